Background: an optimization exercise with open tools, aiming at small area. Do not read the settings as production practice. At most, simulation tests tie the RTL to the original design; equivalence was not proved. The runs stand in the order in which they began. Some may have run side by side, so a run need not build on the results above it, and the first need not be the original design. Not every run is shown, and edits may drop behaviour that the tests do not exercise. Function not checked in runs 1 to 4, 6 to 11, 23 and 24: the RTL went through the layout flow alone. Power is estimated from default activity; no workload was simulated.

**design.v**
```verilog
module dma_module #(
	parameter DATA_SIZE = 1280 * 720 * 3 / 8,
	parameter DATA_SIZE_LOG = 19,
	parameter BURST_SIZE = 16,
	parameter BURST_NUM = DATA_SIZE / BURST_SIZE
)
(
	input					read_active,
	input		[31:0]		read_address,
	output	reg				read_idle,
	input					write_active,
	input		[31:0]		write_address,
	output 	reg 			write_idle,
	output		[3:0]		rw_resp,
	input					m_axi_acp_aclk,
	input					axi_resetn,
	output	reg	[31:0]		m_axi_acp_araddr,
	output	reg				m_axi_acp_arvalid,
	input					m_axi_acp_arready,
	input		[2:0]		m_axi_acp_rid,
	input		[63:0]		m_axi_acp_rdata,
	input		[1:0]		m_axi_acp_rresp,
	input					m_axi_acp_rlast,
	input					m_axi_acp_rvalid,
	output					m_axi_acp_rready,
	output	reg	[31:0]		m_axi_acp_awaddr,
	output	reg				m_axi_acp_awvalid,
	input					m_axi_acp_awready,
	output		[63:0]		m_axi_acp_wdata,
	output					m_axi_acp_wlast,
	output					m_axi_acp_wvalid,
	input					m_axi_acp_wready,
	input		[2:0]		m_axi_acp_bid,
	input		[1:0]		m_axi_acp_bresp,
	input		[4:0]		m_axi_acp_buser,
	input					m_axi_acp_bvalid,
	output	reg				m_axi_acp_bready,
	output		[63:0]		mm2s_data,
	output					mm2s_valid,
	input					mm2s_ready,
	input		[63:0]		s2mm_data,
	input					s2mm_valid,
	output					s2mm_ready
);
	localparam [9:0] BN_HI = BURST_NUM / 32;
	reg	[DATA_SIZE_LOG-1:0]	rdata_count;
	reg						rdata_ch_active;
	reg	[4:0]				rdata_addr_count;
	reg	[DATA_SIZE_LOG-1:0]	wdata_count;
	reg						wdata_ch_active;
	reg	[1:0]				bresp;
	assign rw_resp = {m_axi_acp_rresp, bresp};
	wire ar_hs = m_axi_acp_arvalid & m_axi_acp_arready;
	wire r_beat = m_axi_acp_rready & m_axi_acp_rvalid;
	wire r_last = r_beat & m_axi_acp_rlast;
	wire aw_hs = m_axi_acp_awvalid & m_axi_acp_awready;
	wire w_beat = m_axi_acp_wvalid & m_axi_acp_wready;
	wire [9:0] r_ah = rdata_count[18:9];
	wire [4:0] r_al = rdata_count[8:4];
	wire r_ah_mid = (r_ah[9:1] == BN_HI[9:1]);
	wire r_done = r_ah_mid & r_ah[0] & (r_al == 5'd0);
	wire r_cnt_zero = (rdata_addr_count == 5'd0);
	wire r_sum_hit = r_ah_mid & (r_ah[0] == r_cnt_zero) & (((r_al + rdata_addr_count) & 5'h1f) == 5'd0);
	always @(posedge m_axi_acp_aclk) begin
		if (read_active)
			m_axi_acp_araddr <= read_address;
		else
			m_axi_acp_araddr[31:7] <= m_axi_acp_araddr[31:7] + ar_hs;
	end
	always @(posedge m_axi_acp_aclk) begin
		if (~axi_resetn)
			rdata_addr_count <= 0;
		else if (ar_hs & ~r_last)
			rdata_addr_count <= rdata_addr_count + 1;
		else if (~ar_hs & r_last)
			rdata_addr_count <= rdata_addr_count - 1;
	end
	always @(posedge m_axi_acp_aclk) begin
		if (~axi_resetn)
			m_axi_acp_arvalid <= 0;
		else
			m_axi_acp_arvalid <= ~read_idle & ~(&rdata_addr_count) & ~r_sum_hit;
	end
	always @(posedge m_axi_acp_aclk) begin
		if (~axi_resetn)
			rdata_ch_active <= 0;
		else
			rdata_ch_active <= ~r_cnt_zero;
	end
	always @(posedge m_axi_acp_aclk) begin
		if (~axi_resetn)
			read_idle <= 1;
		else if (r_done)
			read_idle <= 1;
		else if (read_active)
			read_idle <= 0;
	end
	always @(posedge m_axi_acp_aclk) begin
		if (~axi_resetn)
			rdata_count <= 0;
		else
			rdata_count <= rdata_count + r_beat;
	end
	assign mm2s_data = m_axi_acp_rdata;
	assign m_axi_acp_rready = mm2s_ready & rdata_ch_active;
	assign mm2s_valid = m_axi_acp_rvalid & rdata_ch_active;
	wire w_done = (wdata_count[18:4] == BURST_NUM);
	assign m_axi_acp_wlast = &wdata_count[3:0];
	always @(posedge m_axi_acp_aclk) begin
		if (write_active)
			m_axi_acp_awaddr <= write_address;
		else
			m_axi_acp_awaddr[31:10] <= m_axi_acp_awaddr[31:10] + aw_hs;
	end
	always @(posedge m_axi_acp_aclk) begin
		if (~axi_resetn)
			m_axi_acp_awvalid <= 0;
		else
			m_axi_acp_awvalid <= ~aw_hs & ~wdata_ch_active & ((wdata_count[3:0] == 0) | write_active) & ~write_idle;
	end
	always @(posedge m_axi_acp_aclk) begin
		if (~axi_resetn)
			wdata_ch_active <= 0;
		else if (aw_hs)
			wdata_ch_active <= 1;
		else if (w_beat)
			wdata_ch_active <= ~m_axi_acp_wlast;
	end
	always @(posedge m_axi_acp_aclk) begin
		if (~axi_resetn)
			write_idle <= 1;
		else if (w_done)
			write_idle <= 1;
		else if (write_active)
			write_idle <= 0;
	end
	always @(posedge m_axi_acp_aclk) begin
		if (~axi_resetn)
			wdata_count <= 0;
		else
			wdata_count <= wdata_count + w_beat;
	end
	assign m_axi_acp_wdata = s2mm_data;
	assign m_axi_acp_wvalid = s2mm_valid & wdata_ch_active;
	assign s2mm_ready = m_axi_acp_wready & wdata_ch_active;
	always @(posedge m_axi_acp_aclk) begin
		if (~axi_resetn)
			m_axi_acp_bready <= 0;
		else
			m_axi_acp_bready <= w_beat & m_axi_acp_wlast;
	end
	always @(posedge m_axi_acp_aclk) begin
		if (~axi_resetn)
			bresp <= 0;
		else if (w_beat)
			bresp <= m_axi_acp_bresp;
	end
endmodule
```
**run.sh**
```bash
#!/bin/bash
# synth_recipe.tcl (not shown) runs the flow's synth.tcl, then flattens the netlist and writes it again
# the make line also repeats each setting of config.mk as NAME=value (left out here)
make -C /OpenROAD-flow-scripts/flow DESIGN_CONFIG=/design/flow/config.mk WORK_HOME=/design/flow/orfs CLKGATE_MAP_FILE= SYNTH_SCRIPT=/design/flow/synth_recipe.tcl finish
```
**config.mk**
```make
export PLATFORM = sky130hd
export DESIGN_NAME = dma_module
export DESIGN_NICKNAME = dma_module
export VERILOG_FILES = /design/flow/design.v
export SDC_FILE = /design/flow/constraint.sdc
export NUM_CORES = 4
export LEC_CHECK = 0
export CAP_MARGIN = 20
export CORE_MARGIN = 2
export CORE_UTILIZATION = 40
export SLEW_MARGIN = 20
```
**constraint.sdc**
```tcl
create_clock -name core_clock -period 2.5 [get_ports {m_axi_acp_aclk}]
set_input_delay 0.5000 -clock core_clock [delete_from_list [all_inputs] [get_ports {m_axi_acp_aclk}]]
set_output_delay 0.5000 -clock core_clock [all_outputs]
set_load 0.01 [all_outputs]
```
==> results of run 1 <==
-- registers in the layout, indices dropped and copies added (netlist names) --
register and flops:
rdata_ch_active 1, rdata_count 19, write_idle 1, m_axi_acp_arvalid 1, wdata_ch_active 1, rdata_addr_count 5
m_axi_acp_araddr 32, bresp 2, m_axi_acp_awaddr 32, wdata_count 19, m_axi_acp_awvalid 1, m_axi_acp_bready 1
read_idle 1
-- power breakdown --
group	switching (mW)	total (mW)	leakage (nW)	internal, mW
Clock	0.846	2.40	0.281	1.56
Sequential	0.115	2.12	0.983	2.01
Combinational	0.244	0.639	1.88	0.395
Total	1.20	5.17	3.14	3.96
-- routing by layer --
metal	track usage [%]	vias to the layer above	wire, um
met4	12.02	0	718
met2	29.29	206	7240
met5	1.176	-	0
li1	-	2313	-
met3	4.560	98	1081
met1	19.11	2127	5843
-- area by class of cell --
type | instances | area [um2]
clock buffer | 18 | 429.2
clock inverter | 14 | 162.7
fill | 1510 | 7823
inverter | 15 | 56.30
multi-input combinational | 413 | 2798
sequential | 116 | 2492
tap | 216 | 270.3
timing repair buffer | 180 | 1739
-- per-stage QoR --
step	cells	hold WS, ns	setup slack, ns	TNS, ns	power [mW]
final	972	0.4904	0.2241	0	5.166
after global routing	972	0.5467	0.01314	0	5.379
after CTS	972	0.4906	0.2216	0	5.228
after detailed placement	940	0.4842	-0.2073	-1.332	2.808
after global placement	940	0.4643	-0.1153	-0.5156	2.793
after floorplan	694	0.4544	0.3658	0	2.605
-- cell families after synthesis --
kind of cell	Yosys count	synth area share, %
flip-flops	116	38.94
AND/OR/NAND/NOR	241	21.62
adder cells (fa/ha/maj)	18	3.754
XOR/XNOR	81	11.09
buffers and inverters	165	17.34
AO/OA/AOI/OAI	62	5.396
multiplexers	11	1.857
-- cells in the mapped netlist, types with 3 or more instances --
library cell,number
a21boi_0,5
a21o_1,4
a21oi_1,4
and2_1,42
and3_1,18
and4_1,9
buf_4,130
clkbuf_1,18
dfxtp_1,99
edfxtp_1,17
ha_1,16
inv_1,15
mux2_2,7
mux2i_1,4
nand2_1,63
nand3_1,36
nand4_1,22
nor2_1,15
nor2b_1,4
nor3_1,6
nor4_1,5
nor4_4,3
o21ai_0,42
o21ai_1,4
or3_1,3
xnor2_1,43
xor2_1,38
-- tightest hold or removal path, stage by stage, from the launching register on --
cell	delay, ns
dfxtp_1	0.32
nand2_1	0.05
a21boi_0	0.07
-- worst max path at each step --
stage / start / to / slack (ns) / depth (start not counted)
final: mm2s_ready / rdata_count[18]$_SDFF_PN0_ / 0.22 / 10
after global routing: mm2s_ready / rdata_count[18]$_SDFF_PN0_ / 0.01 / 10
after CTS: mm2s_ready / rdata_count[18]$_SDFF_PN0_ / 0.22 / 10
after detailed placement: mm2s_ready / rdata_count[18]$_SDFF_PN0_ / -0.21 / 10
after global placement: mm2s_ready / rdata_addr_count[3]$_SDFFE_PN0P_ / -0.12 / 11
after floorplan: m_axi_acp_arready / m_axi_acp_araddr[31]$_DFF_P_ / 0.37 / 8
==> impl_metrics.json, run 1 <==
{
  "final_common_cell": "clkdlybuf4s50_1",
  "max_slew.worst_pin.slew_ns": 0.5994,
  "power_density_nw_per_um2": 650.0,
  "finalHoldViolations": 0,
  "cap_viol_max_count": 0,
  "synth_async_sr_flop_share_pct": 0,
  "grt_remaining_overflow": 0,
  "cts_root_buffer": "clkbuf_16",
  "detail_route.first_pass.iterations": 4,
  "wl_per_cell_um": 15.31,
  "layout-area-overhead-vs-synth_pct": 24.18,
  "globalRouteTotalUtil_pct": 17.39,
  "r2r_setup_slack_ns": 0.45,
  "tritoncts": "built",
  "synth-edff-count": 17,
  "cts.repair_timing.setup_buffer_count": 0,
  "wire_length_of_the_first_global_routing_pass_um": 23620,
  "timing.critical_path.slowest_cell_delay_ns": 0.47,
  "cts_hold_buffers": 0,
  "final_net_count": 980,
  "clock_pin_slew_reported_for_the_worst_setup_and_hold_paths_after_clock_tree_synthesis_ns": 0.05,
  "yosysTopAreaCellShare_pct": 30.97,
  "globalplace.congestion": 0.7981,
  "vdd_ir_drop_max_v": 0.0004011,
  "worstPathRequired_ns": 2.80,
  "die_h_um": 130.5,
  "io_buffers": 152,
  "worst_hold_startpoint": "wdata_count[16]$_SDFF_PN0_",
  "drive_gt1_share_pct": 10.19,
  "synthesis.instances": 694,
  "timing.rr.end": "rdata_count[18]$_SDFF_PN0_",
  "crit_path_frequent_cell": "ha_1",
  "grt_setup_unrepaired": "no",
  "clock_sink_count": 116,
  "floorplan.initialDensity_pct": 40.58,
  "drc": 0,
  "dp_hpwl_um": 11260,
  "hold_end": "wdata_count[16]$_SDFF_PN0_",
  "grt_antenna_before_repair": 0,
  "clock_tree.buffer_depth": 2,
  "holdCritPathClass": "flop to flop",
  "io_pins": 425,
  "grt_max_degree": 54,
  "final_standard_cell_area_without_fillers_um2": 7948,
  "grt_pass1_vias": 4815,
  "initialDrtViolationCount": 205,
  "htree_levels": 4,
  "wl_um": 14880,
  "cts_inserted_buffers": 17,
  "worst_r2r_path_depth": 9,
  "period_minus_slack_ns": 2.276,
  "core.rowCount": 46,
  "synthFlopType": "dfxtp_1",
  "synth_warnings": 1,
  "vias": 4744,
  "synthTopCellsByArea": "dfxtp_1, buf_4, edfxtp_1",
  "antenna_cells_inserted": 0,
  "post_route_core_utilization_pct": 50.40,
  "path_cells": "clkdlybuf4s50_1 > and3_1 > ha_1 > ha_1 > nand3_1 > buf_4 > nor3_1 > nand4_1 > xnor2_1 > and2_1",
  "cp_max_fo": 3,
  "static-leakage-power_nw": 3.140,
  "cpLargestDelayFamily": "simple AND/OR/NAND/NOR gates",
  "worstSetupStartpointType": "primary input",
  "synth_cell_type_count": 45,
  "wp_buf_inv": 2,
  "maxClockFrequency_mhz": 439.4,
  "synth.largest_area_cell": "dfxtp_1",
  "final_min_period_over_clock_period_pct": 91.04,
  "timing.final.max_slew_violations": 0,
  "final_cell_mix": "clkdlybuf4s50_1, dfxtp_1, nand2_1",
  "launch_point_of_the_worst_reg_to_reg_path": "rdata_ch_active$_SDFF_PN0_",
  "detail-route-antenna-nets": 0,
  "slew_headroom_pct": 60.04,
  "setup-violations-final": 0,
  "timing_worst_setup_path_type": "primary input to flop",
  "syn-mean-instance-area_um2": 9.222,
  "synth_area_um2": 6400,
  "outcome": "timing/DRC/antenna clean",
  "avgViaCountPerCell": 4.881,
  "critical_path_arrival_ns": 2.57,
  "cts-resized-gates": 0,
  "core_region_area_um2": 15770,
  "skew_ns": 0.006310,
  "die_area_um2": 17030,
  "die_w_um": 130.5,
  "clock_insertion_delay_worst_skew_ns": 0.41,
  "placement.cell_area_um2": 7356,
  "worst_hold_path.num_cells": 2,
  "seq_area_frac_synth_pct": 38.94,
  "element_type_at_the_critical_path_end": "flop",
  "postSynthRegisterBits": 116,
  "cpMaxStageDelayCell": "clkdlybuf4s50_1",
  "syn-num-nets": 931
}
==> inputs of run 2 (changes only) <==
==> flow/run.sh (new file) <==
#!/bin/bash
# Standard ORFS layout, with small port buffers and a lighter clock tree.
set -euo pipefail
cd "$(dirname "$0")/.."
cat >> config.mk <<'MK'
export BUFFER_PORTS_ARGS = -buffer_cell sky130_fd_sc_hd__buf_1
export CTS_ARGS = -sink_clustering_enable -repair_clock_nets -dont_use_dummy_load
MK
bash standard.sh > standard.log 2>&1
==> standard.sh (new file) <==
#!/bin/bash
# synth_recipe.tcl (not shown) runs the flow's synth.tcl, then flattens the netlist and writes it again
# the make line also repeats each setting of config.mk as NAME=value (left out here)
make -C /OpenROAD-flow-scripts/flow DESIGN_CONFIG=/design/flow/config.mk WORK_HOME=/design/flow/orfs CLKGATE_MAP_FILE= SYNTH_SCRIPT=/design/flow/synth_recipe.tcl "${@:-finish}"
--- a/config.mk
+++ b/config.mk
@@ -9,3 +9,5 @@
 export CORE_MARGIN = 2
 export CORE_UTILIZATION = 40
 export SLEW_MARGIN = 20
+export BUFFER_PORTS_ARGS = -buffer_cell sky130_fd_sc_hd__buf_1
+export CTS_ARGS = -sink_clustering_enable -repair_clock_nets -dont_use_dummy_load
removed: run.sh
==> run 2 against run 1 <==
Synthesized cell count unchanged. Die area unchanged. Via count down 4.6%. Sequential power about the same. Global-route usage down 2.0 points. Utilization down 7.9 points. Wire length down 9.4%. First-iteration DRC count up 7.3%. Critical path depth down 1. Clock power down 22%. Cell count down 3.3%. Power down 14%.
==> impl_metrics.json, run 2 <==
{
  "holdCritPathClass": "primary input to flop",
  "timing.critical_path.slowest_cell_delay_ns": 0.33,
  "synth.largest_area_cell": "dfxtp_1",
  "htree_levels": 4,
  "grt_pass1_vias": 4153,
  "clock_sink_count": 116,
  "cts_inserted_buffers": 17,
  "timing_worst_setup_path_type": "flop to flop",
  "grt_busiest_layer": "met2",
  "non_filler_instances": 940,
  "yosysTopAreaCellShare_pct": 30.97,
  "worst_hold_path.num_cells": 1,
  "total_power_mw": 4.418,
  "globalplace.congestion": 0.7725,
  "worstSetupStartpointType": "flop",
  "timing.final.max_slew_violations": 0,
  "antenna_cells_inserted": 0,
  "max_slew.worst_pin.slew_ns": 0.8247,
  "die_w_um": 130.5,
  "maxClockFrequency_mhz": 487.4,
  "die_area_um2": 17030,
  "power_density_nw_per_um2": 659.6,
  "globalRouteTotalUtil_pct": 15.41,
  "detail_route.first_pass.iterations": 5,
  "io_buffers": 152,
  "worst_r2r_path_depth": 9,
  "wire_length_of_the_first_global_routing_pass_um": 20480,
  "reg.largest.list": "m_axi_acp_araddr: 32 flops, m_axi_acp_awaddr: 32 flops",
  "dp_hpwl_um": 10110,
  "grt_remaining_overflow": 0,
  "syn-mean-instance-area_um2": 9.222,
  "clock_tree.buffer_depth": 2,
  "setup-violations-final": 0,
  "layout-area-overhead-vs-synth_pct": 4.653,
  "timing.rr.end": "rdata_addr_count[4]$_SDFFE_PN0P_",
  "slew_headroom_pct": 45.02,
  "tritoncts": "built",
  "static-leakage-power_nw": 2.579,
  "synth-edff-count": 17,
  "grt_use_met3_pct": 6.393,
  "hold_end": "m_axi_acp_awaddr[2]$_DFFE_PP_",
  "finalHoldViolations": 0,
  "cts_root_buffer": "clkbuf_16",
  "nFillCells": 1593,
  "synthesis.instances": 694,
  "post_synth_most_frequent_cells": "buf_4, dfxtp_1, nand2_1",
  "synthFlopType": "dfxtp_1",
  "skew_ns": 0.01664,
  "outcome": "timing/DRC/antenna clean",
  "synth_area_um2": 6400,
  "core_region_area_um2": 15770,
  "cp_max_fo": 4,
  "die_h_um": 130.5,
  "io_pins": 425,
  "worstPathRequired_ns": 2.83,
  "clock_insertion_delay_worst_skew_ns": 0.41,
  "final_cell_mix": "buf_1, dfxtp_1, nand2_1",
  "postSynthRegisterBits": 116,
  "grt.met1_usage_pct": 17.41,
  "cts.repair_timing.setup_buffer_count": 0,
  "final_common_cell": "buf_1",
  "post_route_core_utilization_pct": 42.47,
  "drc": 0,
  "final_net_count": 963,
  "wl_per_cell_um": 14.34,
  "synth_async_sr_flop_share_pct": 0,
  "r2r_setup_slack_ns": 0.45,
  "syn-num-nets": 931,
  "core.rowCount": 46,
  "synth_warnings": 1,
  "avgViaCountPerCell": 4.815,
  "synthTopCellsByArea": "dfxtp_1, buf_4, edfxtp_1",
  "critical_path_arrival_ns": 2.38,
  "vias": 4526,
  "element_type_at_the_critical_path_end": "flop",
  "grt_setup_unrepaired": "no",
  "seq_area_frac_synth_pct": 38.94,
  "floorplan.initialDensity_pct": 40.58,
  "launch_point_of_the_worst_reg_to_reg_path": "rdata_ch_active$_SDFF_PN0_",
  "detail-route-antenna-nets": 0,
  "cts-resized-gates": 0,
  "wl_um": 13480,
  "cap_viol_max_count": 0,
  "grt_antenna_before_repair": 0,
  "cpMaxStageDelayCell": "dfxtp_1",
  "cts_hold_buffers": 0,
  "path_cells": "and3_1 > nand2_1 > ha_1 > inv_1 > ha_1 > a21o_1 > a21oi_1 > mux2i_1 > mux2i_1",
  "grt_max_degree": 54,
  "clock_pin_slew_reported_for_the_worst_setup_and_hold_paths_after_clock_tree_synthesis_ns": 0.05,
  "period_minus_slack_ns": 2.052,
  "post-place-cells": 923,
  "post-synth-top-count-cell": "buf_4",
  "synth_cell_type_count": 45,
  "worst_hold_startpoint": "write_address[2]",
  "tns_ns": 0,
  "drive_gt1_share_pct": 6.492,
  "initialDrtViolationCount": 220,
  "global_route.usage.met2_pct": 24.05,
  "final_min_period_over_clock_period_pct": 82.07,
  "vdd_ir_drop_max_v": 0.0004574
}
[run 2: cell counts after synthesis]
Identical to the previous run, type by type.
[run 2: worst max-delay path: cells and delay by family (launching register included)]
family	cells	cell delay, ns
adders and majority gates	2	0.50
buffers and inverters	1	0.13
AOI/OAI and AO/OA	2	0.34
muxes	2	0.44
DFF	1	0.33
and+or+nand+nor	2	0.26
[run 2: per-stage QoR]
stage	cell area [um2]	hold slack, ns	worst slack, ns
after floorplan	6400	0.4544	0.3658
after global placement	6272	0.4716	0.1793
after detailed placement	6272	0.4801	0.1809
after CTS	6698	0.2399	0.4197
after global routing	6698	0.2396	0.2704
final	6698	0.2620	0.4484
[run 2: power breakdown]
group	switching (mW)	leakage, nW	internal (mW)
clock	0.708	0.209	1.17
combinational	0.234	1.39	0.184
sequential	0.110	0.983	2.01
total	1.05	2.58	3.36
[run 2: kinds of logic (layout without fill, tap and decap cells)]
group | Yosys count | after routing | synth area share (%)
AOI/OAI and AO/OA | 62 | 62 | 5.396
xor gates and xnor gates | 81 | 81 | 11.09
adders and majority gates | 18 | 18 | 3.754
buffers and inverters | 165 | 195 | 17.34
DFF | 116 | 116 | 38.94
muxes | 11 | 11 | 1.857
and+or+nand+nor | 241 | 241 | 21.62
[run 2: worst max path at each step]
stage / start / end / depth (start not counted)
after global routing: rdata_ch_active$_SDFF_PN0_ / rdata_addr_count[4]$_SDFFE_PN0P_ / 9
after floorplan: m_axi_acp_arready / m_axi_acp_araddr[31]$_DFF_P_ / 8
after CTS: m_axi_acp_arvalid$_SDFF_PN0_ / m_axi_acp_araddr[31]$_DFF_P_ / 8
after global placement: mm2s_ready / rdata_addr_count[4]$_SDFFE_PN0P_ / 10
after detailed placement: mm2s_ready / rdata_addr_count[4]$_SDFFE_PN0P_ / 10
final: rdata_ch_active$_SDFF_PN0_ / rdata_addr_count[4]$_SDFFE_PN0P_ / 9
[run 2: final cells by class]
cell class                      count  area [um2]  share of cell area (%)
Multi-Input combinational cell    413        2798                   41.77
Sequential cell                   116        2492                   37.21
Timing Repair Buffer              163       655.6                   9.789
Clock buffer                       17       425.4                   6.352
Tap cell                          216       270.3                   4.035
Inverter                           15       56.30                  0.8407
[run 2: routing by layer]
layer,wire length [um],vias to the layer above
met1,5643,2002
met3,1017,83
met2,6238,173
li1,-,2268
met5,0,-
met4,585,0
==> inputs of run 3 (changes only) <==
==> flow/run.sh (replaced) <==
#!/bin/bash
set -euo pipefail
cd "$(dirname "$0")/.."
cat >> config.mk <<'MK'
export BUFFER_PORTS_ARGS = -buffer_cell sky130_fd_sc_hd__buf_1
export CTS_ARGS = -sink_clustering_enable -repair_clock_nets -dont_use_dummy_load -buf_list {sky130_fd_sc_hd__clkbuf_2 sky130_fd_sc_hd__clkbuf_4 sky130_fd_sc_hd__clkbuf_8}
MK
bash standard.sh > standard.log 2>&1
--- a/config.mk
+++ b/config.mk
@@ -10,4 +10,4 @@
 export CORE_UTILIZATION = 40
 export SLEW_MARGIN = 20
 export BUFFER_PORTS_ARGS = -buffer_cell sky130_fd_sc_hd__buf_1
-export CTS_ARGS = -sink_clustering_enable -repair_clock_nets -dont_use_dummy_load
+export CTS_ARGS = -sink_clustering_enable -repair_clock_nets -dont_use_dummy_load -buf_list {sky130_fd_sc_hd__clkbuf_2 sky130_fd_sc_hd__clkbuf_4 sky130_fd_sc_hd__clkbuf_8}
==> run 3 against run 2 <==
Die area is the same. Still clean. Critical path type unchanged. Flip-flop and latch count unchanged. Cell area decreased by 2.9%.
==> impl_metrics.json, run 3 <==
{
  "outcome": "timing/DRC/antenna clean",
  "final_net_count": 963,
  "drive_gt1_share_pct": 6.492,
  "htree_levels": 4,
  "globalRouteTotalUtil_pct": 15.38,
  "non_filler_instances": 940,
  "max_slew.worst_pin.slew_ns": 0.8179,
  "tritoncts": "built",
  "cts.repair_timing.setup_buffer_count": 0,
  "finalHoldViolations": 0,
  "tns_ns": 0,
  "core.rowCount": 46,
  "power_density_nw_per_um2": 577.1,
  "launch_point_of_the_worst_reg_to_reg_path": "m_axi_acp_arvalid$_SDFF_PN0_",
  "worst_hold_startpoint": "read_address[1]",
  "postSynthRegisterBits": 116,
  "dp_hpwl_um": 10110,
  "cts_inserted_buffers": 17,
  "synthesis.instances": 694,
  "vias": 4545,
  "yosysTopAreaCellShare_pct": 30.97,
  "post_synth_most_frequent_cells": "buf_4, dfxtp_1, nand2_1",
  "io_pins": 425,
  "skew_ns": 0.02664,
  "synth_cell_type_count": 45,
  "die_area_um2": 17030,
  "reg.largest.list": "m_axi_acp_araddr: 32 flops, m_axi_acp_awaddr: 32 flops",
  "post-synth-top-count-cell": "buf_4",
  "static-leakage-power_nw": 2.491,
  "placement.cell_area_um2": 6272,
  "worstPathRequired_ns": 2.80,
  "layout-area-overhead-vs-synth_pct": 1.662,
  "grt_pass1_vias": 4154,
  "clock_power_share_pct": 32.4,
  "wire_length_of_the_first_global_routing_pass_um": 20490,
  "grt_remaining_overflow": 0,
  "clock_sink_count": 116,
  "synth-edff-count": 17,
  "cts_root_buffer": "clkbuf_8",
  "setup-violations-final": 0,
  "antenna_cells_inserted": 0,
  "element_type_at_the_critical_path_end": "flop",
  "wl_per_cell_um": 14.35,
  "drc": 0,
  "syn-num-nets": 931,
  "avgViaCountPerCell": 4.835,
  "syn-mean-instance-area_um2": 9.222,
  "slew_headroom_pct": 45.47,
  "grt_antenna_before_repair": 0,
  "synthFlopType": "dfxtp_1",
  "pwr-share-comb_pct": 11.2,
  "timing_worst_setup_path_type": "flop to flop",
  "vdd_ir_drop_max_v": 0.0002963,
  "worstSetupStartpointType": "flop",
  "critical_path_arrival_ns": 2.38,
  "post-place-cells": 923,
  "die_w_um": 130.5,
  "initialDrtViolationCount": 177,
  "worst_hold_slack_ns": 0.2379,
  "globalplace.congestion": 0.7725,
  "p_seq_share_pct": 56.5,
  "clock_insertion_delay_worst_skew_ns": 0.44,
  "grt_max_degree": 54,
  "synth.largest_area_cell": "dfxtp_1",
  "final_common_cell": "buf_1",
  "period_minus_slack_ns": 2.078,
  "io_buffers": 152,
  "core_region_area_um2": 15770,
  "final_standard_cell_area_without_fillers_um2": 6506,
  "holdCritPathClass": "primary input to flop",
  "maxClockFrequency_mhz": 481.1,
  "power.internal_mw": 2.788,
  "synth_area_um2": 6400,
  "crit_startpoint": "m_axi_acp_arvalid$_SDFF_PN0_",
  "cap_viol_max_count": 0,
  "die_h_um": 130.5,
  "final_min_period_over_clock_period_pct": 83.14,
  "seq_area_frac_synth_pct": 38.94,
  "floorplan.initialDensity_pct": 40.58,
  "clock_pin_slew_reported_for_the_worst_setup_and_hold_paths_after_clock_tree_synthesis_ns": 0.06,
  "detail-route-antenna-nets": 0,
  "sw_frac_of_total_pct": 25.74,
  "synth_async_sr_flop_share_pct": 0,
  "clock_tree.buffer_depth": 2,
  "cts-resized-gates": 0,
  "wl_um": 13490,
  "final_cell_mix": "buf_1, dfxtp_1, nand2_1",
  "total_power_mw": 3.755,
  "cts_hold_buffers": 0,
  "cp_max_fo": 3,
  "synthTopCellsByArea": "dfxtp_1, buf_4, edfxtp_1",
  "detail_route.first_pass.iterations": 4,
  "grt_setup_unrepaired": "no",
  "synth_warnings": 1,
  "timing.final.max_slew_violations": 0,
  "p_sw_uw": 966.5
}
-- run 3: changes by cell type in the layout (fill, tap and decap cells not counted) --
cell / previous run / this run
clkbuf_16: 17 / 0
clkbuf_8: 0 / 17
-- run 3: power by group through the flow --
stage | Combinational, mW | Sequential (mW) | Clock (mW)
6_report | 0.419 | 2.12 | 1.22
5_1_grt | 0.477 | 2.14 | 1.37
4_1_cts | 0.427 | 2.12 | 1.28
3_5_place_dp | 0.424 | 2.16 | 0
3_3_place_gp | 0.421 | 2.16 | 0
2_1_floorplan | 0.418 | 2.19 | 0
-- run 3: final timing paths --
kind | end | slack, ns | depth (start not counted)
worst min-delay path | m_axi_acp_araddr[1]$_DFFE_PP_ | 0.24 | 1
worst max register to register | m_axi_acp_araddr[31]$_DFF_P_ | 0.42 | 8
worst max-delay path | m_axi_acp_araddr[31]$_DFF_P_ | 0.42 | 8
worst min register to register | wdata_count[16]$_SDFF_PN0_ | 0.49 | 2
-- run 3: layer usage --
layer  vias up  global-route usage (%)  wire length [um]
li1       2263                       -                 -
met1      2012                   17.31              5511
met2       186                   24.20              6299
met3        84                   5.863              1080
met4         0                   10.20               600
met5         -                   1.176                 0
-- run 3: final cells by class --
type	count	area, um2
sequential	116	2492
clock buffer	17	234.0
tap	216	270.3
multi-input combinational	413	2798
fill	1615	9264
inverter	15	56.30
timing repair buffer	163	655.6
-- run 3: cells by family (layout without fill, tap and decap cells) --
| group | Yosys count | in the layout | synth area share [%] |
|---|---|---|---|
| AOI/OAI and AO/OA | 62 | 62 | 5.396 |
| xor gates and xnor gates | 81 | 81 | 11.09 |
| buffers and inverters | 165 | 195 | 17.34 |
| adders and majority gates | 18 | 18 | 3.754 |
| DFF | 116 | 116 | 38.94 |
| muxes | 11 | 11 | 1.857 |
| and+or+nand+nor | 241 | 241 | 21.62 |
-- run 3: stage by stage --
| stage | setup WS [ns] | utilization (%) |
|---|---|---|
| after floorplan | 0.3658 | - |
| after detailed placement | 0.1809 | 39.77 |
| final | 0.4215 | 41.26 |
| after global routing | 0.2679 | 41.26 |
| after CTS | 0.4154 | 41.26 |
| after global placement | 0.1793 | 39.77 |
-- run 3: critical path, stage by stage, from the launching register on --
cell     delay (ns)
dfxtp_1        0.31
and2_1         0.15
ha_1           0.23
ha_1           0.24
nand4_1        0.17
nor4_4         0.29
nand3_1        0.16
xnor2_1        0.15
mux2_2         0.25
==> inputs of run 4 (changes only) <==
==> flow/run.sh (replaced) <==
#!/bin/bash
set -euo pipefail
cd "$(dirname "$0")/.."
cat >> config.mk <<'MK'
export BUFFER_PORTS_ARGS = -buffer_cell sky130_fd_sc_hd__buf_1
export CTS_ARGS = -sink_clustering_enable -repair_clock_nets -dont_use_dummy_load -buf_list {sky130_fd_sc_hd__clkbuf_4} -sink_clustering_size 30 -sink_clustering_max_diameter 100
MK
bash standard.sh > standard.log 2>&1
--- a/config.mk
+++ b/config.mk
@@ -10,4 +10,4 @@
 export CORE_UTILIZATION = 40
 export SLEW_MARGIN = 20
 export BUFFER_PORTS_ARGS = -buffer_cell sky130_fd_sc_hd__buf_1
-export CTS_ARGS = -sink_clustering_enable -repair_clock_nets -dont_use_dummy_load -buf_list {sky130_fd_sc_hd__clkbuf_2 sky130_fd_sc_hd__clkbuf_4 sky130_fd_sc_hd__clkbuf_8}
+export CTS_ARGS = -sink_clustering_enable -repair_clock_nets -dont_use_dummy_load -buf_list {sky130_fd_sc_hd__clkbuf_4} -sink_clustering_size 30 -sink_clustering_max_diameter 100
==> run 4 against run 3 <==
Die area unchanged. Non-clock buffer count unchanged. Flip-flop and latch count unchanged. Utilization down 0.66 points. Sequential share of layout area up 0.62 points. Register-to-register slack better by 0.03 ns. Critical endpoint unchanged. Still clean on timing, DRC and antenna. Fmax up 1.3%.
==> impl_metrics.json, run 4 <==
{
  "cts_inserted_buffers": 17,
  "static-leakage-power_nw": 2.447,
  "tns_ns": 0,
  "reg.largest.list": "m_axi_acp_araddr: 32 flops, m_axi_acp_awaddr: 32 flops",
  "htree_levels": 4,
  "grt_antenna_before_repair": 1,
  "io_pins": 425,
  "max_slew.worst_pin.slew_ns": 0.8197,
  "outcome": "timing/DRC/antenna clean",
  "globalRouteTotalUtil_pct": 15.27,
  "synthesis.instances": 694,
  "die_h_um": 130.5,
  "post_route_core_utilization_pct": 40.60,
  "synth_async_sr_flop_share_pct": 0,
  "detail-route-antenna-nets": 0,
  "worstPathRequired_ns": 2.88,
  "power_density_nw_per_um2": 535.3,
  "layout_setup_ws_ns": 0.4480,
  "grt_max_degree": 54,
  "cts.repair_timing.setup_buffer_count": 0,
  "die_area_um2": 17030,
  "cp_max_fo": 3,
  "route.met2.wl_um": 6226,
  "slew_headroom_pct": 45.36,
  "synthFlopType": "dfxtp_1",
  "final_common_cell": "buf_1",
  "route.met3.wl_um": 1073,
  "post_synth_most_frequent_cells": "buf_4, dfxtp_1, nand2_1",
  "globalplace.congestion": 0.7725,
  "synth.largest_area_cell": "dfxtp_1",
  "synth_warnings": 1,
  "post-synth-top-count-cell": "buf_4",
  "detail_route.first_pass.iterations": 4,
  "dp_hpwl_um": 10110,
  "core_region_area_um2": 15770,
  "holdCritPathClass": "primary input to flop",
  "timing.final.max_slew_violations": 0,
  "final_net_count": 963,
  "seq_area_frac_synth_pct": 38.94,
  "synthTopCellsByArea": "dfxtp_1, buf_4, edfxtp_1",
  "m1WireLength_um": 5515,
  "clock_sink_count": 116,
  "cts_root_buffer": "clkbuf_4",
  "final_min_period_over_clock_period_pct": 82.08,
  "sw_frac_of_total_pct": 27.08,
  "drive_gt1_share_pct": 6.492,
  "syn-num-nets": 931,
  "maxClockFrequency_mhz": 487.3,
  "synth_area_um2": 6400,
  "postSynthRegisterBits": 116,
  "final_cell_mix": "buf_1, dfxtp_1, nand2_1",
  "pwr-share-comb_pct": 12.2,
  "die_w_um": 130.5,
  "wl_per_cell_um": 14.25,
  "wl_um": 13410,
  "vias": 4515,
  "drc": 0,
  "yosysTopAreaCellShare_pct": 30.97,
  "initialDrtViolationCount": 185,
  "clock_pin_slew_reported_for_the_worst_setup_and_hold_paths_after_clock_tree_synthesis_ns": 0.10,
  "p_sw_uw": 928.2,
  "grt_remaining_overflow": 0,
  "skew_ns": 0.03882,
  "layout-area-overhead-vs-synth_pct": 0.03909,
  "timing_worst_setup_path_type": "flop to flop",
  "finalHoldViolations": 0,
  "cts-resized-gates": 0,
  "placement.setup.worst_slack_ns": 0.1809,
  "p_seq_share_pct": 61.7,
  "power.internal_mw": 2.499,
  "io_buffers": 152,
  "worstSetupStartpointType": "flop",
  "core.rowCount": 46,
  "wire_length_of_the_first_global_routing_pass_um": 20380,
  "tritoncts": "built",
  "vdd_ir_drop_max_v": 0.0002090,
  "element_type_at_the_critical_path_end": "flop",
  "top_layer_used": "met4",
  "grt_pass1_vias": 4142,
  "syn-mean-instance-area_um2": 9.222,
  "floorplan.initialDensity_pct": 40.58,
  "synth_cell_type_count": 45,
  "cap_viol_max_count": 0,
  "period_minus_slack_ns": 2.052,
  "critical_path_arrival_ns": 2.44,
  "setup-violations-final": 0,
  "synth-edff-count": 17,
  "cts_hold_buffers": 0,
  "clock_power_share_pct": 26.1,
  "clock_tree.buffer_depth": 2,
  "clock_insertion_delay_worst_skew_ns": 0.53,
  "grt_setup_unrepaired": "no",
  "avgViaCountPerCell": 4.798
}
==> run 4: cell counts after synthesis <==
No cell type changed its count.
==> run 4: power by group through the flow <==
stage               logic [mW]  registers (mW)  clock network, mW
floorplan                0.418            2.19                  0
global placement         0.421            2.16                  0
detailed placement       0.424            2.16                  0
CTS                      0.427            2.11              0.949
global route             0.477            2.13               1.03
finish                   0.419            2.12              0.893
==> run 4: final timing paths <==
kind	start	endpoint	cells after the start	slack (ns)
worst max-delay path	m_axi_acp_arvalid$_SDFF_PN0_	m_axi_acp_araddr[31]$_DFF_P_	8	0.45
worst min-delay path	write_address[2]	m_axi_acp_awaddr[2]$_DFFE_PP_	1	0.14
worst max register to register	m_axi_acp_arvalid$_SDFF_PN0_	m_axi_acp_araddr[31]$_DFF_P_	8	0.45
worst min register to register	wdata_count[16]$_SDFF_PN0_	wdata_count[16]$_SDFF_PN0_	2	0.49
==> run 4: logic make-up after synthesis <==
family | synth area share [%]
AOI/OAI and AO/OA | 5.396
and+or+nand+nor | 21.62
muxes | 1.857
DFF | 38.94
xor gates and xnor gates | 11.09
adders and majority gates | 3.754
buffers and inverters | 17.34
==> run 4: per-layer routing <==
layer	vias up	track usage [%]
met5	-	1.176
met1	1987	17.18
met2	173	24.05
li1	2268	-
met3	87	6.107
met4	0	9.700
==> run 4: through the flow <==
stage               hold WS (ns)  std cells  total power, mW  area, um2
floorplan                 0.4544        694            2.605       6400
global placement          0.4716        923            2.578       6272
detailed placement        0.4801        923            2.583       6272
CTS                      0.09054        940            3.491       6400
global route             0.09782        941            3.643       6402
finish                    0.1445        941            3.427       6402
==> run 4: final cells by class <==
type                       count  area (um2)
fill                        1622        9368
antenna                        1       2.502
multi-input combinational    413        2798
clock buffer                  17       127.6
inverter                      15       56.30
tap                          216       270.3
sequential                   116        2492
timing repair buffer         163       655.6
==> run 4: worst max-delay path, stage by stage, from the launching register on <==
cell	delay (ns)
dfxtp_1	0.32
and2_1	0.15
ha_1	0.23
ha_1	0.23
nand4_1	0.17
nor4_4	0.28
nand3_1	0.16
xnor2_1	0.15
mux2_2	0.25
==> inputs of run 5 (changes only) <==
--- a/design.v
+++ b/design.v
@@ -61,11 +61,29 @@
 	wire r_done = r_ah_mid & r_ah[0] & (r_al == 5'd0);
 	wire r_cnt_zero = (rdata_addr_count == 5'd0);
 	wire r_sum_hit = r_ah_mid & (r_ah[0] == r_cnt_zero) & (((r_al + rdata_addr_count) & 5'h1f) == 5'd0);
+	wire [24:0] ra_q = m_axi_acp_araddr[31:7];
+	wire [24:0] ra_s;
+	wire [25:0] ra_c;
+	wire [6:0]  ra_g;
+	wire [6:0]  ra_p;
+	assign ra_p[0] = 1'b1;
+	genvar gi;
+	generate for (gi = 0; gi < 25; gi = gi + 1) begin : g_ra
+		if (gi % 4 == 0) begin : g_head
+			assign ra_g[gi/4] = &ra_q[(gi+3 > 24 ? 24 : gi+3):gi];
+			if (gi > 0) begin : g_pre
+				assign ra_p[gi/4] = ra_p[gi/4-1] & ra_g[gi/4-1];
+			end
+		end
+		wire cin = (gi % 4 == 0) ? (ar_hs & ra_p[gi/4]) : ra_c[gi];
+		assign ra_s[gi] = ra_q[gi] ^ cin;
+		assign ra_c[gi+1] = ra_q[gi] & cin;
+	end endgenerate
 	always @(posedge m_axi_acp_aclk) begin
 		if (read_active)
 			m_axi_acp_araddr <= read_address;
 		else
-			m_axi_acp_araddr[31:7] <= m_axi_acp_araddr[31:7] + ar_hs;
+			m_axi_acp_araddr[31:7] <= ra_s;
 	end
 	always @(posedge m_axi_acp_aclk) begin
 		if (~axi_resetn)
@@ -95,22 +113,55 @@
 		else if (read_active)
 			read_idle <= 0;
 	end
+	wire [18:0] rc_s;
+	wire [19:0] rc_c;
+	wire [4:0]  rc_g;
+	wire [4:0]  rc_p;
+	assign rc_p[0] = 1'b1;
+	generate for (gi = 0; gi < 19; gi = gi + 1) begin : g_rc
+		if (gi % 4 == 0) begin : g_head
+			assign rc_g[gi/4] = &rdata_count[(gi+3 > 18 ? 18 : gi+3):gi];
+			if (gi > 0) begin : g_pre
+				assign rc_p[gi/4] = rc_p[gi/4-1] & rc_g[gi/4-1];
+			end
+		end
+		wire cin = (gi % 4 == 0) ? (r_beat & rc_p[gi/4]) : rc_c[gi];
+		assign rc_s[gi] = rdata_count[gi] ^ cin;
+		assign rc_c[gi+1] = rdata_count[gi] & cin;
+	end endgenerate
 	always @(posedge m_axi_acp_aclk) begin
 		if (~axi_resetn)
 			rdata_count <= 0;
 		else
-			rdata_count <= rdata_count + r_beat;
+			rdata_count <= rc_s;
 	end
 	assign mm2s_data = m_axi_acp_rdata;
 	assign m_axi_acp_rready = mm2s_ready & rdata_ch_active;
 	assign mm2s_valid = m_axi_acp_rvalid & rdata_ch_active;
 	wire w_done = (wdata_count[18:4] == BURST_NUM);
 	assign m_axi_acp_wlast = &wdata_count[3:0];
+	wire [21:0] wa_q = m_axi_acp_awaddr[31:10];
+	wire [21:0] wa_s;
+	wire [22:0] wa_c;
+	wire [5:0]  wa_g;
+	wire [5:0]  wa_p;
+	assign wa_p[0] = 1'b1;
+	generate for (gi = 0; gi < 22; gi = gi + 1) begin : g_wa
+		if (gi % 4 == 0) begin : g_head
+			assign wa_g[gi/4] = &wa_q[(gi+3 > 21 ? 21 : gi+3):gi];
+			if (gi > 0) begin : g_pre
+				assign wa_p[gi/4] = wa_p[gi/4-1] & wa_g[gi/4-1];
+			end
+		end
+		wire cin = (gi % 4 == 0) ? (aw_hs & wa_p[gi/4]) : wa_c[gi];
+		assign wa_s[gi] = wa_q[gi] ^ cin;
+		assign wa_c[gi+1] = wa_q[gi] & cin;
+	end endgenerate
 	always @(posedge m_axi_acp_aclk) begin
 		if (write_active)
 			m_axi_acp_awaddr <= write_address;
 		else
-			m_axi_acp_awaddr[31:10] <= m_axi_acp_awaddr[31:10] + aw_hs;
+			m_axi_acp_awaddr[31:10] <= wa_s;
 	end
 	always @(posedge m_axi_acp_aclk) begin
 		if (~axi_resetn)
@@ -134,11 +185,27 @@
 		else if (write_active)
 			write_idle <= 0;
 	end
+	wire [18:0] wc_s;
+	wire [19:0] wc_c;
+	wire [4:0]  wc_g;
+	wire [4:0]  wc_p;
+	assign wc_p[0] = 1'b1;
+	generate for (gi = 0; gi < 19; gi = gi + 1) begin : g_wc
+		if (gi % 4 == 0) begin : g_head
+			assign wc_g[gi/4] = &wdata_count[(gi+3 > 18 ? 18 : gi+3):gi];
+			if (gi > 0) begin : g_pre
+				assign wc_p[gi/4] = wc_p[gi/4-1] & wc_g[gi/4-1];
+			end
+		end
+		wire cin = (gi % 4 == 0) ? (w_beat & wc_p[gi/4]) : wc_c[gi];
+		assign wc_s[gi] = wdata_count[gi] ^ cin;
+		assign wc_c[gi+1] = wdata_count[gi] & cin;
+	end endgenerate
 	always @(posedge m_axi_acp_aclk) begin
 		if (~axi_resetn)
 			wdata_count <= 0;
 		else
-			wdata_count <= wdata_count + w_beat;
+			wdata_count <= wc_s;
 	end
 	assign m_axi_acp_wdata = s2mm_data;
 	assign m_axi_acp_wvalid = s2mm_valid & wdata_ch_active;
==> run 5 against run 4 <==
Register-to-register slack worse by 0.22 ns. Area after synthesis fell by 4.1%. Die area decreased by 4.0%. Still clean.
==> impl_metrics.json, run 5 <==
{
  "tns_ns": 0,
  "timing.critical_path.slowest_cell_delay_ns": 0.33,
  "die_h_um": 127.9,
  "synth_area_um2": 6138,
  "wl_um": 17230,
  "clock_sink_count": 116,
  "core.rowCount": 45,
  "critical_path_arrival_ns": 2.68,
  "grt_busiest_layer": "met2",
  "cap_viol_max_count": 0,
  "floorplan.initialDensity_pct": 40.68,
  "synthFlopType": "dfxtp_1",
  "detail_route.first_pass.iterations": 4,
  "post_synth_most_frequent_cells": "buf_4, dfxtp_1, ha_1",
  "vdd_ir_drop_max_v": 0.0002151,
  "post-place-cells": 778,
  "postSynthRegisterBits": 116,
  "element_type_at_the_critical_path_end": "flop",
  "post_route_core_utilization_pct": 40.34,
  "reg.largest.list": "m_axi_acp_araddr: 32 flops, m_axi_acp_awaddr: 32 flops",
  "non_filler_instances": 797,
  "globalplace.congestion": 0.8606,
  "cpMaxStageDelayCell": "dfxtp_1",
  "final_common_cell": "buf_1",
  "worstPathRequired_ns": 2.91,
  "setup-violations-final": 0,
  "timing.final.max_slew_violations": 0,
  "synth.largest_area_cell": "dfxtp_1",
  "maxClockFrequency_mhz": 440.4,
  "cts_root_buffer": "clkbuf_4",
  "holdCritPathClass": "primary input to flop",
  "total_power_mw": 3.443,
  "die_area_um2": 16350,
  "tritoncts": "built",
  "io_buffers": 152,
  "wl_per_cell_um": 21.62,
  "grt_pass1_vias": 4185,
  "layout-area-overhead-vs-synth_pct": -0.8357,
  "synth_warnings": 1,
  "yosysTopAreaCellShare_pct": 32.29,
  "drc": 0,
  "avgViaCountPerCell": 5.085,
  "synthesis.instances": 577,
  "timing_worst_setup_path_type": "flop to flop",
  "grt_setup_unrepaired": "no",
  "synth_cell_type_count": 37,
  "die_w_um": 127.9,
  "final_cell_mix": "buf_1, dfxtp_1, ha_1",
  "grt_max_degree": 54,
  "synth-edff-count": 17,
  "detail-route-antenna-nets": 0,
  "clock_insertion_delay_worst_skew_ns": 0.52,
  "globalRouteTotalUtil_pct": 21.32,
  "cts_inserted_buffers": 17,
  "initialDrtViolationCount": 150,
  "grt_remaining_overflow": 0,
  "vias": 4053,
  "syn-num-nets": 868,
  "slew_headroom_pct": 40.95,
  "grt_use_met3_pct": 21.62,
  "cp_max_fo": 4,
  "global_route.usage.met2_pct": 28.91,
  "path_cells": "and2_1 > nand2_1 > inv_1 > nand2_1 > ha_2 > inv_2 > ha_1 > a21o_1 > a21oi_1 > mux2i_1 > mux2i_1",
  "seq_area_frac_synth_pct": 40.60,
  "synthTopCellsByArea": "dfxtp_1, buf_4, ha_1",
  "dp_hpwl_um": 14640,
  "synth_async_sr_flop_share_pct": 0,
  "core_region_area_um2": 15090,
  "wire_length_of_the_first_global_routing_pass_um": 24900,
  "skew_ns": 0.04172,
  "period_minus_slack_ns": 2.271,
  "final_min_period_over_clock_period_pct": 90.83,
  "worstSetupStartpointType": "flop",
  "finalHoldViolations": 0,
  "drive_gt1_share_pct": 10.38,
  "io_pins": 425,
  "power_density_nw_per_um2": 565.7,
  "outcome": "timing/DRC/antenna clean",
  "clock_tree.buffer_depth": 2,
  "post-synth-top-count-cell": "buf_4",
  "htree_levels": 4,
  "final_net_count": 900,
  "grt.met1_usage_pct": 19.99,
  "clock_pin_slew_reported_for_the_worst_setup_and_hold_paths_after_clock_tree_synthesis_ns": 0.11,
  "static-leakage-power_nw": 2.742,
  "grt_antenna_before_repair": 2,
  "syn-mean-instance-area_um2": 10.64,
  "max_slew.worst_pin.slew_ns": 0.8858
}
-- run 5: cell count changes after synthesis, moves of 5 or more --
cell / change
ha_1: +54
nand2_1: -39
nand3_1: -33
mux2_2: +27
o21ai_0: -27
xnor2_1: -26
xor2_1: -24
and3_1: -17
and2_1: +8
nand4_1: -7
a21boi_0: -5
clkbuf_1: -5
-- run 5: final cells by class --
class,instances,area [um2]
multi-input cells,303,2567
clock buffers,17,127.6
flip-flops and latches,116,2492
diodes,2,5.005
repair buffers,156,603.1
fillers,1519,9002
inverters,15,56.30
well taps,188,235.2
-- run 5: worst max-delay path: cells and delay by family, from the launching register on --
family          cells  cell delay (ns)
mux                 2             0.42
buf+inv             2             0.14
flops               1             0.33
fa+ha+maj           2             0.53
simple gates        3             0.41
compound gates      2             0.35
-- run 5: timing repair --
item / in CTS / in global routing
gates resized for setup: 0 / 2
endpoints found under the setup margin: 0 / 2
hold buffers: 0 / 0
buffers inserted: 0 / 0
-- run 5: kinds of logic (layout without fill, tap and decap cells) --
family	after synthesis	count (layout)	synth area share (%)
compound gates	28	28	2.670
xor+xnor	31	31	4.423
fa+ha+maj	72	72	14.92
buf+inv	158	188	17.61
flops	116	116	40.60
mux	38	38	6.890
other cells	0	2	0
simple gates	134	134	12.88
-- run 5: worst paths after layout --
| path | from | to | slack, ns | cells after the start |
|---|---|---|---|---|
| max reg2reg | rdata_ch_active$_SDFF_PN0_ | rdata_addr_count[4]$_SDFFE_PN0P_ | 0.23 | 11 |
| min reg2reg | bresp[1]$_SDFFE_PN0P_ | bresp[1]$_SDFFE_PN0P_ | 0.53 | 2 |
| min | write_address[1] | m_axi_acp_awaddr[1]$_DFFE_PP_ | 0.14 | 1 |
| max | rdata_ch_active$_SDFF_PN0_ | rdata_addr_count[4]$_SDFFE_PN0P_ | 0.23 | 11 |
-- run 5: metal layers --
metal,routed length [um],vias up
li1,-,1892
met1,5625,1844
met2,7082,248
met3,3635,63
met4,563,6
met5,322,-
-- run 5: stage by stage --
step                cell area [um2]  worst slack (ns)  hold WS (ns)
finish                         6087            0.2293        0.1361
global route                   6087           0.01517       0.07171
CTS                            6080            0.1594       0.07466
detailed placement             5952          -0.02370        0.5151
global placement               5952           0.06732        0.5067
floorplan                      6138            0.2215        0.4791
-- run 5: power breakdown --
group | leakage [nW] | internal (mW) | switching [mW]
sequential | 0.983 | 2.01 | 0.101
clock | 0.0782 | 0.309 | 0.575
combinational | 1.68 | 0.202 | 0.244
total | 2.74 | 2.52 | 0.920
==> inputs of run 6 (changes only) <==
--- a/design.v
+++ b/design.v
@@ -45,7 +45,7 @@
 	localparam [9:0] BN_HI = BURST_NUM / 32;
 	reg	[DATA_SIZE_LOG-1:0]	rdata_count;
 	reg						rdata_ch_active;
-	reg	[4:0]				rdata_addr_count;
+	reg	[4:0]				rd_neg;
 	reg	[DATA_SIZE_LOG-1:0]	wdata_count;
 	reg						wdata_ch_active;
 	reg	[1:0]				bresp;
@@ -59,8 +59,8 @@
 	wire [4:0] r_al = rdata_count[8:4];
 	wire r_ah_mid = (r_ah[9:1] == BN_HI[9:1]);
 	wire r_done = r_ah_mid & r_ah[0] & (r_al == 5'd0);
-	wire r_cnt_zero = (rdata_addr_count == 5'd0);
-	wire r_sum_hit = r_ah_mid & (r_ah[0] == r_cnt_zero) & (((r_al + rdata_addr_count) & 5'h1f) == 5'd0);
+	wire r_cnt_zero = (rd_neg == 5'd0);
+	wire r_sum_hit = r_ah_mid & (r_ah[0] == r_cnt_zero) & (r_al == rd_neg);
 	wire [24:0] ra_q = m_axi_acp_araddr[31:7];
 	wire [24:0] ra_s;
 	wire [25:0] ra_c;
@@ -87,17 +87,17 @@
 	end
 	always @(posedge m_axi_acp_aclk) begin
 		if (~axi_resetn)
-			rdata_addr_count <= 0;
+			rd_neg <= 0;
 		else if (ar_hs & ~r_last)
-			rdata_addr_count <= rdata_addr_count + 1;
+			rd_neg <= rd_neg - 1;
 		else if (~ar_hs & r_last)
-			rdata_addr_count <= rdata_addr_count - 1;
+			rd_neg <= rd_neg + 1;
 	end
 	always @(posedge m_axi_acp_aclk) begin
 		if (~axi_resetn)
 			m_axi_acp_arvalid <= 0;
 		else
-			m_axi_acp_arvalid <= ~read_idle & ~(&rdata_addr_count) & ~r_sum_hit;
+			m_axi_acp_arvalid <= ~read_idle & ~(rd_neg == 5'd1) & ~r_sum_hit;
 	end
 	always @(posedge m_axi_acp_aclk) begin
 		if (~axi_resetn)
==> run 6 against run 5 <==
Hold slack got worse by 0.0042 ns. Critical path type unchanged. Fmax rose by 2.0%. Non-clock buffer count rose by 1. Largest power group unchanged. Setup slack improved by 0.044 ns. First-iteration DRC count rose by 17%. Clock power rose by 2%. Via count fell by 3.3%. Die area fell by 1.8%. Synthesized cell count fell by 2.4%.
==> impl_metrics.json, run 6 <==
{
  "outcome": "timing/DRC/antenna clean",
  "clock_pin_slew_reported_for_the_worst_setup_and_hold_paths_after_clock_tree_synthesis_ns": 0.11,
  "static-leakage-power_nw": 2.618,
  "final_cell_mix": "buf_1, dfxtp_1, ha_1",
  "cts_hold_buffers": 0,
  "synthesis.instances": 563,
  "crit_startpoint": "m_axi_acp_araddr[7]$_DFF_P_",
  "synth-edff-count": 17,
  "die_h_um": 126.7,
  "core.rowCount": 44,
  "finalHoldViolations": 0,
  "wire_length_of_the_first_global_routing_pass_um": 23440,
  "worst_r2r_path_depth": 7,
  "element_type_at_the_critical_path_end": "flop",
  "die_w_um": 126.7,
  "grt_antenna_before_repair": 2,
  "initialDrtViolationCount": 176,
  "synth_cell_type_count": 36,
  "cts_root_buffer": "clkbuf_4",
  "postSynthRegisterBits": 116,
  "seq_area_frac_synth_pct": 41.38,
  "layout-area-overhead-vs-synth_pct": -0.8309,
  "holdCritPathClass": "primary input to flop",
  "synth.largest_area_cell": "dfxtp_1",
  "timing.final.max_slew_violations": 0,
  "tritoncts": "built",
  "dp_hpwl_um": 13430,
  "detail-route-antenna-nets": 0,
  "worst_hold_path.num_cells": 1,
  "wl_um": 16250,
  "final_min_period_over_clock_period_pct": 89.08,
  "post-synth-top-count-cell": "buf_4",
  "vias": 3921,
  "synth_async_sr_flop_share_pct": 0,
  "synth_area_um2": 6023,
  "power_density_nw_per_um2": 568.5,
  "cts.repair_timing.setup_buffer_count": 0,
  "reg.largest.list": "m_axi_acp_araddr: 32 flops, m_axi_acp_awaddr: 32 flops",
  "clock_tree.buffer_depth": 2,
  "cp_max_fo": 4,
  "slew_headroom_pct": 40.68,
  "globalRouteTotalUtil_pct": 20.08,
  "drive_gt1_share_pct": 10.25,
  "detail_route.first_pass.iterations": 4,
  "clock_sink_count": 116,
  "avgViaCountPerCell": 5.027,
  "core_region_area_um2": 14640,
  "timing.rr.end": "m_axi_acp_araddr[29]$_DFF_P_",
  "yosysTopAreaCellShare_pct": 32.90,
  "cts_inserted_buffers": 17,
  "synthTopCellsByArea": "dfxtp_1, buf_4, ha_1",
  "maxClockFrequency_mhz": 449.0,
  "die_area_um2": 16060,
  "grt_remaining_overflow": 0,
  "final_net_count": 883,
  "clock_insertion_delay_worst_skew_ns": 0.52,
  "htree_levels": 4,
  "worst_hold_slack_ns": 0.1319,
  "period_minus_slack_ns": 2.227,
  "floorplan.initialDensity_pct": 41.13,
  "post_synth_most_frequent_cells": "buf_4, dfxtp_1, ha_1",
  "worstPathRequired_ns": 2.91,
  "synth_warnings": 1,
  "cap_viol_max_count": 0,
  "syn-mean-instance-area_um2": 10.70,
  "wl_per_cell_um": 20.83,
  "vdd_ir_drop_max_v": 0.0002310,
  "worst_hold_startpoint": "write_address[0]",
  "launch_point_of_the_worst_reg_to_reg_path": "m_axi_acp_araddr[7]$_DFF_P_",
  "syn-num-nets": 849,
  "setup-violations-final": 0,
  "cts-resized-gates": 0,
  "r2r_setup_slack_ns": 0.27,
  "worstSetupStartpointType": "flop",
  "skew_ns": 0.03462,
  "grt_pass1_vias": 3945,
  "drc": 0,
  "critical_path_arrival_ns": 2.63,
  "nFillCells": 1470,
  "synthFlopType": "dfxtp_1",
  "final_common_cell": "buf_1",
  "grt_max_degree": 53,
  "globalplace.congestion": 0.8589,
  "io_buffers": 152,
  "max_slew.worst_pin.slew_ns": 0.8897,
  "grt_setup_unrepaired": "no",
  "tns_ns": 0,
  "io_pins": 425,
  "setup.worst_path.end": "m_axi_acp_araddr[29]$_DFF_P_",
  "timing_worst_setup_path_type": "flop to flop"
}
-- run 6: cell count changes after synthesis, sizes merged, moves of 3 or more --
cell,previous run,this run
nand2,24,18
ha,70,67
nor3,5,9
and4,5,2
a21o,4,0
-- run 6: layer usage --
metal	track usage [%]	share of wire (%)	routed length, um
met1	21.35	37	6070
met2	26.74	40	6469
met3	19.36	19	3165
met4	7.628	2.6	420
met5	5.263	0.78	126
-- run 6: power by group --
group | total, mW | leakage, nW | internal, mW | switching, mW
clock network | 0.900 | 0.0782 | 0.310 | 0.590
registers | 2.09 | 0.983 | 2.00 | 0.0856
logic | 0.406 | 1.56 | 0.176 | 0.230
total | 3.40 | 2.62 | 2.49 | 0.905
-- run 6: worst min path at each step --
stage | endpoint | slack (ns)
after global placement | m_axi_acp_araddr[31]$_DFF_P_ | 0.48
after floorplan | wdata_ch_active$_SDFFE_PN0P_ | 0.49
after CTS | m_axi_acp_awaddr[0]$_DFFE_PP_ | 0.08
final | m_axi_acp_awaddr[0]$_DFFE_PP_ | 0.13
after detailed placement | m_axi_acp_araddr[31]$_DFF_P_ | 0.49
after global routing | m_axi_acp_awaddr[3]$_DFFE_PP_ | 0.07
-- run 6: kinds of logic (layout without fill, tap and decap cells) --
group,after synthesis,in the layout,synth area share (%)
buf+inv,155,187,17.76
simple gates,131,131,12.84
mux,37,37,6.855
compound gates,25,25,2.597
xor+xnor,32,32,4.653
fa+ha+maj,67,67,13.92
flops,116,116,41.38
other cells,0,1,0
-- run 6: layout make-up --
| type | instances | area (um2) | area share (%) |
|---|---|---|---|
| timing repair buffer | 157 | 610.6 | 10.22 |
| clock buffer | 17 | 127.6 | 2.137 |
| multi-input combinational | 292 | 2461 | 41.20 |
| inverter | 13 | 48.80 | 0.8169 |
| sequential | 116 | 2492 | 41.73 |
| antenna | 1 | 2.502 | 0.04189 |
| tap | 184 | 230.2 | 3.854 |
-- run 6: through the flow --
stage | instance area (um2) | instances | power [mW] | worst slack, ns | utilization, %
2_1_floorplan | 6023 | 563 | 2.547 | 0.3237 | -
3_3_place_gp | 5843 | 762 | 2.526 | 0.1099 | 39.90
3_5_place_dp | 5843 | 762 | 2.544 | 0.06435 | 39.90
4_1_cts | 5971 | 779 | 3.456 | 0.2909 | 40.77
5_1_grt | 5973 | 780 | 3.587 | 0.08590 | 40.79
6_report | 5973 | 780 | 3.396 | 0.2730 | 40.79
-- run 6: critical path: stages (launching register included) --
cell and delay (ns):
dfxtp_1 0.39, nand4_2 0.15, or4_4 0.58, nor3_1 0.22, ha_1 0.18, ha_1 0.14, ha_1 0.22, mux2_2 0.26
==> inputs of run 7 (changes only) <==
--- a/config.mk
+++ b/config.mk
@@ -7,7 +7,7 @@
 export LEC_CHECK = 0
 export CAP_MARGIN = 20
 export CORE_MARGIN = 2
-export CORE_UTILIZATION = 40
+export CORE_UTILIZATION = 75
 export SLEW_MARGIN = 20
 export BUFFER_PORTS_ARGS = -buffer_cell sky130_fd_sc_hd__buf_1
 export CTS_ARGS = -sink_clustering_enable -repair_clock_nets -dont_use_dummy_load -buf_list {sky130_fd_sc_hd__clkbuf_4} -sink_clustering_size 30 -sink_clustering_max_diameter 100
==> run 7 against run 6 <==
Synthesized cell count stayed put. The run now fails in 3_2_place_iop. Area after synthesis unchanged.
==> impl_metrics.json, run 7 <==
{
  "postSynthRegisterBits": 116,
  "first-error": "[ERROR PPL-0024] Number of IO pins (425) exceeds maximum number of available positions (330). Increase the die perimeter from 374.46um to 578.00um.",
  "floorplan.initialDensity_pct": 77.55,
  "core.rowCount": 32,
  "seq_area_frac_synth_pct": 41.38,
  "synth-edff-count": 17,
  "yosysTopAreaCellShare_pct": 32.90,
  "synthFlopType": "dfxtp_1",
  "synth_area_um2": 6023,
  "syn-num-nets": 849,
  "synth_warnings": 1,
  "halt_stage": "3_2_place_iop",
  "post-synth-top-count-cell": "buf_4",
  "synth.largest_area_cell": "dfxtp_1",
  "synth_async_sr_flop_share_pct": 0,
  "synthTopCellsByArea": "dfxtp_1, buf_4, ha_1",
  "die_h_um": 93.62,
  "outcome": "stopped before the end",
  "synthesis.instances": 563,
  "post_synth_most_frequent_cells": "buf_4, dfxtp_1, ha_1",
  "syn-mean-instance-area_um2": 10.70,
  "synth_cell_type_count": 36,
  "die_w_um": 93.62
}
## run 7: cell counts after synthesis
Identical to the previous run, type by type.
## run 7: cell families after synthesis
group                      Yosys count  synth area share [%]
DFF                                116                 41.38
adders and majority gates           67                 13.92
buffers and inverters              155                 17.76
and+or+nand+nor                    131                 12.84
AOI/OAI and AO/OA                   25                 2.597
muxes                               37                 6.855
xor gates and xnor gates            32                 4.653
==> inputs of run 8 (changes only) <==
--- a/config.mk
+++ b/config.mk
@@ -7,7 +7,7 @@
 export LEC_CHECK = 0
 export CAP_MARGIN = 20
 export CORE_MARGIN = 2
-export CORE_UTILIZATION = 75
+export CORE_UTILIZATION = 60
 export SLEW_MARGIN = 20
 export BUFFER_PORTS_ARGS = -buffer_cell sky130_fd_sc_hd__buf_1
 export CTS_ARGS = -sink_clustering_enable -repair_clock_nets -dont_use_dummy_load -buf_list {sky130_fd_sc_hd__clkbuf_4} -sink_clustering_size 30 -sink_clustering_max_diameter 100
==> run 8 against run 7 <==
The flow again stops in 3_2_place_iop. Area after synthesis is the same. Synthesized cell count stayed put.
==> impl_metrics.json, run 8 <==
{
  "outcome": "stopped before the end",
  "halt_stage": "3_2_place_iop",
  "first-error": "[ERROR PPL-0024] Number of IO pins (425) exceeds maximum number of available positions (368). Increase the die perimeter from 416.78um to 578.00um.",
  "syn-mean-instance-area_um2": 10.70,
  "synth.largest_area_cell": "dfxtp_1",
  "synth_area_um2": 6023,
  "post-synth-top-count-cell": "buf_4",
  "synthTopCellsByArea": "dfxtp_1, buf_4, ha_1",
  "synth_async_sr_flop_share_pct": 0,
  "synth_cell_type_count": 36,
  "die_h_um": 104.2,
  "floorplan.initialDensity_pct": 61.62,
  "syn-num-nets": 849,
  "postSynthRegisterBits": 116,
  "synth-edff-count": 17,
  "seq_area_frac_synth_pct": 41.38,
  "synthFlopType": "dfxtp_1",
  "synth_warnings": 1,
  "yosysTopAreaCellShare_pct": 32.90,
  "synthesis.instances": 563,
  "core.rowCount": 36,
  "post_synth_most_frequent_cells": "buf_4, dfxtp_1, ha_1",
  "die_w_um": 104.2
}
[run 8: cell counts after synthesis]
No cell type changed its count.
[run 8: kinds of logic after synthesis]
logic type                 Yosys count  share of synthesized area, %
AOI/OAI and AO/OA                   25                         2.597
adders and majority gates           67                         13.92
muxes                               37                         6.855
DFF                                116                         41.38
and+or+nand+nor                    131                         12.84
buffers and inverters              155                         17.76
xor gates and xnor gates            32                         4.653
==> inputs of run 9 (changes only) <==
--- a/config.mk
+++ b/config.mk
@@ -5,9 +5,11 @@
 export SDC_FILE = /design/flow/constraint.sdc
 export NUM_CORES = 4
 export LEC_CHECK = 0
-export CAP_MARGIN = 20
+export CAP_MARGIN = 0
 export CORE_MARGIN = 2
-export CORE_UTILIZATION = 60
-export SLEW_MARGIN = 20
+export CORE_UTILIZATION = 40
+export GPL_ROUTABILITY_DRIVEN = 0
+export GPL_TIMING_DRIVEN = 0
+export SLEW_MARGIN = 0
 export BUFFER_PORTS_ARGS = -buffer_cell sky130_fd_sc_hd__buf_1
 export CTS_ARGS = -sink_clustering_enable -repair_clock_nets -dont_use_dummy_load -buf_list {sky130_fd_sc_hd__clkbuf_4} -sink_clustering_size 30 -sink_clustering_max_diameter 100
==> run 9 against run 8 <==
The run now finishes clean. Synthesized cell count did not move. Area after synthesis unchanged.
==> impl_metrics.json, run 9 <==
{
  "outcome": "timing/DRC/antenna clean",
  "maxClockFrequency_mhz": 442.8,
  "dp_hpwl_um": 15250,
  "power_density_nw_per_um2": 495.3,
  "postSynthRegisterBits": 116,
  "tns_ns": 0,
  "cap_viol_max_count": 0,
  "timing.final.max_slew_violations": 0,
  "clock_insertion_delay_worst_skew_ns": 0.51,
  "nFillCells": 1380,
  "wl_per_cell_um": 16.85,
  "htree_levels": 4,
  "critical_path_arrival_ns": 2.65,
  "vdd_ir_drop_max_v": 0.0003109,
  "grt_max_degree": 17,
  "syn-mean-instance-area_um2": 10.70,
  "layout-area-overhead-vs-synth_pct": 23.60,
  "io_pins": 425,
  "grt_remaining_overflow": 0,
  "post_synth_most_frequent_cells": "buf_4, dfxtp_1, ha_1",
  "final_cell_mix": "buf_1, buf_4, dfxtp_1",
  "die_w_um": 126.7,
  "share_of_the_synthesized_area_in_compound_gates_ao_oa_aoi_oai_pct": 2.597,
  "clock_pin_slew_reported_for_the_worst_setup_and_hold_paths_after_clock_tree_synthesis_ns": 0.10,
  "floorplan.initialDensity_pct": 41.13,
  "post_route_core_utilization_pct": 50.84,
  "tritoncts": "built",
  "vias": 4910,
  "globalRouteTotalUtil_pct": 21.15,
  "synth_top_family_by_area": "buffers and inverters",
  "synth_cell_type_count": 36,
  "die_area_um2": 16060,
  "muxShareOfSynthArea_pct": 6.855,
  "initialDrtViolationCount": 208,
  "cts.repair_timing.setup_buffer_count": 0,
  "worst_hold_startpoint": "read_address[5]",
  "worstPathRequired_ns": 2.89,
  "detail-route-antenna-nets": 0,
  "cts-resized-gates": 0,
  "multi_input_area_um2": 2461,
  "syn-num-nets": 849,
  "cp_max_fo": 3,
  "slew_headroom_pct": 48.65,
  "clock_sink_count": 116,
  "cts_hold_buffers": 0,
  "synth.largest_area_cell": "dfxtp_1",
  "synthesis.instances": 563,
  "grt_pass1_vias": 4703,
  "detail_route.first_pass.iterations": 4,
  "r2r_setup_slack_ns": 0.24,
  "synthTopCellsByArea": "dfxtp_1, buf_4, ha_1",
  "die_h_um": 126.7,
  "drive_gt1_share_pct": 21.35,
  "finalHoldViolations": 0,
  "final_net_count": 1150,
  "static-leakage-power_nw": 3.382,
  "post-synth-top-count-cell": "buf_4",
  "post_synth_xor_area_fraction_pct": 4.653,
  "hold_end": "m_axi_acp_araddr[5]$_DFFE_PP_",
  "area.sequential_um2": 2492,
  "timing.rr.end": "m_axi_acp_awaddr[28]$_DFF_P_",
  "core.rowCount": 44,
  "reg.largest.list": "m_axi_acp_araddr: 32 flops, m_axi_acp_awaddr: 32 flops",
  "synth_fa_ha_area_share_pct": 13.92,
  "cts_root_buffer": "clkbuf_4",
  "skew_ns": 0.04307,
  "avgViaCountPerCell": 4.685,
  "basic_gate_share_of_the_synthesized_area_counting_and_or_nand_and_nor_cells_pct": 12.84,
  "seq_area_frac_synth_pct": 41.38,
  "timing_worst_setup_path_type": "flop to flop",
  "synth-edff-count": 17,
  "io_buffers": 282,
  "holdCritPathClass": "primary input to flop",
  "max_slew.worst_pin.slew_ns": 0.7703,
  "core_region_area_um2": 14640,
  "synth_warnings": 1,
  "wire_length_of_the_first_global_routing_pass_um": 25930,
  "synth_area_um2": 6023,
  "worstSetupStartpointType": "flop",
  "synthFlopType": "dfxtp_1",
  "grt_setup_unrepaired": "no",
  "launch_point_of_the_worst_reg_to_reg_path": "m_axi_acp_awaddr[10]$_DFF_P_",
  "setup-violations-final": 0,
  "drc": 0,
  "synth_async_sr_flop_share_pct": 0,
  "cts_inserted_buffers": 17,
  "element_type_at_the_critical_path_end": "flop",
  "grt_antenna_before_repair": 3,
  "wl_um": 17650,
  "worst_r2r_path_depth": 8,
  "period_minus_slack_ns": 2.258,
  "final_common_cell": "buf_1",
  "yosysTopAreaCellShare_pct": 32.90,
  "worst_hold_path.num_cells": 1,
  "clock_tree.buffer_depth": 2,
  "final_min_period_over_clock_period_pct": 90.33
}
-- run 9: cell counts after synthesis --
No cell type changed its count.
-- run 9: metal layers --
layer | global-route usage [%] | vias to the layer above | wire length, um
met1 | 29.90 | 2312 | 8239
li1 | - | 2388 | -
met2 | 31.41 | 192 | 7736
met5 | 0 | - | 13
met4 | 3.555 | 2 | 114
met3 | 7.887 | 16 | 1550
-- run 9: worst max path at each step --
| stage | startpoint | end | slack [ns] |
|---|---|---|---|
| finish | m_axi_acp_awaddr[10]$_DFF_P_ | m_axi_acp_awaddr[28]$_DFF_P_ | 0.24 |
| detailed placement | m_axi_acp_arready | m_axi_acp_araddr[29]$_DFF_P_ | 0.06 |
| floorplan | m_axi_acp_arready | m_axi_acp_araddr[29]$_DFF_P_ | 0.32 |
| CTS | m_axi_acp_araddr[7]$_DFF_P_ | m_axi_acp_araddr[29]$_DFF_P_ | 0.24 |
| global route | m_axi_acp_awaddr[10]$_DFF_P_ | m_axi_acp_awaddr[28]$_DFF_P_ | 0.12 |
| global placement | m_axi_acp_arready | m_axi_acp_araddr[29]$_DFF_P_ | 0.09 |
-- run 9: final cells by class --
class,instances,share of cell area (%)
inverters,13,0.6555
flip-flops and latches,116,33.48
clock buffers,17,1.714
repair buffers,282,14.22
diodes,2,0.06723
plain buffers,142,13.71
well taps,184,3.092
multi-input cells,292,33.06
-- run 9: logic make-up (layout without fill, tap and decap cells) --
group,Yosys count,count (layout)
AOI/OAI and AO/OA,25,25
xor gates and xnor gates,32,32
adders and majority gates,67,67
buffers and inverters,155,454
DFF,116,116
muxes,37,37
other,0,2
and+or+nand+nor,131,131
-- run 9: critical path, stage by stage, from the launching register on --
cell and delay (ns):
dfxtp_1 0.43, nand4_1 0.18, nor4_1 0.48, inv_1 0.12, nor2_1 0.14, ha_1 0.16
ha_1 0.15, ha_1 0.22, mux2_2 0.26
-- run 9: stage by stage --
step	power [mW]	hold WS [ns]	cell area, um2	instances	setup WS [ns]
global route	3.882	0.1103	7440	1046	0.1238
CTS	3.737	0.1259	7440	1046	0.2448
finish	3.687	0.1759	7445	1048	0.2417
global placement	2.839	0.4764	7312	1029	0.08683
detailed placement	2.850	0.4908	7312	1029	0.05782
floorplan	2.547	0.4876	6023	563	0.3237
-- run 9: where the power goes --
group | total (mW) | internal (mW) | leakage, nW | switching, mW
sequential | 2.09 | 2.00 | 0.983 | 0.0888
clock | 0.886 | 0.310 | 0.0782 | 0.576
combinational | 0.707 | 0.343 | 2.32 | 0.364
==> inputs of run 10 (changes only) <==
--- a/config.mk
+++ b/config.mk
@@ -8,8 +8,6 @@
 export CAP_MARGIN = 0
 export CORE_MARGIN = 2
 export CORE_UTILIZATION = 40
-export GPL_ROUTABILITY_DRIVEN = 0
-export GPL_TIMING_DRIVEN = 0
 export SLEW_MARGIN = 0
 export BUFFER_PORTS_ARGS = -buffer_cell sky130_fd_sc_hd__buf_1
 export CTS_ARGS = -sink_clustering_enable -repair_clock_nets -dont_use_dummy_load -buf_list {sky130_fd_sc_hd__clkbuf_4} -sink_clustering_size 30 -sink_clustering_max_diameter 100
==> run 10 against run 9 <==
Hold slack got worse by 0.044 ns. Area after synthesis did not move. Largest power group unchanged. Still clean. Cell area decreased by 20%. Highest routed layer unchanged.
==> impl_metrics.json, run 10 <==
{
  "synthTopCellsByArea": "dfxtp_1, buf_4, ha_1",
  "wire_length_of_the_first_global_routing_pass_um": 23440,
  "cts-resized-gates": 0,
  "cts_inserted_buffers": 17,
  "placement.setup.worst_slack_ns": 0.06435,
  "worst_hold_path.num_cells": 1,
  "skew_ns": 0.03462,
  "layout_setup_ws_ns": 0.2730,
  "worst_r2r_path_depth": 7,
  "io_pins": 425,
  "die_area_um2": 16060,
  "drive_gt1_share_pct": 10.25,
  "timing.critical_path.slowest_cell_delay_ns": 0.58,
  "detail-route-antenna-nets": 0,
  "cts_root_buffer": "clkbuf_4",
  "element_type_at_the_critical_path_end": "flop",
  "die_w_um": 126.7,
  "clock_tree.buffer_depth": 2,
  "clock_sink_count": 116,
  "period_minus_slack_ns": 2.227,
  "final_min_period_over_clock_period_pct": 89.08,
  "tritoncts": "built",
  "holdCritPathClass": "primary input to flop",
  "syn-num-nets": 849,
  "critical_path_arrival_ns": 2.63,
  "crit_path_frequent_cell": "ha_1",
  "cts_hold_buffers": 0,
  "die_h_um": 126.7,
  "grt_pass1_vias": 3945,
  "timing_worst_setup_path_type": "flop to flop",
  "wl_per_cell_um": 20.83,
  "vdd_ir_drop_max_v": 0.0002310,
  "reg.largest.list": "m_axi_acp_araddr: 32 flops, m_axi_acp_awaddr: 32 flops",
  "max_slew.worst_pin.slew_ns": 0.8897,
  "synth_cell_type_count": 36,
  "cp_max_fo": 4,
  "globalplace.congestion": 0.8589,
  "r2r_setup_slack_ns": 0.27,
  "vias": 3921,
  "seq_area_frac_synth_pct": 41.38,
  "synthesis.instances": 563,
  "synth_async_sr_flop_share_pct": 0,
  "worstSetupStartpointType": "flop",
  "maxClockFrequency_mhz": 449.0,
  "yosysTopAreaCellShare_pct": 32.90,
  "static-leakage-power_nw": 2.618,
  "post_synth_most_frequent_cells": "buf_4, dfxtp_1, ha_1",
  "cap_viol_max_count": 0,
  "syn-mean-instance-area_um2": 10.70,
  "timing.final.max_slew_violations": 0,
  "hold_end": "m_axi_acp_awaddr[0]$_DFFE_PP_",
  "drc": 0,
  "wp_buf_inv": 0,
  "final_cell_mix": "buf_1, dfxtp_1, ha_1",
  "setup-violations-final": 0,
  "worstPathRequired_ns": 2.91,
  "synth.largest_area_cell": "dfxtp_1",
  "synth-edff-count": 17,
  "post-synth-top-count-cell": "buf_4",
  "core.rowCount": 44,
  "power_density_nw_per_um2": 568.5,
  "synthFlopType": "dfxtp_1",
  "globalRouteTotalUtil_pct": 20.08,
  "grt_setup_unrepaired": "no",
  "cts.repair_timing.setup_buffer_count": 0,
  "initialDrtViolationCount": 176,
  "grt_remaining_overflow": 0,
  "synth_warnings": 1,
  "cpLargestDelayFamily": "simple AND/OR/NAND/NOR gates",
  "final_common_cell": "buf_1",
  "layout-area-overhead-vs-synth_pct": -0.8309,
  "synth_area_um2": 6023,
  "clock_pin_slew_reported_for_the_worst_setup_and_hold_paths_after_clock_tree_synthesis_ns": 0.11,
  "final_net_count": 883,
  "path_cells": "nand4_2 > or4_4 > nor3_1 > ha_1 > ha_1 > ha_1 > mux2_2",
  "timing.rr.end": "m_axi_acp_araddr[29]$_DFF_P_",
  "htree_levels": 4,
  "detail_route.first_pass.iterations": 4,
  "tns_ns": 0,
  "wl_um": 16250,
  "postSynthRegisterBits": 116,
  "slew_headroom_pct": 40.68,
  "outcome": "timing/DRC/antenna clean",
  "clock_insertion_delay_worst_skew_ns": 0.52,
  "floorplan.initialDensity_pct": 41.13,
  "worst_hold_startpoint": "write_address[0]",
  "cpMaxStageDelayCell": "or4_4",
  "dp_hpwl_um": 13430,
  "io_buffers": 152,
  "finalHoldViolations": 0,
  "launch_point_of_the_worst_reg_to_reg_path": "m_axi_acp_araddr[7]$_DFF_P_",
  "avgViaCountPerCell": 5.027,
  "core_region_area_um2": 14640,
  "grt_max_degree": 53,
  "grt_antenna_before_repair": 2
}
==> run 10: metrics by stage <==
stage,std cells,utilization [%],instance area (um2),hold slack (ns),power [mW]
floorplan,563,-,6023,0.4876,2.547
detailed placement,762,39.90,5843,0.4880,2.544
CTS,779,40.77,5971,0.08220,3.456
finish,780,40.79,5973,0.1319,3.396
global route,780,40.79,5973,0.07371,3.587
global placement,762,39.90,5843,0.4796,2.526
==> run 10: cell type report <==
class                      count  area (um2)
antenna                        1       2.502
fill                        1470        8671
clock buffer                  17       127.6
multi-input combinational    292        2461
timing repair buffer         157       610.6
sequential                   116        2492
tap                          184       230.2
inverter                      13       48.80
==> run 10: power breakdown <==
part / internal [mW] / switching (mW)
Sequential: 2.00 / 0.0856
Clock: 0.310 / 0.590
Combinational: 0.176 / 0.230
==> run 10: layer usage <==
metal | wire length (um) | global-route usage [%]
met4 | 420 | 7.628
met2 | 6469 | 26.74
met5 | 126 | 5.263
met3 | 3165 | 19.36
met1 | 6070 | 21.35
==> run 10: worst max-delay path by stage <==
stage | slack [ns] | cells past startpoint | to | startpoint
2_1_floorplan | 0.32 | 7 | m_axi_acp_araddr[29]$_DFF_P_ | m_axi_acp_arready
4_1_cts | 0.29 | 7 | m_axi_acp_araddr[29]$_DFF_P_ | m_axi_acp_araddr[8]$_DFF_P_
3_3_place_gp | 0.11 | 8 | m_axi_acp_araddr[29]$_DFF_P_ | m_axi_acp_arready
3_5_place_dp | 0.06 | 8 | m_axi_acp_araddr[29]$_DFF_P_ | m_axi_acp_arready
6_report | 0.27 | 7 | m_axi_acp_araddr[29]$_DFF_P_ | m_axi_acp_araddr[7]$_DFF_P_
5_1_grt | 0.09 | 8 | m_axi_acp_awaddr[28]$_DFF_P_ | m_axi_acp_awaddr[10]$_DFF_P_
==> run 10: logic make-up after synthesis <==
kind of cell | Yosys count | synth area share (%)
and+or+nand+nor | 131 | 12.84
muxes | 37 | 6.855
xor gates and xnor gates | 32 | 4.653
AOI/OAI and AO/OA | 25 | 2.597
DFF | 116 | 41.38
buffers and inverters | 155 | 17.76
adders and majority gates | 67 | 13.92
==> run 10: worst register-to-register path: cells and delay by family (launching register included) <==
| kind | cells | cell delay, ns |
|---|---|---|
| mux | 1 | 0.26 |
| flops | 1 | 0.39 |
| fa+ha+maj | 3 | 0.54 |
| simple gates | 3 | 0.95 |
==> inputs of run 11 (changes only) <==
==> design.v (replaced) <==
module dma_module #(
	parameter DATA_SIZE = 1280 * 720 * 3 / 8,
	parameter DATA_SIZE_LOG = 19,
	parameter BURST_SIZE = 16,
	parameter BURST_NUM = DATA_SIZE / BURST_SIZE
)
(
	input					read_active,
	input		[31:0]		read_address,
	output	reg				read_idle,
	input					write_active,
	input		[31:0]		write_address,
	output	reg				write_idle,
	output		[3:0]		rw_resp,
	input					m_axi_acp_aclk,
	input					axi_resetn,
	output	reg	[31:0]		m_axi_acp_araddr,
	output	reg				m_axi_acp_arvalid,
	input					m_axi_acp_arready,
	input		[2:0]		m_axi_acp_rid,
	input		[63:0]		m_axi_acp_rdata,
	input		[1:0]		m_axi_acp_rresp,
	input					m_axi_acp_rlast,
	input					m_axi_acp_rvalid,
	output					m_axi_acp_rready,
	output	reg	[31:0]		m_axi_acp_awaddr,
	output	reg				m_axi_acp_awvalid,
	input					m_axi_acp_awready,
	output		[63:0]		m_axi_acp_wdata,
	output					m_axi_acp_wlast,
	output					m_axi_acp_wvalid,
	input					m_axi_acp_wready,
	input		[2:0]		m_axi_acp_bid,
	input		[1:0]		m_axi_acp_bresp,
	input		[4:0]		m_axi_acp_buser,
	input					m_axi_acp_bvalid,
	output	reg				m_axi_acp_bready,
	output		[63:0]		mm2s_data,
	output					mm2s_valid,
	input					mm2s_ready,
	input		[63:0]		s2mm_data,
	input					s2mm_valid,
	output					s2mm_ready
);
	localparam GS = 6;
	localparam [9:0] BN_HI = BURST_NUM / 32;
	reg	[DATA_SIZE_LOG-1:0]	rdata_count;
	reg						rdata_ch_active;
	reg	[4:0]				rd_neg;
	reg	[DATA_SIZE_LOG-1:0]	wdata_count;
	reg						wdata_ch_active;
	reg	[1:0]				bresp;
	assign rw_resp = {m_axi_acp_rresp, bresp};
	wire ar_hs  = m_axi_acp_arvalid & m_axi_acp_arready;
	wire r_beat = m_axi_acp_rready & m_axi_acp_rvalid;
	wire r_last = r_beat & m_axi_acp_rlast;
	wire aw_hs  = m_axi_acp_awvalid & m_axi_acp_awready;
	wire w_beat = m_axi_acp_wvalid & m_axi_acp_wready;
	genvar i;
	wire [24:0] ra_q = m_axi_acp_araddr[31:7];
	wire [24:0] ra_s;
	wire [25:0] ra_c;
	wire [4:0]  ra_g, ra_p;
	generate for (i = 0; i < 25; i = i + 1) begin : g_ra
		if (i % GS == 0) begin : g_grp
			assign ra_g[i/GS] = &ra_q[(i+GS-1 > 24 ? 24 : i+GS-1):i];
			if (i == 0) begin : g_first
				assign ra_p[0] = 1'b1;
			end else begin : g_next
				assign ra_p[i/GS] = ra_p[i/GS-1] & ra_g[i/GS-1];
			end
			assign ra_c[i] = ar_hs & ra_p[i/GS];
		end
		assign ra_s[i] = ra_q[i] ^ ra_c[i];
		assign ra_c[i+1] = ra_q[i] & ra_c[i];
	end endgenerate
	always @(posedge m_axi_acp_aclk) begin
		if (read_active)
			m_axi_acp_araddr <= read_address;
		else
			m_axi_acp_araddr[31:7] <= ra_s;
	end
	wire [18:0] rc_s;
	wire [19:0] rc_c;
	wire [3:0]  rc_g, rc_p;
	generate for (i = 0; i < 19; i = i + 1) begin : g_rc
		if (i % GS == 0) begin : g_grp
			assign rc_g[i/GS] = &rdata_count[(i+GS-1 > 18 ? 18 : i+GS-1):i];
			if (i == 0) begin : g_first
				assign rc_p[0] = 1'b1;
			end else begin : g_next
				assign rc_p[i/GS] = rc_p[i/GS-1] & rc_g[i/GS-1];
			end
			assign rc_c[i] = r_beat & rc_p[i/GS];
		end
		assign rc_s[i] = rdata_count[i] ^ rc_c[i];
		assign rc_c[i+1] = rdata_count[i] & rc_c[i];
	end endgenerate
	always @(posedge m_axi_acp_aclk) begin
		if (~axi_resetn)
			rdata_count <= 0;
		else
			rdata_count <= rc_s;
	end
	wire [9:0] r_ah = rdata_count[18:9];
	wire [4:0] r_al = rdata_count[8:4];
	wire r_ah_mid = (r_ah[9:1] == BN_HI[9:1]);
	wire r_done = r_ah_mid & r_ah[0] & (r_al == 5'd0);
	wire r_cnt_zero = (rd_neg == 5'd0);
	wire r_sum_hit = r_ah_mid & (r_ah[0] == r_cnt_zero) & (r_al == rd_neg);
	always @(posedge m_axi_acp_aclk) begin
		if (~axi_resetn)
			rd_neg <= 0;
		else if (ar_hs & ~r_last)
			rd_neg <= rd_neg - 1;
		else if (~ar_hs & r_last)
			rd_neg <= rd_neg + 1;
	end
	always @(posedge m_axi_acp_aclk) begin
		if (~axi_resetn)
			m_axi_acp_arvalid <= 0;
		else
			m_axi_acp_arvalid <= ~read_idle & (rd_neg != 5'd1) & ~r_sum_hit;
	end
	always @(posedge m_axi_acp_aclk) begin
		if (~axi_resetn)
			rdata_ch_active <= 0;
		else
			rdata_ch_active <= ~r_cnt_zero;
	end
	always @(posedge m_axi_acp_aclk) begin
		if (~axi_resetn)
			read_idle <= 1;
		else if (r_done)
			read_idle <= 1;
		else if (read_active)
			read_idle <= 0;
	end
	assign mm2s_data = m_axi_acp_rdata;
	assign m_axi_acp_rready = mm2s_ready & rdata_ch_active;
	assign mm2s_valid = m_axi_acp_rvalid & rdata_ch_active;
	wire [21:0] wa_q = m_axi_acp_awaddr[31:10];
	wire [21:0] wa_s;
	wire [22:0] wa_c;
	wire [3:0]  wa_g, wa_p;
	generate for (i = 0; i < 22; i = i + 1) begin : g_wa
		if (i % GS == 0) begin : g_grp
			assign wa_g[i/GS] = &wa_q[(i+GS-1 > 21 ? 21 : i+GS-1):i];
			if (i == 0) begin : g_first
				assign wa_p[0] = 1'b1;
			end else begin : g_next
				assign wa_p[i/GS] = wa_p[i/GS-1] & wa_g[i/GS-1];
			end
			assign wa_c[i] = aw_hs & wa_p[i/GS];
		end
		assign wa_s[i] = wa_q[i] ^ wa_c[i];
		assign wa_c[i+1] = wa_q[i] & wa_c[i];
	end endgenerate
	always @(posedge m_axi_acp_aclk) begin
		if (write_active)
			m_axi_acp_awaddr <= write_address;
		else
			m_axi_acp_awaddr[31:10] <= wa_s;
	end
	wire [18:0] wc_s;
	wire [19:0] wc_c;
	wire [3:0]  wc_g, wc_p;
	generate for (i = 0; i < 19; i = i + 1) begin : g_wc
		if (i % GS == 0) begin : g_grp
			assign wc_g[i/GS] = &wdata_count[(i+GS-1 > 18 ? 18 : i+GS-1):i];
			if (i == 0) begin : g_first
				assign wc_p[0] = 1'b1;
			end else begin : g_next
				assign wc_p[i/GS] = wc_p[i/GS-1] & wc_g[i/GS-1];
			end
			assign wc_c[i] = w_beat & wc_p[i/GS];
		end
		assign wc_s[i] = wdata_count[i] ^ wc_c[i];
		assign wc_c[i+1] = wdata_count[i] & wc_c[i];
	end endgenerate
	always @(posedge m_axi_acp_aclk) begin
		if (~axi_resetn)
			wdata_count <= 0;
		else
			wdata_count <= wc_s;
	end
	wire w_done = (wdata_count[18:4] == BURST_NUM);
	assign m_axi_acp_wlast = &wdata_count[3:0];
	always @(posedge m_axi_acp_aclk) begin
		if (~axi_resetn)
			m_axi_acp_awvalid <= 0;
		else
			m_axi_acp_awvalid <= ~aw_hs & ~wdata_ch_active & ((wdata_count[3:0] == 4'd0) | write_active) & ~write_idle;
	end
	always @(posedge m_axi_acp_aclk) begin
		if (~axi_resetn)
			wdata_ch_active <= 0;
		else if (aw_hs)
			wdata_ch_active <= 1;
		else if (w_beat)
			wdata_ch_active <= ~m_axi_acp_wlast;
	end
	always @(posedge m_axi_acp_aclk) begin
		if (~axi_resetn)
			write_idle <= 1;
		else if (w_done)
			write_idle <= 1;
		else if (write_active)
			write_idle <= 0;
	end
	assign m_axi_acp_wdata = s2mm_data;
	assign m_axi_acp_wvalid = s2mm_valid & wdata_ch_active;
	assign s2mm_ready = m_axi_acp_wready & wdata_ch_active;
	always @(posedge m_axi_acp_aclk) begin
		if (~axi_resetn)
			m_axi_acp_bready <= 0;
		else
			m_axi_acp_bready <= w_beat & m_axi_acp_wlast;
	end
	always @(posedge m_axi_acp_aclk) begin
		if (~axi_resetn)
			bresp <= 0;
		else if (w_beat)
			bresp <= m_axi_acp_bresp;
	end
endmodule
--- a/config.mk
+++ b/config.mk
@@ -5,9 +5,9 @@
 export SDC_FILE = /design/flow/constraint.sdc
 export NUM_CORES = 4
 export LEC_CHECK = 0
-export CAP_MARGIN = 0
+export CAP_MARGIN = 20
 export CORE_MARGIN = 2
 export CORE_UTILIZATION = 40
-export SLEW_MARGIN = 0
+export SLEW_MARGIN = 20
 export BUFFER_PORTS_ARGS = -buffer_cell sky130_fd_sc_hd__buf_1
 export CTS_ARGS = -sink_clustering_enable -repair_clock_nets -dont_use_dummy_load -buf_list {sky130_fd_sc_hd__clkbuf_4} -sink_clustering_size 30 -sink_clustering_max_diameter 100
==> run 11 against run 10 <==
The layout now fails its checks (negative setup slack). Area after synthesis shrank 2.4%. Wire length shrank 20%. Non-clock buffer count grew 27. Largest power group unchanged.
==> impl_metrics.json, run 11 <==
{
  "grt_antenna_before_repair": 4,
  "synth_cell_type_count": 36,
  "clock_pin_slew_reported_for_the_worst_setup_and_hold_paths_after_clock_tree_synthesis_ns": 0.10,
  "placement.setup.worst_slack_ns": -2.346,
  "timing_worst_setup_path_type": "flop to flop",
  "htree_levels": 4,
  "clock_tree.buffer_depth": 2,
  "skew_ns": 0.03042,
  "check-failures": "negative setup slack",
  "grt_pass1_vias": 3834,
  "initialDrtViolationCount": 135,
  "synthTopCellsByArea": "dfxtp_1, ha_1, buf_4",
  "max_slew.worst_pin.slew_ns": 0.9269,
  "wl_per_cell_um": 17.20,
  "final_standard_cell_area_without_fillers_um2": 7188,
  "cts_root_buffer": "clkbuf_4",
  "worstSetupStartpointType": "flop",
  "final_cell_mix": "buf_1, dfxtp_1, ha_4",
  "core.rowCount": 44,
  "static-leakage-power_nw": 2.703,
  "dp_hpwl_um": 10500,
  "final_min_period_over_clock_period_pct": 181.9,
  "cp_max_fo": 2,
  "io_buffers": 152,
  "timing.critical_path.slowest_cell_delay_ns": 0.32,
  "outcome": "failed layout checks",
  "clock_sink_count": 116,
  "post-synth-top-count-cell": "buf_4",
  "reg.largest.list": "m_axi_acp_araddr: 32 flops, m_axi_acp_awaddr: 32 flops",
  "finalHoldViolations": 0,
  "synth-edff-count": 17,
  "floorplan.initialDensity_pct": 40.77,
  "cts_inserted_buffers": 17,
  "synth_async_sr_flop_share_pct": 0,
  "cts_hold_buffers": 0,
  "die_h_um": 125.3,
  "wl_um": 12940,
  "detail_route.first_pass.iterations": 5,
  "critical_path_arrival_ns": 4.97,
  "syn-mean-instance-area_um2": 11.60,
  "wp_buf_inv": 0,
  "slew_headroom_pct": 38.21,
  "placement.cell_area_um2": 6974,
  "power_density_nw_per_um2": 484.8,
  "vdd_ir_drop_max_v": 0.0002441,
  "layout-area-overhead-vs-synth_pct": 22.23,
  "grt_remaining_overflow": 0,
  "drc": 0,
  "total_power_mw": 3.484,
  "globalRouteTotalUtil_pct": 16.42,
  "tritoncts": "built",
  "seq_area_frac_synth_pct": 42.38,
  "synthFlopType": "dfxtp_1",
  "crit_path_frequent_cell": "ha_4",
  "timing.final.max_slew_violations": 0,
  "worst_hold_slack_ns": 0.1449,
  "cap_viol_max_count": 0,
  "avgViaCountPerCell": 4.918,
  "cpLargestDelayFamily": "adder cells",
  "globalplace.congestion": 0.8116,
  "grt_setup_unrepaired": "yes",
  "core_region_area_um2": 14420,
  "holdCritPathClass": "primary input to flop",
  "detail-route-antenna-nets": 0,
  "drive_gt1_share_pct": 36.04,
  "die_w_um": 125.3,
  "syn-num-nets": 812,
  "wire_length_of_the_first_global_routing_pass_um": 19860,
  "worstPathRequired_ns": 2.92,
  "element_type_at_the_critical_path_end": "flop",
  "synthesis.instances": 507,
  "layout_setup_ws_ns": -2.049,
  "vias": 3698,
  "synth.largest_area_cell": "dfxtp_1",
  "cpMaxStageDelayCell": "dfxtp_2",
  "synth_area_um2": 5881,
  "yosysTopAreaCellShare_pct": 33.70,
  "io_pins": 425,
  "final_common_cell": "buf_1",
  "synth_warnings": 14,
  "postSynthRegisterBits": 116,
  "setup-violations-final": 43,
  "grt_max_degree": 36,
  "die_area_um2": 15690,
  "clock_insertion_delay_worst_skew_ns": 0.52,
  "period_minus_slack_ns": 4.549,
  "maxClockFrequency_mhz": 219.9,
  "final_net_count": 873,
  "post_synth_most_frequent_cells": "buf_4, dfxtp_1, ha_1"
}
-- run 11: cell count changes in the layout (fill, tap and decap cells not counted), sizes merged, moves of 8 or more --
cell   previous run  this run
buf             155       182
ha               67        86
nand4            18         1
mux2             34        45
nand2            18         7
o21ai            15         5
xnor2            17         7
inv              13         5
xor2             15         7
-- run 11: routing by layer --
| layer | up-vias | wire, um | global-route usage (%) |
|---|---|---|---|
| li1 | 1721 | - | - |
| met3 | 49 | 1505 | 10.61 |
| met1 | 1706 | 5649 | 20.26 |
| met2 | 218 | 5474 | 23.15 |
| met4 | 4 | 280 | 5.621 |
| met5 | - | 26 | 0 |
-- run 11: kinds of logic after synthesis --
logic type | Yosys count | share of synthesized area, %
AO/OA/AOI/OAI | 14 | 1.638
buffers and inverters | 147 | 17.77
flip-flops | 116 | 42.38
AND/OR/NAND/NOR | 82 | 8.702
multiplexers | 48 | 9.128
adder cells (fa/ha/maj) | 86 | 18.30
XOR/XNOR | 14 | 2.085
-- run 11: where the power goes --
group / internal [mW] / switching (mW) / total [mW]
registers: 2.01 / 0.111 / 2.12
clock network: 0.309 / 0.580 / 0.890
logic: 0.249 / 0.227 / 0.476
-- run 11: final timing paths --
check	startpoint	cells after the start	slack [ns]	end
max	m_axi_acp_arvalid$_SDFF_PN0_	26	-2.05	m_axi_acp_araddr[30]$_DFF_P_
min	read_address[3]	1	0.14	m_axi_acp_araddr[3]$_DFFE_PP_
max reg2reg	m_axi_acp_arvalid$_SDFF_PN0_	26	-2.05	m_axi_acp_araddr[30]$_DFF_P_
min reg2reg	bresp[1]$_SDFFE_PN0P_	2	0.53	bresp[1]$_SDFFE_PN0P_
-- run 11: timing repair --
action | 4_1_cts | 5_1_grt
buffers inserted | 0 | 1
endpoints found under the setup margin | 43 | 46
resized for setup | 11 | 14
pin swaps | 24 | 3
-- run 11: worst reg2reg max path, stage by stage (launching register included) --
cell	delay, ns
dfxtp_2	0.32
and2_4	0.14
ha_4	0.15
ha_4	0.15
ha_4	0.15
ha_4	0.15
ha_4	0.15
ha_4	0.15
ha_4	0.16
ha_4	0.15
ha_4	0.15
ha_4	0.15
ha_4	0.16
ha_4	0.16
ha_4	0.15
ha_4	0.15
ha_4	0.15
ha_4	0.16
ha_4	0.15
ha_4	0.15
ha_4	0.16
ha_4	0.16
ha_4	0.15
ha_4	0.15
ha_4	0.15
ha_4	0.20
mux2_4	0.26
-- run 11: cell type report --
class	instances	area, um2
Fill cell	1304	7236
Clock buffer	17	127.6
Multi-Input combinational cell	244	3478
Timing Repair Buffer	184	825.8
Antenna cell	2	5.005
Inverter	5	21.27
Sequential cell	116	2500
Tap cell	184	230.2
-- run 11: through the flow --
stage	TNS, ns	utilization [%]	cells
6_report	-38.19	49.84	752
5_1_grt	-41.06	49.82	751
4_1_cts	-38.88	49.46	749
3_5_place_dp	-52.91	48.35	732
3_3_place_gp	-50.78	48.35	732
2_1_floorplan	-44.16	-	507
==> inputs of run 12 (changes only) <==
--- a/design.v
+++ b/design.v
@@ -69,10 +69,10 @@
 			end else begin : g_next
 				assign ra_p[i/GS] = ra_p[i/GS-1] & ra_g[i/GS-1];
 			end
-			assign ra_c[i] = ar_hs & ra_p[i/GS];
-		end
-		assign ra_s[i] = ra_q[i] ^ ra_c[i];
-		assign ra_c[i+1] = ra_q[i] & ra_c[i];
+		end
+		wire cin = (i % GS == 0) ? (ar_hs & ra_p[i/GS]) : ra_c[i];
+		assign ra_s[i] = ra_q[i] ^ cin;
+		assign ra_c[i+1] = ra_q[i] & cin;
 	end endgenerate
 	always @(posedge m_axi_acp_aclk) begin
 		if (read_active)
@@ -91,10 +91,10 @@
 			end else begin : g_next
 				assign rc_p[i/GS] = rc_p[i/GS-1] & rc_g[i/GS-1];
 			end
-			assign rc_c[i] = r_beat & rc_p[i/GS];
-		end
-		assign rc_s[i] = rdata_count[i] ^ rc_c[i];
-		assign rc_c[i+1] = rdata_count[i] & rc_c[i];
+		end
+		wire cin = (i % GS == 0) ? (r_beat & rc_p[i/GS]) : rc_c[i];
+		assign rc_s[i] = rdata_count[i] ^ cin;
+		assign rc_c[i+1] = rdata_count[i] & cin;
 	end endgenerate
 	always @(posedge m_axi_acp_aclk) begin
 		if (~axi_resetn)
@@ -151,10 +151,10 @@
 			end else begin : g_next
 				assign wa_p[i/GS] = wa_p[i/GS-1] & wa_g[i/GS-1];
 			end
-			assign wa_c[i] = aw_hs & wa_p[i/GS];
-		end
-		assign wa_s[i] = wa_q[i] ^ wa_c[i];
-		assign wa_c[i+1] = wa_q[i] & wa_c[i];
+		end
+		wire cin = (i % GS == 0) ? (aw_hs & wa_p[i/GS]) : wa_c[i];
+		assign wa_s[i] = wa_q[i] ^ cin;
+		assign wa_c[i+1] = wa_q[i] & cin;
 	end endgenerate
 	always @(posedge m_axi_acp_aclk) begin
 		if (write_active)
@@ -173,10 +173,10 @@
 			end else begin : g_next
 				assign wc_p[i/GS] = wc_p[i/GS-1] & wc_g[i/GS-1];
 			end
-			assign wc_c[i] = w_beat & wc_p[i/GS];
-		end
-		assign wc_s[i] = wdata_count[i] ^ wc_c[i];
-		assign wc_c[i+1] = wdata_count[i] & wc_c[i];
+		end
+		wire cin = (i % GS == 0) ? (w_beat & wc_p[i/GS]) : wc_c[i];
+		assign wc_s[i] = wdata_count[i] ^ cin;
+		assign wc_c[i+1] = wdata_count[i] & cin;
 	end endgenerate
 	always @(posedge m_axi_acp_aclk) begin
 		if (~axi_resetn)
==> run 12 against run 11 <==
Now clean on timing, DRC and antenna. Register-to-register slack better by 2.3 ns. Sequential power hardly changed. Cell count up 2.8%. Critical path type unchanged. Largest power group unchanged.
==> impl_metrics.json, run 12 <==
{
  "total_power_mw": 3.387,
  "clock_pin_slew_reported_for_the_worst_setup_and_hold_paths_after_clock_tree_synthesis_ns": 0.12,
  "worstPathRequired_ns": 2.88,
  "vdd_ir_drop_max_v": 0.0003346,
  "detail-route-antenna-nets": 0,
  "core.rowCount": 44,
  "io_buffers": 152,
  "finalHoldViolations": 0,
  "power_density_nw_per_um2": 568.9,
  "wl_per_cell_um": 19.04,
  "cts_inserted_buffers": 17,
  "skew_ns": 0.04017,
  "globalplace.congestion": 0.8700,
  "post_synth_xor_area_fraction_pct": 3.496,
  "synth_async_sr_flop_share_pct": 0,
  "grt_pass1_vias": 3898,
  "htree_levels": 4,
  "synth_warnings": 1,
  "synth.largest_area_cell": "dfxtp_1",
  "avgViaCountPerCell": 5.017,
  "timing.rr.end": "m_axi_acp_araddr[29]$_DFF_P_",
  "worst_hold_startpoint": "write_address[9]",
  "static-leakage-power_nw": 2.560,
  "critical_path_arrival_ns": 2.66,
  "synth_area_um2": 6012,
  "cap_viol_max_count": 0,
  "launch_point_of_the_worst_reg_to_reg_path": "m_axi_acp_araddr[12]$_DFF_P_",
  "worstSetupStartpointType": "flop",
  "worst_hold_path.num_cells": 1,
  "hold_end": "m_axi_acp_awaddr[9]$_DFFE_PP_",
  "grt_setup_unrepaired": "no",
  "synth-edff-count": 17,
  "cts-resized-gates": 0,
  "drc": 0,
  "path_cells": "nand4_1 > nor4_1 > and2_1 > ha_1 > ha_1 > ha_1 > ha_1 > ha_1 > mux2_2",
  "crit_path_frequent_cell": "ha_1",
  "final_min_period_over_clock_period_pct": 91.38,
  "cts.repair_timing.setup_buffer_count": 0,
  "grt_antenna_before_repair": 0,
  "clock_tree.buffer_depth": 2,
  "syn-num-nets": 849,
  "wp_buf_inv": 0,
  "slew_headroom_pct": 40.37,
  "placement.setup.worst_slack_ns": -0.03774,
  "yosysTopAreaCellShare_pct": 32.97,
  "io_pins": 425,
  "outcome": "timing/DRC/antenna clean",
  "holdCritPathClass": "primary input to flop",
  "timing_worst_setup_path_type": "flop to flop",
  "synthFlopType": "dfxtp_1",
  "die_w_um": 126.6,
  "basic_gate_share_of_the_synthesized_area_counting_and_or_nand_and_nor_cells_pct": 12.09,
  "clock_sink_count": 116,
  "drive_gt1_share_pct": 11.22,
  "cts_hold_buffers": 0,
  "die_area_um2": 16030,
  "worst_r2r_path_depth": 9,
  "cpMaxStageDelayCell": "dfxtp_1",
  "floorplan.initialDensity_pct": 41.21,
  "synthesis.instances": 557,
  "cp_max_fo": 3,
  "path_depth": 9,
  "post-synth-top-count-cell": "buf_4",
  "share_of_the_synthesized_area_in_compound_gates_ao_oa_aoi_oai_pct": 2.373,
  "maxClockFrequency_mhz": 437.7,
  "r2r_setup_slack_ns": 0.22,
  "vias": 3878,
  "postSynthRegisterBits": 116,
  "layout-area-overhead-vs-synth_pct": -0.9573,
  "element_type_at_the_critical_path_end": "flop",
  "cts_root_buffer": "clkbuf_4",
  "final_cell_mix": "buf_1, dfxtp_1, ha_1",
  "seq_area_frac_synth_pct": 41.46,
  "timing.critical_path.slowest_cell_delay_ns": 0.40,
  "post_synth_most_frequent_cells": "buf_4, dfxtp_1, ha_1",
  "synth_cell_type_count": 42,
  "grt_remaining_overflow": 0,
  "wl_um": 14720,
  "initialDrtViolationCount": 132,
  "setup-violations-final": 0,
  "tritoncts": "built",
  "synthTopCellsByArea": "dfxtp_1, buf_4, ha_1",
  "nFillCells": 1430,
  "globalRouteTotalUtil_pct": 18.13,
  "final_net_count": 882,
  "muxShareOfSynthArea_pct": 7.784,
  "period_minus_slack_ns": 2.285,
  "layout_setup_ws_ns": 0.2154,
  "synth_fa_ha_area_share_pct": 15.19,
  "detail_route.first_pass.iterations": 4,
  "crit_startpoint": "m_axi_acp_araddr[12]$_DFF_P_",
  "syn-mean-instance-area_um2": 10.79,
  "max_slew.worst_pin.slew_ns": 0.8945,
  "reg.largest.list": "m_axi_acp_araddr: 32 flops, m_axi_acp_awaddr: 32 flops",
  "timing.final.max_slew_violations": 0,
  "core_region_area_um2": 14590,
  "dp_hpwl_um": 12150,
  "grt_max_degree": 40,
  "cpLargestDelayFamily": "adder cells",
  "die_h_um": 126.6,
  "synth_top_family_by_area": "buffers and inverters",
  "final_common_cell": "buf_1",
  "clock_insertion_delay_worst_skew_ns": 0.53,
  "wire_length_of_the_first_global_routing_pass_um": 22000
}
## run 12: cell families (layout without fill, tap and decap cells)
kind of cell / after synthesis / after routing
flops: 116 / 116
buf+inv: 152 / 183
xor+xnor: 24 / 24
simple gates: 127 / 127
mux: 42 / 42
compound gates: 23 / 23
other cells: 0 / 1
fa+ha+maj: 73 / 73
## run 12: where the power goes
group / switching (mW) / leakage (nW) / total, mW / internal [mW]
clock network: 0.584 / 0.0782 / 0.894 / 0.310
registers: 0.0900 / 0.983 / 2.10 / 2.01
logic: 0.216 / 1.50 / 0.396 / 0.180
## run 12: metal layers
metal	vias to the layer above	share of wire, %	global-route usage (%)
met5	-	0	0
met4	0	2.4	6.981
met3	50	18	15.52
met2	224	44	27.49
met1	1755	35	18.02
li1	1849	-	-
## run 12: worst max path at each step
stage                                         endpoint
after floorplan           m_axi_acp_araddr[29]$_DFF_P_
after global placement    m_axi_acp_araddr[29]$_DFF_P_
after detailed placement  m_axi_acp_araddr[29]$_DFF_P_
after CTS                 m_axi_acp_araddr[29]$_DFF_P_
after global routing      m_axi_acp_araddr[29]$_DFF_P_
final                     m_axi_acp_araddr[29]$_DFF_P_
## run 12: cell type report
class / count / area, um2 / area share [%]
Sequential cell: 116 / 2492 / 41.86
Multi-Input combinational cell: 289 / 2461 / 41.33
Timing Repair Buffer: 156 / 603.1 / 10.13
Tap cell: 184 / 230.2 / 3.866
Clock buffer: 17 / 127.6 / 2.143
Inverter: 10 / 37.54 / 0.6304
Antenna cell: 1 / 2.502 / 0.04203
## run 12: per-stage QoR
step                      setup TNS, ns  utilization, %  instance area, um2  std cells  hold slack (ns)
final                                 0           40.81                5954        773           0.1356
after global routing                  0           40.80                5952        772          0.06774
after CTS                             0           40.80                5952        772          0.07213
after detailed placement       -0.07147           39.92                5824        755           0.4535
after global placement         -0.02058           39.92                5824        755           0.4494
after floorplan                       0               -                6012        557           0.4379
## run 12: worst register-to-register path: cells and delay by family (launching register included)
kind / cells / cell delay, ns
muxes: 1 / 0.25
and+or+nand+nor: 3 / 0.72
adders and majority gates: 5 / 0.78
DFF: 1 / 0.40
==> inputs of run 13 (changes only) <==
==> flow/run.sh (replaced) <==
#!/bin/bash
# The standard ORFS layout, with three changes:
#  - ABC maps the logic with an area-oriented script (flow/abc_map.script)
#    instead of ORFS's speed script; the rest of the synthesis is unchanged
#  - the port buffers are the smallest buffer, sky130_fd_sc_hd__buf_1
#  - CTS uses clkbuf_4 only and no dummy loads
set -euo pipefail
cd "$(dirname "$0")/.."
W=$PWD
cat >> config.mk <<'MK'
export BUFFER_PORTS_ARGS = -buffer_cell sky130_fd_sc_hd__buf_1
export CTS_ARGS = -sink_clustering_enable -repair_clock_nets -dont_use_dummy_load -buf_list {sky130_fd_sc_hd__clkbuf_4} -sink_clustering_size 30 -sink_clustering_max_diameter 100
MK
# synthesis with a copy of ORFS's scripts whose ABC script is replaced
rm -rf "$W/scripts_abc"
cp -r "$FLOW_HOME/scripts" "$W/scripts_abc"
cp "$W/flow/abc_map.script" "$W/scripts_abc/abc_speed.script"
sed "s#^make #make SCRIPTS_DIR=$W/scripts_abc #" standard.sh > synth.sh
bash synth.sh synth > synth.log 2>&1
# the rest of the layout, as the standard flow
bash standard.sh > standard.log 2>&1
==> flow/abc_map.script (new file) <==
strash
dc2
dch -f
amap
topo
stime -c
==> run 13 against run 12 <==
Still clean. Setup slack worse by 0.023 ns. Clock skew down 0.019 ns. Sequential power about the same. Non-clock buffer count up 11. Power down 1.7%.
==> impl_metrics.json, run 13 <==
{
  "wl_per_cell_um": 18.68,
  "dp_hpwl_um": 12050,
  "area.sequential_um2": 2500,
  "vdd_ir_drop_max_v": 0.0001894,
  "drive_gt1_share_pct": 8.239,
  "worstSetupStartpointType": "flop",
  "period_minus_slack_ns": 2.307,
  "non_filler_instances": 805,
  "floorplan.initialDensity_pct": 40.49,
  "grt_setup_unrepaired": "no",
  "tns_ns": 0,
  "post-place-cells": 783,
  "syn-mean-instance-area_um2": 10.30,
  "tritoncts": "built",
  "syn-num-nets": 857,
  "clock_tree.buffer_depth": 2,
  "grt_max_degree": 39,
  "globalRouteTotalUtil_pct": 19.21,
  "layout-area-overhead-vs-synth_pct": 2.366,
  "maxClockFrequency_mhz": 433.4,
  "yosysTopAreaCellShare_pct": 34.06,
  "clock_insertion_delay_worst_skew_ns": 0.52,
  "setup-violations-final": 0,
  "initialDrtViolationCount": 188,
  "globalplace.congestion": 0.8680,
  "synthesis.instances": 565,
  "synth_warnings": 1,
  "clock_pin_slew_reported_for_the_worst_setup_and_hold_paths_after_clock_tree_synthesis_ns": 0.09,
  "io_buffers": 152,
  "max_slew.worst_pin.slew_ns": 0.6895,
  "post-synth-top-count-cell": "buf_4",
  "drc": 0,
  "slew_headroom_pct": 53.75,
  "io_pins": 425,
  "timing.final.max_slew_violations": 0,
  "synth.largest_area_cell": "dfxtp_1",
  "detail_route.first_pass.iterations": 4,
  "finalHoldViolations": 0,
  "placement.setup.worst_slack_ns": -0.08201,
  "synth_cell_type_count": 30,
  "cts_root_buffer": "clkbuf_4",
  "vias": 4186,
  "holdCritPathClass": "primary input to flop",
  "power_density_nw_per_um2": 559.0,
  "core_region_area_um2": 14370,
  "placement.cell_area_um2": 5733,
  "skew_ns": 0.02131,
  "cts_inserted_buffers": 17,
  "reg.largest.list": "m_axi_acp_araddr: 32 flops, m_axi_acp_awaddr: 32 flops",
  "final_common_cell": "buf_1",
  "seq_area_frac_synth_pct": 42.84,
  "launch_point_of_the_worst_reg_to_reg_path": "wdata_count[2]$_SDFF_PN0_",
  "postSynthRegisterBits": 116,
  "final_cell_mix": "buf_1, dfxtp_1, ha_1",
  "outcome": "timing/DRC/antenna clean",
  "die_w_um": 124.6,
  "cap_viol_max_count": 0,
  "critical_path_arrival_ns": 2.69,
  "die_h_um": 124.6,
  "detail-route-antenna-nets": 0,
  "die_area_um2": 15530,
  "layout_setup_ws_ns": 0.1926,
  "worstPathRequired_ns": 2.89,
  "crit_startpoint": "wdata_count[2]$_SDFF_PN0_",
  "grt_antenna_before_repair": 2,
  "final_min_period_over_clock_period_pct": 92.29,
  "synth_area_um2": 5818,
  "element_type_at_the_critical_path_end": "flop",
  "grt_pass1_vias": 4129,
  "wire_length_of_the_first_global_routing_pass_um": 22800,
  "wl_um": 15040,
  "final_standard_cell_area_without_fillers_um2": 5956,
  "synth-edff-count": 17,
  "worst_hold_startpoint": "read_address[4]",
  "timing_worst_setup_path_type": "flop to flop",
  "cts_hold_buffers": 0,
  "static-leakage-power_nw": 2.503,
  "core.rowCount": 44,
  "multi_input_area_um2": 2301,
  "clock_sink_count": 116,
  "synthFlopType": "dfxtp_1",
  "grt_remaining_overflow": 0,
  "synth_async_sr_flop_share_pct": 0,
  "post_synth_most_frequent_cells": "buf_4, dfxtp_1, ha_1",
  "avgViaCountPerCell": 5.200,
  "nFillCells": 1421,
  "final_net_count": 913,
  "cp_max_fo": 3,
  "synthTopCellsByArea": "dfxtp_1, buf_4, ha_1",
  "htree_levels": 4
}
## run 13: what timing repair did
item,4_1_cts,5_1_grt
endpoints found under the hold margin,0,0
endpoints found under the setup margin,0,6
buffers inserted,0,3
gates resized for setup,0,21
## run 13: through the flow
step	hold slack [ns]	utilization, %	total power, mW
2_1_floorplan	0.4055	-	2.496
3_5_place_dp	0.4204	39.90	2.490
4_1_cts	0.08184	40.79	3.385
6_report	0.1435	41.45	3.329
5_1_grt	0.08211	41.45	3.504
3_3_place_gp	0.4195	39.90	2.477
## run 13: area by class of cell
type	count	area share, %
Sequential cell	116	41.97
Multi-Input combinational cell	290	38.63
Timing Repair Buffer	167	11.47
Tap cell	184	3.866
Clock buffer	17	2.143
Inverter	29	1.828
Antenna cell	2	0.08403
## run 13: final timing paths
path	endpoint	slack, ns	cells past startpoint
worst max-delay path	wdata_count[16]$_SDFF_PN0_	0.19	11
worst min-delay path	m_axi_acp_araddr[4]$_DFFE_PP_	0.14	1
worst max register to register	wdata_count[16]$_SDFF_PN0_	0.19	11
worst min register to register	m_axi_acp_awvalid$_SDFF_PN0_	0.44	1
## run 13: kinds of logic after synthesis
family,Yosys count,share of synthesized area [%]
XOR/XNOR,1,0.1506
AND/OR/NAND/NOR,122,11.27
buffers and inverters,159,18.65
AO/OA/AOI/OAI,94,11.40
adder cells (fa/ha/maj),73,15.70
flip-flops,116,42.84
## run 13: per-layer routing
metal	global-route usage [%]	vias to the layer above	routed length (um)
met4	11.30	0	657
met1	22.37	1907	6218
li1	-	1976	-
met5	1.634	-	0
met2	26.20	237	6147
met3	12.33	66	2017
## run 13: where the power goes
group | internal (mW) | leakage (nW) | switching, mW
clock network | 0.310 | 0.0782 | 0.573
logic | 0.154 | 1.44 | 0.217
registers | 2.00 | 0.985 | 0.0802
## run 13: critical path, stage by stage (launching register included)
cell     delay, ns
dfxtp_2       0.34
nand4_1       0.21
nor2_4        0.18
nand3_2       0.10
nor4_2        0.26
buf_4         0.15
ha_2          0.18
ha_4          0.12
ha_2          0.16
ha_2          0.16
ha_1          0.21
nor2b_1       0.12
==> inputs of run 14 (changes only) <==
--- a/design.v
+++ b/design.v
@@ -42,7 +42,6 @@
 	input					s2mm_valid,
 	output					s2mm_ready
 );
-	localparam GS = 6;
 	localparam [9:0] BN_HI = BURST_NUM / 32;
 	reg	[DATA_SIZE_LOG-1:0]	rdata_count;
 	reg						rdata_ch_active;
@@ -58,21 +57,23 @@
 	wire w_beat = m_axi_acp_wvalid & m_axi_acp_wready;
 	genvar i;
 	wire [24:0] ra_q = m_axi_acp_araddr[31:7];
-	wire [24:0] ra_s;
-	wire [25:0] ra_c;
-	wire [4:0]  ra_g, ra_p;
+	localparam [24:0] RA_HEAD = 25'b0010001000010000010000001;
+	wire [24:0] ra_s, ra_c, ra_a, ra_p;
 	generate for (i = 0; i < 25; i = i + 1) begin : g_ra
-		if (i % GS == 0) begin : g_grp
-			assign ra_g[i/GS] = &ra_q[(i+GS-1 > 24 ? 24 : i+GS-1):i];
-			if (i == 0) begin : g_first
-				assign ra_p[0] = 1'b1;
-			end else begin : g_next
-				assign ra_p[i/GS] = ra_p[i/GS-1] & ra_g[i/GS-1];
-			end
-		end
-		wire cin = (i % GS == 0) ? (ar_hs & ra_p[i/GS]) : ra_c[i];
-		assign ra_s[i] = ra_q[i] ^ cin;
-		assign ra_c[i+1] = ra_q[i] & cin;
+		if (i == 0) begin : g_first
+			assign ra_a[i] = ra_q[i];
+			assign ra_p[i] = 1'b1;
+			assign ra_c[i] = ar_hs;
+		end else if (RA_HEAD[i]) begin : g_head
+			assign ra_a[i] = ra_q[i];
+			assign ra_p[i] = ra_p[i-1] & ra_a[i-1];
+			assign ra_c[i] = ar_hs & ra_p[i];
+		end else begin : g_body
+			assign ra_a[i] = ra_a[i-1] & ra_q[i];
+			assign ra_p[i] = ra_p[i-1];
+			assign ra_c[i] = ra_q[i-1] & ra_c[i-1];
+		end
+		assign ra_s[i] = ra_q[i] ^ ra_c[i];
 	end endgenerate
 	always @(posedge m_axi_acp_aclk) begin
 		if (read_active)
@@ -80,21 +81,23 @@
 		else
 			m_axi_acp_araddr[31:7] <= ra_s;
 	end
-	wire [18:0] rc_s;
-	wire [19:0] rc_c;
-	wire [3:0]  rc_g, rc_p;
+	localparam [18:0] RC_HEAD = 19'b0001000100001000001;
+	wire [18:0] rc_s, rc_c, rc_a, rc_p;
 	generate for (i = 0; i < 19; i = i + 1) begin : g_rc
-		if (i % GS == 0) begin : g_grp
-			assign rc_g[i/GS] = &rdata_count[(i+GS-1 > 18 ? 18 : i+GS-1):i];
-			if (i == 0) begin : g_first
-				assign rc_p[0] = 1'b1;
-			end else begin : g_next
-				assign rc_p[i/GS] = rc_p[i/GS-1] & rc_g[i/GS-1];
-			end
-		end
-		wire cin = (i % GS == 0) ? (r_beat & rc_p[i/GS]) : rc_c[i];
-		assign rc_s[i] = rdata_count[i] ^ cin;
-		assign rc_c[i+1] = rdata_count[i] & cin;
+		if (i == 0) begin : g_first
+			assign rc_a[i] = rdata_count[i];
+			assign rc_p[i] = 1'b1;
+			assign rc_c[i] = r_beat;
+		end else if (RC_HEAD[i]) begin : g_head
+			assign rc_a[i] = rdata_count[i];
+			assign rc_p[i] = rc_p[i-1] & rc_a[i-1];
+			assign rc_c[i] = r_beat & rc_p[i];
+		end else begin : g_body
+			assign rc_a[i] = rc_a[i-1] & rdata_count[i];
+			assign rc_p[i] = rc_p[i-1];
+			assign rc_c[i] = rdata_count[i-1] & rc_c[i-1];
+		end
+		assign rc_s[i] = rdata_count[i] ^ rc_c[i];
 	end endgenerate
 	always @(posedge m_axi_acp_aclk) begin
 		if (~axi_resetn)
@@ -140,21 +143,23 @@
 	assign m_axi_acp_rready = mm2s_ready & rdata_ch_active;
 	assign mm2s_valid = m_axi_acp_rvalid & rdata_ch_active;
 	wire [21:0] wa_q = m_axi_acp_awaddr[31:10];
-	wire [21:0] wa_s;
-	wire [22:0] wa_c;
-	wire [3:0]  wa_g, wa_p;
+	localparam [21:0] WA_HEAD = 22'b0001000010000010000001;
+	wire [21:0] wa_s, wa_c, wa_a, wa_p;
 	generate for (i = 0; i < 22; i = i + 1) begin : g_wa
-		if (i % GS == 0) begin : g_grp
-			assign wa_g[i/GS] = &wa_q[(i+GS-1 > 21 ? 21 : i+GS-1):i];
-			if (i == 0) begin : g_first
-				assign wa_p[0] = 1'b1;
-			end else begin : g_next
-				assign wa_p[i/GS] = wa_p[i/GS-1] & wa_g[i/GS-1];
-			end
-		end
-		wire cin = (i % GS == 0) ? (aw_hs & wa_p[i/GS]) : wa_c[i];
-		assign wa_s[i] = wa_q[i] ^ cin;
-		assign wa_c[i+1] = wa_q[i] & cin;
+		if (i == 0) begin : g_first
+			assign wa_a[i] = wa_q[i];
+			assign wa_p[i] = 1'b1;
+			assign wa_c[i] = aw_hs;
+		end else if (WA_HEAD[i]) begin : g_head
+			assign wa_a[i] = wa_q[i];
+			assign wa_p[i] = wa_p[i-1] & wa_a[i-1];
+			assign wa_c[i] = aw_hs & wa_p[i];
+		end else begin : g_body
+			assign wa_a[i] = wa_a[i-1] & wa_q[i];
+			assign wa_p[i] = wa_p[i-1];
+			assign wa_c[i] = wa_q[i-1] & wa_c[i-1];
+		end
+		assign wa_s[i] = wa_q[i] ^ wa_c[i];
 	end endgenerate
 	always @(posedge m_axi_acp_aclk) begin
 		if (write_active)
@@ -162,21 +167,23 @@
 		else
 			m_axi_acp_awaddr[31:10] <= wa_s;
 	end
-	wire [18:0] wc_s;
-	wire [19:0] wc_c;
-	wire [3:0]  wc_g, wc_p;
+	localparam [18:0] WC_HEAD = 19'b0001000100001000001;
+	wire [18:0] wc_s, wc_c, wc_a, wc_p;
 	generate for (i = 0; i < 19; i = i + 1) begin : g_wc
-		if (i % GS == 0) begin : g_grp
-			assign wc_g[i/GS] = &wdata_count[(i+GS-1 > 18 ? 18 : i+GS-1):i];
-			if (i == 0) begin : g_first
-				assign wc_p[0] = 1'b1;
-			end else begin : g_next
-				assign wc_p[i/GS] = wc_p[i/GS-1] & wc_g[i/GS-1];
-			end
-		end
-		wire cin = (i % GS == 0) ? (w_beat & wc_p[i/GS]) : wc_c[i];
-		assign wc_s[i] = wdata_count[i] ^ cin;
-		assign wc_c[i+1] = wdata_count[i] & cin;
+		if (i == 0) begin : g_first
+			assign wc_a[i] = wdata_count[i];
+			assign wc_p[i] = 1'b1;
+			assign wc_c[i] = w_beat;
+		end else if (WC_HEAD[i]) begin : g_head
+			assign wc_a[i] = wdata_count[i];
+			assign wc_p[i] = wc_p[i-1] & wc_a[i-1];
+			assign wc_c[i] = w_beat & wc_p[i];
+		end else begin : g_body
+			assign wc_a[i] = wc_a[i-1] & wdata_count[i];
+			assign wc_p[i] = wc_p[i-1];
+			assign wc_c[i] = wdata_count[i-1] & wc_c[i-1];
+		end
+		assign wc_s[i] = wdata_count[i] ^ wc_c[i];
 	end endgenerate
 	always @(posedge m_axi_acp_aclk) begin
 		if (~axi_resetn)
==> run 14 against run 13 <==
Highest routed layer is now met5. Flip-flop and latch count unchanged. Combinational power hardly changed. First-iteration DRC count up 1.6%. Clock skew up 0.0016 ns. Critical endpoint is now m_axi_acp_araddr[30]$_DFF_P_.
==> impl_metrics.json, run 14 <==
{
  "outcome": "timing/DRC/antenna clean",
  "cts_root_buffer": "clkbuf_4",
  "clock_pin_slew_reported_for_the_worst_setup_and_hold_paths_after_clock_tree_synthesis_ns": 0.09,
  "synthTopCellsByArea": "dfxtp_1, buf_4, ha_1",
  "crit_path_frequent_cell": "ha_1",
  "nFillCells": 1462,
  "grt_setup_unrepaired": "no",
  "synth-edff-count": 17,
  "final_cell_mix": "buf_1, dfxtp_1, ha_1",
  "wp_buf_inv": 1,
  "grt_antenna_before_repair": 3,
  "initialDrtViolationCount": 191,
  "synth.largest_area_cell": "dfxtp_1",
  "grt_pass1_vias": 4047,
  "route.met2.wl_um": 5765,
  "die_area_um2": 15530,
  "grt_remaining_overflow": 0,
  "finalHoldViolations": 0,
  "post-place-cells": 781,
  "io_pins": 425,
  "skew_ns": 0.02288,
  "vdd_ir_drop_max_v": 0.0002047,
  "synth_cell_type_count": 30,
  "synthFlopType": "dfxtp_1",
  "io_buffers": 152,
  "wl_um": 13790,
  "floorplan.initialDensity_pct": 40.49,
  "drive_gt1_share_pct": 5.041,
  "timing.critical_path.slowest_cell_delay_ns": 0.38,
  "timing.final.max_slew_violations": 0,
  "setup-violations-final": 0,
  "seq_area_frac_synth_pct": 42.84,
  "m1WireLength_um": 5749,
  "drc": 0,
  "clock_sink_count": 116,
  "tns_ns": 0,
  "core_region_area_um2": 14370,
  "maxClockFrequency_mhz": 440.5,
  "synthesis.instances": 568,
  "wl_per_cell_um": 17.21,
  "detail_route.first_pass.iterations": 5,
  "synth_warnings": 1,
  "placement.setup.worst_slack_ns": 0.04466,
  "tritoncts": "built",
  "final_common_cell": "buf_1",
  "die_w_um": 124.6,
  "period_minus_slack_ns": 2.270,
  "worstSetupStartpointType": "flop",
  "layout_setup_ws_ns": 0.2297,
  "synth_area_um2": 5818,
  "grt_max_degree": 38,
  "max_slew.worst_pin.slew_ns": 0.6381,
  "final_min_period_over_clock_period_pct": 90.81,
  "final_net_count": 909,
  "critical_path_arrival_ns": 2.66,
  "yosysTopAreaCellShare_pct": 34.06,
  "holdCritPathClass": "primary input to flop",
  "layout-area-overhead-vs-synth_pct": 0.5806,
  "cp_max_fo": 3,
  "detail-route-antenna-nets": 0,
  "avgViaCountPerCell": 5.112,
  "syn-num-nets": 860,
  "core.rowCount": 44,
  "worstPathRequired_ns": 2.89,
  "top_layer_used": "met5",
  "non_filler_instances": 801,
  "cts_inserted_buffers": 17,
  "syn-mean-instance-area_um2": 10.24,
  "postSynthRegisterBits": 116,
  "post-synth-top-count-cell": "buf_4",
  "die_h_um": 124.6,
  "clock_tree.buffer_depth": 2,
  "path_cells": "nand4_1 > nor4_1 > buf_4 > and4b_1 > nand4b_1 > nor3_1 > ha_1 > ha_1 > a22o_1",
  "timing_worst_setup_path_type": "flop to flop",
  "vias": 4095,
  "cpLargestDelayFamily": "simple AND/OR/NAND/NOR gates",
  "globalRouteTotalUtil_pct": 17.68,
  "dp_hpwl_um": 11010,
  "cap_viol_max_count": 0,
  "element_type_at_the_critical_path_end": "flop",
  "reg.largest.list": "m_axi_acp_araddr: 32 flops, m_axi_acp_awaddr: 32 flops",
  "clock_insertion_delay_worst_skew_ns": 0.51,
  "post_synth_most_frequent_cells": "buf_4, dfxtp_1, ha_1",
  "synth_async_sr_flop_share_pct": 0,
  "slew_headroom_pct": 57.20,
  "wire_length_of_the_first_global_routing_pass_um": 21360,
  "power_density_nw_per_um2": 570.2,
  "globalplace.congestion": 0.8934,
  "static-leakage-power_nw": 2.472,
  "cpMaxStageDelayCell": "dfxtp_2",
  "total_power_mw": 3.337,
  "htree_levels": 4,
  "route.met3.wl_um": 1863
}
==> run 14: cell count changes after synthesis, moves of 2 or more <==
| cell | delta |
|---|---|
| nand2_1 | -6 |
| o221ai_1 | -2 |
| o22ai_1 | +2 |
| a21oi_1 | +4 |
| clkinv_1 | +2 |
| nor3_1 | -2 |
| a22oi_1 | -2 |
| nand3_1 | +9 |
| nor3b_1 | +2 |
| nand4_1 | -3 |
| nor4_1 | -3 |
==> run 14: path summary, 6_finish.rpt <==
kind | slack (ns) | cells past startpoint | startpoint | end
setup / recovery | 0.23 | 9 | m_axi_acp_araddr[8]$_DFF_P_ | m_axi_acp_araddr[30]$_DFF_P_
hold / removal | 0.16 | 1 | read_address[4] | m_axi_acp_araddr[4]$_DFFE_PP_
setup reg to reg | 0.23 | 9 | m_axi_acp_araddr[8]$_DFF_P_ | m_axi_acp_araddr[30]$_DFF_P_
hold reg to reg | 0.47 | 1 | wdata_count[5]$_SDFF_PN0_ | wdata_count[5]$_SDFF_PN0_
==> run 14: logic make-up after synthesis <==
family	count (synthesis)	synth area share (%)
buf+inv	161	18.77
flops	116	42.84
simple gates	121	11.16
fa+ha+maj	73	15.70
compound gates	97	11.53
==> run 14: routing by layer <==
metal | vias to the layer above | global-route usage [%]
li1 | 1972 | -
met1 | 1857 | 20.65
met2 | 207 | 24.49
met3 | 57 | 11.90
met4 | 2 | 7.997
met5 | - | 4.248
==> run 14: worst reg2reg max path: stages (launching register included) <==
cell and delay (ns):
dfxtp_2 0.38, nand4_1 0.13, nor4_1 0.26, buf_4 0.17
and4b_1 0.24, nand4b_1 0.16, nor3_1 0.19, ha_1 0.19
ha_1 0.23, a22o_1 0.20
==> run 14: stage by stage <==
stage	area (um2)	util [%]	hold WS (ns)
floorplan	5818	-	0.4219
global placement	5697	39.65	0.4328
detailed placement	5697	39.65	0.4510
global route	5849	40.71	0.08534
CTS	5824	40.53	0.09319
finish	5852	40.73	0.1574
==> run 14: area by class of cell <==
type | count | area, um2 | area share [%]
inverters | 31 | 116.4 | 1.988
well taps | 184 | 230.2 | 3.934
multi-input cells | 291 | 2246 | 38.38
flip-flops and latches | 116 | 2495 | 42.63
repair buffers | 160 | 631.9 | 10.80
clock buffers | 17 | 127.6 | 2.181
diodes | 2 | 5.005 | 0.08552
==> run 14: where the power goes <==
group	total, mW	leakage (nW)	internal (mW)	switching [mW]
combinational	0.368	1.41	0.151	0.217
sequential	2.07	0.983	2.00	0.0775
clock	0.895	0.0782	0.310	0.585
total	3.34	2.47	2.46	0.880
==> run 14: repair_timing <==
item | 4_1_cts | 5_1_grt
resized for setup | 0 | 5
setup buffers | 0 | 1
endpoints found under the setup margin | 0 | 4
hold buffers | 0 | 0
==> inputs of run 15 (changes only) <==
--- a/config.mk
+++ b/config.mk
@@ -8,6 +8,7 @@
 export CAP_MARGIN = 20
 export CORE_MARGIN = 2
 export CORE_UTILIZATION = 40
+export PLACE_DENSITY = 0.6
 export SLEW_MARGIN = 20
 export BUFFER_PORTS_ARGS = -buffer_cell sky130_fd_sc_hd__buf_1
 export CTS_ARGS = -sink_clustering_enable -repair_clock_nets -dont_use_dummy_load -buf_list {sky130_fd_sc_hd__clkbuf_4} -sink_clustering_size 30 -sink_clustering_max_diameter 100
==> run 15 against run 14 <==
Fmax did not move. Critical path depth did not move. Non-clock buffer count did not move. Clock power barely moved. Cell count did not move. Clock skew did not move. Cell area did not move. First-iteration DRC count did not move. Die area did not move. Flip-flop and latch count did not move. Critical endpoint unchanged.
==> impl_metrics.json, run 15 <==
{
  "outcome": "timing/DRC/antenna clean",
  "drive_gt1_share_pct": 5.041,
  "post_synth_most_frequent_cells": "buf_4, dfxtp_1, ha_1",
  "element_type_at_the_critical_path_end": "flop",
  "post-synth-top-count-cell": "buf_4",
  "globalRouteTotalUtil_pct": 17.68,
  "finalHoldViolations": 0,
  "grt_antenna_before_repair": 3,
  "p_seq_share_pct": 62.1,
  "postSynthRegisterBits": 116,
  "synth_area_um2": 5818,
  "synth_cell_type_count": 30,
  "power_density_nw_per_um2": 570.2,
  "placement.setup.worst_slack_ns": 0.04466,
  "post_route_core_utilization_pct": 40.73,
  "vias": 4095,
  "vdd_ir_drop_max_v": 0.0002047,
  "synth_async_sr_flop_share_pct": 0,
  "timing_worst_setup_path_type": "flop to flop",
  "core_region_area_um2": 14370,
  "muxShareOfSynthArea_pct": 0,
  "synthTopCellsByArea": "dfxtp_1, buf_4, ha_1",
  "multi_input_area_um2": 2246,
  "clock_sink_count": 116,
  "static-leakage-power_nw": 2.472,
  "final_cell_mix": "buf_1, dfxtp_1, ha_1",
  "timing.critical_path.slowest_cell_delay_ns": 0.38,
  "floorplan.initialDensity_pct": 40.49,
  "clock_insertion_delay_worst_skew_ns": 0.51,
  "worstSetupStartpointType": "flop",
  "worstPathRequired_ns": 2.89,
  "synthFlopType": "dfxtp_1",
  "post_synth_xor_area_fraction_pct": 0,
  "clock_pin_slew_reported_for_the_worst_setup_and_hold_paths_after_clock_tree_synthesis_ns": 0.09,
  "detail_route.first_pass.iterations": 5,
  "die_area_um2": 15530,
  "die_h_um": 124.6,
  "skew_ns": 0.02288,
  "io_pins": 425,
  "drc": 0,
  "core.rowCount": 44,
  "holdCritPathClass": "primary input to flop",
  "grt_setup_unrepaired": "no",
  "wire_length_of_the_first_global_routing_pass_um": 21360,
  "cts_inserted_buffers": 17,
  "power.internal_mw": 2.457,
  "die_w_um": 124.6,
  "slew_headroom_pct": 57.20,
  "path_cells": "nand4_1 > nor4_1 > buf_4 > and4b_1 > nand4b_1 > nor3_1 > ha_1 > ha_1 > a22o_1",
  "critical_path_arrival_ns": 2.66,
  "io_buffers": 152,
  "synth-edff-count": 17,
  "final_common_cell": "buf_1",
  "crit_path_frequent_cell": "ha_1",
  "nFillCells": 1462,
  "wl_per_cell_um": 17.21,
  "pwr-share-comb_pct": 11.0,
  "syn-num-nets": 860,
  "cts_root_buffer": "clkbuf_4",
  "clock_power_share_pct": 26.8,
  "period_minus_slack_ns": 2.270,
  "tritoncts": "built",
  "clock_tree.buffer_depth": 2,
  "avgViaCountPerCell": 5.112,
  "globalplace.congestion": 0.8934,
  "synthesis.instances": 568,
  "reg.largest.list": "m_axi_acp_araddr: 32 flops, m_axi_acp_awaddr: 32 flops",
  "cpMaxStageDelayCell": "dfxtp_2",
  "grt_remaining_overflow": 0,
  "cap_viol_max_count": 0,
  "maxClockFrequency_mhz": 440.5,
  "final_net_count": 909,
  "grt_pass1_vias": 4047,
  "final_min_period_over_clock_period_pct": 90.81,
  "seq_area_frac_synth_pct": 42.84,
  "cts_hold_buffers": 0,
  "initialDrtViolationCount": 191,
  "yosysTopAreaCellShare_pct": 34.06,
  "synth_warnings": 1,
  "syn-mean-instance-area_um2": 10.24,
  "grt_max_degree": 38,
  "synth_top_family_by_area": "buffers and inverters",
  "dp_hpwl_um": 11010,
  "area.sequential_um2": 2495,
  "synth_fa_ha_area_share_pct": 15.70,
  "layout_setup_ws_ns": 0.2297,
  "synth.largest_area_cell": "dfxtp_1",
  "p_sw_uw": 879.5,
  "wl_um": 13790,
  "layout-area-overhead-vs-synth_pct": 0.5806,
  "timing.final.max_slew_violations": 0,
  "cp_max_fo": 3,
  "share_of_the_synthesized_area_in_compound_gates_ao_oa_aoi_oai_pct": 11.53,
  "setup-violations-final": 0,
  "sw_frac_of_total_pct": 26.36,
  "htree_levels": 4,
  "max_slew.worst_pin.slew_ns": 0.6381,
  "basic_gate_share_of_the_synthesized_area_counting_and_or_nand_and_nor_cells_pct": 11.16,
  "detail-route-antenna-nets": 0,
  "tns_ns": 0
}
==> run 15: worst paths after layout <==
kind	slack (ns)	cells past startpoint	end	from
min	0.16	1	m_axi_acp_araddr[4]$_DFFE_PP_	read_address[4]
max	0.23	9	m_axi_acp_araddr[30]$_DFF_P_	m_axi_acp_araddr[8]$_DFF_P_
min reg2reg	0.47	1	wdata_count[5]$_SDFF_PN0_	wdata_count[5]$_SDFF_PN0_
max reg2reg	0.23	9	m_axi_acp_araddr[30]$_DFF_P_	m_axi_acp_araddr[8]$_DFF_P_
==> run 15: cell families (layout without fill, tap and decap cells) <==
| group | after synthesis | in the layout |
|---|---|---|
| and+or+nand+nor | 121 | 121 |
| DFF | 116 | 116 |
| AOI/OAI and AO/OA | 97 | 97 |
| adders and majority gates | 73 | 73 |
| buffers and inverters | 161 | 208 |
| other | 0 | 2 |
==> run 15: final cells by class <==
type,count,area share [%]
Tap cell,184,3.934
Sequential cell,116,42.63
Clock buffer,17,2.181
Timing Repair Buffer,160,10.80
Multi-Input combinational cell,291,38.38
Antenna cell,2,0.08552
Inverter,31,1.988
==> run 15: per-stage QoR <==
| step | cells | power (mW) | hold WS, ns | area [um2] |
|---|---|---|---|---|
| after CTS | 798 | 3.400 | 0.09319 | 5824 |
| final | 801 | 3.337 | 0.1574 | 5852 |
| after floorplan | 568 | 2.493 | 0.4219 | 5818 |
| after detailed placement | 781 | 2.488 | 0.4510 | 5697 |
| after global routing | 800 | 3.529 | 0.08534 | 5849 |
| after global placement | 781 | 2.476 | 0.4328 | 5697 |
==> run 15: power groups by stage <==
stage	Clock [mW]	Sequential (mW)	Combinational (mW)
2_1_floorplan	0	2.15	0.345
3_3_place_gp	0	2.11	0.363
3_5_place_dp	0	2.12	0.370
4_1_cts	0.953	2.07	0.373
5_1_grt	1.03	2.09	0.408
6_report	0.895	2.07	0.368
==> run 15: worst max-delay path: cells and delay by family, from the launching register on <==
| kind | cells | cell delay, ns |
|---|---|---|
| compound gates | 1 | 0.20 |
| simple gates | 5 | 0.98 |
| flops | 1 | 0.38 |
| fa+ha+maj | 2 | 0.42 |
| buf+inv | 1 | 0.17 |
==> run 15: timing repair <==
item	4_1_cts	5_1_grt
resized for setup	0	5
setup endpoints to repair	0	4
buffers inserted	0	1
==> run 15: routing by layer <==
layer / wire length [um] / vias up / part of all wire (%) / track usage, %
met5: 93 / - / 0.67 / 4.248
met4: 312 / 2 / 2.3 / 7.997
met3: 1863 / 57 / 14 / 11.90
met2: 5765 / 207 / 42 / 24.49
met1: 5749 / 1857 / 42 / 20.65
li1: - / 1972 / - / -
==> inputs of run 16 (changes only) <==
--- a/config.mk
+++ b/config.mk
@@ -8,7 +8,7 @@
 export CAP_MARGIN = 20
 export CORE_MARGIN = 2
 export CORE_UTILIZATION = 40
-export PLACE_DENSITY = 0.6
+export PLACE_DENSITY = 0.25
 export SLEW_MARGIN = 20
 export BUFFER_PORTS_ARGS = -buffer_cell sky130_fd_sc_hd__buf_1
 export CTS_ARGS = -sink_clustering_enable -repair_clock_nets -dont_use_dummy_load -buf_list {sky130_fd_sc_hd__clkbuf_4} -sink_clustering_size 30 -sink_clustering_max_diameter 100
==> run 16 against run 15 <==
Sequential power is essentially flat. Hold slack lost 0.0012 ns. Cell count shrank 0.37%. Register-to-register slack gained 0.04 ns. Critical path type unchanged. Critical endpoint is now wdata_count[17]$_SDFF_PN0_.
==> impl_metrics.json, run 16 <==
{
  "reg.largest.list": "m_axi_acp_araddr: 32 flops, m_axi_acp_awaddr: 32 flops",
  "globalplace.congestion": 0.8380,
  "cpMaxStageDelayCell": "dfxtp_1",
  "syn-mean-instance-area_um2": 10.24,
  "vdd_ir_drop_max_v": 0.0002457,
  "io_buffers": 152,
  "grt_max_degree": 38,
  "cts_inserted_buffers": 17,
  "cpLargestDelayFamily": "simple AND/OR/NAND/NOR gates",
  "path_cells": "clkinv_1 > nor2b_1 > nand2_1 > nor2_2 > nand3_1 > nor3_2 > nor3b_1 > ha_1 > ha_1 > ha_1 > nor2b_1",
  "outcome": "timing/DRC/antenna clean",
  "worst_r2r_path_depth": 11,
  "pwr-share-comb_pct": 10.9,
  "core_region_area_um2": 14370,
  "final_net_count": 907,
  "wp_buf_inv": 1,
  "power_density_nw_per_um2": 572.5,
  "grt_antenna_before_repair": 1,
  "io_pins": 425,
  "wire_length_of_the_first_global_routing_pass_um": 24660,
  "grt_setup_unrepaired": "no",
  "holdCritPathClass": "primary input to flop",
  "die_w_um": 124.6,
  "sw_frac_of_total_pct": 26.37,
  "post-synth-top-count-cell": "buf_4",
  "synth_warnings": 1,
  "seq_area_frac_synth_pct": 42.84,
  "post_synth_most_frequent_cells": "buf_4, dfxtp_1, ha_1",
  "cp_max_fo": 4,
  "clock_tree.buffer_depth": 2,
  "yosysTopAreaCellShare_pct": 34.06,
  "dp_hpwl_um": 13550,
  "worstPathRequired_ns": 2.90,
  "skew_ns": 0.02954,
  "die_h_um": 124.6,
  "synth_cell_type_count": 30,
  "final_common_cell": "buf_1",
  "launch_point_of_the_worst_reg_to_reg_path": "wdata_ch_active$_SDFFE_PN0P_",
  "timing.final.max_slew_violations": 0,
  "drc": 0,
  "maxClockFrequency_mhz": 449.0,
  "floorplan.initialDensity_pct": 40.49,
  "p_sw_uw": 879.5,
  "drive_gt1_share_pct": 4.241,
  "clock_pin_slew_reported_for_the_worst_setup_and_hold_paths_after_clock_tree_synthesis_ns": 0.10,
  "timing_worst_setup_path_type": "flop to flop",
  "die_area_um2": 15530,
  "synthTopCellsByArea": "dfxtp_1, buf_4, ha_1",
  "clock_power_share_pct": 27.0,
  "cts_root_buffer": "clkbuf_4",
  "power.internal_mw": 2.456,
  "synth.largest_area_cell": "dfxtp_1",
  "synthFlopType": "dfxtp_1",
  "nFillCells": 1494,
  "static-leakage-power_nw": 2.462,
  "worst_hold_path.num_cells": 1,
  "worst_hold_slack_ns": 0.1562,
  "grt_remaining_overflow": 0,
  "worst_hold_startpoint": "read_address[2]",
  "final_cell_mix": "buf_1, dfxtp_1, ha_1",
  "detail_route.first_pass.iterations": 4,
  "wl_per_cell_um": 20.72,
  "synth-edff-count": 17,
  "core.rowCount": 44,
  "vias": 4066,
  "htree_levels": 4,
  "tritoncts": "built",
  "critical_path_arrival_ns": 2.63,
  "synthesis.instances": 568,
  "avgViaCountPerCell": 5.095,
  "grt_pass1_vias": 4110,
  "cap_viol_max_count": 0,
  "synth_area_um2": 5818,
  "final_min_period_over_clock_period_pct": 89.09,
  "crit_startpoint": "wdata_ch_active$_SDFFE_PN0P_",
  "postSynthRegisterBits": 116,
  "synth_async_sr_flop_share_pct": 0,
  "clock_insertion_delay_worst_skew_ns": 0.52,
  "crit_path_frequent_cell": "ha_1",
  "r2r_setup_slack_ns": 0.27,
  "initialDrtViolationCount": 147,
  "wl_um": 16540,
  "layout-area-overhead-vs-synth_pct": 0.1506,
  "max_slew.worst_pin.slew_ns": 0.6506,
  "tns_ns": 0,
  "hold_end": "m_axi_acp_araddr[2]$_DFFE_PP_",
  "element_type_at_the_critical_path_end": "flop",
  "timing.rr.end": "wdata_count[17]$_SDFF_PN0_",
  "detail-route-antenna-nets": 0,
  "worstSetupStartpointType": "flop",
  "timing.critical_path.slowest_cell_delay_ns": 0.37,
  "globalRouteTotalUtil_pct": 21.26,
  "finalHoldViolations": 0,
  "clock_sink_count": 116,
  "setup-violations-final": 0,
  "cts.repair_timing.setup_buffer_count": 0,
  "p_seq_share_pct": 62.2,
  "post_route_core_utilization_pct": 40.55,
  "slew_headroom_pct": 56.36,
  "syn-num-nets": 860,
  "period_minus_slack_ns": 2.227
}
-- run 16: cell counts after synthesis --
Identical to the previous run, type by type.
-- run 16: final cells by class --
cell class | count | area, um2 | share of cell area, %
Clock buffer | 17 | 127.6 | 2.190
Sequential cell | 116 | 2492 | 42.77
Multi-Input combinational cell | 291 | 2241 | 38.46
Antenna cell | 1 | 2.502 | 0.04295
Timing Repair Buffer | 158 | 616.8 | 10.59
Tap cell | 184 | 230.2 | 3.951
Inverter | 31 | 116.4 | 1.997
-- run 16: cell families after synthesis --
logic type	after synthesis	synth area share, %
flops	116	42.84
simple gates	121	11.16
compound gates	97	11.53
fa+ha+maj	73	15.70
buf+inv	161	18.77
-- run 16: worst max path at each step --
stage          slack [ns]  cells after the start                    endpoint
2_1_floorplan        0.24                     10  wdata_count[17]$_SDFF_PN0_
3_3_place_gp         0.07                     11  wdata_count[17]$_SDFF_PN0_
3_5_place_dp         0.07                     11  wdata_count[17]$_SDFF_PN0_
4_1_cts              0.14                     11  wdata_count[17]$_SDFF_PN0_
5_1_grt             0.006                     11  wdata_count[17]$_SDFF_PN0_
6_report             0.27                     11  wdata_count[17]$_SDFF_PN0_
-- run 16: repair_timing --
action,in CTS,in global routing
hold buffers,0,0
gates resized for setup,0,2
endpoints found under the setup margin,0,2
-- run 16: power by group through the flow --
| stage | Clock (mW) | Sequential [mW] | Combinational (mW) |
|---|---|---|---|
| 6_report | 0.899 | 2.07 | 0.363 |
| 5_1_grt | 1.04 | 2.09 | 0.409 |
| 4_1_cts | 0.955 | 2.07 | 0.371 |
| 3_5_place_dp | 0 | 2.12 | 0.369 |
| 3_3_place_gp | 0 | 2.12 | 0.367 |
| 2_1_floorplan | 0 | 2.15 | 0.345 |
-- run 16: routing by layer --
metal / share of wire [%] / track usage (%) / vias up
met5: 0.82 / 5.556 / -
met4: 2.0 / 5.948 / 4
met3: 20 / 21.52 / 42
met2: 41 / 29.86 / 275
met1: 36 / 21.42 / 1775
li1: - / - / 1970
-- run 16: worst reg2reg max path: cells and delay by family, from the launching register on --
family | cells | cell delay, ns
simple gates | 7 | 1.10
fa+ha+maj | 3 | 0.53
buf+inv | 1 | 0.10
flops | 1 | 0.37
-- run 16: metrics by stage --
stage	power [mW]	worst slack (ns)	instances	area, um2
floorplan	2.493	0.2362	568	5818
detailed placement	2.487	0.06535	780	5689
finish	3.336	0.2727	798	5827
global placement	2.482	0.07111	780	5689
CTS	3.401	0.1366	797	5817
global route	3.540	0.005770	797	5824
==> inputs of run 17 (changes only) <==
--- a/config.mk
+++ b/config.mk
@@ -8,7 +8,7 @@
 export CAP_MARGIN = 20
 export CORE_MARGIN = 2
 export CORE_UTILIZATION = 40
-export PLACE_DENSITY = 0.25
+export PLACE_DENSITY = 0.4
 export SLEW_MARGIN = 20
 export BUFFER_PORTS_ARGS = -buffer_cell sky130_fd_sc_hd__buf_1
 export CTS_ARGS = -sink_clustering_enable -repair_clock_nets -dont_use_dummy_load -buf_list {sky130_fd_sc_hd__clkbuf_4} -sink_clustering_size 30 -sink_clustering_max_diameter 100
==> run 17 against run 16 <==
Clock-buffer cell count did not move. Flip-flop and latch count stayed put. Critical endpoint unchanged. Power unchanged. Still clean on timing, DRC and antenna. Highest routed layer unchanged.
==> impl_metrics.json, run 17 <==
{
  "outcome": "timing/DRC/antenna clean",
  "crit_path_frequent_cell": "ha_1",
  "yosysTopAreaCellShare_pct": 34.06,
  "slew_headroom_pct": 56.36,
  "cpLargestDelayFamily": "simple AND/OR/NAND/NOR gates",
  "cts.repair_timing.setup_buffer_count": 0,
  "path_cells": "clkinv_1 > nor2b_1 > nand2_1 > nor2_2 > nand3_1 > nor3_2 > nor3b_1 > ha_1 > ha_1 > ha_1 > nor2b_1",
  "synth_warnings": 1,
  "final_common_cell": "buf_1",
  "nFillCells": 1494,
  "drc": 0,
  "post_synth_most_frequent_cells": "buf_4, dfxtp_1, ha_1",
  "worst_hold_slack_ns": 0.1562,
  "final_net_count": 907,
  "route.met2.wl_um": 6767,
  "tritoncts": "built",
  "top_layer_used": "met5",
  "cap_viol_max_count": 0,
  "cts_hold_buffers": 0,
  "cts-resized-gates": 0,
  "postSynthRegisterBits": 116,
  "final_cell_mix": "buf_1, dfxtp_1, ha_1",
  "post_route_core_utilization_pct": 40.55,
  "maxClockFrequency_mhz": 449.0,
  "wl_per_cell_um": 20.72,
  "wire_length_of_the_first_global_routing_pass_um": 24660,
  "die_w_um": 124.6,
  "globalplace.congestion": 0.8380,
  "io_buffers": 152,
  "cp_max_fo": 4,
  "setup-violations-final": 0,
  "grt_pass1_vias": 4110,
  "placement.setup.worst_slack_ns": 0.06535,
  "synth_area_um2": 5818,
  "dp_hpwl_um": 13550,
  "hold_end": "m_axi_acp_araddr[2]$_DFFE_PP_",
  "cts_root_buffer": "clkbuf_4",
  "die_area_um2": 15530,
  "reg.largest.list": "m_axi_acp_araddr: 32 flops, m_axi_acp_awaddr: 32 flops",
  "post-place-cells": 780,
  "m1WireLength_um": 5966,
  "synth-edff-count": 17,
  "clock_pin_slew_reported_for_the_worst_setup_and_hold_paths_after_clock_tree_synthesis_ns": 0.10,
  "synthFlopType": "dfxtp_1",
  "grt_remaining_overflow": 0,
  "synthTopCellsByArea": "dfxtp_1, buf_4, ha_1",
  "final_min_period_over_clock_period_pct": 89.09,
  "r2r_setup_slack_ns": 0.27,
  "placement.cell_area_um2": 5689,
  "finalHoldViolations": 0,
  "worst_hold_path.num_cells": 1,
  "timing.final.max_slew_violations": 0,
  "synth_cell_type_count": 30,
  "timing.critical_path.slowest_cell_delay_ns": 0.37,
  "cts_inserted_buffers": 17,
  "initialDrtViolationCount": 147,
  "layout_setup_ws_ns": 0.2727,
  "clock_sink_count": 116,
  "critical_path_arrival_ns": 2.63,
  "worst_hold_startpoint": "read_address[2]",
  "period_minus_slack_ns": 2.227,
  "layout-area-overhead-vs-synth_pct": 0.1506,
  "synth_async_sr_flop_share_pct": 0,
  "die_h_um": 124.6,
  "detail-route-antenna-nets": 0,
  "core.rowCount": 44,
  "htree_levels": 4,
  "launch_point_of_the_worst_reg_to_reg_path": "wdata_ch_active$_SDFFE_PN0P_",
  "seq_area_frac_synth_pct": 42.84,
  "clock_tree.buffer_depth": 2,
  "grt_antenna_before_repair": 1,
  "floorplan.initialDensity_pct": 40.49,
  "grt_setup_unrepaired": "no",
  "grt_max_degree": 38,
  "final_standard_cell_area_without_fillers_um2": 5827,
  "element_type_at_the_critical_path_end": "flop",
  "worstSetupStartpointType": "flop",
  "wp_buf_inv": 1,
  "timing.rr.end": "wdata_count[17]$_SDFF_PN0_",
  "core_region_area_um2": 14370,
  "skew_ns": 0.02954,
  "syn-mean-instance-area_um2": 10.24,
  "wl_um": 16540,
  "avgViaCountPerCell": 5.095,
  "vdd_ir_drop_max_v": 0.0002457,
  "non_filler_instances": 798,
  "static-leakage-power_nw": 2.462,
  "total_power_mw": 3.336,
  "drive_gt1_share_pct": 4.241,
  "vias": 4066,
  "clock_insertion_delay_worst_skew_ns": 0.52,
  "io_pins": 425,
  "cpMaxStageDelayCell": "dfxtp_1",
  "detail_route.first_pass.iterations": 4,
  "power_density_nw_per_um2": 572.5,
  "worstPathRequired_ns": 2.90,
  "synth.largest_area_cell": "dfxtp_1",
  "tns_ns": 0,
  "max_slew.worst_pin.slew_ns": 0.6506,
  "worst_r2r_path_depth": 11,
  "globalRouteTotalUtil_pct": 21.26,
  "synthesis.instances": 568,
  "route.met3.wl_um": 3340,
  "holdCritPathClass": "primary input to flop",
  "post-synth-top-count-cell": "buf_4",
  "syn-num-nets": 860,
  "timing_worst_setup_path_type": "flop to flop"
}
[run 17: cell counts in the layout (fill, tap and decap cells not counted)]
Identical to the previous run, type by type.
[run 17: cells by family (layout without fill, tap and decap cells)]
| kind of cell | count (synthesis) | count (layout) | share of synthesized area (%) |
|---|---|---|---|
| buffers and inverters | 161 | 206 | 18.77 |
| and+or+nand+nor | 121 | 121 | 11.16 |
| DFF | 116 | 116 | 42.84 |
| AOI/OAI and AO/OA | 97 | 97 | 11.53 |
| adders and majority gates | 73 | 73 | 15.70 |
| other | 0 | 1 | 0 |
[run 17: cell type report]
| cell class | count | area, um2 | share of cell area (%) |
|---|---|---|---|
| clock buffers | 17 | 127.6 | 2.190 |
| well taps | 184 | 230.2 | 3.951 |
| repair buffers | 158 | 616.8 | 10.59 |
| flip-flops and latches | 116 | 2492 | 42.77 |
| diodes | 1 | 2.502 | 0.04295 |
| inverters | 31 | 116.4 | 1.997 |
| multi-input cells | 291 | 2241 | 38.46 |
[run 17: per-layer routing]
metal  global-route usage, %  vias up
met1                   21.42     1775
met2                   29.86      275
met4                   5.948        4
met5                   5.556        -
met3                   21.52       42
li1                        -     1970
[run 17: power breakdown]
part           switching [mW]  internal, mW  total (mW)
sequential             0.0779          2.00        2.07
combinational           0.212         0.150       0.363
clock                   0.589         0.310       0.899
total                   0.879          2.46        3.34
[run 17: how the worst max path moves through the flow]
| stage | start | endpoint | slack (ns) | cells after the start |
|---|---|---|---|---|
| 6_report | wdata_ch_active$_SDFFE_PN0P_ | wdata_count[17]$_SDFF_PN0_ | 0.27 | 11 |
| 5_1_grt | wdata_ch_active$_SDFFE_PN0P_ | wdata_count[17]$_SDFF_PN0_ | 0.006 | 11 |
| 4_1_cts | wdata_ch_active$_SDFFE_PN0P_ | wdata_count[17]$_SDFF_PN0_ | 0.14 | 11 |
| 3_5_place_dp | m_axi_acp_wready | wdata_count[17]$_SDFF_PN0_ | 0.07 | 11 |
| 3_3_place_gp | m_axi_acp_wready | wdata_count[17]$_SDFF_PN0_ | 0.07 | 11 |
| 2_1_floorplan | m_axi_acp_wready | wdata_count[17]$_SDFF_PN0_ | 0.24 | 10 |
==> inputs of run 18 (changes only) <==
--- a/config.mk
+++ b/config.mk
@@ -8,7 +8,8 @@
 export CAP_MARGIN = 20
 export CORE_MARGIN = 2
 export CORE_UTILIZATION = 40
-export PLACE_DENSITY = 0.4
+export GPL_ROUTABILITY_DRIVEN = 0
+export PLACE_DENSITY = 0.3
 export SLEW_MARGIN = 20
 export BUFFER_PORTS_ARGS = -buffer_cell sky130_fd_sc_hd__buf_1
 export CTS_ARGS = -sink_clustering_enable -repair_clock_nets -dont_use_dummy_load -buf_list {sky130_fd_sc_hd__clkbuf_4} -sink_clustering_size 30 -sink_clustering_max_diameter 100
==> run 18 against run 17 <==
Sequential share of layout area unchanged. Register-to-register slack is essentially flat. Via count unchanged. Non-clock buffer count is the same. Synthesized cell count unchanged. Clock-buffer cell count did not move. Critical path type unchanged.
==> impl_metrics.json, run 18 <==
{
  "synthesis.instances": 568,
  "cts_root_buffer": "clkbuf_4",
  "io_pins": 425,
  "worstSetupStartpointType": "flop",
  "cts_inserted_buffers": 17,
  "crit_path_frequent_cell": "ha_1",
  "critical_path_arrival_ns": 2.63,
  "drive_gt1_share_pct": 4.241,
  "clock_sink_count": 116,
  "die_h_um": 124.6,
  "p_sw_uw": 879.5,
  "synth_warnings": 1,
  "static-leakage-power_nw": 2.462,
  "grt_setup_unrepaired": "no",
  "synth.largest_area_cell": "dfxtp_1",
  "core.rowCount": 44,
  "postSynthRegisterBits": 116,
  "final_standard_cell_area_without_fillers_um2": 5827,
  "io_buffers": 152,
  "max_slew.worst_pin.slew_ns": 0.6506,
  "r2r_setup_slack_ns": 0.27,
  "grt_remaining_overflow": 0,
  "synth_area_um2": 5818,
  "pwr-share-comb_pct": 10.9,
  "cap_viol_max_count": 0,
  "clock_insertion_delay_worst_skew_ns": 0.52,
  "floorplan.initialDensity_pct": 40.49,
  "grt.met1_usage_pct": 21.42,
  "die_w_um": 124.6,
  "dp_hpwl_um": 13550,
  "setup-violations-final": 0,
  "maxClockFrequency_mhz": 449.0,
  "synthTopCellsByArea": "dfxtp_1, buf_4, ha_1",
  "worst_r2r_path_depth": 11,
  "synth_async_sr_flop_share_pct": 0,
  "outcome": "timing/DRC/antenna clean",
  "wl_um": 16540,
  "reg.largest.list": "m_axi_acp_araddr: 32 flops, m_axi_acp_awaddr: 32 flops",
  "sw_frac_of_total_pct": 26.37,
  "syn-mean-instance-area_um2": 10.24,
  "grt_antenna_before_repair": 1,
  "grt_pass1_vias": 4110,
  "grt_busiest_layer": "met2",
  "clock_power_share_pct": 27.0,
  "launch_point_of_the_worst_reg_to_reg_path": "wdata_ch_active$_SDFFE_PN0P_",
  "synth_cell_type_count": 30,
  "worst_hold_path.num_cells": 1,
  "tritoncts": "built",
  "final_net_count": 907,
  "grt_use_met3_pct": 21.52,
  "htree_levels": 4,
  "setup.worst_path.end": "wdata_count[17]$_SDFF_PN0_",
  "finalHoldViolations": 0,
  "globalRouteTotalUtil_pct": 21.26,
  "worstPathRequired_ns": 2.90,
  "placement.cell_area_um2": 5689,
  "avgViaCountPerCell": 5.095,
  "power_density_nw_per_um2": 572.5,
  "slew_headroom_pct": 56.36,
  "path_cells": "clkinv_1 > nor2b_1 > nand2_1 > nor2_2 > nand3_1 > nor3_2 > nor3b_1 > ha_1 > ha_1 > ha_1 > nor2b_1",
  "cpMaxStageDelayCell": "dfxtp_1",
  "p_seq_share_pct": 62.2,
  "vdd_ir_drop_max_v": 0.0002457,
  "clock_tree.buffer_depth": 2,
  "post-synth-top-count-cell": "buf_4",
  "vias": 4066,
  "cts.repair_timing.setup_buffer_count": 0,
  "final_common_cell": "buf_1",
  "tns_ns": 0,
  "final_cell_mix": "buf_1, dfxtp_1, ha_1",
  "detail-route-antenna-nets": 0,
  "global_route.usage.met2_pct": 29.86,
  "final_min_period_over_clock_period_pct": 89.09,
  "yosysTopAreaCellShare_pct": 34.06,
  "synth-edff-count": 17,
  "clock_pin_slew_reported_for_the_worst_setup_and_hold_paths_after_clock_tree_synthesis_ns": 0.10,
  "holdCritPathClass": "primary input to flop",
  "period_minus_slack_ns": 2.227,
  "die_area_um2": 15530,
  "nFillCells": 1494,
  "grt_max_degree": 38,
  "element_type_at_the_critical_path_end": "flop",
  "timing.critical_path.slowest_cell_delay_ns": 0.37,
  "power.internal_mw": 2.456,
  "skew_ns": 0.02954,
  "timing_worst_setup_path_type": "flop to flop",
  "wire_length_of_the_first_global_routing_pass_um": 24660,
  "drc": 0,
  "initialDrtViolationCount": 147,
  "cp_max_fo": 4,
  "core_region_area_um2": 14370,
  "placement.setup.worst_slack_ns": 0.06535,
  "syn-num-nets": 860,
  "seq_area_frac_synth_pct": 42.84,
  "post_synth_most_frequent_cells": "buf_4, dfxtp_1, ha_1",
  "layout-area-overhead-vs-synth_pct": 0.1506,
  "wl_per_cell_um": 20.72,
  "synthFlopType": "dfxtp_1",
  "timing.final.max_slew_violations": 0,
  "timing.rr.end": "wdata_count[17]$_SDFF_PN0_",
  "layout_setup_ws_ns": 0.2727,
  "crit_startpoint": "wdata_ch_active$_SDFFE_PN0P_",
  "detail_route.first_pass.iterations": 4
}
==> run 18: critical path, delay by kind of cell (launching register included) <==
kind / cells / cell delay [ns]
DFF: 1 / 0.37
buffers and inverters: 1 / 0.10
adders and majority gates: 3 / 0.53
and+or+nand+nor: 7 / 1.10
==> run 18: cell families after synthesis <==
logic type,synth area share [%]
AOI/OAI and AO/OA,11.53
adders and majority gates,15.70
buffers and inverters,18.77
DFF,42.84
and+or+nand+nor,11.16
==> run 18: final cells by class <==
cell class	instances	area, um2	share of cell area [%]
antenna	1	2.502	0.04295
clock buffer	17	127.6	2.190
inverter	31	116.4	1.997
multi-input combinational	291	2241	38.46
sequential	116	2492	42.77
tap	184	230.2	3.951
timing repair buffer	158	616.8	10.59
==> run 18: how the worst min path moves through the flow <==
stage	startpoint	end
after detailed placement	rdata_count[18]$_SDFF_PN0_	rdata_count[18]$_SDFF_PN0_
after global placement	rdata_count[18]$_SDFF_PN0_	rdata_count[18]$_SDFF_PN0_
after CTS	write_address[1]	m_axi_acp_awaddr[1]$_DFFE_PP_
after global routing	read_address[0]	m_axi_acp_araddr[0]$_DFFE_PP_
after floorplan	rdata_count[18]$_SDFF_PN0_	rdata_count[18]$_SDFF_PN0_
final	read_address[2]	m_axi_acp_araddr[2]$_DFFE_PP_
==> run 18: repair_timing <==
action | CTS | global route
endpoints found under the setup margin | 0 | 2
hold buffers | 0 | 0
resized for setup | 0 | 2
==> run 18: routing by layer <==
metal,vias up,wire length (um)
li1,1970,-
met1,1775,5966
met2,275,6767
met3,42,3340
met4,4,327
met5,-,135
==> run 18: metrics by stage <==
stage | cells | power (mW) | util (%) | hold WS (ns)
2_1_floorplan | 568 | 2.493 | - | 0.4219
3_3_place_gp | 780 | 2.482 | 39.59 | 0.4366
3_5_place_dp | 780 | 2.487 | 39.59 | 0.4457
4_1_cts | 797 | 3.401 | 40.48 | 0.09868
5_1_grt | 797 | 3.540 | 40.53 | 0.08358
6_report | 798 | 3.336 | 40.55 | 0.1562
==> run 18: power groups by stage <==
stage / clock network (mW) / logic, mW / registers [mW]
finish: 0.899 / 0.363 / 2.07
floorplan: 0 / 0.345 / 2.15
global placement: 0 / 0.367 / 2.12
detailed placement: 0 / 0.369 / 2.12
global route: 1.04 / 0.409 / 2.09
CTS: 0.955 / 0.371 / 2.07
==> inputs of run 19 (changes only) <==
--- a/config.mk
+++ b/config.mk
@@ -8,7 +8,6 @@
 export CAP_MARGIN = 20
 export CORE_MARGIN = 2
 export CORE_UTILIZATION = 40
-export GPL_ROUTABILITY_DRIVEN = 0
 export PLACE_DENSITY = 0.3
 export SLEW_MARGIN = 20
 export BUFFER_PORTS_ARGS = -buffer_cell sky130_fd_sc_hd__buf_1
==> run 19 against run 18 <==
Still clean. Setup slack stayed put. Via count stayed put. Clock-buffer cell count stayed put. Cell area stayed put. Flip-flop and latch count stayed put. Wire length stayed put. Fmax stayed put. Synthesized cell count stayed put. Non-clock buffer count stayed put. Die area stayed put. Combinational power hardly changed. Critical path type unchanged. Highest routed layer unchanged.
==> impl_metrics.json, run 19 <==
{
  "outcome": "timing/DRC/antenna clean",
  "synth-edff-count": 17,
  "core.rowCount": 44,
  "critical_path_arrival_ns": 2.63,
  "grt_max_degree": 38,
  "worstPathRequired_ns": 2.90,
  "tns_ns": 0,
  "wl_um": 16540,
  "seq_area_frac_synth_pct": 42.84,
  "synthFlopType": "dfxtp_1",
  "htree_levels": 4,
  "clock_sink_count": 116,
  "globalplace.congestion": 0.8380,
  "worst_hold_path.num_cells": 1,
  "cap_viol_max_count": 0,
  "clock_tree.buffer_depth": 2,
  "globalRouteTotalUtil_pct": 21.26,
  "final_common_cell": "buf_1",
  "period_minus_slack_ns": 2.227,
  "cts.repair_timing.setup_buffer_count": 0,
  "layout_setup_ws_ns": 0.2727,
  "skew_ns": 0.02954,
  "syn-mean-instance-area_um2": 10.24,
  "synthTopCellsByArea": "dfxtp_1, buf_4, ha_1",
  "timing.final.max_slew_violations": 0,
  "cp_max_fo": 4,
  "wl_per_cell_um": 20.72,
  "cts_inserted_buffers": 17,
  "grt_antenna_before_repair": 1,
  "drive_gt1_share_pct": 4.241,
  "total_power_mw": 3.336,
  "holdCritPathClass": "primary input to flop",
  "drc": 0,
  "placement.setup.worst_slack_ns": 0.06535,
  "grt_pass1_vias": 4110,
  "clock_insertion_delay_worst_skew_ns": 0.52,
  "die_area_um2": 15530,
  "grt_remaining_overflow": 0,
  "dp_hpwl_um": 13550,
  "timing_worst_setup_path_type": "flop to flop",
  "reg.largest.list": "m_axi_acp_araddr: 32 flops, m_axi_acp_awaddr: 32 flops",
  "die_w_um": 124.6,
  "setup-violations-final": 0,
  "floorplan.initialDensity_pct": 40.49,
  "vdd_ir_drop_max_v": 0.0002457,
  "avgViaCountPerCell": 5.095,
  "tritoncts": "built",
  "io_buffers": 152,
  "synth_cell_type_count": 30,
  "static-leakage-power_nw": 2.462,
  "clock_pin_slew_reported_for_the_worst_setup_and_hold_paths_after_clock_tree_synthesis_ns": 0.10,
  "die_h_um": 124.6,
  "worst_r2r_path_depth": 11,
  "power_density_nw_per_um2": 572.5,
  "max_slew.worst_pin.slew_ns": 0.6506,
  "final_min_period_over_clock_period_pct": 89.09,
  "synth_warnings": 1,
  "detail_route.first_pass.iterations": 4,
  "postSynthRegisterBits": 116,
  "wire_length_of_the_first_global_routing_pass_um": 24660,
  "finalHoldViolations": 0,
  "final_cell_mix": "buf_1, dfxtp_1, ha_1",
  "nFillCells": 1494,
  "area.sequential_um2": 2492,
  "core_region_area_um2": 14370,
  "worstSetupStartpointType": "flop",
  "yosysTopAreaCellShare_pct": 34.06,
  "synth_async_sr_flop_share_pct": 0,
  "initialDrtViolationCount": 147,
  "synthesis.instances": 568,
  "final_net_count": 907,
  "multi_input_area_um2": 2241,
  "synth.largest_area_cell": "dfxtp_1",
  "maxClockFrequency_mhz": 449.0,
  "synth_area_um2": 5818,
  "layout-area-overhead-vs-synth_pct": 0.1506,
  "post-synth-top-count-cell": "buf_4",
  "vias": 4066,
  "element_type_at_the_critical_path_end": "flop",
  "io_pins": 425,
  "detail-route-antenna-nets": 0,
  "post_synth_most_frequent_cells": "buf_4, dfxtp_1, ha_1",
  "cts_root_buffer": "clkbuf_4",
  "slew_headroom_pct": 56.36,
  "grt_setup_unrepaired": "no",
  "syn-num-nets": 860,
  "worst_hold_slack_ns": 0.1562
}
## run 19: cell counts after synthesis
Identical to the previous run, type by type.
## run 19: final cells by class
type                    count  area share [%]
well taps                 184           3.951
repair buffers            158           10.59
flip-flops and latches    116           42.77
inverters                  31           1.997
multi-input cells         291           38.46
clock buffers              17           2.190
diodes                      1         0.04295
## run 19: cell families (layout without fill, tap and decap cells)
group	Yosys count	after routing	share of synthesized area [%]
buf+inv	161	206	18.77
fa+ha+maj	73	73	15.70
other cells	0	1	0
simple gates	121	121	11.16
flops	116	116	42.84
compound gates	97	97	11.53
## run 19: worst max-delay path, cell delays in order, from the launching register on
cell and delay [ns]:
dfxtp_1 0.37, clkinv_1 0.10, nor2b_1 0.14, nand2_1 0.14
nor2_2 0.18, nand3_1 0.14, nor3_2 0.17, nor3b_1 0.21
ha_1 0.18, ha_1 0.14, ha_1 0.21, nor2b_1 0.12
## run 19: worst paths after layout
path	start	end	slack, ns
max	wdata_ch_active$_SDFFE_PN0P_	wdata_count[17]$_SDFF_PN0_	0.27
min	read_address[2]	m_axi_acp_araddr[2]$_DFFE_PP_	0.16
max reg2reg	wdata_ch_active$_SDFFE_PN0P_	wdata_count[17]$_SDFF_PN0_	0.27
min reg2reg	rdata_count[18]$_SDFF_PN0_	rdata_count[18]$_SDFF_PN0_	0.46
## run 19: metrics by stage
step / instances / util (%) / area [um2]
after CTS: 797 / 40.48 / 5817
after floorplan: 568 / - / 5818
after detailed placement: 780 / 39.59 / 5689
after global routing: 797 / 40.53 / 5824
final: 798 / 40.55 / 5827
after global placement: 780 / 39.59 / 5689
## run 19: what timing repair did
action	in CTS	in global routing
hold buffers	0	0
resized for setup	0	2
endpoints found under the setup margin	0	2
## run 19: layer usage
metal	share of wire (%)	wire length (um)	global-route usage, %	up-vias
li1	-	-	-	1970
met1	36	5966	21.42	1775
met2	41	6767	29.86	275
met3	20	3340	21.52	42
met4	2.0	327	5.948	4
met5	0.82	135	5.556	-
## run 19: power breakdown
part	internal [mW]	switching, mW	total, mW	leakage (nW)
logic	0.150	0.212	0.363	1.40
clock network	0.310	0.589	0.899	0.0782
registers	2.00	0.0779	2.07	0.982
total	2.46	0.879	3.34	2.46
==> inputs of run 20 (changes only) <==
--- a/design.v
+++ b/design.v
@@ -111,13 +111,19 @@
 	wire r_done = r_ah_mid & r_ah[0] & (r_al == 5'd0);
 	wire r_cnt_zero = (rd_neg == 5'd0);
 	wire r_sum_hit = r_ah_mid & (r_ah[0] == r_cnt_zero) & (r_al == rd_neg);
+	wire rd_inc = ~ar_hs & r_last;
+	wire rd_dec = ar_hs & ~r_last;
+	wire [4:0] rd_t;
+	assign rd_t[0] = rd_inc | rd_dec;
+	assign rd_t[1] = (rd_inc & rd_neg[0]) | (rd_dec & ~rd_neg[0]);
+	assign rd_t[2] = (rd_inc & (&rd_neg[1:0])) | (rd_dec & ~(|rd_neg[1:0]));
+	assign rd_t[3] = (rd_inc & (&rd_neg[2:0])) | (rd_dec & ~(|rd_neg[2:0]));
+	assign rd_t[4] = (rd_inc & (&rd_neg[3:0])) | (rd_dec & ~(|rd_neg[3:0]));
 	always @(posedge m_axi_acp_aclk) begin
 		if (~axi_resetn)
 			rd_neg <= 0;
-		else if (ar_hs & ~r_last)
-			rd_neg <= rd_neg - 1;
-		else if (~ar_hs & r_last)
-			rd_neg <= rd_neg + 1;
+		else
+			rd_neg <= rd_neg ^ rd_t;
 	end
 	always @(posedge m_axi_acp_aclk) begin
 		if (~axi_resetn)
==> run 20 against run 19 <==
Still clean. Via count down 0.22%. Register-to-register slack better by 0.03 ns. Clock-buffer cell count unchanged. Area after synthesis is 1.1% lower. Utilization grew 0.67 points. Critical path depth is the same. Setup slack improved by 0.032 ns. Critical path type unchanged. Largest power group unchanged.
==> impl_metrics.json, run 20 <==
{
  "clock_sink_count": 116,
  "synthesis.instances": 562,
  "synthTopCellsByArea": "dfxtp_1, buf_4, ha_1",
  "static-leakage-power_nw": 2.445,
  "cts_root_buffer": "clkbuf_4",
  "avgViaCountPerCell": 5.142,
  "timing.critical_path.slowest_cell_delay_ns": 0.38,
  "grt_max_degree": 38,
  "grt_remaining_overflow": 0,
  "htree_levels": 4,
  "core.rowCount": 43,
  "power.internal_mw": 2.469,
  "syn-mean-instance-area_um2": 10.24,
  "worstPathRequired_ns": 2.90,
  "wl_per_cell_um": 22.23,
  "maxClockFrequency_mhz": 455.6,
  "pwr-share-comb_pct": 11.7,
  "detail-route-antenna-nets": 0,
  "io_pins": 425,
  "final_common_cell": "buf_1",
  "path_cells": "clkinv_1 > nor2b_1 > nand2_1 > nor2_1 > nand3_1 > nor3_2 > nor3b_1 > ha_1 > ha_1 > ha_1 > nor2b_1",
  "seq_area_frac_synth_pct": 43.32,
  "cts_inserted_buffers": 17,
  "p_sw_uw": 912.0,
  "power_density_nw_per_um2": 586.4,
  "die_h_um": 123.9,
  "detail_route.first_pass.iterations": 4,
  "drive_gt1_share_pct": 4.433,
  "io_buffers": 152,
  "worstSetupStartpointType": "flop",
  "grt.met1_usage_pct": 26.66,
  "wire_length_of_the_first_global_routing_pass_um": 23830,
  "vdd_ir_drop_max_v": 0.0002837,
  "crit_path_frequent_cell": "ha_1",
  "die_w_um": 123.9,
  "synth_area_um2": 5753,
  "final_min_period_over_clock_period_pct": 87.80,
  "floorplan.initialDensity_pct": 41.13,
  "timing_worst_setup_path_type": "flop to flop",
  "wl_um": 17540,
  "cpMaxStageDelayCell": "dfxtp_1",
  "finalHoldViolations": 0,
  "synth_cell_type_count": 27,
  "core_region_area_um2": 13990,
  "synthFlopType": "dfxtp_1",
  "global_route.usage.met2_pct": 35.13,
  "slew_headroom_pct": 56.52,
  "clock_power_share_pct": 26.5,
  "holdCritPathClass": "primary input to flop",
  "skew_ns": 0.02103,
  "final_net_count": 900,
  "yosysTopAreaCellShare_pct": 34.45,
  "synth-edff-count": 17,
  "cap_viol_max_count": 0,
  "cts-resized-gates": 0,
  "synth_warnings": 1,
  "synth.largest_area_cell": "dfxtp_1",
  "die_area_um2": 15360,
  "timing.final.max_slew_violations": 0,
  "outcome": "timing/DRC/antenna clean",
  "drc": 0,
  "grt_busiest_layer": "met2",
  "period_minus_slack_ns": 2.195,
  "syn-num-nets": 851,
  "setup-violations-final": 0,
  "layout-area-overhead-vs-synth_pct": 0.2392,
  "post-synth-top-count-cell": "buf_4",
  "grt_setup_unrepaired": "no",
  "cp_max_fo": 3,
  "antenna_cells_inserted": 0,
  "sw_frac_of_total_pct": 26.97,
  "p_seq_share_pct": 61.8,
  "dp_hpwl_um": 14560,
  "grt_antenna_before_repair": 1,
  "reg.largest.list": "m_axi_acp_araddr: 32 flops, m_axi_acp_awaddr: 32 flops",
  "element_type_at_the_critical_path_end": "flop",
  "cts.repair_timing.setup_buffer_count": 0,
  "final_cell_mix": "buf_1, dfxtp_1, ha_1",
  "cts_hold_buffers": 0,
  "grt_use_met3_pct": 11.08,
  "synth_async_sr_flop_share_pct": 0,
  "worst_hold_slack_ns": 0.1561,
  "clock_pin_slew_reported_for_the_worst_setup_and_hold_paths_after_clock_tree_synthesis_ns": 0.09,
  "clock_tree.buffer_depth": 2,
  "tns_ns": 0,
  "critical_path_arrival_ns": 2.60,
  "vias": 4057,
  "globalplace.congestion": 0.8809,
  "clock_insertion_delay_worst_skew_ns": 0.52,
  "grt_pass1_vias": 3845,
  "total_power_mw": 3.381,
  "max_slew.worst_pin.slew_ns": 0.6482,
  "postSynthRegisterBits": 116,
  "initialDrtViolationCount": 135,
  "post_synth_most_frequent_cells": "buf_4, dfxtp_1, ha_1",
  "globalRouteTotalUtil_pct": 22.44,
  "tritoncts": "built"
}
run 20: kinds of logic after synthesis:
logic type | Yosys count | synth area share [%]
fa+ha+maj | 70 | 15.22
buf+inv | 161 | 18.99
simple gates | 120 | 10.98
compound gates | 95 | 11.48
flops | 116 | 43.32
run 20: path summary, 6_finish.rpt:
check,start,endpoint,slack [ns],depth (start not counted)
setup / recovery,wdata_ch_active$_SDFFE_PN0P_,wdata_count[17]$_SDFF_PN0_,0.31,11
hold / removal,read_address[5],m_axi_acp_araddr[5]$_DFFE_PP_,0.16,1
setup reg to reg,wdata_ch_active$_SDFFE_PN0P_,wdata_count[17]$_SDFF_PN0_,0.31,11
hold reg to reg,rdata_count[18]$_SDFF_PN0_,rdata_count[18]$_SDFF_PN0_,0.45,1
run 20: layout make-up:
| class | count | area (um2) |
|---|---|---|
| clock buffer | 17 | 127.6 |
| fill | 1446 | 8222 |
| inverter | 31 | 116.4 |
| multi-input combinational | 285 | 2173 |
| sequential | 116 | 2492 |
| tap | 180 | 225.2 |
| timing repair buffer | 160 | 631.9 |
run 20: power by group through the flow:
stage                     registers (mW)  clock network [mW]  logic [mW]
after detailed placement            2.13                   0       0.397
after floorplan                     2.16                   0       0.360
final                               2.09               0.897       0.394
after global routing                2.10                1.02       0.447
after CTS                           2.09               0.947       0.400
after global placement              2.13                   0       0.395
run 20: routing by layer:
layer  part of all wire [%]  routed length (um)
met2                     47                8163
met4                    2.7                 465
met3                     11                1991
met5                      0                   0
met1                     39                6917
run 20: critical path: cells and delay by family (launching register included):
kind | cells | cell delay (ns)
adders and majority gates | 3 | 0.53
buffers and inverters | 1 | 0.11
DFF | 1 | 0.38
and+or+nand+nor | 7 | 1.05
run 20: through the flow:
| stage | instance area, um2 | util (%) | worst slack [ns] | cells |
|---|---|---|---|---|
| 2_1_floorplan | 5753 | - | 0.2366 | 562 |
| 3_3_place_gp | 5634 | 40.28 | 0.09107 | 772 |
| 3_5_place_dp | 5634 | 40.28 | 0.1246 | 772 |
| 4_1_cts | 5762 | 41.19 | 0.2132 | 789 |
| 5_1_grt | 5767 | 41.23 | 0.003534 | 789 |
| 6_report | 5767 | 41.23 | 0.3051 | 789 |
==> inputs of run 21 (changes only) <==
--- a/config.mk
+++ b/config.mk
@@ -7,7 +7,7 @@
 export LEC_CHECK = 0
 export CAP_MARGIN = 20
 export CORE_MARGIN = 2
-export CORE_UTILIZATION = 40
+export CORE_UTILIZATION = 50
 export PLACE_DENSITY = 0.3
 export SLEW_MARGIN = 20
 export BUFFER_PORTS_ARGS = -buffer_cell sky130_fd_sc_hd__buf_1
==> run 21 against run 20 <==
The run now fails in 3_2_place_iop. Area after synthesis unchanged. Synthesized cell count did not move.
==> impl_metrics.json, run 21 <==
{
  "post_synth_xor_area_fraction_pct": 0,
  "outcome": "stopped before the end",
  "synthesis.instances": 562,
  "first-error": "[ERROR PPL-0024] Number of IO pins (425) exceeds maximum number of available positions (394). Increase the die perimeter from 445.06um to 578.00um.",
  "seq_area_frac_synth_pct": 43.32,
  "die_w_um": 111.3,
  "synth_async_sr_flop_share_pct": 0,
  "post_synth_most_frequent_cells": "buf_4, dfxtp_1, ha_1",
  "share_of_the_synthesized_area_in_compound_gates_ao_oa_aoi_oai_pct": 11.48,
  "synthTopCellsByArea": "dfxtp_1, buf_4, ha_1",
  "synth_cell_type_count": 27,
  "syn-mean-instance-area_um2": 10.24,
  "synth_area_um2": 5753,
  "synthFlopType": "dfxtp_1",
  "halt_stage": "3_2_place_iop",
  "muxShareOfSynthArea_pct": 0,
  "die_h_um": 111.3,
  "postSynthRegisterBits": 116,
  "floorplan.initialDensity_pct": 50.82,
  "synth_fa_ha_area_share_pct": 15.22,
  "basic_gate_share_of_the_synthesized_area_counting_and_or_nand_and_nor_cells_pct": 10.98,
  "yosysTopAreaCellShare_pct": 34.45,
  "synth_top_family_by_area": "buffers and inverters",
  "synth-edff-count": 17,
  "post-synth-top-count-cell": "buf_4",
  "synth_warnings": 1,
  "synth.largest_area_cell": "dfxtp_1",
  "syn-num-nets": 851,
  "core.rowCount": 39
}
[run 21: cell counts after synthesis]
No cell type changed its count.
[run 21: cell families after synthesis]
logic type	count (synthesis)
compound gates	95
buf+inv	161
fa+ha+maj	70
simple gates	120
flops	116
==> inputs of run 22 (changes only) <==
--- a/config.mk
+++ b/config.mk
@@ -7,7 +7,7 @@
 export LEC_CHECK = 0
 export CAP_MARGIN = 20
 export CORE_MARGIN = 2
-export CORE_UTILIZATION = 50
+export CORE_UTILIZATION = 45
 export PLACE_DENSITY = 0.3
 export SLEW_MARGIN = 20
 export BUFFER_PORTS_ARGS = -buffer_cell sky130_fd_sc_hd__buf_1
==> run 22 against run 21 <==
The run again fails in 3_2_place_iop. Synthesized cell count unchanged. Area after synthesis unchanged.
==> impl_metrics.json, run 22 <==
{
  "synth.largest_area_cell": "dfxtp_1",
  "seq_area_frac_synth_pct": 43.32,
  "syn-num-nets": 851,
  "die_w_um": 117.1,
  "synth_warnings": 1,
  "yosysTopAreaCellShare_pct": 34.45,
  "post_synth_most_frequent_cells": "buf_4, dfxtp_1, ha_1",
  "synth_async_sr_flop_share_pct": 0,
  "synthFlopType": "dfxtp_1",
  "floorplan.initialDensity_pct": 45.77,
  "outcome": "stopped before the end",
  "synthTopCellsByArea": "dfxtp_1, buf_4, ha_1",
  "die_h_um": 117.1,
  "core.rowCount": 41,
  "synth_cell_type_count": 27,
  "synthesis.instances": 562,
  "synth_area_um2": 5753,
  "first-error": "[ERROR PPL-0024] Number of IO pins (425) exceeds maximum number of available positions (414). Increase the die perimeter from 468.28um to 578.00um.",
  "syn-mean-instance-area_um2": 10.24,
  "post-synth-top-count-cell": "buf_4",
  "halt_stage": "3_2_place_iop",
  "synth-edff-count": 17,
  "postSynthRegisterBits": 116
}
run 22: cells by family after synthesis:
group / Yosys count / synth area share, %
compound gates: 95 / 11.48
fa+ha+maj: 70 / 15.22
buf+inv: 161 / 18.99
flops: 116 / 43.32
simple gates: 120 / 10.98
==> inputs of run 23 (changes only) <==
--- a/design.v
+++ b/design.v
@@ -57,7 +57,7 @@
 	wire w_beat = m_axi_acp_wvalid & m_axi_acp_wready;
 	genvar i;
 	wire [24:0] ra_q = m_axi_acp_araddr[31:7];
-	localparam [24:0] RA_HEAD = 25'b0010001000010000010000001;
+	localparam [24:0] RA_HEAD = 25'b0001000001000000100000001;
 	wire [24:0] ra_s, ra_c, ra_a, ra_p;
 	generate for (i = 0; i < 25; i = i + 1) begin : g_ra
 		if (i == 0) begin : g_first
@@ -81,7 +81,7 @@
 		else
 			m_axi_acp_araddr[31:7] <= ra_s;
 	end
-	localparam [18:0] RC_HEAD = 19'b0001000100001000001;
+	localparam [18:0] RC_HEAD = 19'b0000010000010000001;
 	wire [18:0] rc_s, rc_c, rc_a, rc_p;
 	generate for (i = 0; i < 19; i = i + 1) begin : g_rc
 		if (i == 0) begin : g_first
@@ -149,7 +149,7 @@
 	assign m_axi_acp_rready = mm2s_ready & rdata_ch_active;
 	assign mm2s_valid = m_axi_acp_rvalid & rdata_ch_active;
 	wire [21:0] wa_q = m_axi_acp_awaddr[31:10];
-	localparam [21:0] WA_HEAD = 22'b0001000010000010000001;
+	localparam [21:0] WA_HEAD = 22'b0000001000000100000001;
 	wire [21:0] wa_s, wa_c, wa_a, wa_p;
 	generate for (i = 0; i < 22; i = i + 1) begin : g_wa
 		if (i == 0) begin : g_first
@@ -173,7 +173,7 @@
 		else
 			m_axi_acp_awaddr[31:10] <= wa_s;
 	end
-	localparam [18:0] WC_HEAD = 19'b0001000100001000001;
+	localparam [18:0] WC_HEAD = 19'b0000010000010000001;
 	wire [18:0] wc_s, wc_c, wc_a, wc_p;
 	generate for (i = 0; i < 19; i = i + 1) begin : g_wc
 		if (i == 0) begin : g_first
--- a/config.mk
+++ b/config.mk
@@ -7,7 +7,7 @@
 export LEC_CHECK = 0
 export CAP_MARGIN = 20
 export CORE_MARGIN = 2
-export CORE_UTILIZATION = 45
+export CORE_UTILIZATION = 40
 export PLACE_DENSITY = 0.3
 export SLEW_MARGIN = 20
 export BUFFER_PORTS_ARGS = -buffer_cell sky130_fd_sc_hd__buf_1
==> run 23 against run 22 <==
Now clean on timing, DRC and antenna. Area after synthesis down 0.20%. Synthesized cell count down 2.7%.
==> impl_metrics.json, run 23 <==
{
  "core_region_area_um2": 13930,
  "worst_hold_startpoint": "write_address[1]",
  "dp_hpwl_um": 15350,
  "post_synth_most_frequent_cells": "buf_4, dfxtp_1, ha_1",
  "synth_warnings": 1,
  "synth_area_um2": 5742,
  "grt_max_degree": 38,
  "worstSetupStartpointType": "flop",
  "grt_antenna_before_repair": 5,
  "timing_worst_setup_path_type": "flop to flop",
  "final_net_count": 896,
  "synth-edff-count": 17,
  "cts_hold_buffers": 0,
  "die_area_um2": 15330,
  "synthFlopType": "dfxtp_1",
  "period_minus_slack_ns": 2.311,
  "io_pins": 425,
  "io_buffers": 152,
  "final_cell_mix": "buf_1, dfxtp_1, ha_1",
  "area.sequential_um2": 2492,
  "syn-num-nets": 840,
  "setup.worst_path.end": "m_axi_acp_awaddr[16]$_DFF_P_",
  "setup-violations-final": 0,
  "reg.largest.list": "m_axi_acp_araddr: 32 flops, m_axi_acp_awaddr: 32 flops",
  "grt_setup_unrepaired": "no",
  "multi_input_area_um2": 2221,
  "final_common_cell": "buf_1",
  "placement.setup.worst_slack_ns": -0.1355,
  "timing.rr.end": "m_axi_acp_awaddr[16]$_DFF_P_",
  "static-leakage-power_nw": 2.528,
  "vias": 4027,
  "avgViaCountPerCell": 5.143,
  "synth_async_sr_flop_share_pct": 0,
  "cp_max_fo": 3,
  "m1WireLength_um": 6360,
  "power_density_nw_per_um2": 577.2,
  "cts_root_buffer": "clkbuf_4",
  "launch_point_of_the_worst_reg_to_reg_path": "m_axi_acp_awvalid$_SDFF_PN0_",
  "drive_gt1_share_pct": 7.155,
  "route.met3.wl_um": 2131,
  "core.rowCount": 43,
  "globalRouteTotalUtil_pct": 24.17,
  "initialDrtViolationCount": 296,
  "power.internal_mw": 2.477,
  "tritoncts": "built",
  "tns_ns": 0,
  "syn-mean-instance-area_um2": 10.50,
  "worst_r2r_path_depth": 10,
  "floorplan.initialDensity_pct": 41.20,
  "grt_remaining_overflow": 0,
  "vdd_ir_drop_max_v": 0.0002791,
  "die_h_um": 123.8,
  "drc": 0,
  "cts.repair_timing.setup_buffer_count": 0,
  "sw_frac_of_total_pct": 26.88,
  "yosysTopAreaCellShare_pct": 34.52,
  "layout_setup_ws_ns": 0.1887,
  "crit_startpoint": "m_axi_acp_awvalid$_SDFF_PN0_",
  "postSynthRegisterBits": 116,
  "seq_area_frac_synth_pct": 43.41,
  "post-synth-top-count-cell": "buf_4",
  "clock_insertion_delay_worst_skew_ns": 0.51,
  "max_slew.worst_pin.slew_ns": 0.6034,
  "cap_viol_max_count": 0,
  "clock_tree.buffer_depth": 2,
  "timing.final.max_slew_violations": 0,
  "element_type_at_the_critical_path_end": "flop",
  "critical_path_arrival_ns": 2.70,
  "worstPathRequired_ns": 2.89,
  "p_seq_share_pct": 61.3,
  "clock_sink_count": 116,
  "clock_pin_slew_reported_for_the_worst_setup_and_hold_paths_after_clock_tree_synthesis_ns": 0.09,
  "synthTopCellsByArea": "dfxtp_1, buf_4, ha_1",
  "wire_length_of_the_first_global_routing_pass_um": 25480,
  "synthesis.instances": 547,
  "route.met2.wl_um": 8659,
  "p_sw_uw": 910.6,
  "r2r_setup_slack_ns": 0.19,
  "detail_route.first_pass.iterations": 4,
  "htree_levels": 4,
  "worst_hold_slack_ns": 0.1647,
  "nFillCells": 1460,
  "finalHoldViolations": 0,
  "detail-route-antenna-nets": 0,
  "maxClockFrequency_mhz": 432.7,
  "holdCritPathClass": "primary input to flop",
  "synth.largest_area_cell": "dfxtp_1",
  "wl_um": 18190,
  "die_w_um": 123.8,
  "wl_per_cell_um": 23.23,
  "final_min_period_over_clock_period_pct": 92.45,
  "layout-area-overhead-vs-synth_pct": 2.223,
  "cts_inserted_buffers": 17,
  "grt_pass1_vias": 3909,
  "outcome": "timing/DRC/antenna clean",
  "globalplace.congestion": 0.8316,
  "cts-resized-gates": 0,
  "slew_headroom_pct": 59.52,
  "pwr-share-comb_pct": 12.2,
  "synth_cell_type_count": 28,
  "clock_power_share_pct": 26.5,
  "post_route_core_utilization_pct": 42.12,
  "skew_ns": 0.02264,
  "top_layer_used": "met5"
}
run 23: changes by cell type after synthesis, moves of 3 or more:
| cell | delta |
|---|---|
| o21ai_0 | -6 |
| a21oi_1 | -3 |
| ha_1 | +4 |
| nor3_1 | -4 |
| clkinv_1 | -4 |
| nand2_1 | -5 |
| nand3_1 | -5 |
run 23: cell type report:
| type | count | area share [%] |
|---|---|---|
| Sequential cell | 116 | 42.46 |
| Inverter | 27 | 1.727 |
| Multi-Input combinational cell | 274 | 37.84 |
| Tap cell | 180 | 3.837 |
| Clock buffer | 17 | 2.174 |
| Timing Repair Buffer | 167 | 11.87 |
| Antenna cell | 2 | 0.08527 |
run 23: power groups by stage:
stage	sequential, mW	combinational (mW)	clock (mW)
4_1_cts	2.08	0.415	0.953
2_1_floorplan	2.15	0.359	0
5_1_grt	2.10	0.469	1.04
3_5_place_dp	2.12	0.413	0
3_3_place_gp	2.12	0.407	0
6_report	2.08	0.412	0.898
run 23: per-layer routing:
layer / GRT usage (%) / up-vias
met1: 25.42 / 1827
met3: 12.59 / 62
met4: 14.06 / 4
met5: 0 / -
met2: 38.63 / 223
li1: - / 1911
run 23: worst min-delay path by stage:
stage                               endpoint  slack [ns]  cells after the start
6_report       m_axi_acp_awaddr[1]$_DFFE_PP_        0.16                      1
5_1_grt        m_axi_acp_awaddr[1]$_DFFE_PP_        0.10                      1
4_1_cts        m_axi_acp_awaddr[3]$_DFFE_PP_         0.1                      1
3_5_place_dp      rdata_count[18]$_SDFF_PN0_        0.45                      1
3_3_place_gp      rdata_count[18]$_SDFF_PN0_        0.44                      1
2_1_floorplan     wdata_count[18]$_SDFF_PN0_        0.42                      1
run 23: cell families (layout without fill, tap and decap cells):
logic type / Yosys count / count (layout) / share of synthesized area [%]
other cells: 0 / 2 / 0
buf+inv: 157 / 211 / 18.76
simple gates: 111 / 111 / 10.57
flops: 116 / 116 / 43.41
fa+ha+maj: 74 / 74 / 16.13
compound gates: 89 / 89 / 11.14
run 23: worst max-delay path, stage by stage (launching register included):
cell and delay [ns]:
dfxtp_1 0.33, nand2_1 0.18, clkinv_1 0.13, ha_1 0.20, ha_1 0.18, ha_1 0.18
ha_1 0.18, ha_1 0.18, ha_1 0.18, ha_1 0.27, a22o_1 0.20
run 23: through the flow:
step	cell area, um2	total power, mW	instances
floorplan	5742	2.513	547
finish	5869	3.388	783
global placement	5688	2.527	764
CTS	5816	3.447	781
detailed placement	5688	2.535	764
global route	5867	3.602	782
==> inputs of run 24 (changes only) <==
--- a/design.v
+++ b/design.v
@@ -57,7 +57,7 @@
 	wire w_beat = m_axi_acp_wvalid & m_axi_acp_wready;
 	genvar i;
 	wire [24:0] ra_q = m_axi_acp_araddr[31:7];
-	localparam [24:0] RA_HEAD = 25'b0001000001000000100000001;
+	localparam [24:0] RA_HEAD = 25'b0001000100001000001000001;
 	wire [24:0] ra_s, ra_c, ra_a, ra_p;
 	generate for (i = 0; i < 25; i = i + 1) begin : g_ra
 		if (i == 0) begin : g_first
@@ -81,7 +81,7 @@
 		else
 			m_axi_acp_araddr[31:7] <= ra_s;
 	end
-	localparam [18:0] RC_HEAD = 19'b0000010000010000001;
+	localparam [18:0] RC_HEAD = 19'b0001000010000100001;
 	wire [18:0] rc_s, rc_c, rc_a, rc_p;
 	generate for (i = 0; i < 19; i = i + 1) begin : g_rc
 		if (i == 0) begin : g_first
@@ -149,7 +149,7 @@
 	assign m_axi_acp_rready = mm2s_ready & rdata_ch_active;
 	assign mm2s_valid = m_axi_acp_rvalid & rdata_ch_active;
 	wire [21:0] wa_q = m_axi_acp_awaddr[31:10];
-	localparam [21:0] WA_HEAD = 22'b0000001000000100000001;
+	localparam [21:0] WA_HEAD = 22'b0000100001000001000001;
 	wire [21:0] wa_s, wa_c, wa_a, wa_p;
 	generate for (i = 0; i < 22; i = i + 1) begin : g_wa
 		if (i == 0) begin : g_first
@@ -173,7 +173,7 @@
 		else
 			m_axi_acp_awaddr[31:10] <= wa_s;
 	end
-	localparam [18:0] WC_HEAD = 19'b0000010000010000001;
+	localparam [18:0] WC_HEAD = 19'b0001000010000100001;
 	wire [18:0] wc_s, wc_c, wc_a, wc_p;
 	generate for (i = 0; i < 19; i = i + 1) begin : g_wc
 		if (i == 0) begin : g_first
==> run 24 against run 23 <==
Via count fell by 0.87%. Combinational power is 4% lower. Die area about the same. First-iteration DRC count is 29% lower. Clock power shrank 0.7%. Largest cell class unchanged. Synthesized cell count up 2.6%. Highest routed layer unchanged. Cell area is 1.6% lower. Hold slack worse by 0.0057 ns.
==> impl_metrics.json, run 24 <==
{
  "holdCritPathClass": "primary input to flop",
  "postSynthRegisterBits": 116,
  "launch_point_of_the_worst_reg_to_reg_path": "m_axi_acp_awaddr[15]$_DFF_P_",
  "detail_route.first_pass.iterations": 4,
  "cp_max_fo": 4,
  "skew_ns": 0.02161,
  "cap_viol_max_count": 0,
  "slew_headroom_pct": 54.18,
  "seq_area_frac_synth_pct": 43.38,
  "clock_sink_count": 116,
  "yosysTopAreaCellShare_pct": 34.49,
  "area.sequential_um2": 2492,
  "worst_hold_startpoint": "write_address[0]",
  "post_synth_xor_area_fraction_pct": 0,
  "maxClockFrequency_mhz": 439.0,
  "muxShareOfSynthArea_pct": 0,
  "multi_input_area_um2": 2187,
  "layout-area-overhead-vs-synth_pct": 0.5227,
  "globalRouteTotalUtil_pct": 21.63,
  "synth_cell_type_count": 28,
  "detail-route-antenna-nets": 0,
  "timing.final.max_slew_violations": 0,
  "cts_inserted_buffers": 17,
  "wl_per_cell_um": 21.06,
  "grt_setup_unrepaired": "no",
  "synth_fa_ha_area_share_pct": 15.24,
  "synthesis.instances": 561,
  "worstSetupStartpointType": "flop",
  "io_pins": 425,
  "timing_worst_setup_path_type": "flop to flop",
  "worst_hold_slack_ns": 0.1590,
  "vias": 3992,
  "post_route_core_utilization_pct": 41.45,
  "wl_um": 16680,
  "avgViaCountPerCell": 5.040,
  "io_buffers": 152,
  "clock_insertion_delay_worst_skew_ns": 0.51,
  "globalplace.congestion": 0.7204,
  "floorplan.initialDensity_pct": 41.23,
  "post-synth-top-count-cell": "buf_4",
  "tritoncts": "built",
  "placement.setup.worst_slack_ns": -0.02847,
  "grt_max_degree": 44,
  "element_type_at_the_critical_path_end": "flop",
  "die_h_um": 123.9,
  "initialDrtViolationCount": 209,
  "finalHoldViolations": 0,
  "htree_levels": 4,
  "worstPathRequired_ns": 2.89,
  "wire_length_of_the_first_global_routing_pass_um": 23260,
  "synth-edff-count": 17,
  "syn-num-nets": 850,
  "critical_path_arrival_ns": 2.66,
  "static-leakage-power_nw": 2.479,
  "clock_tree.buffer_depth": 2,
  "layout_setup_ws_ns": 0.2219,
  "share_of_the_synthesized_area_in_compound_gates_ao_oa_aoi_oai_pct": 11.13,
  "placement.cell_area_um2": 5627,
  "power_density_nw_per_um2": 582.6,
  "grt_remaining_overflow": 0,
  "clock_pin_slew_reported_for_the_worst_setup_and_hold_paths_after_clock_tree_synthesis_ns": 0.10,
  "nFillCells": 1432,
  "final_cell_mix": "buf_1, dfxtp_1, ha_1",
  "synth_warnings": 1,
  "vdd_ir_drop_max_v": 0.0002063,
  "final_net_count": 899,
  "dp_hpwl_um": 13760,
  "cts_hold_buffers": 0,
  "setup-violations-final": 0,
  "synth_top_family_by_area": "buffers and inverters",
  "final_standard_cell_area_without_fillers_um2": 5776,
  "die_area_um2": 15340,
  "synth.largest_area_cell": "dfxtp_1",
  "grt_antenna_before_repair": 8,
  "basic_gate_share_of_the_synthesized_area_counting_and_or_nand_and_nor_cells_pct": 11.50,
  "die_w_um": 123.9,
  "final_min_period_over_clock_period_pct": 91.12,
  "synth_async_sr_flop_share_pct": 0,
  "grt_pass1_vias": 3842,
  "synth_area_um2": 5746,
  "final_common_cell": "buf_1",
  "syn-mean-instance-area_um2": 10.24,
  "tns_ns": 0,
  "drc": 0,
  "outcome": "timing/DRC/antenna clean",
  "synthTopCellsByArea": "dfxtp_1, buf_4, ha_1",
  "reg.largest.list": "m_axi_acp_araddr: 32 flops, m_axi_acp_awaddr: 32 flops",
  "drive_gt1_share_pct": 4.605,
  "synthFlopType": "dfxtp_1",
  "max_slew.worst_pin.slew_ns": 0.6830,
  "core_region_area_um2": 13930,
  "crit_startpoint": "m_axi_acp_awaddr[15]$_DFF_P_",
  "post_synth_most_frequent_cells": "buf_4, dfxtp_1, ha_1",
  "core.rowCount": 43,
  "period_minus_slack_ns": 2.278,
  "cts_root_buffer": "clkbuf_4"
}
-- run 24: cell types whose count changed in the layout (fill, tap and decap cells not counted), sizes merged, moves of 3 or more --
cell	delta
nand4	-6
a21oi	+3
nand3	+3
buf	-7
ha	-4
nand2	+12
nor3	+4
o21ai	+5
-- run 24: worst paths after layout --
check	endpoint	slack (ns)	cells after the start
hold reg to reg	wdata_count[18]$_SDFF_PN0_	0.47	1
setup reg to reg	m_axi_acp_awaddr[30]$_DFF_P_	0.22	10
hold / removal	m_axi_acp_awaddr[0]$_DFFE_PP_	0.16	1
setup / recovery	m_axi_acp_awaddr[30]$_DFF_P_	0.22	10
-- run 24: cell families (layout without fill, tap and decap cells) --
family          after synthesis  count (layout)
compound gates               92              92
fa+ha+maj                    70              70
flops                       116             116
simple gates                126             126
other cells                   0               4
buf+inv                     157             204
-- run 24: worst max-delay path, stage by stage, from the launching register on --
cell and delay, ns:
dfxtp_1 0.39, nand4_1 0.16, nor3_2 0.16, nor4bb_2 0.24, buf_4 0.16, and4b_1 0.20, ha_1 0.15, ha_1 0.14
ha_1 0.14, ha_1 0.22, a22o_1 0.19
-- run 24: repair_timing --
action,in CTS,in global routing
setup endpoints to repair,0,2
setup buffers,0,0
hold endpoints to repair,0,0
gates resized for setup,0,2
-- run 24: stage by stage --
stage,power [mW],std cells
after floorplan,2.510,561
after global placement,2.515,771
after detailed placement,2.522,771
after CTS,3.435,788
after global routing,3.573,789
final,3.365,792
-- run 24: power breakdown --
| group | switching, mW | total [mW] | internal [mW] |
|---|---|---|---|
| Combinational | 0.240 | 0.397 | 0.157 |
| Sequential | 0.0757 | 2.08 | 2.00 |
| Clock | 0.582 | 0.892 | 0.310 |
-- run 24: layer usage --
| metal | GRT usage [%] | vias up | part of all wire, % |
|---|---|---|---|
| met2 | 31.70 | 221 | 44 |
| met1 | 24.76 | 1771 | 39 |
| li1 | - | 1944 | - |
| met5 | 1.736 | - | 0.44 |
| met3 | 13.74 | 48 | 13 |
| met4 | 9.304 | 8 | 3.3 |
-- run 24: cell type report --
type / count / share of cell area, %
Inverter: 27 / 1.755
Antenna cell: 4 / 0.1733
Tap cell: 180 / 3.899
Clock buffer: 17 / 2.210
Timing Repair Buffer: 160 / 10.94
Sequential cell: 116 / 43.15
Multi-Input combinational cell: 288 / 37.87

re-timing with driven ports:
The results above use ideal ports. As a check the final layouts listed here were re-extracted and re-timed, cells and wires unchanged.
Step 1 assumes that a clkbuf_16 drives the clock port and a buf_2 every other input.
Step 2 adds t to the input delays and takes it off the output delays; t is the mean of the earliest and latest rising clock arrival at the registers after step 1. Input paths then give back, and output paths get back, about the clock's delay inside the block.
Slacks: ideal ports / drivers / drivers and shift; pairs: ideal ports / drivers.
run | t (ns) | setup WS [ns] | worst hold slack (ns) | pins driven straight from the clock port
run 1 | 0.442 | 0.224 / 0.238 / -0.204 | 0.490 / 0.490 / 0.490 | 1
run 2 | 0.441 | 0.448 / 0.448 / 0.158 | 0.262 / 0.255 / 0.485 | 1
run 3 | 0.458 | 0.422 / 0.422 / 0.158 | 0.238 / 0.231 / 0.486 | 1
run 4 | 0.540 | 0.448 / 0.448 / 0.169 | 0.144 / 0.145 / 0.489 | 1
run 5 | 0.542 | 0.229 / 0.229 / 0.002 | 0.136 / 0.132 / 0.525 | 1
run 6 | 0.530 | 0.273 / 0.273 / 0.067 | 0.132 / 0.132 / 0.501 | 1
run 9 | 0.517 | 0.242 / 0.242 / 0.047 | 0.176 / 0.183 / 0.497 | 1
run 10 | 0.530 | 0.273 / 0.273 / 0.067 | 0.132 / 0.132 / 0.501 | 1
run 11 | 0.538 | -2.049 / -2.049 / -2.339 | 0.145 / 0.142 / 0.525 | 1
run 12 | 0.526 | 0.215 / 0.215 / -0.051 | 0.136 / 0.135 / 0.464 | 1
run 13 | 0.546 | 0.193 / 0.193 / -0.042 | 0.143 / 0.147 / 0.436 | 1
run 14 | 0.530 | 0.230 / 0.230 / 0.022 | 0.157 / 0.162 / 0.467 | 1
run 15 | 0.530 | 0.230 / 0.230 / 0.022 | 0.157 / 0.162 / 0.467 | 1
run 16 | 0.529 | 0.273 / 0.273 / 0.101 | 0.156 / 0.154 / 0.456 | 1
run 17 | 0.529 | 0.273 / 0.273 / 0.101 | 0.156 / 0.154 / 0.456 | 1
run 18 | 0.529 | 0.273 / 0.273 / 0.101 | 0.156 / 0.154 / 0.456 | 1
run 19 | 0.529 | 0.273 / 0.273 / 0.101 | 0.156 / 0.154 / 0.456 | 1
run 20 | 0.533 | 0.305 / 0.305 / 0.138 | 0.156 / 0.180 / 0.449 | 1
run 23 | 0.522 | 0.189 / 0.189 / -0.060 | 0.165 / 0.185 / 0.460 | 1
run 24 | 0.527 | 0.222 / 0.222 / 0.063 | 0.159 / 0.160 / 0.468 | 1
Met with ideal ports but missed after step 2: setup timing in run 1, run 12, run 13 and run 23. The setup slack of run 1, which loses most, moves by +0.014 ns with the drivers and by -0.428 ns with both steps.
